Context: an optimization exercise on an open-source flow, tuned for small area. The choices shown serve that exercise and are no tape-out recipe. RTL that was checked went through simulation tests only; none was proved equivalent to the original. The runs stand in the order in which they began. Some may have run side by side, so a run need not build on the results above it, and the first need not be the original design. Some runs may be left out. An edit can pass the tests and still lose a function that they never use. For run 15, only the layout was checked, not whether the RTL still works.

===== flow/config.mk =====
export PLATFORM = sky130hd
export DESIGN_NAME = CCI_stage_top
export DESIGN_NICKNAME = CCI_stage_top
export VERILOG_FILES = /design/flow/design.v
export SDC_FILE = /design/flow/constraint.sdc
export NUM_CORES = 4
export LEC_CHECK = 0
export CAP_MARGIN = 20
export CORE_MARGIN = 2
export CORE_UTILIZATION = 40
export SLEW_MARGIN = 20

===== flow/constraint.sdc =====
create_clock -name core_clock -period 5.0 [get_ports {clk}]
set_input_delay 1.0000 -clock core_clock [delete_from_list [all_inputs] [get_ports {clk}]]
set_output_delay 1.0000 -clock core_clock [all_outputs]
set_load 0.01 [all_outputs]

===== flow/design.v =====
`timescale 1ns / 1ps
module DataBuffer( 	
							input 			clk,					
							input 			reset,				
							input  [31:0]	dataIn,
							output [31:0]	DesDataOut0,	
							output [31:0]	DesDataOut1,				
							output [31:0]	DesDataOut2,				
							output [31:0]	DesDataOut3,				
							output [31:0]	DesDataOut4,				
							output [31:0]	DesDataOut5,				
							output [31:0]	DesDataOut6,				
							output [31:0]	DesDataOut7,				
							output [31:0]	DesDataOut8,				
							output [31:0]	DesDataOut9,				
							output [31:0]	DesDataOut10,				
							output [31:0]	DesDataOut11,				
							output [31:0]	DesDataOut12,				
							output [31:0]	DesDataOut13,				
							output [31:0]	DesDataOut14,				
							output [31:0]	DesDataOut15,				
							output 			d_valid
						);
   parameter 			length_Bitline=16,	length_d=32;    	 
	reg						 [length_d-1:0]	dataOut0;				 
   reg						 [length_d-1:0]	dataOut1;				 
	reg						 [length_d-1:0]	dataOut2;				 
	reg						 [length_d-1:0]	dataOut3;				 
	reg						 [length_d-1:0]	dataOut4;				 
	reg						 [length_d-1:0]	dataOut5;				 
	reg						 [length_d-1:0]	dataOut6;				 
	reg						 [length_d-1:0]	dataOut7;				 
	reg						 [length_d-1:0]	dataOut8;				 
	reg						 [length_d-1:0]	dataOut9;				 
	reg						 [length_d-1:0]	dataOut10;				 
	reg						 [length_d-1:0]	dataOut11;				 
	reg						 [length_d-1:0]	dataOut12;				 
	reg						 [length_d-1:0]	dataOut13;				 
	reg						 [length_d-1:0]	dataOut14;				 
	reg						 [length_d-1:0]	dataOut15;				 
	reg						 [3:0]				count10;
	reg												inputValid;
	reg						 [length_d-1:0]	buffer0[length_Bitline-1:0];
	reg						 [length_d-1:0]	buffer1[length_Bitline-1:0];
   reg    											dataValid;
	reg    					 						sel;
	reg    											ready;
   reg    					[4:0] 				i;
		always @ (posedge clk or posedge reset)
		begin
			if(reset)
			begin
				inputValid <= 1'b0;
				count10    <= 4'b0;
			end
			else 
			begin
				if(inputValid)
					count10 <= count10;
				else if (!inputValid)
				begin
					count10 <= count10 + 4'b1;
					if (count10 == 4'd10)
						inputValid <= 1'b1;			
				end
			end
		end
    always @(posedge clk)
    begin 
			if (reset)
        	begin
				dataOut0<=0;
            dataOut1<=0;
				dataOut2<=0;
				dataOut3<=0;
				dataOut4<=0;
				dataOut5<=0;
				dataOut6<=0;
				dataOut7<=0;
				dataOut8<=0;
				dataOut9<=0;
				dataOut10<=0;
				dataOut11<=0;
				dataOut12<=0;
				dataOut13<=0;
				dataOut14<=0;
				dataOut15<=0;
				ready<=0;
				sel<=0; 
				dataValid <= 0;
				i<=0;
			end
			else if(!reset)
			begin
				if(inputValid==1'b1)
					begin  
						if(sel==1'b0)
						begin	
							buffer0[i]<= dataIn;
							i<=i+ 5'b1;
							ready<=0;
						end						 
						else if (sel == 1'b1)  
						begin
							buffer1[i]<=dataIn;
							i<=i+5'b1;
							ready<=0;
						end						 
						if(i==length_Bitline-1)
						begin
							sel<= ~sel ;
							i<=0;
							ready<=1;    		 
						end					 	 
						else if (i == 5'd1)
						begin
							dataValid <= 1'b0;
						end 					 
				if(ready==1)
				begin
					if(sel==1)
						begin
							dataOut0<=buffer0[0];
							dataOut1<=buffer0[1];
							dataOut2<=buffer0[2];
							dataOut3<=buffer0[3];
							dataOut4<=buffer0[4];
							dataOut5<=buffer0[5];
							dataOut6<=buffer0[6];
							dataOut7<=buffer0[7];
							dataOut8<=buffer0[8];
							dataOut9<=buffer0[9];
							dataOut10<=buffer0[10];
							dataOut11<=buffer0[11];
							dataOut12<=buffer0[12];
							dataOut13<=buffer0[13];
							dataOut14<=buffer0[14];
							dataOut15<=buffer0[15];
							dataValid<=1;
						end			 
					else 
						 begin  
							dataOut0<=buffer1[0];
							dataOut1<=buffer1[1];
							dataOut2<=buffer1[2];  
							dataOut3<=buffer1[3];
							dataOut4<=buffer1[4];
							dataOut5<=buffer1[5];
							dataOut6<=buffer1[6];
							dataOut7<=buffer1[7];
							dataOut8<=buffer1[8];
							dataOut9<=buffer1[9];
							dataOut10<=buffer1[10];
							dataOut11<=buffer1[11];
							dataOut12<=buffer1[12];
							dataOut13<=buffer1[13];
							dataOut14<=buffer1[14];
							dataOut15<=buffer1[15];
							dataValid<=1;
						 end			 
					ready  <=0;
					end	 			 
			end						 
		end							 
	end		
		assign  	  d_valid     = dataValid;
		assign 	  DesDataOut0 = dataOut0;
		assign     DesDataOut1 = dataOut1;
		assign     DesDataOut2 = dataOut2;
		assign     DesDataOut3 = dataOut3;
		assign     DesDataOut4 = dataOut4;
		assign     DesDataOut5 = dataOut5;
		assign     DesDataOut6 = dataOut6;
		assign     DesDataOut7 = dataOut7;
		assign     DesDataOut8 = dataOut8;
		assign     DesDataOut9 = dataOut9;
		assign     DesDataOut10 = dataOut10;
		assign     DesDataOut11 = dataOut11;
		assign     DesDataOut12 = dataOut12;
		assign     DesDataOut13 = dataOut13;
		assign     DesDataOut14 = dataOut14;
		assign     DesDataOut15 = dataOut15;
endmodule 
`timescale 1ns / 1ps
module CCI_distortionUnit(
    input 				clk,
    input 				reset,
    input 				en,
    input 	[31:0]	affectedCellVoltage,
    input 	[15:0]	XY_CCI_left,
    input 	[15:0]	Y_CCI,
    input 	[15:0]	XY_CCI_right,
    output 	[31:0]	VlotageAferCCI,
	 output  			cciDone
    );
	 parameter sigmaY = 15'd131	;			 
	 parameter sigmaXY = 15'd10	;			 
	 reg									startCCI;
	 reg		signed		[15:0]	absDeltaValueXY1,absDeltaValueXY1_tmp;
	 reg		signed		[15:0]	absDeltaValueY,absDeltaValueY_tmp;
	 reg		signed		[15:0]	absDeltaValueXY2,absDeltaValueXY2_tmp;
	 reg						[31:0]	V_tmp1,V_tmp2,V_tmp3;
	 reg						[31:0]	CellVoltageD1,CellVoltageD2,CellVoltageD3;
	 reg						[15:0]   VlotageAferCCI_tmp,initVoltage_tmp;	
	 reg									cciDoneFlag;
	always @( posedge clk or posedge reset )
	begin
	if(reset)
	begin
		startCCI <= 1'b0;
		absDeltaValueXY1 <= 16'd0; absDeltaValueY <= 16'd0; absDeltaValueXY2 <= 16'd0;
		absDeltaValueXY1_tmp <= 16'd0; absDeltaValueY_tmp <= 16'd0; absDeltaValueXY2_tmp <= 16'd0;
		CellVoltageD1 <= 32'd0; CellVoltageD2 <= 32'd0;
		V_tmp1 <= 32'd0; V_tmp2 <= 32'd0; V_tmp3 <= 32'd0;
		VlotageAferCCI_tmp <= 16'd0; initVoltage_tmp <= 16'd0;
		cciDoneFlag <= 1'b0;
	end
	else
	begin
		if(en)
		begin
			startCCI 			<= 1'b1;
			absDeltaValueXY1 	<= XY_CCI_left;
			absDeltaValueY 	<= Y_CCI;
			absDeltaValueXY2	<=	XY_CCI_right;
		end
		if(startCCI==1'b1)
		begin
			if( absDeltaValueXY1 < 0	)                       	 
				absDeltaValueXY1_tmp <= ~(absDeltaValueXY1 - 16'd1);    
			else
				absDeltaValueXY1_tmp <= absDeltaValueXY1;
			if( absDeltaValueY <  0	)
				absDeltaValueY_tmp <= ~(absDeltaValueY - 16'd1);
			else
				absDeltaValueY_tmp <= absDeltaValueY;	
			if( absDeltaValueXY2 <  0	)
				absDeltaValueXY2_tmp <= ~(absDeltaValueXY2 - 16'd1)	;
			else
				absDeltaValueXY2_tmp <= absDeltaValueXY2;
			CellVoltageD1 <= affectedCellVoltage;
			V_tmp1 <= absDeltaValueXY1_tmp * sigmaXY;
			V_tmp2 <= absDeltaValueY_tmp   * sigmaY;
			V_tmp3 <= absDeltaValueXY2_tmp * sigmaXY;
			CellVoltageD2 <= CellVoltageD1;
			VlotageAferCCI_tmp <= CellVoltageD2[31:16] + V_tmp1[26:11] +V_tmp2[26:11] + V_tmp3[26:11];
			initVoltage_tmp <= CellVoltageD2[15:0];
			cciDoneFlag <= 1'b1;	 
		end			 
	end
	end			 
	assign VlotageAferCCI = { {VlotageAferCCI_tmp},initVoltage_tmp};
	assign cciDone  		 =	cciDoneFlag;
endmodule
`timescale 1ns / 1ps
 module CellToCell_Interference(
								input					clk,
								input    			reset,
								input					inputReady,
								input		[31:0]	CCIinputData0,
								input		[31:0]	CCIinputData1,
								input		[31:0]	CCIinputData2,
								input		[31:0]	CCIinputData3,
								input		[31:0]	CCIinputData4,
								input		[31:0]	CCIinputData5,
								input		[31:0]	CCIinputData6,
								input		[31:0]	CCIinputData7,
								input		[31:0]	CCIinputData8,
								input		[31:0]	CCIinputData9,
								input		[31:0]	CCIinputData10,
								input		[31:0]	CCIinputData11,
								input		[31:0]	CCIinputData12,
								input		[31:0]	CCIinputData13,
								input		[31:0]	CCIinputData14,
								input		[31:0]	CCIinputData15,
								output	[31:0]	VthAfterCCI0,
								output	[31:0]	VthAfterCCI1,
								output	[31:0]	VthAfterCCI2,								
								output	[31:0]	VthAfterCCI3,
								output	[31:0]	VthAfterCCI4,
								output	[31:0]	VthAfterCCI5,
								output	[31:0]	VthAfterCCI6,
								output	[31:0]	VthAfterCCI7,
								output	[31:0]	VthAfterCCI8,
								output	[31:0]	VthAfterCCI9,
								output	[31:0]	VthAfterCCI10,
								output	[31:0]	VthAfterCCI11,
								output	[31:0]	VthAfterCCI12,
								output	[31:0]	VthAfterCCI13,
								output	[31:0]	VthAfterCCI14,
								output	[31:0]	VthAfterCCI15,
								output				CCI_Done
								);
			reg	[15:0]	DeltaVoltage 		[15:0];
			reg	[12:0]	WordLine_Cnt				;
			reg	[31:0]	PresentVoltage		[15:0];
			reg	[31:0]	PreviousVoltage	[15:0];
			reg				en;
			wire				cciDoneFlag			[15:0];
			always @ (posedge clk or posedge reset)
			begin
				if(reset)
				begin
					PresentVoltage[0] <= 0;
					PresentVoltage[1] <= 0;
					PresentVoltage[2] <= 0;
					PresentVoltage[3] <= 0;
					PresentVoltage[4] <= 0;
					PresentVoltage[5] <= 0;
					PresentVoltage[6] <= 0;
					PresentVoltage[7] <= 0;
					PresentVoltage[8] <= 0;
					PresentVoltage[9] <= 0;
					PresentVoltage[10] <= 0;
					PresentVoltage[11] <= 0;
					PresentVoltage[12] <= 0;
					PresentVoltage[13] <= 0;
					PresentVoltage[14] <= 0;
					PresentVoltage[15] <= 0;
					PreviousVoltage[0]<=0;	
					PreviousVoltage[1]<=0;
					PreviousVoltage[2]<=0;
					PreviousVoltage[3]<=0;
					PreviousVoltage[4]<=0;
					PreviousVoltage[5]<=0;
					PreviousVoltage[6]<=0;
					PreviousVoltage[7]<=0;
					PreviousVoltage[8]<=0;
					PreviousVoltage[9]<=0;
					PreviousVoltage[10]<=0;
					PreviousVoltage[11]<=0;
					PreviousVoltage[12]<=0;
					PreviousVoltage[13]<=0;
					PreviousVoltage[14]<=0;
					PreviousVoltage[15]<=0;
					WordLine_Cnt       <=0;									
					en 					 <= 1'b0;
				end	
				else 
				begin
					if(inputReady)
					begin
						if (WordLine_Cnt==13'b0)
						begin
							PresentVoltage[0]  <= CCIinputData0[31:0];
							PresentVoltage[1]  <= CCIinputData1[31:0];
							PresentVoltage[2]  <= CCIinputData2[31:0];
							PresentVoltage[3]  <= CCIinputData3[31:0];
							PresentVoltage[4]  <= CCIinputData4[31:0];
							PresentVoltage[5]  <= CCIinputData5[31:0];
							PresentVoltage[6]  <= CCIinputData6[31:0];
							PresentVoltage[7]  <= CCIinputData7[31:0];
							PresentVoltage[8]  <= CCIinputData8[31:0];
							PresentVoltage[9]  <= CCIinputData9[31:0];
							PresentVoltage[10] <= CCIinputData10[31:0];
							PresentVoltage[11] <= CCIinputData11[31:0];
							PresentVoltage[12] <= CCIinputData12[31:0];
							PresentVoltage[13] <= CCIinputData13[31:0];
							PresentVoltage[14] <= CCIinputData14[31:0];
							PresentVoltage[15] <= CCIinputData15[31:0];
							PreviousVoltage[0]<=PresentVoltage[0];	
							PreviousVoltage[1]<=PresentVoltage[1];
							PreviousVoltage[2]<=PresentVoltage[2];
							PreviousVoltage[3]<=PresentVoltage[3];
							PreviousVoltage[4]<=PresentVoltage[4];
							PreviousVoltage[5]<=PresentVoltage[5];
							PreviousVoltage[6]<=PresentVoltage[6];
							PreviousVoltage[7]<=PresentVoltage[7];
							PreviousVoltage[8]<=PresentVoltage[8];
							PreviousVoltage[9]<=PresentVoltage[9];
							PreviousVoltage[10]<=PresentVoltage[10];
							PreviousVoltage[11]<=PresentVoltage[11];
							PreviousVoltage[12]<=PresentVoltage[12];
							PreviousVoltage[13]<=PresentVoltage[13];
							PreviousVoltage[14]<=PresentVoltage[14];
							PreviousVoltage[15]<=PresentVoltage[15];
							DeltaVoltage[0] <=  0;		
							DeltaVoltage[1]  <= 0;
							DeltaVoltage[2]  <= 0;
							DeltaVoltage[3]  <= 0;
							DeltaVoltage[4]  <= 0;
							DeltaVoltage[5]  <= 0;
							DeltaVoltage[6]  <= 0;
							DeltaVoltage[7]  <= 0;
							DeltaVoltage[8]  <= 0;
							DeltaVoltage[9]  <= 0;
							DeltaVoltage[10] <= 0;
							DeltaVoltage[11] <= 0;
							DeltaVoltage[12] <= 0;
							DeltaVoltage[13] <= 0;
							DeltaVoltage[14] <= 0;
							DeltaVoltage[15] <= 0;
							en <= 1'b1;
						end	 
						else	 
						begin 
							PreviousVoltage[0]<=PresentVoltage[0];	
							PreviousVoltage[1]<=PresentVoltage[1];
							PreviousVoltage[2]<=PresentVoltage[2];
							PreviousVoltage[3]<=PresentVoltage[3];
							PreviousVoltage[4]<=PresentVoltage[4];
							PreviousVoltage[5]<=PresentVoltage[5];
							PreviousVoltage[6]<=PresentVoltage[6];
							PreviousVoltage[7]<=PresentVoltage[7];
							PreviousVoltage[8]<=PresentVoltage[8];
							PreviousVoltage[9]<=PresentVoltage[9];
							PreviousVoltage[10]<=PresentVoltage[10];
							PreviousVoltage[11]<=PresentVoltage[11];
							PreviousVoltage[12]<=PresentVoltage[12];
							PreviousVoltage[13]<=PresentVoltage[13];
							PreviousVoltage[14]<=PresentVoltage[14];
							PreviousVoltage[15]<=PresentVoltage[15];
							PresentVoltage[0]  <= CCIinputData0[31:0];
							PresentVoltage[1]  <= CCIinputData1[31:0];
							PresentVoltage[2]  <= CCIinputData2[31:0];
							PresentVoltage[3]  <= CCIinputData3[31:0];
							PresentVoltage[4]  <= CCIinputData4[31:0];
							PresentVoltage[5]  <= CCIinputData5[31:0];
							PresentVoltage[6]  <= CCIinputData6[31:0];
							PresentVoltage[7]  <= CCIinputData7[31:0];
							PresentVoltage[8]  <= CCIinputData8[31:0];
							PresentVoltage[9]  <= CCIinputData9[31:0];
							PresentVoltage[10] <= CCIinputData10[31:0];
							PresentVoltage[11] <= CCIinputData11[31:0];
							PresentVoltage[12] <= CCIinputData12[31:0];
							PresentVoltage[13] <= CCIinputData13[31:0];
							PresentVoltage[14] <= CCIinputData14[31:0];
							PresentVoltage[15] <= CCIinputData15[31:0];
							DeltaVoltage[0] <= CCIinputData0[31:16]-CCIinputData0[15:0];		
							DeltaVoltage[1]  <= CCIinputData1[31:16]-CCIinputData1[15:0];
							DeltaVoltage[2]  <= CCIinputData2[31:16]-CCIinputData2[15:0];
							DeltaVoltage[3]  <= CCIinputData3[31:16]-CCIinputData3[15:0];
							DeltaVoltage[4]  <= CCIinputData4[31:16]-CCIinputData4[15:0];
							DeltaVoltage[5]  <= CCIinputData5[31:16]-CCIinputData5[15:0];
							DeltaVoltage[6]  <= CCIinputData6[31:16]-CCIinputData6[15:0];
							DeltaVoltage[7]  <= CCIinputData7[31:16]-CCIinputData7[15:0];
							DeltaVoltage[8]  <= CCIinputData8[31:16]-CCIinputData8[15:0];
							DeltaVoltage[9]  <= CCIinputData9[31:16]-CCIinputData9[15:0];
							DeltaVoltage[10] <= CCIinputData10[31:16]-CCIinputData10[15:0];
							DeltaVoltage[11] <= CCIinputData11[31:16]-CCIinputData11[15:0];
							DeltaVoltage[12] <= CCIinputData12[31:16]-CCIinputData12[15:0];
							DeltaVoltage[13] <= CCIinputData13[31:16]-CCIinputData13[15:0];
							DeltaVoltage[14] <= CCIinputData14[31:16]-CCIinputData14[15:0];
							DeltaVoltage[15] <= CCIinputData15[31:16]-CCIinputData15[15:0];
							en <= 1'b1;
						end	 
						WordLine_Cnt   <= WordLine_Cnt + 13'b1;
						if(WordLine_Cnt == 13'd8191)
							WordLine_Cnt   <=13'd0;
					end		 
					else
					begin
						en <= 1'b0;
					end
				end			 
			end				 
			CCI_distortionUnit 	 	cell_0(.clk(clk), .reset(reset), .en(en), .affectedCellVoltage(PreviousVoltage[0]),  .XY_CCI_left(16'd0),            .Y_CCI(DeltaVoltage[0]),  .XY_CCI_right(DeltaVoltage[1] ),  .VlotageAferCCI(VthAfterCCI0),  .cciDone(cciDoneFlag[0]));	
			CCI_distortionUnit 	 	cell_1(.clk(clk), .reset(reset), .en(en), .affectedCellVoltage(PreviousVoltage[1]),  .XY_CCI_left(DeltaVoltage[0]),  .Y_CCI(DeltaVoltage[1]),  .XY_CCI_right(DeltaVoltage[2] ),  .VlotageAferCCI(VthAfterCCI1),  .cciDone(cciDoneFlag[1]));	
			CCI_distortionUnit		cell_2(.clk(clk), .reset(reset), .en(en), .affectedCellVoltage(PreviousVoltage[2]),  .XY_CCI_left(DeltaVoltage[1]),  .Y_CCI(DeltaVoltage[2]),  .XY_CCI_right(DeltaVoltage[3] ),  .VlotageAferCCI(VthAfterCCI2),  .cciDone(cciDoneFlag[2]));
			CCI_distortionUnit		cell_3(.clk(clk), .reset(reset), .en(en), .affectedCellVoltage(PreviousVoltage[3]),  .XY_CCI_left(DeltaVoltage[2]),  .Y_CCI(DeltaVoltage[3]),  .XY_CCI_right(DeltaVoltage[4] ),  .VlotageAferCCI(VthAfterCCI3),  .cciDone(cciDoneFlag[3]));
			CCI_distortionUnit		cell_4(.clk(clk), .reset(reset), .en(en), .affectedCellVoltage(PreviousVoltage[4]),  .XY_CCI_left(DeltaVoltage[3]),  .Y_CCI(DeltaVoltage[4]),  .XY_CCI_right(DeltaVoltage[5] ),  .VlotageAferCCI(VthAfterCCI4),  .cciDone(cciDoneFlag[4]));
			CCI_distortionUnit		cell_5(.clk(clk), .reset(reset), .en(en), .affectedCellVoltage(PreviousVoltage[5]),  .XY_CCI_left(DeltaVoltage[4]),  .Y_CCI(DeltaVoltage[5]),  .XY_CCI_right(DeltaVoltage[6] ),  .VlotageAferCCI(VthAfterCCI5),  .cciDone(cciDoneFlag[5]));
			CCI_distortionUnit		cell_6(.clk(clk), .reset(reset), .en(en), .affectedCellVoltage(PreviousVoltage[6]),  .XY_CCI_left(DeltaVoltage[5]),  .Y_CCI(DeltaVoltage[6]),  .XY_CCI_right(DeltaVoltage[7] ),  .VlotageAferCCI(VthAfterCCI6),  .cciDone(cciDoneFlag[6]));
			CCI_distortionUnit		cell_7(.clk(clk), .reset(reset), .en(en), .affectedCellVoltage(PreviousVoltage[7]),  .XY_CCI_left(DeltaVoltage[6]),  .Y_CCI(DeltaVoltage[7]),  .XY_CCI_right(DeltaVoltage[8] ),  .VlotageAferCCI(VthAfterCCI7),  .cciDone(cciDoneFlag[7]));
			CCI_distortionUnit		cell_8(.clk(clk), .reset(reset), .en(en), .affectedCellVoltage(PreviousVoltage[8]),  .XY_CCI_left(DeltaVoltage[7]),  .Y_CCI(DeltaVoltage[8]),  .XY_CCI_right(DeltaVoltage[9] ),  .VlotageAferCCI(VthAfterCCI8),  .cciDone(cciDoneFlag[8]));
			CCI_distortionUnit		cell_9(.clk(clk), .reset(reset), .en(en), .affectedCellVoltage(PreviousVoltage[9]),  .XY_CCI_left(DeltaVoltage[8]),  .Y_CCI(DeltaVoltage[9]),  .XY_CCI_right(DeltaVoltage[10] ), .VlotageAferCCI(VthAfterCCI9),  .cciDone(cciDoneFlag[9]));
			CCI_distortionUnit		cell_10(.clk(clk), .reset(reset), .en(en), .affectedCellVoltage(PreviousVoltage[10]), .XY_CCI_left(DeltaVoltage[9]),  .Y_CCI(DeltaVoltage[10]), .XY_CCI_right(DeltaVoltage[11] ), .VlotageAferCCI(VthAfterCCI10), .cciDone(cciDoneFlag[10]));
			CCI_distortionUnit		cell_11(.clk(clk), .reset(reset), .en(en), .affectedCellVoltage(PreviousVoltage[11]), .XY_CCI_left(DeltaVoltage[10]), .Y_CCI(DeltaVoltage[11]), .XY_CCI_right(DeltaVoltage[12] ), .VlotageAferCCI(VthAfterCCI11), .cciDone(cciDoneFlag[11]));
			CCI_distortionUnit		cell_12(.clk(clk), .reset(reset), .en(en), .affectedCellVoltage(PreviousVoltage[12]), .XY_CCI_left(DeltaVoltage[11]), .Y_CCI(DeltaVoltage[12]), .XY_CCI_right(DeltaVoltage[13] ), .VlotageAferCCI(VthAfterCCI12), .cciDone(cciDoneFlag[12]));
			CCI_distortionUnit		cell_13(.clk(clk), .reset(reset), .en(en), .affectedCellVoltage(PreviousVoltage[13]), .XY_CCI_left(DeltaVoltage[12]), .Y_CCI(DeltaVoltage[13]), .XY_CCI_right(DeltaVoltage[14] ), .VlotageAferCCI(VthAfterCCI13), .cciDone(cciDoneFlag[13]));
			CCI_distortionUnit		cell_14(.clk(clk), .reset(reset), .en(en), .affectedCellVoltage(PreviousVoltage[14]), .XY_CCI_left(DeltaVoltage[13]), .Y_CCI(DeltaVoltage[14]), .XY_CCI_right(DeltaVoltage[15] ), .VlotageAferCCI(VthAfterCCI14), .cciDone(cciDoneFlag[14]));
			CCI_distortionUnit		cell_15(.clk(clk), .reset(reset), .en(en), .affectedCellVoltage(PreviousVoltage[15]), .XY_CCI_left(DeltaVoltage[14]), .Y_CCI(DeltaVoltage[15]), .XY_CCI_right(16'd0 ), 				 .VlotageAferCCI(VthAfterCCI15), .cciDone(cciDoneFlag[15]));
	assign  CCI_Done = cciDoneFlag[0] && cciDoneFlag[1] && cciDoneFlag[2] && cciDoneFlag[3] && cciDoneFlag[4] && cciDoneFlag[5] && cciDoneFlag[6] && cciDoneFlag[7] && cciDoneFlag[8] && cciDoneFlag[9] && cciDoneFlag[10] && cciDoneFlag[11] && cciDoneFlag[12] && cciDoneFlag[13] && cciDoneFlag[14] && cciDoneFlag[15] ;  
endmodule
`timescale 1ns / 1ps
module ParallelToSerialConversion(
											input					clk,
											input					reset,
											input					inputValid,
											input 	[31:0]	input_Vth0,
											input 	[31:0]	input_Vth1,
											input 	[31:0]	input_Vth2,
											input 	[31:0]	input_Vth3,
											input 	[31:0]	input_Vth4,
											input 	[31:0]	input_Vth5,
											input 	[31:0]	input_Vth6,
											input 	[31:0]	input_Vth7,
											input 	[31:0]	input_Vth8,
											input 	[31:0]	input_Vth9,
											input 	[31:0]	input_Vth10,
											input 	[31:0]	input_Vth11,
											input 	[31:0]	input_Vth12,
											input 	[31:0]	input_Vth13,
											input 	[31:0]	input_Vth14,
											input 	[31:0]	input_Vth15,
											output 	[31:0]	outputVoltage,
											output 				outputValid
								);
		reg		[31:0]	dataTmp0		[15:0];						
		reg		[31:0]	dataTmp1		[15:0];
		reg					sel;
		reg		[3:0]		i;
		reg					ready;
		reg		[31:0]	outputVoltagTmp;
		reg					dataValid;
		always @ (posedge clk or posedge reset)
		begin
			if(reset)
			begin
				outputVoltagTmp <= 31'd0;
				dataValid     <= 1'b0;
				i				  <= 4'b0 ;
				sel			  <= 1'b0;
				ready			  <= 1'b0;
			end
			else 
			begin
				if(inputValid)
				begin
					if(sel == 1'b0)
					begin
						dataTmp0[0]  <= 	input_Vth0;
						dataTmp0[1]  <= 	input_Vth1;
						dataTmp0[2]  <= 	input_Vth2;
						dataTmp0[3]  <= 	input_Vth3;
						dataTmp0[4]  <= 	input_Vth4;
						dataTmp0[5]  <= 	input_Vth5;
						dataTmp0[6]  <= 	input_Vth6;
						dataTmp0[7]  <= 	input_Vth7;
						dataTmp0[8]  <= 	input_Vth8;
						dataTmp0[9]  <= 	input_Vth9;
						dataTmp0[10] <= 	input_Vth10;
						dataTmp0[11] <= 	input_Vth11;
						dataTmp0[12] <= 	input_Vth12;
						dataTmp0[13] <= 	input_Vth13;
						dataTmp0[14] <= 	input_Vth14;
						dataTmp0[15] <= 	input_Vth15;
						ready        <=   1'b1;
						sel			 <=   1'b1;
						i				 <=   4'd0;
					end    
					else 
					begin
						dataTmp1[0]  <= 	input_Vth0;
						dataTmp1[1]  <= 	input_Vth1;
						dataTmp1[2]  <= 	input_Vth2;
						dataTmp1[3]  <= 	input_Vth3;
						dataTmp1[4]  <= 	input_Vth4;
						dataTmp1[5]  <= 	input_Vth5;
						dataTmp1[6]  <= 	input_Vth6;
						dataTmp1[7]  <= 	input_Vth7;
						dataTmp1[8]  <= 	input_Vth8;
						dataTmp1[9]  <= 	input_Vth9;
						dataTmp1[10] <= 	input_Vth10;
						dataTmp1[11] <= 	input_Vth11;
						dataTmp1[12] <= 	input_Vth12;
						dataTmp1[13] <= 	input_Vth13;
						dataTmp1[14] <= 	input_Vth14;
						dataTmp1[15] <= 	input_Vth15;
						ready        <=   1'b1;
						sel			 <=   1'b0;
						i            <=   4'd0;
					end	 
				end 		 
				if (ready == 1'b1)
				begin
				   if(sel == 1'b1)
					begin
						outputVoltagTmp 	<= 	dataTmp0[i];
						i 						<= 	i+1'b1;
						dataValid     		<= 	1'b1;
					end	 
					else
					begin
						outputVoltagTmp 	<= 	dataTmp1[i];
						i 						<= 	i+1'b1;
						dataValid     		<= 	1'b1;
					end	 
				end		 
			end			 
		end				 
assign  			outputVoltage 	= 	outputVoltagTmp;
assign			outputValid		= 	dataValid ; 
endmodule
`timescale 1ns / 1ps
module CCI_stage_top(
		input				clk,
		input				reset,
		input		[31:0]	dataIn,
		output	[31:0]	outputVoltage,
		output				outputValid
		);
	wire	[31:0]	CCIVthInput		[15:0];
	wire	[31:0]	VoltageAfterCCI	[15:0];
	wire			dataInputCCIValid;
	wire			cciDoneFlag;
	DataBuffer Buff_uut(
		.clk(clk), .reset(reset), .dataIn(dataIn),
		.DesDataOut0(CCIVthInput[0]),   .DesDataOut1(CCIVthInput[1]),
		.DesDataOut2(CCIVthInput[2]),   .DesDataOut3(CCIVthInput[3]),
		.DesDataOut4(CCIVthInput[4]),   .DesDataOut5(CCIVthInput[5]),
		.DesDataOut6(CCIVthInput[6]),   .DesDataOut7(CCIVthInput[7]),
		.DesDataOut8(CCIVthInput[8]),   .DesDataOut9(CCIVthInput[9]),
		.DesDataOut10(CCIVthInput[10]), .DesDataOut11(CCIVthInput[11]),
		.DesDataOut12(CCIVthInput[12]), .DesDataOut13(CCIVthInput[13]),
		.DesDataOut14(CCIVthInput[14]), .DesDataOut15(CCIVthInput[15]),
		.d_valid(dataInputCCIValid)
	);
	CellToCell_Interference cci_uut(
		.clk(clk), .reset(reset), .inputReady(dataInputCCIValid),
		.CCIinputData0(CCIVthInput[0]),   .CCIinputData1(CCIVthInput[1]),
		.CCIinputData2(CCIVthInput[2]),   .CCIinputData3(CCIVthInput[3]),
		.CCIinputData4(CCIVthInput[4]),   .CCIinputData5(CCIVthInput[5]),
		.CCIinputData6(CCIVthInput[6]),   .CCIinputData7(CCIVthInput[7]),
		.CCIinputData8(CCIVthInput[8]),   .CCIinputData9(CCIVthInput[9]),
		.CCIinputData10(CCIVthInput[10]), .CCIinputData11(CCIVthInput[11]),
		.CCIinputData12(CCIVthInput[12]), .CCIinputData13(CCIVthInput[13]),
		.CCIinputData14(CCIVthInput[14]), .CCIinputData15(CCIVthInput[15]),
		.VthAfterCCI0(VoltageAfterCCI[0]),   .VthAfterCCI1(VoltageAfterCCI[1]),
		.VthAfterCCI2(VoltageAfterCCI[2]),   .VthAfterCCI3(VoltageAfterCCI[3]),
		.VthAfterCCI4(VoltageAfterCCI[4]),   .VthAfterCCI5(VoltageAfterCCI[5]),
		.VthAfterCCI6(VoltageAfterCCI[6]),   .VthAfterCCI7(VoltageAfterCCI[7]),
		.VthAfterCCI8(VoltageAfterCCI[8]),   .VthAfterCCI9(VoltageAfterCCI[9]),
		.VthAfterCCI10(VoltageAfterCCI[10]), .VthAfterCCI11(VoltageAfterCCI[11]),
		.VthAfterCCI12(VoltageAfterCCI[12]), .VthAfterCCI13(VoltageAfterCCI[13]),
		.VthAfterCCI14(VoltageAfterCCI[14]), .VthAfterCCI15(VoltageAfterCCI[15]),
		.CCI_Done(cciDoneFlag)
	);
	ParallelToSerialConversion ParlToSeri_uut(
		.clk(clk), .reset(reset), .inputValid(cciDoneFlag),
		.input_Vth0(VoltageAfterCCI[0]),   .input_Vth1(VoltageAfterCCI[1]),
		.input_Vth2(VoltageAfterCCI[2]),   .input_Vth3(VoltageAfterCCI[3]),
		.input_Vth4(VoltageAfterCCI[4]),   .input_Vth5(VoltageAfterCCI[5]),
		.input_Vth6(VoltageAfterCCI[6]),   .input_Vth7(VoltageAfterCCI[7]),
		.input_Vth8(VoltageAfterCCI[8]),   .input_Vth9(VoltageAfterCCI[9]),
		.input_Vth10(VoltageAfterCCI[10]), .input_Vth11(VoltageAfterCCI[11]),
		.input_Vth12(VoltageAfterCCI[12]), .input_Vth13(VoltageAfterCCI[13]),
		.input_Vth14(VoltageAfterCCI[14]), .input_Vth15(VoltageAfterCCI[15]),
		.outputVoltage(outputVoltage),
		.outputValid(outputValid)
	);
endmodule

===== flow/run.sh =====
#!/bin/bash
# synth_recipe.tcl (not shown) runs the flow's synth.tcl, then flattens the netlist and writes it again
# the make line also repeats each setting of config.mk as NAME=value (left out here)
make -C /OpenROAD-flow-scripts/flow DESIGN_CONFIG=/design/flow/config.mk WORK_HOME=/design/flow/orfs CLKGATE_MAP_FILE= SYNTH_SCRIPT=/design/flow/synth_recipe.tcl finish

==> flow_summary.yaml, run 1 <==
synth:
  yosys.cell_types.count: 99
  postSynthAreaPerCell_um2: 13.06
  syn-num-nets: 24360
  netlist.area_leader.share: 0.3018
  synth-seq-cells: 6308
  yosysSeqAreaShare: 0.5773
  ys.warnings.count: 13
  postSynth.topFlopCell: "sky130_fd_sc_hd__dfrtp_1"
  synthesis.instances: 22120
  syn-cell-area_um2: 288900
  synth_async_reset_ratio: 0.5523
  post_synth_main_area_contributors: "sky130_fd_sc_hd__dfrtp_1 (30%), sky130_fd_sc_hd__edfxtp_1 (24%), sky130_fd_sc_hd__mux2_2 (11%), sky130_fd_sc_hd__ha_1 (7.7%), sky130_fd_sc_hd__dfxtp_1 (3.6%)"
  synth-edff-count: 2304
  post-synth-top-area-cell: "sky130_fd_sc_hd__dfrtp_1"
min_path:
  worst_hold_launch: "dataIn[29]"
  holdCritPathClass: "in -> reg"
worst_setup_path:
  end_kind: "register"
  worstReg2RegStart: "cci_uut.cell_6.V_tmp3[12]"
  worstPathCellList: "inv_1 > fa_1 > inv_1 > fa_1 > ha_1 > fa_1 > a21o_1 > a21oi_1 > o21bai_1 > a2111o_1 > a31o_2 > a21oi_1 > xnor2_1 > mux2_2"
  critPathMaxStageDelay_ns: 0.60
  critPathLaunchType: "register"
  path_type_of_the_worst_setup_path: "reg -> reg"
  cpMostUsedCell: "sky130_fd_sc_hd__fa_1"
  required_ns: 5.98
  critical_path.slowest_cell: "sky130_fd_sc_hd__dfrtp_1"
  worst_ep_arrival_time_ns: 5.40
  setup.worst_path.start: "cci_uut.cell_6.V_tmp3[12]"
  critical_path.max_fanout: 3
sta:
  slew_headroom: 0.2312
  worstMarginPinSlew_ns: 1.153
  setup_total_negative_slack_ns: 0
  finalWorstPathRequiredPeriod_ns: 4.418
  setup_violations: 0
  hold_viol_final: 0
  finalCritPeriodShare: 0.8836
  maxSlewViolCount: 0
  clock_skew_ns: 0.06167
  grt_setup_unrepaired: "false"
  fmax_ghz: 0.2263
finish:
  area_of_the_multi_input_gates_um2: 112800
  seqCellArea_um2: 166800
  layout-drive-gt1-share: 0.1920
  layout.filler_cells: 64560
  layout.cells.most_common_list: "sky130_fd_sc_hd__dfrtp_1 (3,478), sky130_fd_sc_hd__mux2_2 (2,694), sky130_fd_sc_hd__edfxtp_1 (2,304)"
  layout_commonest_cell: "sky130_fd_sc_hd__dfrtp_1"
  stdcell_count: 32720
  postLayoutCellArea_um2: 326400
  layout.nets: 24710
  area_growth_pct: 12.98
  finished_core_util: 0.4529
detailed_routing:
  drt-total-wl_mm: 890.8
  route.detailed.wl_per_inst_um: 27.23
  initial_drc_count: 18350
  vias_per_cell: 5.470
  drcViolationCount: 0
  route.vias.total: 179000
  drtAntennaViolNets: 0
  firstDrtPassIters: 8
clock_tree:
  cts.sink_count: 6308
  clkTransAtPathRegs_ns: 0.06
  cts_buffer_depth: 4
  postCtsSetupBuffers: 0
  cts_tree: "built"
  cts-buffers-inserted: 671
  ctsHtreeMaxLevel: 6
  cts_root_buffer: "sky130_fd_sc_hd__clkbuf_16"
  worstSkewPairLatency_ns: 1.14
  post_cts_resized: 0
  cts-hold-fix-buffers: 0
floorplanning:
  die_x_um: 853.9
  pin_count: 67
  starting_utilization_of_the_core_area: 0.4009
  dieHeight_um: 853.9
  floorplan.rows: 312
  floorplan.die_area_um2: 729100
  core_region_area_um2: 720600
place:
  dpl_cell_area_um2: 303400
  place.detailed.instances: 31370
  finalWeightedCongestion: 0.9457
  buffer_ports.inserted: 66
  post-dp-hpwl_mm: 657.5
global_route:
  initial_antenna_violation_count: 126
  grt_max_degree: 176
  global_route.overflow_total: 0
  grt_pass1_vias: 173800
  grt_first_pass_wirelength_mm: 1275
  globalRouteTotalUtil: 0.2402
outcome:
  status: "timing/DRC/antenna clean"
run:
  max_cap_violations: 0
-- area by class of cell --
cell class                      count  share of cell area
Sequential cell                  6308              0.5110
Multi-Input combinational cell  13300              0.3457
Clock buffer                      979             0.05885
Tap cell                         9577             0.03671
Inverter                         1660             0.01912
Timing Repair Buffer              530             0.01689
Clock inverter                    281             0.01100
Antenna cell                       86           0.0006593
-- layer usage --
| layer | global-route usage | share of wire | vias up |
|---|---|---|---|
| met5 | 0 | 0.00016 | - |
| met4 | 0.08098 | 0.039 | 22 |
| met3 | 0.04034 | 0.073 | 1260 |
| met2 | 0.3699 | 0.45 | 6112 |
| met1 | 0.3452 | 0.44 | 91300 |
| li1 | - | - | 80280 |
-- final timing paths --
path | to | slack, ns | cells past startpoint
min in group asynchronous | cci_uut.cell_3.VlotageAferCCI_tmp[9] | 1.31 | 5
worst min register to register | cci_uut.cell_7.absDeltaValueXY2[1] | 0.44 | 2
worst min-delay path | Buff_uut.buffer1[13][29] | 0.28 | 1
worst max register to register | cci_uut.cell_6.VlotageAferCCI_tmp[11] | 0.58 | 14
worst max-delay path | cci_uut.cell_6.VlotageAferCCI_tmp[11] | 0.58 | 14
max in group asynchronous | cci_uut.cell_3.absDeltaValueXY1_tmp[2] | 2.05 | 6
-- metrics by stage --
step / worst slack (ns) / hold WS [ns]
global route: 0.3859 / 0.2625
detailed placement: 0.6355 / 0.4491
global placement: 0.6360 / 0.4356
finish: 0.5819 / 0.2836
floorplan: -63.06 / 0.3310
CTS: 0.6216 / 0.2449
-- registers in the layout (all words and copies together) (netlist names), 256 cells and up --
| name | flops |
|---|---|
| cci_uut.PreviousVoltage | 512 |
| cci_uut.DeltaVoltage | 256 |
| Buff_uut.buffer0 | 512 |
| cci_uut.PresentVoltage | 512 |
| ParlToSeri_uut.dataTmp0 | 512 |
| ParlToSeri_uut.dataTmp1 | 512 |
| Buff_uut.buffer1 | 512 |
-- cell usage after synthesis, drive strengths merged, types with 78 or more instances --
| library cell | number |
|---|---|
| xor2 | 414 |
| or3 | 121 |
| dfxtp | 520 |
| dfrtp | 3484 |
| nand2 | 1331 |
| ha | 1774 |
| a22o | 79 |
| edfxtp | 2304 |
| inv | 1659 |
| o21ai | 1053 |
| nor2 | 892 |
| a221oi | 116 |
| buf | 109 |
| a22oi | 189 |
| o31ai | 170 |
| mux2 | 2694 |
| and3 | 105 |
| clkbuf | 746 |
| nor3 | 288 |
| nor2b | 115 |
| a21o | 158 |
| fa | 432 |
| and2 | 103 |
| xnor2 | 312 |
| a211oi | 78 |
| a31oi | 116 |
| mux2i | 649 |
| nand3 | 290 |
| a21oi | 794 |
-- cell families after synthesis --
| logic type | count (synthesis) | synth area share |
|---|---|---|
| flip-flops | 6308 | 0.5773 |
| AO/OA/AOI/OAI | 3395 | 0.07545 |
| XOR/XNOR | 726 | 0.02201 |
| buffers and inverters | 2515 | 0.03291 |
| AND/OR/NAND/NOR | 3624 | 0.05784 |
| adder cells (fa/ha/maj) | 2206 | 0.1068 |
| multiplexers | 3346 | 0.1277 |
-- worst max-delay path: cells and delay by family, from the launching register on --
family / cells / cell delay, ns
AOI/OAI and AO/OA: 6 / 1.40
xor gates and xnor gates: 1 / 0.08
adders and majority gates: 4 / 1.69
buffers and inverters: 2 / 0.26
DFF: 1 / 0.60
muxes: 1 / 0.27
Power of run 1 is not shown: the default activity estimate is doubtful for this run.
==> run 2, diff against run 1 <==
==> flow/design.v (replaced) <==
`timescale 1ns / 1ps
module CCI_stage_top(
		input				clk,
		input				reset,
		input		[31:0]	dataIn,
		output	reg	[31:0]	outputVoltage,
		output	reg			outputValid
		);
	localparam DEPTH = 37;			 
	reg		[16:0]	q;
	reg				live;			 
	reg		[32*DEPTH-1:0]	sr;		 
	reg		[31:0]	hold0;			 
	reg		[7:0]	y1;				 
	reg		[11:0]	z;				 
	reg		[11:0]	cr;				 
	reg		[11:0]	k1;				 
	wire	[31:0]	s0  = sr[0 +: 32];
	wire	[31:0]	s18 = sr[32*18 +: 32];
	wire	[31:0]	s36 = sr[32*36 +: 32];
	wire	[15:0]	d   = s0[31:16] - s0[15:0];
	wire	[15:0]	ad0 = d[15] ? (~d + 16'd1) : d;
	wire	[15:0]	ad  = (q[16:4] == 13'd0) ? 16'd0 : ad0;
	wire	[26:0]	p10  = ad * 5'd10;
	wire	[26:0]	p131 = ad * 8'd131;
	wire	[7:0]	f10  = p10[18:11];
	wire	[11:0]	f131 = p131[22:11];
	wire			edge0 = (q[3:0] == 4'd0);	 
	wire			cell1 = (q[3:0] == 4'd3);	 
	wire			cell0 = (q[3:0] == 4'd4);	 
	wire	[11:0]	term = cell1 ? k1 : cr;
	wire	[15:0]	upd  = s18[31:16] + {4'd0, term};
	always @(posedge clk) begin
		sr <= {sr[32*(DEPTH-1)-1 : 32*19], upd, s18[15:0], sr[32*18-1 : 0], dataIn};
		y1 <= f10;
		z  <= f131 + (edge0 ? 12'd0 : {4'd0, y1});
		cr <= (edge0 ? 12'd0 : {4'd0, f10}) + z;
		if (cell1) k1 <= cr;
		if (cell0) hold0 <= s36;
	end
	always @(posedge clk or posedge reset) begin
		if (reset) begin
			q             <= 17'h1FFF4;
			live          <= 1'b0;
			outputValid   <= 1'b0;
			outputVoltage <= 32'd0;
		end else begin
			q <= q + 17'd1;
			if (q[5] & ~q[4] & q[2]) live <= 1'b1;				 
			if (~q[5] & q[4] & q[2]) outputValid <= 1'b1;		 
			outputVoltage <= live ? (cell0 ? hold0 : s36) : 32'd0;
		end
	end
endmodule
==> run 2 against run 1 <==
  * The layout now fails its checks (setup timing)
  * Cell count shrank 89%
  * Area after synthesis shrank 89%
  * Core utilization grew 5.6 points
==> flow_summary.yaml, run 2 <==
synth:
  synth_common_cells: "sky130_fd_sc_hd__dfxtp_1 (1,216), sky130_fd_sc_hd__ha_1 (117), sky130_fd_sc_hd__inv_1 (93), sky130_fd_sc_hd__nand2_1 (88), sky130_fd_sc_hd__xnor2_1 (51)"
  postSynthAreaPerCell_um2: 15.63
  netlist.area_leader.share: 0.7486
  synth_async_reset_ratio: 0.03890
  synth-seq-cells: 1311
  post-synth-top-area-cell: "sky130_fd_sc_hd__dfxtp_1"
  leading_cell_type_by_number_of_instances_after_synthesis: "sky130_fd_sc_hd__dfxtp_1"
  ys.warnings.count: 1
  syn-num-nets: 2244
  yosys.cell_types.count: 71
  postSynth.topFlopCell: "sky130_fd_sc_hd__dfxtp_1"
  synthesis.instances: 2080
  yosysSeqAreaShare: 0.8290
  post_synth_main_area_contributors: "sky130_fd_sc_hd__dfxtp_1 (75%), sky130_fd_sc_hd__ha_1 (4.5%), sky130_fd_sc_hd__edfxtp_1 (4.1%), sky130_fd_sc_hd__dfrtp_1 (2.8%), sky130_fd_sc_hd__xnor2_1 (1.4%)"
  synth-edff-count: 44
  syn-cell-area_um2: 32520
detailed_routing:
  initial_drc_count: 419
  route.vias.total: 14620
  route.detailed.wl_per_inst_um: 10.75
  drcViolationCount: 0
  drt-total-wl_mm: 39.08
  firstDrtPassIters: 4
  drtAntennaViolNets: 0
  vias_per_cell: 4.022
worst_setup_path:
  regToRegSetupSlack_ns: -1.70
  worstReg2RegStart: "sr[1]"
  end_kind: "register"
  critPathMaxStageDelay_ns: 0.53
  worstRegToRegCells: 36
  cpMostUsedCell: "sky130_fd_sc_hd__a21oi_2"
  critPathLaunchType: "register"
  required_ns: 5.57
  critical_path.max_fanout: 3
  reg_to_reg_endpoint: "z[11]"
  worst_ep_arrival_time_ns: 7.26
  critPathCapture: "z[11]"
  path_type_of_the_worst_setup_path: "reg -> reg"
  critical_path.slowest_cell: "sky130_fd_sc_hd__or4b_1"
  setup.worst_path.start: "sr[1]"
finish:
  postLayoutCellArea_um2: 41000
  layout-drive-gt1-share: 0.2276
  max_flop_register: "sr"
  layout.nets: 2640
  largest_reg_flops: 1184
  layout_commonest_cell: "sky130_fd_sc_hd__dfxtp_1"
  layout.cells.most_common_list: "sky130_fd_sc_hd__dfxtp_1 (1,206), sky130_fd_sc_hd__buf_4 (207), sky130_fd_sc_hd__clkbuf_16 (124)"
  finished_core_util: 0.5091
  layout.filler_cells: 6635
  n_antenna_cell: 0
  area_growth_pct: 26.09
  layout_top_registers: "sr: 1184 flops, hold0: 32 flops, outputVoltage: 32 flops"
place:
  detailedPlace.worstSlack_ns: -1.846
  buffer_ports.inserted: 66
  post-dp-hpwl_mm: 25.15
  finalWeightedCongestion: 0.8240
  dpl_cell_area_um2: 36070
sta:
  grt_setup_unrepaired: "true"
  hold_viol_final: 0
  layout_setup_ws_ns: -1.695
  finalWorstPathRequiredPeriod_ns: 6.695
  slew_headroom: 0.3929
  maxSlewViolCount: 0
  setup_violations: 25
  fmax_ghz: 0.1494
  finalCritPeriodShare: 1.339
  worstMarginPinSlew_ns: 0.9106
  clock_skew_ns: 0.01825
clock_tree:
  cts_buffer_depth: 3
  clkTransAtPathRegs_ns: 0.06
  cts-hold-fix-buffers: 0
  cts_root_buffer: "sky130_fd_sc_hd__clkbuf_16"
  cts_tree: "built"
  cts-buffers-inserted: 116
  worstSkewPairLatency_ns: 0.66
  cts.sink_count: 1311
  ctsHtreeMaxLevel: 3
floorplanning:
  core_region_area_um2: 80550
  dieHeight_um: 289.1
  pin_count: 67
  floorplan.rows: 104
  floorplan.die_area_um2: 83600
  starting_utilization_of_the_core_area: 0.4037
  die_x_um: 289.1
run:
  max_cap_violations: 0
global_route:
  grt_first_pass_wirelength_mm: 66.78
  grt_max_degree: 65
  globalRouteTotalUtil: 0.09707
  global_route.overflow_total: 0
  grt_pass1_vias: 14940
  initial_antenna_violation_count: 0
min_path:
  holdCritPathClass: "reg -> reg"
outcome:
  status: "finished with violations"
  layout.failed_checks: "setup timing"
==> run 2: changes by cell type in the layout (fill, tap and decap cells not counted), sizes merged, moves of 751 or more <==
cell / previous run / this run
a21oi: 794 / 43
clkbuf: 979 / 171
dfrtp: 3484 / 37
edfxtp: 2304 / 44
ha: 1774 / 117
inv: 1679 / 96
mux2: 2694 / 13
nand2: 1331 / 89
nor2: 892 / 44
o21ai: 1053 / 23
==> run 2: critical path: cells and delay by family (launching register included) <==
family	cells	cell delay, ns
adders and majority gates	6	1.92
and+or+nand+nor	10	1.70
AOI/OAI and AO/OA	11	1.52
buffers and inverters	6	0.64
xor gates and xnor gates	3	0.45
DFF	1	0.36
==> run 2: per-stage QoR <==
stage                     instances  hold WS, ns  TNS, ns
after floorplan                2080       0.3096   -15.10
after global placement         3386       0.3096   -23.89
after detailed placement       3386       0.3121   -25.12
after CTS                      3621       0.3162   -20.04
after global routing           3635       0.3186   -29.78
final                          3635       0.3076   -20.80
==> run 2: kinds of logic (layout without fill, tap and decap cells) <==
kind of cell	Yosys count	after routing	share of synthesized area
buffers and inverters	107	602	0.01247
XOR/XNOR	82	82	0.02208
multiplexers	14	14	0.004925
adder cells (fa/ha/maj)	131	131	0.05333
AND/OR/NAND/NOR	259	259	0.04001
AO/OA/AOI/OAI	176	176	0.03821
flip-flops	1311	1311	0.8290
==> run 2: cell type report <==
type | instances | area [um^2] | share of cell area
well taps | 1060 | 1326 | 0.03235
flip-flops and latches | 1311 | 26970 | 0.6578
multi-input cells | 662 | 5889 | 0.1436
inverters | 93 | 354.1 | 0.008636
clock buffers | 171 | 3460 | 0.08437
clock inverters | 46 | 563.0 | 0.01373
repair buffers | 292 | 2437 | 0.05944
==> run 2: worst min-delay path by stage <==
stage,startpoint,to,slack [ns],depth (start not counted)
after floorplan,sr[968],sr[1000],0.31,0
after global placement,sr[482],sr[514],0.31,0
after detailed placement,sr[1010],sr[1042],0.31,0
after CTS,sr[575],sr[607],0.32,0
after global routing,sr[574],sr[606],0.32,0
final,sr[961],sr[993],0.31,0
==> run 2: metal layers <==
layer	global-route usage	up-vias	routed length, um
li1	-	7617	-
met1	0.1141	6715	17660
met2	0.1667	197	18690
met3	0.02709	91	1571
met4	0.04072	0	1152
met5	0	-	0
==> run 2: repair_timing <==
item	CTS	global route
buffers inserted	18	15
resized for setup	53	89
endpoints found under the setup margin	26	27
pin swaps	74	53
Power of run 2 is not shown: the default activity estimate is doubtful for this run.
==> run 3, diff against run 2 <==
==> flow/design.v (replaced) <==
`timescale 1ns / 1ps
module CCI_stage_top(
		input				clk,
		input				reset,
		input		[31:0]	dataIn,
		output	reg	[31:0]	outputVoltage,
		output	reg			outputValid
		);
	localparam DEPTH = 37;			 
	reg		[16:0]	u;
	reg				live;			 
	reg		[32*DEPTH-1:0]	sr;		 
	reg		[31:0]	hold0;			 
	reg				an;				 
	reg		[15:0]	ax;				 
	reg		[7:0]	y1;				 
	reg		[11:0]	z;				 
	reg		[11:0]	cr;				 
	reg		[11:0]	k1;				 
	wire	[31:0]	s0  = sr[0 +: 32];
	wire	[31:0]	s19 = sr[32*19 +: 32];
	wire	[31:0]	s36 = sr[32*36 +: 32];
	wire	[15:0]	d    = s0[31:16] - s0[15:0];
	wire			edge0 = (u[3:0] == 4'd15);	 
	wire			lineM = (u[16:4] == 13'd0);	 
	wire			cell0 = (u[3:0] == 4'd2);	 
	wire	[18:0]	p10 = {ax, 3'd0} + {2'd0, ax, 1'd0} + (an ? 19'd10 : 19'd0);
	wire	[7:0]	f10 = p10[18:11];
	wire	[7:0]	y1m = edge0 ? 8'd0 : y1;
	wire	[22:0]	pz  = {ax, 7'd0} + {6'd0, ax, 1'd0} + {7'd0, ax} + (an ? 23'd131 : 23'd0) + {y1m, 11'd0};
	wire	[11:0]	crn = (edge0 ? 12'd0 : {4'd0, f10}) + z;
	wire	[11:0]	term = cell0 ? k1 : cr;
	wire	[15:0]	upd  = s19[31:16] + {4'd0, term};
	always @(posedge clk) begin
		sr <= {sr[32*(DEPTH-1)-1 : 32*20], upd, s19[15:0], sr[32*19-1 : 0], dataIn};
		an <= d[15];
		ax <= d ^ {16{d[15]}};
		y1 <= f10;
		z  <= pz[22:11];
		cr <= lineM ? 12'd0 : crn;
		if (cell0) k1 <= cr;
		if (cell0) hold0 <= s36;
	end
	always @(posedge clk or posedge reset) begin
		if (reset) begin
			u             <= 17'h1FFF2;
			live          <= 1'b0;
			outputValid   <= 1'b0;
			outputVoltage <= 32'd0;
		end else begin
			u <= u + 17'd1;
			if (u[5] & ~u[4] & u[1]) live <= 1'b1;				 
			if (~u[5] & u[4] & u[1]) outputValid <= 1'b1;		 
			outputVoltage <= live ? (cell0 ? hold0 : s36) : 32'd0;
		end
	end
endmodule
==> run 3 against run 2 <==
  * The run now finishes clean
  * Routed wire length fell by 6.7%
  * Non-clock buffer count down 224
  * Via count fell by 11%
  * Global-route usage fell by 0.63 points
  * Critical path type unchanged
  * Largest cell class unchanged
==> flow_summary.yaml, run 3 <==
floorplanning:
  die_x_um: 287.0
  dieHeight_um: 287.0
  starting_utilization_of_the_core_area: 0.4048
  core_region_area_um2: 79130
  floorplan.rows: 103
  pin_count: 67
  floorplan.die_area_um2: 82360
finish:
  largest_reg_flops: 1184
  max_flop_register: "sr"
  n_antenna_cell: 0
  finished_core_util: 0.4785
  layout-drive-gt1-share: 0.09611
  area_growth_pct: 18.20
  layout_commonest_cell: "sky130_fd_sc_hd__dfxtp_1"
  layout.cells.most_common_list: "sky130_fd_sc_hd__dfxtp_1 (1,232), sky130_fd_sc_hd__nand2_1 (120), sky130_fd_sc_hd__clkbuf_16 (119)"
  layout_top_registers: "sr: 1184 flops, hold0: 32 flops, outputVoltage: 32 flops"
  layout.nets: 2297
min_path:
  holdCritPathClass: "reg -> reg"
synth:
  synth-seq-cells: 1327
  synth-edff-count: 44
  yosys.cell_types.count: 59
  synth_async_reset_ratio: 0.03843
  syn-cell-area_um2: 32030
  netlist.area_leader.share: 0.7700
  ys.warnings.count: 1
  syn-num-nets: 2128
  postSynth.topFlopCell: "sky130_fd_sc_hd__dfxtp_1"
  synth_common_cells: "sky130_fd_sc_hd__dfxtp_1 (1,232), sky130_fd_sc_hd__nand2_1 (120), sky130_fd_sc_hd__ha_1 (102), sky130_fd_sc_hd__xnor2_1 (53), sky130_fd_sc_hd__edfxtp_1 (44)"
  leading_cell_type_by_number_of_instances_after_synthesis: "sky130_fd_sc_hd__dfxtp_1"
  synthesis.instances: 1973
  post_synth_main_area_contributors: "sky130_fd_sc_hd__dfxtp_1 (77%), sky130_fd_sc_hd__edfxtp_1 (4.1%), sky130_fd_sc_hd__ha_1 (4.0%), sky130_fd_sc_hd__dfrtp_1 (2.9%), sky130_fd_sc_hd__xnor2_1 (1.4%)"
  post-synth-top-area-cell: "sky130_fd_sc_hd__dfxtp_1"
  yosysSeqAreaShare: 0.8516
  postSynthAreaPerCell_um2: 16.24
place:
  post-dp-hpwl_mm: 22.52
  finalWeightedCongestion: 0.8358
  buffer_ports.inserted: 66
clock_tree:
  cts-hold-fix-buffers: 0
  post_cts_resized: 0
  cts-buffers-inserted: 114
  cts_buffer_depth: 3
  postCtsSetupBuffers: 0
  ctsHtreeMaxLevel: 3
  clkTransAtPathRegs_ns: 0.06
  worstSkewPairLatency_ns: 0.65
  cts.sink_count: 1327
  cts_root_buffer: "sky130_fd_sc_hd__clkbuf_16"
  cts_tree: "built"
sta:
  setup_violations: 0
  finalWorstPathRequiredPeriod_ns: 4.289
  setup_total_negative_slack_ns: 0
  clock_skew_ns: 0.02603
  grt_setup_unrepaired: "false"
  hold_viol_final: 0
  worst_hold_margin_ns: 0.2987
  slew_headroom: 0.3047
  maxSlewViolCount: 0
  finalCritPeriodShare: 0.8577
  fmax_ghz: 0.2332
  worstMarginPinSlew_ns: 1.043
worst_setup_path:
  critical_path.max_fanout: 4
  path_type_of_the_worst_setup_path: "reg -> reg"
  worst_ep_arrival_time_ns: 4.80
  required_ns: 5.52
  end_kind: "register"
  regToRegSetupSlack_ns: 0.71
  critPathLaunchType: "register"
global_route:
  grt_first_pass_wirelength_mm: 61.09
  initial_antenna_violation_count: 0
  global_route.overflow_total: 0
  grt_pass1_vias: 13130
  grt_max_degree: 67
  globalRouteTotalUtil: 0.09079
detailed_routing:
  initial_drc_count: 450
  drtAntennaViolNets: 0
  firstDrtPassIters: 4
  met2_length_mm: 17.08
  top_layer_reached_by_signal_wires: "met4"
  drt-total-wl_mm: 36.46
  vias_per_cell: 3.976
  route.vias.total: 13070
  wl_met3_mm: 1.511
  route.detailed.wl_per_inst_um: 11.09
  drcViolationCount: 0
  m1WireLength_mm: 16.47
run:
  max_cap_violations: 0
outcome:
  status: "timing/DRC/antenna clean"
## run 3: cell types whose count changed in the layout (fill, tap and decap cells not counted), sizes merged, moves of 10 or more
cell / before / now
mux2: 13 / 1
and2: 3 / 16
nor2: 44 / 34
nand2: 89 / 120
xor2: 31 / 17
dfxtp: 1216 / 1232
buf: 226 / 2
nand3: 25 / 13
inv: 96 / 43
nor2b: 26 / 11
ha: 117 / 102
## run 3: routing by layer
metal / GRT usage / vias to the layer above
li1: - / 6755
met1: 0.1073 / 5983
met2: 0.1519 / 221
met3: 0.02349 / 111
met4: 0.04818 / 0
met5: 0 / -
## run 3: cells by family (layout without fill, tap and decap cells)
| logic type | after synthesis | in the layout | synth area share |
|---|---|---|---|
| muxes | 2 | 2 | 0.0006640 |
| DFF | 1327 | 1327 | 0.8516 |
| adders and majority gates | 121 | 121 | 0.05172 |
| and+or+nand+nor | 240 | 240 | 0.03394 |
| buffers and inverters | 53 | 317 | 0.006445 |
| xor gates and xnor gates | 73 | 73 | 0.02187 |
| AOI/OAI and AO/OA | 157 | 157 | 0.03375 |
## run 3: through the flow
stage | std cells | area [um^2] | setup WS (ns)
2_1_floorplan | 1973 | 32030 | 0.6561
3_3_place_gp | 3076 | 33960 | 0.7841
3_5_place_dp | 3076 | 33960 | 0.6529
4_1_cts | 3287 | 37850 | 0.6496
5_1_grt | 3287 | 37860 | 0.4173
6_report | 3287 | 37860 | 0.7115
## run 3: worst paths after layout
path / startpoint / endpoint / cells after the start
setup / recovery: an / cr[9] / 16
setup reg to reg: an / cr[9] / 16
min in group asynchronous: reset / outputVoltage[10] / 2
hold / removal: sr[537] / sr[569] / 0
max in group asynchronous: reset / u[2] / 2
hold reg to reg: sr[537] / sr[569] / 0
## run 3: cell type report
type	instances	area, um^2
clock buffers	172	3457
clock inverters	39	430.4
fillers	6752	41270
inverters	38	143.9
multi-input cells	593	4562
flip-flops and latches	1327	27280
well taps	1050	1314
repair buffers	68	675.6
## run 3: critical path: stages, from the launching register on
cell and delay, ns:
sky130_fd_sc_hd__dfxtp_1 0.38, sky130_fd_sc_hd__fa_1 0.45, sky130_fd_sc_hd__ha_1 0.29, sky130_fd_sc_hd__a41o_1 0.23
sky130_fd_sc_hd__a211oi_1 0.35, sky130_fd_sc_hd__or3_1 0.23, sky130_fd_sc_hd__nand2_1 0.09, sky130_fd_sc_hd__xor2_1 0.18
sky130_fd_sc_hd__and2_1 0.20, sky130_fd_sc_hd__ha_1 0.28, sky130_fd_sc_hd__a21o_1 0.16, sky130_fd_sc_hd__a21oi_1 0.22
sky130_fd_sc_hd__o21bai_1 0.14, sky130_fd_sc_hd__a2111o_1 0.49, sky130_fd_sc_hd__a32oi_1 0.23, sky130_fd_sc_hd__xor2_1 0.17
sky130_fd_sc_hd__nor2_1 0.05
Power of run 3 is not shown: the default activity estimate is doubtful for this run.
==> run 4, diff against run 3 <==
--- a/flow/config.mk
+++ b/flow/config.mk
@@ -9,3 +9,7 @@
 export CORE_MARGIN = 2
-export CORE_UTILIZATION = 40
+export CORE_UTILIZATION = 70
+export CTS_BUF_LIST = sky130_fd_sc_hd__clkbuf_4
+export CTS_CLUSTER_SIZE = 20
+export GPL_TIMING_DRIVEN = 0
+export PLACE_DENSITY = 0.8
 export SLEW_MARGIN = 20
==> run 4 against run 3 <==
  * Still clean
  * Worst setup slack got worse by 0.21 ns
  * Critical path depth fell by 2
  * Synthesized cell count unchanged
  * Final area down 1.9%
  * Routed wire length increased by 27%
  * Non-clock buffer count grew 14
  * First-iteration DRC count rose by 33%
  * Sequential share of layout area increased by 1.4 points
  * Critical endpoint is now sr[669]
  * Largest cell class unchanged
  * Highest routed layer unchanged
==> flow_summary.yaml, run 4 <==
outcome:
  status: "timing/DRC/antenna clean"
synth:
  leading_cell_type_by_number_of_instances_after_synthesis: "sky130_fd_sc_hd__dfxtp_1"
  syn-cell-area_um2: 32030
  yosys.cell_types.count: 59
  synthesis.instances: 1973
  yosysSeqAreaShare: 0.8516
  netlist.area_leader.share: 0.7700
  post-synth-top-area-cell: "sky130_fd_sc_hd__dfxtp_1"
  post_synth_main_area_contributors: "sky130_fd_sc_hd__dfxtp_1 (77%), sky130_fd_sc_hd__edfxtp_1 (4.1%), sky130_fd_sc_hd__ha_1 (4.0%), sky130_fd_sc_hd__dfrtp_1 (2.9%), sky130_fd_sc_hd__xnor2_1 (1.4%)"
  syn-num-nets: 2128
  synth_async_reset_ratio: 0.03843
  synth-edff-count: 44
  synth-seq-cells: 1327
  synth_common_cells: "sky130_fd_sc_hd__dfxtp_1 (1,232), sky130_fd_sc_hd__nand2_1 (120), sky130_fd_sc_hd__ha_1 (102), sky130_fd_sc_hd__xnor2_1 (53), sky130_fd_sc_hd__edfxtp_1 (44)"
  ys.warnings.count: 1
  postSynthAreaPerCell_um2: 16.24
  postSynth.topFlopCell: "sky130_fd_sc_hd__dfxtp_1"
place:
  post-dp-hpwl_mm: 25.12
  finalWeightedCongestion: 0.8343
  buffer_ports.inserted: 66
clock_tree:
  cts.sink_count: 1327
  post_cts_resized: 0
  cts-hold-fix-buffers: 0
  cts_buffer_depth: 4
  clkTransAtPathRegs_ns: 0.08
  cts_root_buffer: "sky130_fd_sc_hd__clkbuf_4"
  worstSkewPairLatency_ns: 1.06
  cts_tree: "built"
  ctsHtreeMaxLevel: 5
  postCtsSetupBuffers: 0
  cts-buffers-inserted: 305
detailed_routing:
  initial_drc_count: 598
  drtAntennaViolNets: 0
  drcViolationCount: 0
  drt-total-wl_mm: 46.31
  vias_per_cell: 4.715
  route.vias.total: 14850
  route.detailed.wl_per_inst_um: 14.70
  firstDrtPassIters: 5
worst_setup_path:
  required_ns: 5.92
  worst_ep_arrival_time_ns: 5.42
  end_kind: "register"
  critical_path.max_fanout: 53
  path_type_of_the_worst_setup_path: "reg -> reg"
  critPathLaunchType: "register"
global_route:
  grt_first_pass_wirelength_mm: 76.92
  grt_pass1_vias: 16800
  globalRouteTotalUtil: 0.2101
  global_route.overflow_total: 0
  initial_antenna_violation_count: 2
  grt_max_degree: 54
finish:
  layout_commonest_cell: "sky130_fd_sc_hd__dfxtp_1"
  layout.nets: 2502
  layout-drive-gt1-share: 0.1963
  layout.cells.most_common_list: "sky130_fd_sc_hd__dfxtp_1 (1,232), sky130_fd_sc_hd__clkbuf_4 (466), sky130_fd_sc_hd__nand2_1 (120)"
  max_flop_register: "sr"
  layout_top_registers: "sr: 1184 flops, hold0: 32 flops, outputVoltage: 32 flops"
  area_growth_pct: 15.98
  largest_reg_flops: 1184
sta:
  fmax_ghz: 0.2224
  hold_viol_final: 0
  finalWorstPathRequiredPeriod_ns: 4.497
  grt_setup_unrepaired: "false"
  slew_headroom: 0.4782
  worstMarginPinSlew_ns: 0.7755
  setup_violations: 0
  finalCritPeriodShare: 0.8993
  clock_skew_ns: 0.06278
  maxSlewViolCount: 0
  worst_hold_margin_ns: 0.2470
floorplanning:
  pin_count: 67
  die_x_um: 217.9
  starting_utilization_of_the_core_area: 0.7074
  dieHeight_um: 217.9
  core_region_area_um2: 45280
  floorplan.die_area_um2: 47490
  floorplan.rows: 78
min_path:
  holdCritPathClass: "in -> async"
run:
  max_cap_violations: 0
## run 4: cell counts after synthesis
No cell type changed its count.
## run 4: cell families after synthesis
kind of cell    after synthesis  synth area share
simple gates                240           0.03394
mux                           2         0.0006640
compound gates              157           0.03375
buf+inv                      53          0.006445
fa+ha+maj                   121           0.05172
xor+xnor                     73           0.02187
flops                      1327            0.8516
## run 4: through the flow
stage / TNS [ns] / instance area [um^2] / worst slack, ns / utilization / cells
floorplan: 0 / 32030 / 0.6561 / - / 1973
global placement: -2.415 / 33440 / -0.6368 / 0.7385 / 2639
detailed placement: 0 / 33470 / 0.6341 / 0.7391 / 2640
CTS: 0 / 37140 / 0.4877 / 0.8202 / 3147
global route: 0 / 37150 / 0.2304 / 0.8204 / 3150
finish: 0 / 37150 / 0.5033 / 0.8204 / 3150
## run 4: metal layers
metal,GRT usage,wire length (um)
met5,0,0
met4,0.1147,1244
met3,0.07448,2239
met2,0.3902,25770
met1,0.1997,17050
## run 4: area by class of cell
cell class | instances | area, um^2
inverters | 38 | 142.6
clock inverters | 42 | 185.2
fillers | 2198 | 8133
plain buffers | 15 | 67.56
repair buffers | 67 | 680.7
well taps | 600 | 750.7
clock buffers | 465 | 3491
diodes | 3 | 7.507
flip-flops and latches | 1327 | 27280
multi-input cells | 593 | 4547
## run 4: critical path: stages, from the launching register on
cell	delay [ns]
sky130_fd_sc_hd__dfstp_2	0.60
sky130_fd_sc_hd__ha_1	0.18
sky130_fd_sc_hd__nand2_1	0.31
sky130_fd_sc_hd__inv_2	0.30
sky130_fd_sc_hd__clkbuf_4	0.67
sky130_fd_sc_hd__nand2_1	0.11
sky130_fd_sc_hd__nand2_1	0.14
sky130_fd_sc_hd__ha_1	0.25
sky130_fd_sc_hd__a21o_1	0.16
sky130_fd_sc_hd__a21oi_1	0.37
sky130_fd_sc_hd__o21a_1	0.24
sky130_fd_sc_hd__o21ai_0	0.13
sky130_fd_sc_hd__a31oi_1	0.41
sky130_fd_sc_hd__mux2_2	0.40
sky130_fd_sc_hd__o2111ai_1	0.10
## run 4: final timing paths
kind,startpoint,to,slack (ns),cells past startpoint
setup / recovery,u[1],sr[669],0.50,14
hold / removal,reset,outputVoltage[5],0.25,2
setup reg to reg,u[1],sr[669],0.50,14
hold reg to reg,sr[61],sr[93],0.29,0
max in group asynchronous,reset,u[1],4.11,3
min in group core_clock,sr[61],sr[93],0.29,0
Power of run 4 is not shown: the default activity estimate is doubtful for this run.
==> run 5, diff against run 4 <==
--- a/flow/config.mk
+++ b/flow/config.mk
@@ -9,7 +9,7 @@
 export CORE_MARGIN = 2
-export CORE_UTILIZATION = 70
-export CTS_BUF_LIST = sky130_fd_sc_hd__clkbuf_4
-export CTS_CLUSTER_SIZE = 20
-export GPL_TIMING_DRIVEN = 0
-export PLACE_DENSITY = 0.8
+export CORE_UTILIZATION = 80
+export CTS_BUF_LIST = sky130_fd_sc_hd__clkbuf_16
+export CTS_CLUSTER_DIAMETER = 45
+export CTS_CLUSTER_SIZE = 30
+export PLACE_DENSITY = 0.88
 export SLEW_MARGIN = 20
==> run 5 against run 4 <==
  * Now fails the layout checks on setup timing
  * Via count grew 6.9%
  * First-iteration DRC count grew 130%
  * Global-route usage grew 16 points
  * Worst setup slack lost 0.51 ns
  * Cell count shrank 15%
==> flow_summary.yaml, run 5 <==
detailed_routing:
  drcViolationCount: 0
  vias_per_cell: 5.921
  drt-total-wl_mm: 78.06
  route.vias.total: 15870
  route.detailed.wl_per_inst_um: 29.11
  firstDrtPassIters: 6
  initial_drc_count: 1396
  drtAntennaViolNets: 0
finish:
  layout.nets: 2254
  layout.filler_cells: 1133
  layout_top_registers: "sr: 1184 flops, hold0: 32 flops, outputVoltage: 32 flops"
  postLayoutCellArea_um2: 35920
  n_antenna_cell: 0
  max_flop_register: "sr"
  layout-drive-gt1-share: 0.07328
  layout_commonest_cell: "sky130_fd_sc_hd__dfxtp_1"
  largest_reg_flops: 1184
  layout.cells.most_common_list: "sky130_fd_sc_hd__dfxtp_1 (1,230), sky130_fd_sc_hd__nand2_1 (120), sky130_fd_sc_hd__ha_1 (102)"
  area_growth_pct: 12.13
floorplanning:
  floorplan.rows: 73
  dieHeight_um: 204.1
  floorplan.die_area_um2: 41660
  pin_count: 67
  starting_utilization_of_the_core_area: 0.8081
  die_x_um: 204.1
  core_region_area_um2: 39640
place:
  post-dp-hpwl_mm: 34.66
  finalWeightedCongestion: 0.8045
  buffer_ports.inserted: 66
  dpl_cell_area_um2: 33310
sta:
  fmax_ghz: 0.1996
  finalCritPeriodShare: 1.002
  hold_viol_final: 0
  slew_headroom: 0.2151
  grt_setup_unrepaired: "true"
  layout_setup_ws_ns: -0.01081
  finalWorstPathRequiredPeriod_ns: 5.011
  maxSlewViolCount: 0
  worstMarginPinSlew_ns: 1.169
  clock_skew_ns: 0.03739
  setup_violations: 1
worst_setup_path:
  worst_ep_arrival_time_ns: 5.61
  worstReg2RegStart: "ax[5]"
  path_type_of_the_worst_setup_path: "reg -> reg"
  critical_path.max_fanout: 5
  critPathLaunchType: "register"
  end_kind: "register"
  required_ns: 5.59
  setup.worst_path.start: "ax[5]"
synth:
  yosysSeqAreaShare: 0.8516
  synth_simple_gate_area_share: 0.03394
  netlist.area_leader.share: 0.7700
  post-synth-top-area-cell: "sky130_fd_sc_hd__dfxtp_1"
  syn-num-nets: 2128
  synth-adder-area-share: 0.05172
  main_combinational_cell_family_by_area_after_synthesis: "adder cells"
  synthesis.instances: 1973
  postSynthAreaPerCell_um2: 16.24
  synth-compound-area-share: 0.03375
  leading_cell_type_by_number_of_instances_after_synthesis: "sky130_fd_sc_hd__dfxtp_1"
  ys.warnings.count: 1
  post_synth_main_area_contributors: "sky130_fd_sc_hd__dfxtp_1 (77%), sky130_fd_sc_hd__edfxtp_1 (4.1%), sky130_fd_sc_hd__ha_1 (4.0%), sky130_fd_sc_hd__dfrtp_1 (2.9%), sky130_fd_sc_hd__xnor2_1 (1.4%)"
  share_of_synthesized_area_spent_on_multiplexers: 0.0006640
  synthXorXnorAreaFrac: 0.02187
  syn-cell-area_um2: 32030
  synth-seq-cells: 1327
  synth-edff-count: 44
  postSynth.topFlopCell: "sky130_fd_sc_hd__dfxtp_1"
  yosys.cell_types.count: 59
  synth_common_cells: "sky130_fd_sc_hd__dfxtp_1 (1,232), sky130_fd_sc_hd__nand2_1 (120), sky130_fd_sc_hd__ha_1 (102), sky130_fd_sc_hd__xnor2_1 (53), sky130_fd_sc_hd__edfxtp_1 (44)"
  synth_async_reset_ratio: 0.03843
clock_tree:
  cts_tree: "built"
  clkTransAtPathRegs_ns: 0.11
  cts.sink_count: 1327
  cts_root_buffer: "sky130_fd_sc_hd__clkbuf_16"
  worstSkewPairLatency_ns: 0.65
  cts_buffer_depth: 3
  ctsHtreeMaxLevel: 3
  cts-buffers-inserted: 71
global_route:
  global_route.overflow_total: 0
  grt_max_degree: 65
  globalRouteTotalUtil: 0.3680
  grt_pass1_vias: 17250
  grt_first_pass_wirelength_mm: 110.1
  initial_antenna_violation_count: 1
run:
  max_cap_violations: 0
min_path:
  worst_hold_launch: "sr[321]"
  holdCritPathClass: "reg -> reg"
outcome:
  layout.failed_checks: "setup timing"
  status: "finished with violations"
## run 5: cell count changes in the layout (fill, tap and decap cells not counted), moves of 6 or more
cell and delta:
sky130_fd_sc_hd__clkbuf_1 -13, sky130_fd_sc_hd__clkbuf_16 +75, sky130_fd_sc_hd__clkbuf_4 -466, sky130_fd_sc_hd__clkinv_1 -33
sky130_fd_sc_hd__clkinv_4 +6, sky130_fd_sc_hd__inv_16 +9, sky130_fd_sc_hd__inv_6 +8, sky130_fd_sc_hd__inv_8 +7
## run 5: layout make-up
| class | count | area (um^2) | share of cell area |
|---|---|---|---|
| Clock buffer | 75 | 1877 | 0.05225 |
| Sequential cell | 1327 | 27280 | 0.7595 |
| Clock inverter | 55 | 694.4 | 0.01933 |
| Inverter | 38 | 143.9 | 0.004006 |
| Multi-Input combinational cell | 593 | 4589 | 0.1278 |
| Timing Repair Buffer | 68 | 675.6 | 0.01881 |
| Tap cell | 525 | 656.9 | 0.01829 |
## run 5: per-stage QoR
| stage | cells | hold slack (ns) | worst slack, ns | utilization | setup TNS (ns) |
|---|---|---|---|---|---|
| finish | 2681 | 0.3194 | -0.01081 | 0.9061 | -0.01081 |
| global route | 2681 | 0.3216 | -0.04081 | 0.9061 | -0.06298 |
| global placement | 2551 | 0.3095 | 0.8660 | 0.8402 | 0 |
| detailed placement | 2551 | 0.3121 | 0.5418 | 0.8402 | 0 |
| floorplan | 1973 | 0.3096 | 0.6561 | - | 0 |
| CTS | 2681 | 0.3180 | 0.03541 | 0.9053 | 0 |
## run 5: final timing paths
kind | depth (start not counted) | endpoint | slack, ns
max reg2reg | 14 | cr[11] | -0.01
min in group asynchronous | 2 | outputVoltage[4] | 0.85
max | 14 | cr[11] | -0.01
max in group asynchronous | 2 | u[3] | 3.52
min reg2reg | 0 | sr[353] | 0.32
min | 0 | sr[353] | 0.32
## run 5: timing repair
action | CTS | global route
endpoints found under the setup margin | 2 | 6
hold buffers | 0 | 0
pin swaps | 0 | 1
resized for setup | 2 | 6
buffers inserted | 0 | 0
## run 5: kinds of logic after synthesis
| logic type | after synthesis |
|---|---|
| flip-flops | 1327 |
| AO/OA/AOI/OAI | 157 |
| adder cells (fa/ha/maj) | 121 |
| buffers and inverters | 53 |
| XOR/XNOR | 73 |
| AND/OR/NAND/NOR | 240 |
| multiplexers | 2 |
## run 5: layer usage
metal | track usage | part of all wire
met5 | 0 | 0.00019
met4 | 0.2324 | 0.084
met3 | 0.08179 | 0.068
met2 | 0.6690 | 0.52
met1 | 0.3841 | 0.33
## run 5: critical path, cell delays in order (launching register included)
cell,delay [ns]
sky130_fd_sc_hd__dfxtp_1,0.56
sky130_fd_sc_hd__ha_1,0.33
sky130_fd_sc_hd__ha_1,0.34
sky130_fd_sc_hd__o2111ai_1,0.18
sky130_fd_sc_hd__or3_1,0.45
sky130_fd_sc_hd__a31oi_1,0.57
sky130_fd_sc_hd__xor2_1,0.23
sky130_fd_sc_hd__and2_1,0.24
sky130_fd_sc_hd__ha_1,0.32
sky130_fd_sc_hd__inv_1,0.10
sky130_fd_sc_hd__o21bai_1,0.41
sky130_fd_sc_hd__a2111o_1,0.43
sky130_fd_sc_hd__a31oi_2,0.19
sky130_fd_sc_hd__or3_1,0.45
sky130_fd_sc_hd__a21oi_1,0.17
Power of run 5 is not shown: the default activity estimate is doubtful for this run.
==> run 6, diff against run 5 <==
--- a/flow/config.mk
+++ b/flow/config.mk
@@ -9,7 +9,7 @@
 export CORE_MARGIN = 2
-export CORE_UTILIZATION = 80
+export CORE_UTILIZATION = 60
 export CTS_BUF_LIST = sky130_fd_sc_hd__clkbuf_16
-export CTS_CLUSTER_DIAMETER = 45
-export CTS_CLUSTER_SIZE = 30
-export PLACE_DENSITY = 0.88
+export CTS_CLUSTER_DIAMETER = 50
+export CTS_CLUSTER_SIZE = 25
+export PLACE_DENSITY = 0.75
 export SLEW_MARGIN = 20
==> run 6 against run 5 <==
  * The run now finishes clean
  * First-iteration DRC count shrank 63%
  * Cell count grew 5.3%
  * Fmax grew 19%
  * Core utilization shrank 23 points
  * Largest cell class unchanged
  * Register-to-register slack gained 0.80 ns
  * Worst hold slack gained 0.0011 ns
  * Clock-buffer cell count shrank 1
  * Worst setup slack gained 0.80 ns
==> flow_summary.yaml, run 6 <==
sta:
  hold_viol_final: 0
  finalWorstPathRequiredPeriod_ns: 4.210
  finalCritPeriodShare: 0.8419
  clock_skew_ns: 0.01837
  setup_total_negative_slack_ns: 0
  maxSlewViolCount: 0
  slew_headroom: 0.3472
  worst_hold_margin_ns: 0.3205
  setup_violations: 0
  fmax_ghz: 0.2375
  grt_setup_unrepaired: "false"
  worstMarginPinSlew_ns: 0.9792
finish:
  layout-drive-gt1-share: 0.06089
  layout_commonest_cell: "sky130_fd_sc_hd__dfxtp_1"
  area_growth_pct: 11.70
  max_flop_register: "sr"
  largest_reg_flops: 1184
  n_antenna_cell: 0
  layout.cells.most_common_list: "sky130_fd_sc_hd__dfxtp_1 (1,232), sky130_fd_sc_hd__nand2_1 (120), sky130_fd_sc_hd__ha_1 (102)"
  finished_core_util: 0.6795
  stdcell_count: 2823
  layout.nets: 2254
  layout_top_registers: "sr: 1184 flops, hold0: 32 flops, outputVoltage: 32 flops"
global_route:
  globalRouteTotalUtil: 0.1368
  initial_antenna_violation_count: 0
  global_route.overflow_total: 0
  grt_first_pass_wirelength_mm: 61.61
  grt_max_degree: 65
  grt_pass1_vias: 13220
clock_tree:
  postCtsSetupBuffers: 0
  cts-hold-fix-buffers: 0
  ctsHtreeMaxLevel: 3
  worstSkewPairLatency_ns: 0.61
  cts_tree: "built"
  post_cts_resized: 0
  cts-buffers-inserted: 71
  cts_buffer_depth: 3
  cts_root_buffer: "sky130_fd_sc_hd__clkbuf_16"
  clkTransAtPathRegs_ns: 0.09
  cts.sink_count: 1327
outcome:
  status: "timing/DRC/antenna clean"
synth:
  leading_cell_type_by_number_of_instances_after_synthesis: "sky130_fd_sc_hd__dfxtp_1"
  syn-num-nets: 2128
  ys.warnings.count: 1
  synth_common_cells: "sky130_fd_sc_hd__dfxtp_1 (1,232), sky130_fd_sc_hd__nand2_1 (120), sky130_fd_sc_hd__ha_1 (102), sky130_fd_sc_hd__xnor2_1 (53), sky130_fd_sc_hd__edfxtp_1 (44)"
  postSynth.topFlopCell: "sky130_fd_sc_hd__dfxtp_1"
  yosys.cell_types.count: 59
  postSynthAreaPerCell_um2: 16.24
  synth-edff-count: 44
  synth_async_reset_ratio: 0.03843
  post-synth-top-area-cell: "sky130_fd_sc_hd__dfxtp_1"
  synth-seq-cells: 1327
  post_synth_main_area_contributors: "sky130_fd_sc_hd__dfxtp_1 (77%), sky130_fd_sc_hd__edfxtp_1 (4.1%), sky130_fd_sc_hd__ha_1 (4.0%), sky130_fd_sc_hd__dfrtp_1 (2.9%), sky130_fd_sc_hd__xnor2_1 (1.4%)"
  syn-cell-area_um2: 32030
  synthesis.instances: 1973
  netlist.area_leader.share: 0.7700
  yosysSeqAreaShare: 0.8516
min_path:
  worst_hold_launch: "sr[211]"
  whs_path_depth: 0
  end_point_of_the_most_critical_hold_path: "sr[243]"
  holdCritPathClass: "reg -> reg"
worst_setup_path:
  worstRegToRegCells: 17
  critical_path.slowest_cell: "sky130_fd_sc_hd__fa_1"
  critPathMaxStageDelay_ns: 0.44
  critical_path.max_fanout: 4
  reg_to_reg_endpoint: "cr[10]"
  worst_ep_arrival_time_ns: 4.69
  critPathLaunchType: "register"
  worstPathCellList: "fa_1 > ha_1 > a41o_1 > a211oi_1 > o21bai_1 > a21oi_1 > xnor2_1 > and2_1 > ha_1 > fa_1 > a21o_1 > a21oi_1 > nor2b_1 > o21ai_0 > a211oi_1 > xnor2_1 > nor2_1"
  regToRegSetupSlack_ns: 0.79
  end_kind: "register"
  required_ns: 5.48
  path_type_of_the_worst_setup_path: "reg -> reg"
  worstReg2RegStart: "an"
place:
  place.detailed.instances: 2714
  finalWeightedCongestion: 0.8154
  post-dp-hpwl_mm: 22.81
  buffer_ports.inserted: 66
detailed_routing:
  initial_drc_count: 522
  drtAntennaViolNets: 0
  firstDrtPassIters: 4
  drcViolationCount: 0
  vias_per_cell: 4.591
  route.detailed.wl_per_inst_um: 12.96
  drt-total-wl_mm: 36.57
  route.vias.total: 12960
run:
  max_cap_violations: 0
floorplanning:
  starting_utilization_of_the_core_area: 0.6083
  pin_count: 67
  die_x_um: 235.1
  floorplan.rows: 84
  floorplan.die_area_um2: 55250
  dieHeight_um: 235.1
  core_region_area_um2: 52660
## run 6: worst max-delay path: cells and delay by family, from the launching register on
family	cells	cell delay [ns]
AO/OA/AOI/OAI	8	1.73
flip-flops	1	0.38
XOR/XNOR	2	0.31
adder cells (fa/ha/maj)	4	1.33
AND/OR/NAND/NOR	3	0.33
## run 6: kinds of logic after synthesis
kind of cell / after synthesis / share of synthesized area
flops: 1327 / 0.8516
simple gates: 240 / 0.03394
compound gates: 157 / 0.03375
fa+ha+maj: 121 / 0.05172
xor+xnor: 73 / 0.02187
buf+inv: 53 / 0.006445
mux: 2 / 0.0006640
## run 6: metrics by stage
step           setup WS [ns]  cell area, um^2
2_1_floorplan         0.6561            32030
3_3_place_gp          0.8009            33510
3_5_place_dp          0.7608            33510
4_1_cts               0.7630            35770
5_1_grt               0.3995            35780
6_report              0.7903            35780
## run 6: layout make-up
class / instances / area (um^2)
fillers: 3455 / 16880
multi-input cells: 593 / 4562
clock inverters: 35 / 406.6
well taps: 688 / 860.8
inverters: 38 / 143.9
clock buffers: 74 / 1852
repair buffers: 68 / 675.6
flip-flops and latches: 1327 / 27280
## run 6: per-layer routing
layer,GRT usage,vias to the layer above,part of all wire
li1,-,6630,-
met1,0.1604,6056,0.44
met2,0.2367,191,0.49
met3,0.02949,82,0.038
met4,0.07039,0,0.040
met5,0,-,0
## run 6: worst max path at each step
| stage | cells past startpoint | slack (ns) | from | endpoint |
|---|---|---|---|---|
| 2_1_floorplan | 14 | 0.66 | u[1] | sr[669] |
| 3_3_place_gp | 16 | 0.80 | an | cr[9] |
| 3_5_place_dp | 17 | 0.76 | an | cr[10] |
| 4_1_cts | 17 | 0.76 | an | cr[10] |
| 5_1_grt | 17 | 0.40 | an | cr[10] |
| 6_report | 17 | 0.79 | an | cr[10] |
Power of run 6 is not shown: the default activity estimate is doubtful for this run.
==> run 7, diff against run 6 <==
--- a/flow/config.mk
+++ b/flow/config.mk
@@ -10,5 +10,5 @@
 export CORE_UTILIZATION = 60
-export CTS_BUF_LIST = sky130_fd_sc_hd__clkbuf_16
+export CTS_BUF_LIST = sky130_fd_sc_hd__clkbuf_8
 export CTS_CLUSTER_DIAMETER = 50
-export CTS_CLUSTER_SIZE = 25
+export CTS_CLUSTER_SIZE = 18
 export PLACE_DENSITY = 0.75
==> run 7 against run 6 <==
  * Cell count up 0.43%
  * Critical path type unchanged
  * Sequential share of layout area is 1.8 points higher
  * Core utilization down 1.5 points
  * Still clean on timing, DRC and antenna
  * Area after synthesis is the same
  * First-iteration DRC count decreased by 4.0%
==> flow_summary.yaml, run 7 <==
worst_setup_path:
  timing.critical_path.buf_inv: 0
  worstReg2RegStart: "an"
  critPathMaxStageDelay_ns: 0.43
  path_type_of_the_worst_setup_path: "reg -> reg"
  setup.worst_path.start: "an"
  top_cell_family_by_delay_on_the_critical_path: "compound AO/OA/AOI/OAI gates"
  critPathLaunchType: "register"
  end_kind: "register"
  critical_path.slowest_cell: "sky130_fd_sc_hd__fa_1"
  critical_path.max_fanout: 4
  worstPathCellList: "fa_1 > ha_1 > a41o_1 > a211oi_1 > o21bai_1 > a21oi_1 > xnor2_1 > and2_1 > ha_1 > fa_1 > a21o_1 > a21oi_1 > nor2b_1 > o21ai_0 > a211oi_1 > xnor2_1 > nor2_1"
  worst_ep_arrival_time_ns: 4.77
  required_ns: 5.57
global_route:
  grt_pass1_vias: 13120
  globalRouteTotalUtil: 0.1321
  grt.met2_usage: 0.2242
  global_route.overflow_total: 0
  groute.layer.met1.usage: 0.1547
  grt_max_degree: 65
  initial_antenna_violation_count: 0
  grt_first_pass_wirelength_mm: 59.76
  met3_usage: 0.03019
  global_route.peak_usage_layer: "met2"
place:
  finalWeightedCongestion: 0.8154
  place.detailed.instances: 2714
  buffer_ports.inserted: 66
  post-dp-hpwl_mm: 22.81
  detailedPlace.worstSlack_ns: 0.7608
sta:
  setup_total_negative_slack_ns: 0
  layout_setup_ws_ns: 0.7990
  hold_viol_final: 0
  worstMarginPinSlew_ns: 0.9897
  slew_headroom: 0.3402
  setup_violations: 0
  grt_setup_unrepaired: "false"
  clock_skew_ns: 0.03939
  fmax_ghz: 0.2380
  maxSlewViolCount: 0
  finalCritPeriodShare: 0.8402
  finalWorstPathRequiredPeriod_ns: 4.201
synth:
  synth-edff-count: 44
  yosysSeqAreaShare: 0.8516
  post-synth-top-area-cell: "sky130_fd_sc_hd__dfxtp_1"
  synth_common_cells: "sky130_fd_sc_hd__dfxtp_1 (1,232), sky130_fd_sc_hd__nand2_1 (120), sky130_fd_sc_hd__ha_1 (102), sky130_fd_sc_hd__xnor2_1 (53), sky130_fd_sc_hd__edfxtp_1 (44)"
  post_synth_main_area_contributors: "sky130_fd_sc_hd__dfxtp_1 (77%), sky130_fd_sc_hd__edfxtp_1 (4.1%), sky130_fd_sc_hd__ha_1 (4.0%), sky130_fd_sc_hd__dfrtp_1 (2.9%), sky130_fd_sc_hd__xnor2_1 (1.4%)"
  synthesis.instances: 1973
  synth_async_reset_ratio: 0.03843
  postSynth.topFlopCell: "sky130_fd_sc_hd__dfxtp_1"
  synth-seq-cells: 1327
  leading_cell_type_by_number_of_instances_after_synthesis: "sky130_fd_sc_hd__dfxtp_1"
  syn-cell-area_um2: 32030
  netlist.area_leader.share: 0.7700
  syn-num-nets: 2128
  yosys.cell_types.count: 59
  postSynthAreaPerCell_um2: 16.24
  ys.warnings.count: 1
detailed_routing:
  vias_per_cell: 4.560
  drtAntennaViolNets: 0
  route.vias.total: 12930
  route.detailed.wl_per_inst_um: 12.56
  firstDrtPassIters: 4
  initial_drc_count: 501
  drcViolationCount: 0
  drt-total-wl_mm: 35.61
floorplanning:
  dieHeight_um: 235.1
  pin_count: 67
  floorplan.rows: 84
  floorplan.die_area_um2: 55250
  die_x_um: 235.1
  starting_utilization_of_the_core_area: 0.6083
  core_region_area_um2: 52660
clock_tree:
  cts_tree: "built"
  cts-hold-fix-buffers: 0
  cts_root_buffer: "sky130_fd_sc_hd__clkbuf_8"
  post_cts_resized: 0
  ctsHtreeMaxLevel: 3
  cts.sink_count: 1327
  cts_buffer_depth: 3
  postCtsSetupBuffers: 0
  worstSkewPairLatency_ns: 0.69
  clkTransAtPathRegs_ns: 0.11
  cts-buffers-inserted: 88
finish:
  largest_reg_flops: 1184
  layout-drive-gt1-share: 0.06148
  layout.cells.most_common_list: "sky130_fd_sc_hd__dfxtp_1 (1,232), sky130_fd_sc_hd__nand2_1 (120), sky130_fd_sc_hd__ha_1 (102)"
  layout.filler_cells: 3576
  finished_core_util: 0.6640
  stdcell_count: 2835
  seqCellArea_um2: 27280
  layout.nets: 2271
  layout_top_registers: "sr: 1184 flops, hold0: 32 flops, outputVoltage: 32 flops"
  area_growth_pct: 9.156
  layout_commonest_cell: "sky130_fd_sc_hd__dfxtp_1"
  area_of_the_multi_input_gates_um2: 4562
  n_antenna_cell: 0
  max_flop_register: "sr"
min_path:
  worst_hold_launch: "sr[1003]"
  holdCritPathClass: "reg -> reg"
outcome:
  status: "timing/DRC/antenna clean"
run:
  max_cap_violations: 0
run 7: cell counts after synthesis:
No cell type changed its count.
run 7: worst paths after layout:
check	end	depth (start not counted)	slack, ns
worst max-delay path	cr[10]	17	0.80
worst min register to register	sr[1035]	0	0.31
worst min-delay path	sr[1035]	0	0.31
worst max register to register	cr[10]	17	0.80
max in group asynchronous	outputVoltage[29]	2	3.62
min in group asynchronous	outputVoltage[4]	2	0.81
run 7: per-layer routing:
layer	wire [um]	part of all wire
met5	0	0
met4	1576	0.044
met3	1481	0.042
met2	16730	0.47
met1	15830	0.44
run 7: logic make-up after synthesis:
| logic type | after synthesis | share of synthesized area |
|---|---|---|
| DFF | 1327 | 0.8516 |
| and+or+nand+nor | 240 | 0.03394 |
| AOI/OAI and AO/OA | 157 | 0.03375 |
| adders and majority gates | 121 | 0.05172 |
| xor gates and xnor gates | 73 | 0.02187 |
| buffers and inverters | 53 | 0.006445 |
| muxes | 2 | 0.0006640 |
run 7: cell type report:
class | count | area share
inverters | 38 | 0.004115
clock inverters | 31 | 0.005869
repair buffers | 68 | 0.01932
flip-flops and latches | 1327 | 0.7802
well taps | 688 | 0.02462
clock buffers | 90 | 0.03543
multi-input cells | 593 | 0.1305
run 7: worst reg2reg max path: stages, from the launching register on:
cell and delay [ns]:
sky130_fd_sc_hd__dfxtp_1 0.39, sky130_fd_sc_hd__fa_1 0.44, sky130_fd_sc_hd__ha_1 0.28, sky130_fd_sc_hd__a41o_1 0.24, sky130_fd_sc_hd__a211oi_1 0.34, sky130_fd_sc_hd__o21bai_1 0.11, sky130_fd_sc_hd__a21oi_1 0.18, sky130_fd_sc_hd__xnor2_1 0.14
sky130_fd_sc_hd__and2_1 0.19, sky130_fd_sc_hd__ha_1 0.20, sky130_fd_sc_hd__fa_1 0.41, sky130_fd_sc_hd__a21o_1 0.17, sky130_fd_sc_hd__a21oi_1 0.18, sky130_fd_sc_hd__nor2b_1 0.09, sky130_fd_sc_hd__o21ai_0 0.33, sky130_fd_sc_hd__a211oi_1 0.17
sky130_fd_sc_hd__xnor2_1 0.17, sky130_fd_sc_hd__nor2_1 0.05
run 7: per-stage QoR:
stage	instance area (um^2)	hold slack (ns)
4_1_cts	34950	0.3133
5_1_grt	34960	0.3204
3_5_place_dp	33510	0.3121
6_report	34960	0.3141
2_1_floorplan	32030	0.3096
3_3_place_gp	33510	0.3095
Power of run 7 is not shown: the default activity estimate is doubtful for this run.
==> run 8, diff against run 7 <==
--- a/flow/config.mk
+++ b/flow/config.mk
@@ -11,4 +11,4 @@
 export CTS_BUF_LIST = sky130_fd_sc_hd__clkbuf_8
-export CTS_CLUSTER_DIAMETER = 50
-export CTS_CLUSTER_SIZE = 18
+export CTS_CLUSTER_DIAMETER = 45
+export CTS_CLUSTER_SIZE = 20
 export PLACE_DENSITY = 0.75
==> run 8 against run 7 <==
  * Area after synthesis unchanged
  * Sequential cell count unchanged
  * First-iteration DRC count decreased by 6.4%
  * Largest cell class unchanged
  * Critical path depth unchanged
  * Fmax decreased by 0.37%
  * Critical path type unchanged
  * Final area increased by 1.6%
  * Global-route usage increased by 0.16 points
  * Critical endpoint unchanged
==> flow_summary.yaml, run 8 <==
worst_setup_path:
  critical_path.slowest_cell: "sky130_fd_sc_hd__fa_1"
  critPathLaunchType: "register"
  timing.critical_path.buf_inv: 0
  top_cell_family_by_delay_on_the_critical_path: "compound AO/OA/AOI/OAI gates"
  required_ns: 5.57
  end_kind: "register"
  critical_path.max_fanout: 4
  critPathMaxStageDelay_ns: 0.44
  path_type_of_the_worst_setup_path: "reg -> reg"
  regToRegSetupSlack_ns: 0.78
  worstPathCellList: "fa_1 > ha_1 > a41o_1 > a211oi_1 > o21bai_1 > a21oi_1 > xnor2_1 > and2_1 > ha_1 > fa_1 > a21o_1 > a21oi_1 > nor2b_1 > o21ai_0 > a211oi_1 > xnor2_1 > nor2_1"
  worst_ep_arrival_time_ns: 4.79
sta:
  clock_skew_ns: 0.03732
  hold_viol_final: 0
  setup_total_negative_slack_ns: 0
  finalWorstPathRequiredPeriod_ns: 4.217
  grt_setup_unrepaired: "false"
  fmax_ghz: 0.2372
  setup_violations: 0
  worstMarginPinSlew_ns: 0.9962
  layout_setup_ws_ns: 0.7833
  finalCritPeriodShare: 0.8433
  slew_headroom: 0.3359
  maxSlewViolCount: 0
clock_tree:
  postCtsSetupBuffers: 0
  cts-buffers-inserted: 92
  cts_tree: "built"
  cts-hold-fix-buffers: 0
  post_cts_resized: 0
  cts.sink_count: 1327
  clkTransAtPathRegs_ns: 0.11
  cts_buffer_depth: 3
  worstSkewPairLatency_ns: 0.70
  cts_root_buffer: "sky130_fd_sc_hd__clkbuf_8"
  ctsHtreeMaxLevel: 3
detailed_routing:
  drt-total-wl_mm: 35.90
  firstDrtPassIters: 4
  drcViolationCount: 0
  route.vias.total: 12960
  route.detailed.wl_per_inst_um: 12.50
  vias_per_cell: 4.514
  initial_drc_count: 469
  drtAntennaViolNets: 0
finish:
  layout.nets: 2275
  largest_reg_flops: 1184
  n_antenna_cell: 0
  layout.cells.most_common_list: "sky130_fd_sc_hd__dfxtp_1 (1,232), sky130_fd_sc_hd__nand2_1 (120), sky130_fd_sc_hd__ha_1 (102)"
  max_flop_register: "sr"
  layout_commonest_cell: "sky130_fd_sc_hd__dfxtp_1"
  layout-drive-gt1-share: 0.08059
  area_growth_pct: 10.89
  layout_top_registers: "sr: 1184 flops, hold0: 32 flops, outputVoltage: 32 flops"
place:
  post-dp-hpwl_mm: 22.81
  finalWeightedCongestion: 0.8154
  detailedPlace.worstSlack_ns: 0.7608
  buffer_ports.inserted: 66
synth:
  synth-seq-cells: 1327
  syn-num-nets: 2128
  synth_async_reset_ratio: 0.03843
  post-synth-top-area-cell: "sky130_fd_sc_hd__dfxtp_1"
  synthesis.instances: 1973
  postSynthAreaPerCell_um2: 16.24
  leading_cell_type_by_number_of_instances_after_synthesis: "sky130_fd_sc_hd__dfxtp_1"
  yosys.cell_types.count: 59
  postSynth.topFlopCell: "sky130_fd_sc_hd__dfxtp_1"
  syn-cell-area_um2: 32030
  ys.warnings.count: 1
  post_synth_main_area_contributors: "sky130_fd_sc_hd__dfxtp_1 (77%), sky130_fd_sc_hd__edfxtp_1 (4.1%), sky130_fd_sc_hd__ha_1 (4.0%), sky130_fd_sc_hd__dfrtp_1 (2.9%), sky130_fd_sc_hd__xnor2_1 (1.4%)"
  yosysSeqAreaShare: 0.8516
  netlist.area_leader.share: 0.7700
  synth_common_cells: "sky130_fd_sc_hd__dfxtp_1 (1,232), sky130_fd_sc_hd__nand2_1 (120), sky130_fd_sc_hd__ha_1 (102), sky130_fd_sc_hd__xnor2_1 (53), sky130_fd_sc_hd__edfxtp_1 (44)"
  synth-edff-count: 44
floorplanning:
  starting_utilization_of_the_core_area: 0.6083
  pin_count: 67
  dieHeight_um: 235.1
  floorplan.die_area_um2: 55250
  floorplan.rows: 84
  die_x_um: 235.1
  core_region_area_um2: 52660
global_route:
  grt_pass1_vias: 13160
  globalRouteTotalUtil: 0.1338
  global_route.overflow_total: 0
  grt_first_pass_wirelength_mm: 60.55
  grt_max_degree: 65
  initial_antenna_violation_count: 0
outcome:
  status: "timing/DRC/antenna clean"
min_path:
  holdCritPathClass: "reg -> reg"
run:
  max_cap_violations: 0
run 8: cell counts after synthesis:
Identical to the previous run, type by type.
run 8: through the flow:
step                        util  instance area [um^2]  instances  hold WS (ns)
after floorplan                -                 32030       1973        0.3096
after global placement    0.6364                 33510       2714        0.3095
after detailed placement  0.6364                 33510       2714        0.3121
after CTS                 0.6744                 35510       2872        0.3013
after global routing      0.6746                 35520       2872        0.3091
final                     0.6746                 35520       2872        0.3092
run 8: area by class of cell:
type	instances	area, um^2
clock inverter	57	609.3
clock buffer	101	1390
multi-input combinational	593	4562
fill	3504	17140
tap	688	860.8
inverter	38	143.9
sequential	1327	27280
timing repair buffer	68	675.6
run 8: path summary, 6_finish.rpt:
kind	start	endpoint	cells after the start
hold reg to reg	sr[670]	sr[702]	0
hold / removal	sr[670]	sr[702]	0
setup reg to reg	an	cr[10]	17
setup / recovery	an	cr[10]	17
max in group asynchronous	reset	u[2]	2
min in group asynchronous	reset	outputVoltage[4]	2
run 8: cells by family after synthesis:
logic type | after synthesis | share of synthesized area
buf+inv | 53 | 0.006445
xor+xnor | 73 | 0.02187
flops | 1327 | 0.8516
mux | 2 | 0.0006640
simple gates | 240 | 0.03394
compound gates | 157 | 0.03375
fa+ha+maj | 121 | 0.05172
run 8: metal layers:
metal / GRT usage / up-vias / share of wire
met3: 0.03066 / 90 / 0.040
met4: 0.07979 / 0 / 0.045
met2: 0.2242 / 214 / 0.47
met5: 0 / - / 0
met1: 0.1577 / 5970 / 0.45
li1: - / 6690 / -
Power of run 8 is not shown: the default activity estimate is doubtful for this run.
==> run 9, diff against run 8 <==
==> flow/flow/run.sh (new file) <==
#!/bin/bash
# The standard layout (standard.sh), with two changes made through ORFS's own
# variables: the port buffers use the smallest buffer cell, and CTS balances
# the tree without dummy loads. Each tool's output goes to orfs/logs; make's
# own output goes to flow_make.log here.
set -euo pipefail
export BUFFER_PORTS_ARGS="-buffer_cell sky130_fd_sc_hd__buf_1"
export CTS_ARGS="-sink_clustering_enable -repair_clock_nets -dont_use_dummy_load -sink_clustering_size 18 -sink_clustering_max_diameter 50 -buf_list sky130_fd_sc_hd__clkbuf_8"
bash standard.sh > flow_make.log 2>&1
==> flow/standard.sh (new file) <==
#!/bin/bash
# synth_recipe.tcl (not shown) runs the flow's synth.tcl, then flattens the netlist and writes it again
# the make line also repeats each setting of config.mk as NAME=value (left out here)
make -C /OpenROAD-flow-scripts/flow DESIGN_CONFIG=/design/flow/config.mk WORK_HOME=/design/flow/orfs CLKGATE_MAP_FILE= SYNTH_SCRIPT=/design/flow/synth_recipe.tcl "${@:-finish}"
--- a/flow/config.mk
+++ b/flow/config.mk
@@ -11,4 +11,4 @@
 export CTS_BUF_LIST = sky130_fd_sc_hd__clkbuf_8
-export CTS_CLUSTER_DIAMETER = 45
-export CTS_CLUSTER_SIZE = 20
+export CTS_CLUSTER_DIAMETER = 50
+export CTS_CLUSTER_SIZE = 18
 export PLACE_DENSITY = 0.75
removed: flow/run.sh
==> run 9 against run 8 <==
  * Still clean on timing, DRC and antenna
  * First-iteration DRC count down 5.5%
  * Area after synthesis unchanged
  * Die area unchanged
==> flow_summary.yaml, run 9 <==
worst_setup_path:
  critical_path.slowest_cell: "sky130_fd_sc_hd__a2111o_1"
  end_kind: "register"
  critical_path.max_fanout: 4
  required_ns: 5.50
  worstPathCellList: "fa_1 > ha_1 > a41o_1 > a211oi_1 > or3_1 > nand2_1 > xor2_1 > and2_1 > ha_1 > a21o_1 > a21oi_1 > o21bai_1 > a2111o_1 > a32oi_1 > xor2_1 > nor2_1"
  timing.critical_path.buf_inv: 0
  path_type_of_the_worst_setup_path: "reg -> reg"
  top_cell_family_by_delay_on_the_critical_path: "compound AO/OA/AOI/OAI gates"
  worst_ep_arrival_time_ns: 4.73
  critPathMaxStageDelay_ns: 0.48
  critPathLaunchType: "register"
sta:
  clock_skew_ns: 0.08635
  finalCritPeriodShare: 0.8457
  setup_total_negative_slack_ns: 0
  setup_violations: 0
  fmax_ghz: 0.2365
  maxSlewViolCount: 0
  worstMarginPinSlew_ns: 0.9705
  grt_setup_unrepaired: "false"
  slew_headroom: 0.3530
  finalWorstPathRequiredPeriod_ns: 4.228
  hold_viol_final: 0
detailed_routing:
  initial_drc_count: 443
  drcViolationCount: 0
  firstDrtPassIters: 4
  route.detailed.wl_per_inst_um: 12.48
  drt-total-wl_mm: 34.97
  drtAntennaViolNets: 0
  vias_per_cell: 4.571
  route.vias.total: 12810
clock_tree:
  ctsHtreeMaxLevel: 3
  cts.sink_count: 1327
  clkTransAtPathRegs_ns: 0.09
  postCtsSetupBuffers: 0
  cts_root_buffer: "sky130_fd_sc_hd__clkbuf_8"
  cts-buffers-inserted: 89
  cts_buffer_depth: 3
  cts_tree: "built"
  post_cts_resized: 0
  cts-hold-fix-buffers: 0
  worstSkewPairLatency_ns: 0.68
finish:
  layout_commonest_cell: "sky130_fd_sc_hd__dfxtp_1"
  area_growth_pct: 7.183
  largest_reg_flops: 1184
  layout.cells.most_common_list: "sky130_fd_sc_hd__dfxtp_1 (1,232), sky130_fd_sc_hd__nand2_1 (120), sky130_fd_sc_hd__ha_1 (102)"
  n_antenna_cell: 0
  layout_top_registers: "sr: 1184 flops, hold0: 32 flops, outputVoltage: 32 flops"
  layout-drive-gt1-share: 0.05579
  layout.nets: 2272
  stdcell_count: 2803
  max_flop_register: "sr"
synth:
  yosysSeqAreaShare: 0.8516
  synthesis.instances: 1973
  post_synth_main_area_contributors: "sky130_fd_sc_hd__dfxtp_1 (77%), sky130_fd_sc_hd__edfxtp_1 (4.1%), sky130_fd_sc_hd__ha_1 (4.0%), sky130_fd_sc_hd__dfrtp_1 (2.9%), sky130_fd_sc_hd__xnor2_1 (1.4%)"
  postSynthAreaPerCell_um2: 16.24
  ys.warnings.count: 1
  synth-seq-cells: 1327
  synth-edff-count: 44
  yosys.cell_types.count: 59
  synth_common_cells: "sky130_fd_sc_hd__dfxtp_1 (1,232), sky130_fd_sc_hd__nand2_1 (120), sky130_fd_sc_hd__ha_1 (102), sky130_fd_sc_hd__xnor2_1 (53), sky130_fd_sc_hd__edfxtp_1 (44)"
  leading_cell_type_by_number_of_instances_after_synthesis: "sky130_fd_sc_hd__dfxtp_1"
  syn-cell-area_um2: 32030
  synth_async_reset_ratio: 0.03843
  netlist.area_leader.share: 0.7700
  syn-num-nets: 2128
  postSynth.topFlopCell: "sky130_fd_sc_hd__dfxtp_1"
  post-synth-top-area-cell: "sky130_fd_sc_hd__dfxtp_1"
min_path:
  holdCritPathClass: "reg -> reg"
global_route:
  grt_pass1_vias: 12870
  grt_first_pass_wirelength_mm: 58.35
  globalRouteTotalUtil: 0.1292
  grt_max_degree: 65
  initial_antenna_violation_count: 0
  global_route.overflow_total: 0
place:
  buffer_ports.inserted: 66
  post-dp-hpwl_mm: 22.56
  finalWeightedCongestion: 0.7669
  place.detailed.instances: 2714
floorplanning:
  pin_count: 67
  starting_utilization_of_the_core_area: 0.6083
  dieHeight_um: 235.1
  core_region_area_um2: 52660
  floorplan.rows: 84
  floorplan.die_area_um2: 55250
  die_x_um: 235.1
outcome:
  status: "timing/DRC/antenna clean"
run:
  max_cap_violations: 0
==> run 9: cell counts after synthesis <==
No cell type changed its count.
==> run 9: path summary, 6_finish.rpt <==
path / from / cells after the start / endpoint / slack [ns]
setup / recovery: an / 16 / cr[9] / 0.77
min in group asynchronous: reset / 2 / outputVoltage[5] / 0.45
max in group asynchronous: reset / 2 / u[0] / 3.93
hold / removal: sr[440] / 0 / sr[472] / 0.29
setup reg to reg: an / 16 / cr[9] / 0.77
hold reg to reg: sr[440] / 0 / sr[472] / 0.29
==> run 9: cell families (layout without fill, tap and decap cells) <==
kind of cell / Yosys count / in the layout / share of synthesized area
xor+xnor: 73 / 73 / 0.02187
buf+inv: 53 / 195 / 0.006445
simple gates: 240 / 240 / 0.03394
mux: 2 / 2 / 0.0006640
fa+ha+maj: 121 / 121 / 0.05172
flops: 1327 / 1327 / 0.8516
compound gates: 157 / 157 / 0.03375
==> run 9: final cells by class <==
type	count	area, um^2
clock buffers	89	1225
fillers	3684	18320
inverters	38	143.9
multi-input cells	593	4562
flip-flops and latches	1327	27280
well taps	688	860.8
repair buffers	68	262.8
==> run 9: layer usage <==
metal  up-vias  part of all wire  routed length [um]  global-route usage
li1       6584                 -                   -                   -
met1      5954              0.44               15500              0.1514
met2       194              0.48               16650              0.2205
met3        80             0.043                1494             0.03102
met4         0             0.038                1325             0.06866
met5         -                 0                   0                   0
==> run 9: through the flow <==
stage                     hold slack, ns  worst slack, ns  utilization  area, um^2
after floorplan                   0.3096           0.6561            -       32030
after global placement            0.3095           0.8010       0.6286       33100
after detailed placement          0.3121           0.7969       0.6286       33100
after CTS                         0.2806           0.7256       0.6518       34320
after global routing              0.2884           0.4953       0.6520       34330
final                             0.2912           0.7715       0.6520       34330
Power of run 9 is not shown: the default activity estimate is doubtful for this run.
==> run 10, diff against run 9 <==
--- a/flow/flow/run.sh
+++ b/flow/flow/run.sh
@@ -7,3 +7,3 @@
 export BUFFER_PORTS_ARGS="-buffer_cell sky130_fd_sc_hd__buf_1"
-export CTS_ARGS="-sink_clustering_enable -repair_clock_nets -dont_use_dummy_load -sink_clustering_size 18 -sink_clustering_max_diameter 50 -buf_list sky130_fd_sc_hd__clkbuf_8"
+export CTS_ARGS="-sink_clustering_enable -repair_clock_nets -dont_use_dummy_load -sink_clustering_size 22 -sink_clustering_max_diameter 40 -buf_list sky130_fd_sc_hd__clkbuf_8"
 bash standard.sh > flow_make.log 2>&1
--- a/flow/config.mk
+++ b/flow/config.mk
@@ -9,7 +9,4 @@
 export CORE_MARGIN = 2
-export CORE_UTILIZATION = 60
-export CTS_BUF_LIST = sky130_fd_sc_hd__clkbuf_8
-export CTS_CLUSTER_DIAMETER = 50
-export CTS_CLUSTER_SIZE = 18
-export PLACE_DENSITY = 0.75
+export CORE_UTILIZATION = 70
+export PLACE_DENSITY = 0.8
 export SLEW_MARGIN = 20
==> run 10 against run 9 <==
  * Sequential share of layout area decreased by 0.15 points
  * Fmax is 1.7% higher
  * First-iteration DRC count is 20% higher
  * Clock skew down 0.012 ns
  * Core utilization is 11 points higher
  * Die area shrank 14%
  * Synthesized cell count is the same
  * Clock-buffer cell count up 11
  * Critical endpoint unchanged
  * Highest routed layer unchanged
==> flow_summary.yaml, run 10 <==
outcome:
  status: "timing/DRC/antenna clean"
floorplanning:
  dieHeight_um: 217.9
  floorplan.rows: 78
  pin_count: 67
  core_region_area_um2: 45280
  starting_utilization_of_the_core_area: 0.7074
  die_x_um: 217.9
  floorplan.die_area_um2: 47490
worst_setup_path:
  required_ns: 5.52
  critPathLaunchType: "register"
  critical_path.max_fanout: 4
  end_kind: "register"
  worstReg2RegStart: "an"
  worstRegToRegCells: 16
  reg_to_reg_endpoint: "cr[9]"
  worst_ep_arrival_time_ns: 4.68
  regToRegSetupSlack_ns: 0.84
  path_type_of_the_worst_setup_path: "reg -> reg"
detailed_routing:
  drcViolationCount: 0
  firstDrtPassIters: 7
  initial_drc_count: 532
  vias_per_cell: 4.803
  route.detailed.wl_per_inst_um: 15.29
  drt-total-wl_mm: 41.74
  drtAntennaViolNets: 0
  route.vias.total: 13110
global_route:
  globalRouteTotalUtil: 0.1839
  grt_pass1_vias: 14170
  global_route.overflow_total: 0
  initial_antenna_violation_count: 1
  grt_max_degree: 65
  grt_first_pass_wirelength_mm: 67.53
clock_tree:
  post_cts_resized: 0
  cts_tree: "built"
  cts_root_buffer: "sky130_fd_sc_hd__clkbuf_8"
  cts_buffer_depth: 3
  cts.sink_count: 1327
  cts-buffers-inserted: 100
  ctsHtreeMaxLevel: 3
  clkTransAtPathRegs_ns: 0.11
  worstSkewPairLatency_ns: 0.69
  cts-hold-fix-buffers: 0
  postCtsSetupBuffers: 0
finish:
  max_flop_register: "sr"
  layout-drive-gt1-share: 0.06200
  largest_reg_flops: 1184
  layout_commonest_cell: "sky130_fd_sc_hd__dfxtp_1"
  layout_top_registers: "sr: 1184 flops, hold0: 32 flops, outputVoltage: 32 flops"
  area_growth_pct: 7.386
  layout.nets: 2286
  layout.cells.most_common_list: "sky130_fd_sc_hd__dfxtp_1 (1,232), sky130_fd_sc_hd__nand2_1 (120), sky130_fd_sc_hd__ha_1 (102)"
place:
  buffer_ports.inserted: 66
  finalWeightedCongestion: 0.8142
  post-dp-hpwl_mm: 27.02
run:
  max_cap_violations: 0
synth:
  yosysSeqAreaShare: 0.8516
  synth-seq-cells: 1327
  synth-edff-count: 44
  ys.warnings.count: 1
  syn-cell-area_um2: 32030
  post_synth_main_area_contributors: "sky130_fd_sc_hd__dfxtp_1 (77%), sky130_fd_sc_hd__edfxtp_1 (4.1%), sky130_fd_sc_hd__ha_1 (4.0%), sky130_fd_sc_hd__dfrtp_1 (2.9%), sky130_fd_sc_hd__xnor2_1 (1.4%)"
  syn-num-nets: 2128
  postSynthAreaPerCell_um2: 16.24
  yosys.cell_types.count: 59
  synthesis.instances: 1973
  synth_async_reset_ratio: 0.03843
  leading_cell_type_by_number_of_instances_after_synthesis: "sky130_fd_sc_hd__dfxtp_1"
  synth_common_cells: "sky130_fd_sc_hd__dfxtp_1 (1,232), sky130_fd_sc_hd__nand2_1 (120), sky130_fd_sc_hd__ha_1 (102), sky130_fd_sc_hd__xnor2_1 (53), sky130_fd_sc_hd__edfxtp_1 (44)"
  netlist.area_leader.share: 0.7700
  post-synth-top-area-cell: "sky130_fd_sc_hd__dfxtp_1"
  postSynth.topFlopCell: "sky130_fd_sc_hd__dfxtp_1"
sta:
  finalWorstPathRequiredPeriod_ns: 4.158
  slew_headroom: 0.3220
  finalCritPeriodShare: 0.8315
  worstMarginPinSlew_ns: 1.017
  maxSlewViolCount: 0
  grt_setup_unrepaired: "false"
  clock_skew_ns: 0.07399
  setup_violations: 0
  hold_viol_final: 0
  fmax_ghz: 0.2405
  setup_total_negative_slack_ns: 0
min_path:
  whs_path_depth: 0
  worst_hold_launch: "sr[679]"
  holdCritPathClass: "reg -> reg"
  end_point_of_the_most_critical_hold_path: "sr[711]"
[run 10: cell counts after synthesis]
No cell type changed its count.
[run 10: metal layers]
metal	GRT usage	vias to the layer above	share of wire
li1	-	6618	-
met4	0.08367	0	0.041
met5	0	-	0
met2	0.3428	234	0.52
met1	0.1984	6142	0.41
met3	0.04003	118	0.034
[run 10: cells by family after synthesis]
family	after synthesis	synth area share
multiplexers	2	0.0006640
adder cells (fa/ha/maj)	121	0.05172
buffers and inverters	53	0.006445
XOR/XNOR	73	0.02187
AND/OR/NAND/NOR	240	0.03394
AO/OA/AOI/OAI	157	0.03375
flip-flops	1327	0.8516
[run 10: per-stage QoR]
stage | hold WS, ns | setup WS (ns) | std cells | utilization | instance area [um^2]
floorplan | 0.3096 | 0.6561 | 1973 | - | 32030
global placement | 0.3095 | 0.7993 | 2629 | 0.7290 | 33010
detailed placement | 0.3121 | 0.7630 | 2629 | 0.7290 | 33010
CTS | 0.2744 | 0.7565 | 2729 | 0.7594 | 34390
global route | 0.2690 | 0.4380 | 2730 | 0.7596 | 34400
finish | 0.2712 | 0.8425 | 2730 | 0.7596 | 34400
[run 10: worst max-delay path, stage by stage (launching register included)]
cell and delay [ns]:
sky130_fd_sc_hd__dfxtp_1 0.37, sky130_fd_sc_hd__fa_1 0.44, sky130_fd_sc_hd__ha_1 0.28, sky130_fd_sc_hd__a41o_1 0.25, sky130_fd_sc_hd__a211oi_1 0.37, sky130_fd_sc_hd__or3_1 0.19, sky130_fd_sc_hd__nand2_1 0.09, sky130_fd_sc_hd__xor2_1 0.16
sky130_fd_sc_hd__and2_1 0.19, sky130_fd_sc_hd__ha_1 0.27, sky130_fd_sc_hd__a21o_1 0.15, sky130_fd_sc_hd__a21oi_1 0.20, sky130_fd_sc_hd__o21bai_1 0.12, sky130_fd_sc_hd__a2111o_1 0.48, sky130_fd_sc_hd__a32oi_1 0.25, sky130_fd_sc_hd__xor2_1 0.17
sky130_fd_sc_hd__nor2_1 0.05
[run 10: worst max-delay path by stage]
stage | startpoint | endpoint | slack [ns] | depth (start not counted)
after floorplan | u[1] | sr[669] | 0.66 | 14
after global placement | an | cr[9] | 0.80 | 16
after detailed placement | an | cr[9] | 0.76 | 16
after CTS | an | cr[9] | 0.76 | 16
after global routing | an | cr[9] | 0.44 | 16
final | an | cr[9] | 0.84 | 16
[run 10: final cells by class]
class,instances,area [um^2]
tap,600,750.7
timing repair buffer,71,285.3
sequential,1327,27280
inverter,38,142.6
fill,2528,10890
antenna,1,2.502
multi-input combinational,593,4562
clock buffer,100,1376
Power of run 10 is not shown: the default activity estimate is doubtful for this run.
==> run 11, diff against run 10 <==
--- a/flow/flow/run.sh
+++ b/flow/flow/run.sh
@@ -7,3 +7,3 @@
 export BUFFER_PORTS_ARGS="-buffer_cell sky130_fd_sc_hd__buf_1"
-export CTS_ARGS="-sink_clustering_enable -repair_clock_nets -dont_use_dummy_load -sink_clustering_size 22 -sink_clustering_max_diameter 40 -buf_list sky130_fd_sc_hd__clkbuf_8"
+export CTS_ARGS="-sink_clustering_enable -repair_clock_nets -dont_use_dummy_load -sink_clustering_size 20 -sink_clustering_max_diameter 50 -buf_list sky130_fd_sc_hd__clkbuf_8"
 bash standard.sh > flow_make.log 2>&1
--- a/flow/config.mk
+++ b/flow/config.mk
@@ -7,6 +7,7 @@
 export LEC_CHECK = 0
+export ABC_AREA = 1
 export CAP_MARGIN = 20
 export CORE_MARGIN = 2
-export CORE_UTILIZATION = 70
-export PLACE_DENSITY = 0.8
+export CORE_UTILIZATION = 60
+export PLACE_DENSITY = 0.75
 export SLEW_MARGIN = 20
==> run 11 against run 10 <==
  * Via count rose by 14%
  * Final area rose by 3.4%
  * Cell count rose by 21%
  * Worst hold slack barely moved
  * Area after synthesis rose by 3.8%
  * Global-route usage fell by 2.9 points
  * Synthesized cell count rose by 22%
  * Sequential share of layout area fell by 2.6 points
  * Fmax rose by 17%
  * Die area rose by 21%
  * Non-clock buffer count fell by 3
  * Highest routed layer unchanged
==> flow_summary.yaml, run 11 <==
finish:
  area_growth_pct: 6.918
  layout.filler_cells: 3948
  postLayoutCellArea_um2: 35560
  largest_reg_flops: 1184
  layout_top_registers: "sr: 1184 flops, hold0: 32 flops, outputVoltage: 32 flops"
  layout.nets: 2711
  n_antenna_cell: 0
  layout-drive-gt1-share: 0.04894
  layout.cells.most_common_list: "sky130_fd_sc_hd__dfxtp_1 (1,232), sky130_fd_sc_hd__nand2_1 (357), sky130_fd_sc_hd__inv_1 (157)"
  layout_commonest_cell: "sky130_fd_sc_hd__dfxtp_1"
  max_flop_register: "sr"
worst_setup_path:
  worstReg2RegStart: "an"
  cpMostUsedCell: "sky130_fd_sc_hd__nand2_1"
  critical_path.max_fanout: 4
  path_type_of_the_worst_setup_path: "reg -> reg"
  critical_path.slowest_cell: "sky130_fd_sc_hd__fa_1"
  required_ns: 5.58
  worst_ep_arrival_time_ns: 4.12
  worstPathCellList: "fa_1 > ha_1 > nand2_1 > o21bai_1 > nand2_1 > nand2_1 > nand3_1 > nand2_1 > nand2_1 > a21oi_1 > ha_1 > fa_1 > nand2_1 > o21ai_0 > a21oi_1 > or2_2 > a21oi_1"
  regToRegSetupSlack_ns: 1.46
  end_kind: "register"
  critPathLaunchType: "register"
  setup.worst_path.start: "an"
  critPathMaxStageDelay_ns: 0.44
place:
  post-dp-hpwl_mm: 30.15
  dpl_cell_area_um2: 34390
  buffer_ports.inserted: 66
  finalWeightedCongestion: 0.8315
  detailedPlace.worstSlack_ns: 1.498
floorplanning:
  dieHeight_um: 239.5
  die_x_um: 239.5
  starting_utilization_of_the_core_area: 0.6049
  floorplan.die_area_um2: 57340
  floorplan.rows: 86
  core_region_area_um2: 54990
  pin_count: 67
detailed_routing:
  firstDrtPassIters: 4
  drt-total-wl_mm: 42.87
  drcViolationCount: 0
  route.detailed.wl_per_inst_um: 12.98
  drtAntennaViolNets: 0
  route.vias.total: 14900
  initial_drc_count: 555
  vias_per_cell: 4.512
global_route:
  grt_max_degree: 65
  globalRouteTotalUtil: 0.1550
  initial_antenna_violation_count: 0
  grt_first_pass_wirelength_mm: 70.22
  grt_pass1_vias: 14970
  global_route.overflow_total: 0
clock_tree:
  cts-buffers-inserted: 85
  postCtsSetupBuffers: 0
  worstSkewPairLatency_ns: 0.65
  cts-hold-fix-buffers: 0
  cts_tree: "built"
  post_cts_resized: 0
  ctsHtreeMaxLevel: 3
  cts_buffer_depth: 3
  cts.sink_count: 1327
  clkTransAtPathRegs_ns: 0.10
  cts_root_buffer: "sky130_fd_sc_hd__clkbuf_8"
synth:
  synth_common_cells: "sky130_fd_sc_hd__dfxtp_1 (1,232), sky130_fd_sc_hd__nand2_1 (357), sky130_fd_sc_hd__inv_1 (158), sky130_fd_sc_hd__nor2_1 (138), sky130_fd_sc_hd__ha_1 (102)"
  synthesis.instances: 2414
  yosys.cell_types.count: 41
  leading_cell_type_by_number_of_instances_after_synthesis: "sky130_fd_sc_hd__dfxtp_1"
  post-synth-top-area-cell: "sky130_fd_sc_hd__dfxtp_1"
  ys.warnings.count: 1
  yosysSeqAreaShare: 0.8201
  postSynthAreaPerCell_um2: 13.78
  postSynth.topFlopCell: "sky130_fd_sc_hd__dfxtp_1"
  netlist.area_leader.share: 0.7415
  synth-edff-count: 44
  syn-num-nets: 2569
  post_synth_main_area_contributors: "sky130_fd_sc_hd__dfxtp_1 (74%), sky130_fd_sc_hd__nand2_1 (4.0%), sky130_fd_sc_hd__edfxtp_1 (4.0%), sky130_fd_sc_hd__ha_1 (3.8%), sky130_fd_sc_hd__dfrtp_1 (2.8%)"
  synth_async_reset_ratio: 0.03843
  synth-seq-cells: 1327
  syn-cell-area_um2: 33260
sta:
  setup_total_negative_slack_ns: 0
  finalWorstPathRequiredPeriod_ns: 3.545
  hold_viol_final: 0
  finalCritPeriodShare: 0.7090
  worstMarginPinSlew_ns: 0.9399
  clock_skew_ns: 0.06225
  slew_headroom: 0.3734
  fmax_ghz: 0.2821
  worst_hold_margin_ns: 0.2707
  grt_setup_unrepaired: "false"
  setup_violations: 0
  layout_setup_ws_ns: 1.455
  maxSlewViolCount: 0
min_path:
  worst_hold_launch: "sr[446]"
  holdCritPathClass: "reg -> reg"
run:
  max_cap_violations: 0
outcome:
  status: "timing/DRC/antenna clean"
run 11: worst max-delay path: cells and delay by family (launching register included):
family | cells | cell delay (ns)
adders and majority gates | 4 | 1.20
DFF | 1 | 0.38
AOI/OAI and AO/OA | 5 | 1.07
and+or+nand+nor | 8 | 0.83
run 11: layer usage:
layer	share of wire	GRT usage	vias up	routed length, um
met5	0	0	-	0
met4	0.034	0.07481	0	1470
met3	0.034	0.03008	86	1461
met2	0.50	0.2806	199	21290
met1	0.44	0.1753	6796	18650
li1	-	-	7816	-
run 11: through the flow:
stage,utilization,instances
after floorplan,-,2414
after global placement,0.6255,3217
after detailed placement,0.6255,3217
after CTS,0.6467,3302
after global routing,0.6468,3302
final,0.6468,3302
run 11: final timing paths:
check,end,cells after the start
min reg2reg,sr[478],0
max,cr[6],17
max reg2reg,cr[6],17
min,sr[478],0
min in group asynchronous,outputVoltage[4],2
max in group asynchronous,u[0],2
run 11: cells by family (layout without fill, tap and decap cells):
kind of cell             Yosys count  count (layout)  synth area share
flip-flops                      1327            1327            0.8201
AND/OR/NAND/NOR                  618             618           0.07775
buffers and inverters            174             314           0.02028
AO/OA/AOI/OAI                    137             137           0.02231
adder cells (fa/ha/maj)          121             121           0.04980
XOR/XNOR                          37              37          0.009743
run 11: area by class of cell:
class,instances,area [um^2],area share
well taps,748,935.9,0.02632
repair buffers,68,262.8,0.007388
clock buffers,85,1170,0.03290
inverters,161,606.8,0.01706
flip-flops and latches,1327,27280,0.7671
multi-input cells,913,5309,0.1493
Power of run 11 is not shown: the default activity estimate is doubtful for this run.
==> run 12, diff against run 11 <==
--- a/flow/config.mk
+++ b/flow/config.mk
@@ -7,3 +7,2 @@
 export LEC_CHECK = 0
-export ABC_AREA = 1
 export CAP_MARGIN = 20
==> run 12 against run 11 <==
  * Die area down 3.6%
  * Area after synthesis down 3.7%
  * Clock-buffer cell count down 2
  * Clock skew up 0.020 ns
  * Register-to-register slack worse by 0.63 ns
  * Global-route usage down 2.7 points
  * Largest cell class unchanged
==> flow_summary.yaml, run 12 <==
min_path:
  holdCritPathClass: "reg -> reg"
sta:
  fmax_ghz: 0.2393
  clock_skew_ns: 0.08203
  maxSlewViolCount: 0
  slew_headroom: 0.3469
  finalWorstPathRequiredPeriod_ns: 4.179
  setup_total_negative_slack_ns: 0
  worstMarginPinSlew_ns: 0.9797
  finalCritPeriodShare: 0.8358
  hold_viol_final: 0
  setup_violations: 0
  grt_setup_unrepaired: "false"
detailed_routing:
  drcViolationCount: 0
  drt-total-wl_mm: 34.88
  drtAntennaViolNets: 0
  firstDrtPassIters: 6
  vias_per_cell: 4.576
  initial_drc_count: 462
  route.vias.total: 12800
  route.detailed.wl_per_inst_um: 12.47
clock_tree:
  post_cts_resized: 0
  ctsHtreeMaxLevel: 3
  cts-buffers-inserted: 83
  cts.sink_count: 1327
  worstSkewPairLatency_ns: 0.66
  cts_tree: "built"
  postCtsSetupBuffers: 0
  clkTransAtPathRegs_ns: 0.10
  cts_root_buffer: "sky130_fd_sc_hd__clkbuf_8"
  cts_buffer_depth: 3
  cts-hold-fix-buffers: 0
global_route:
  global_route.overflow_total: 0
  grt_max_degree: 65
  initial_antenna_violation_count: 0
  globalRouteTotalUtil: 0.1282
  grt_pass1_vias: 12710
  grt_first_pass_wirelength_mm: 57.98
floorplanning:
  starting_utilization_of_the_core_area: 0.6083
  die_x_um: 235.1
  pin_count: 67
  floorplan.die_area_um2: 55250
  dieHeight_um: 235.1
  floorplan.rows: 84
  core_region_area_um2: 52660
finish:
  finished_core_util: 0.6505
  layout-drive-gt1-share: 0.05311
  area_growth_pct: 6.925
  max_flop_register: "sr"
  layout.nets: 2266
  n_antenna_cell: 0
  layout.cells.most_common_list: "sky130_fd_sc_hd__dfxtp_1 (1,232), sky130_fd_sc_hd__nand2_1 (120), sky130_fd_sc_hd__ha_1 (102)"
  stdcell_count: 2797
  largest_reg_flops: 1184
  layout_commonest_cell: "sky130_fd_sc_hd__dfxtp_1"
  layout_top_registers: "sr: 1184 flops, hold0: 32 flops, outputVoltage: 32 flops"
synth:
  synthesis.instances: 1973
  postSynth.topFlopCell: "sky130_fd_sc_hd__dfxtp_1"
  postSynthAreaPerCell_um2: 16.24
  syn-num-nets: 2128
  yosysSeqAreaShare: 0.8516
  synth-edff-count: 44
  ys.warnings.count: 1
  synth_common_cells: "sky130_fd_sc_hd__dfxtp_1 (1,232), sky130_fd_sc_hd__nand2_1 (120), sky130_fd_sc_hd__ha_1 (102), sky130_fd_sc_hd__xnor2_1 (53), sky130_fd_sc_hd__edfxtp_1 (44)"
  netlist.area_leader.share: 0.7700
  post-synth-top-area-cell: "sky130_fd_sc_hd__dfxtp_1"
  leading_cell_type_by_number_of_instances_after_synthesis: "sky130_fd_sc_hd__dfxtp_1"
  synth_async_reset_ratio: 0.03843
  yosys.cell_types.count: 59
  syn-cell-area_um2: 32030
  post_synth_main_area_contributors: "sky130_fd_sc_hd__dfxtp_1 (77%), sky130_fd_sc_hd__edfxtp_1 (4.1%), sky130_fd_sc_hd__ha_1 (4.0%), sky130_fd_sc_hd__dfrtp_1 (2.9%), sky130_fd_sc_hd__xnor2_1 (1.4%)"
  synth-seq-cells: 1327
worst_setup_path:
  critPathLaunchType: "register"
  required_ns: 5.53
  worstPathCellList: "fa_1 > ha_1 > a41o_1 > a211oi_1 > or3_1 > nand2_1 > xor2_1 > and2_1 > ha_1 > a21o_1 > a21oi_1 > o21bai_1 > a2111o_1 > a32oi_1 > xor2_1 > nor2_1"
  path_type_of_the_worst_setup_path: "reg -> reg"
  critical_path.slowest_cell: "sky130_fd_sc_hd__a2111o_1"
  critPathMaxStageDelay_ns: 0.48
  end_kind: "register"
  worst_ep_arrival_time_ns: 4.70
  critical_path.max_fanout: 4
run:
  max_cap_violations: 0
place:
  finalWeightedCongestion: 0.7669
  post-dp-hpwl_mm: 22.56
  place.detailed.instances: 2714
  buffer_ports.inserted: 66
outcome:
  status: "timing/DRC/antenna clean"
run 12: area by class of cell:
cell class,count,area (um^2)
Fill cell,3702,18410
Clock buffer,83,1142
Tap cell,688,860.8
Timing Repair Buffer,68,262.8
Sequential cell,1327,27280
Multi-Input combinational cell,593,4562
Inverter,38,143.9
run 12: critical path, delay by kind of cell, from the launching register on:
family / cells / cell delay (ns)
DFF: 1 / 0.39
adders and majority gates: 3 / 0.99
and+or+nand+nor: 4 / 0.56
xor gates and xnor gates: 2 / 0.35
AOI/OAI and AO/OA: 7 / 1.78
run 12: worst paths after layout:
| kind | from | endpoint | slack [ns] | depth (start not counted) |
|---|---|---|---|---|
| min reg2reg | sr[311] | sr[343] | 0.27 | 0 |
| max | an | cr[9] | 0.82 | 16 |
| max in group asynchronous | reset | u[0] | 3.95 | 2 |
| min in group asynchronous | reset | outputVoltage[4] | 0.46 | 2 |
| max reg2reg | an | cr[9] | 0.82 | 16 |
| min | sr[311] | sr[343] | 0.27 | 0 |
run 12: logic make-up after synthesis:
logic type	share of synthesized area
adder cells (fa/ha/maj)	0.05172
AND/OR/NAND/NOR	0.03394
flip-flops	0.8516
multiplexers	0.0006640
XOR/XNOR	0.02187
buffers and inverters	0.006445
AO/OA/AOI/OAI	0.03375
run 12: through the flow:
stage	hold slack (ns)	cell area (um^2)	worst slack (ns)
3_5_place_dp	0.3121	33100	0.7969
2_1_floorplan	0.3096	32030	0.6561
3_3_place_gp	0.3095	33100	0.8010
6_report	0.2662	34250	0.8210
5_1_grt	0.2569	34250	0.5649
4_1_cts	0.2671	34240	0.7955
run 12: per-layer routing:
layer	share of wire	global-route usage
met5	0	0
met4	0.039	0.06809
met3	0.042	0.02937
met2	0.47	0.2168
met1	0.45	0.1529
Power of run 12 is not shown: the default activity estimate is doubtful for this run.
==> run 13, diff against run 12 <==
--- a/flow/config.mk
+++ b/flow/config.mk
@@ -9,4 +9,4 @@
 export CORE_MARGIN = 2
-export CORE_UTILIZATION = 60
-export PLACE_DENSITY = 0.75
+export CORE_UTILIZATION = 50
+export PLACE_DENSITY = 0.65
 export SLEW_MARGIN = 20
==> run 13 against run 12 <==
  * Sequential share of layout area down 0.73 points
  * Routed wire length down 0.65%
  * First-iteration DRC count up 11%
  * Area after synthesis unchanged
  * Worst hold slack better by 0.0076 ns
  * Synthesized cell count unchanged
  * Cell count up 6.0%
  * Die area up 20%
  * Sequential cell count unchanged
  * Fmax down 2.6%
  * Clock skew up 0.0021 ns
  * Register-to-register slack worse by 0.11 ns
==> flow_summary.yaml, run 13 <==
clock_tree:
  clkTransAtPathRegs_ns: 0.10
  post_cts_resized: 0
  worstSkewPairLatency_ns: 0.67
  cts_buffer_depth: 3
  cts-hold-fix-buffers: 0
  cts.sink_count: 1327
  postCtsSetupBuffers: 0
  cts_tree: "built"
  cts-buffers-inserted: 91
  ctsHtreeMaxLevel: 3
  cts_root_buffer: "sky130_fd_sc_hd__clkbuf_8"
worst_setup_path:
  critical_path.max_fanout: 4
  regToRegSetupSlack_ns: 0.71
  path_type_of_the_worst_setup_path: "reg -> reg"
  required_ns: 5.48
  worst_ep_arrival_time_ns: 4.77
  critPathMaxStageDelay_ns: 0.48
  critical_path.slowest_cell: "sky130_fd_sc_hd__a2111o_1"
  worstPathCellList: "fa_1 > ha_1 > a41o_1 > a211oi_1 > or3_1 > nand2_1 > xor2_1 > and2_1 > ha_1 > a21o_1 > a21oi_1 > o21bai_1 > a2111o_1 > a31oi_1 > or3_1 > a21oi_1"
  worstRegToRegCells: 16
  worstReg2RegStart: "an"
  critPathLaunchType: "register"
  end_kind: "register"
  reg_to_reg_endpoint: "cr[11]"
synth:
  synth-seq-cells: 1327
  post_synth_main_area_contributors: "sky130_fd_sc_hd__dfxtp_1 (77%), sky130_fd_sc_hd__edfxtp_1 (4.1%), sky130_fd_sc_hd__ha_1 (4.0%), sky130_fd_sc_hd__dfrtp_1 (2.9%), sky130_fd_sc_hd__xnor2_1 (1.4%)"
  synth_common_cells: "sky130_fd_sc_hd__dfxtp_1 (1,232), sky130_fd_sc_hd__nand2_1 (120), sky130_fd_sc_hd__ha_1 (102), sky130_fd_sc_hd__xnor2_1 (53), sky130_fd_sc_hd__edfxtp_1 (44)"
  ys.warnings.count: 1
  yosys.cell_types.count: 59
  netlist.area_leader.share: 0.7700
  post-synth-top-area-cell: "sky130_fd_sc_hd__dfxtp_1"
  synth-edff-count: 44
  synth_async_reset_ratio: 0.03843
  syn-num-nets: 2128
  yosysSeqAreaShare: 0.8516
  syn-cell-area_um2: 32030
  postSynth.topFlopCell: "sky130_fd_sc_hd__dfxtp_1"
  synthesis.instances: 1973
  leading_cell_type_by_number_of_instances_after_synthesis: "sky130_fd_sc_hd__dfxtp_1"
  postSynthAreaPerCell_um2: 16.24
sta:
  worst_hold_margin_ns: 0.2738
  finalWorstPathRequiredPeriod_ns: 4.290
  slew_headroom: 0.3996
  worstMarginPinSlew_ns: 0.9007
  finalCritPeriodShare: 0.8579
  setup_total_negative_slack_ns: 0
  maxSlewViolCount: 0
  grt_setup_unrepaired: "false"
  setup_violations: 0
  clock_skew_ns: 0.08411
  fmax_ghz: 0.2331
  hold_viol_final: 0
outcome:
  status: "timing/DRC/antenna clean"
place:
  finalWeightedCongestion: 0.7720
  place.detailed.instances: 2873
  post-dp-hpwl_mm: 22.14
  buffer_ports.inserted: 66
detailed_routing:
  drtAntennaViolNets: 0
  route.detailed.wl_per_inst_um: 11.69
  route.vias.total: 12790
  initial_drc_count: 512
  firstDrtPassIters: 5
  drt-total-wl_mm: 34.65
  vias_per_cell: 4.315
  drcViolationCount: 0
min_path:
  worst_hold_launch: "sr[148]"
  holdCritPathClass: "reg -> reg"
  end_point_of_the_most_critical_hold_path: "sr[180]"
  whs_path_depth: 0
finish:
  largest_reg_flops: 1184
  max_flop_register: "sr"
  layout_commonest_cell: "sky130_fd_sc_hd__dfxtp_1"
  layout.cells.most_common_list: "sky130_fd_sc_hd__dfxtp_1 (1,232), sky130_fd_sc_hd__nand2_1 (120), sky130_fd_sc_hd__ha_1 (102)"
  stdcell_count: 2964
  layout.nets: 2275
  n_antenna_cell: 0
  layout_top_registers: "sr: 1184 flops, hold0: 32 flops, outputVoltage: 32 flops"
  area_growth_pct: 7.910
  layout-drive-gt1-share: 0.05713
  layout.filler_cells: 5041
floorplanning:
  core_region_area_um2: 63200
  floorplan.rows: 92
  floorplan.die_area_um2: 66110
  starting_utilization_of_the_core_area: 0.5069
  pin_count: 67
  dieHeight_um: 257.1
  die_x_um: 257.1
run:
  max_cap_violations: 0
global_route:
  initial_antenna_violation_count: 0
  grt_first_pass_wirelength_mm: 57.95
  grt_max_degree: 65
  globalRouteTotalUtil: 0.1078
  grt_pass1_vias: 12750
  global_route.overflow_total: 0
==> run 13: logic make-up (layout without fill, tap and decap cells) <==
family,count (synthesis),in the layout,synth area share
XOR/XNOR,73,73,0.02187
buffers and inverters,53,198,0.006445
adder cells (fa/ha/maj),121,121,0.05172
multiplexers,2,2,0.0006640
flip-flops,1327,1327,0.8516
AO/OA/AOI/OAI,157,157,0.03375
AND/OR/NAND/NOR,240,240,0.03394
==> run 13: worst max-delay path, delay by kind of cell (launching register included) <==
family                   cells  cell delay, ns
adder cells (fa/ha/maj)      3            1.01
XOR/XNOR                     1            0.17
AND/OR/NAND/NOR              4            0.61
flip-flops                   1            0.39
AO/OA/AOI/OAI                8            1.92
==> run 13: through the flow <==
stage / setup slack (ns) / utilization / area, um^2
floorplan: 0.6561 / - / 32030
global placement: 0.7817 / 0.5270 / 33300
detailed placement: 0.7333 / 0.5271 / 33310
CTS: 0.6794 / 0.5469 / 34560
global route: 0.3899 / 0.5470 / 34570
finish: 0.7105 / 0.5470 / 34570
==> run 13: routing by layer <==
metal  vias to the layer above  GRT usage  part of all wire
li1                       6605          -                 -
met1                      5882     0.1220              0.44
met2                       209     0.1895              0.48
met3                        95    0.02876             0.044
met4                         0    0.04974             0.037
met5                         -          0                 0
==> run 13: layout make-up <==
cell class                      instances  area [um^2]  area share
Inverter                               38        143.9    0.004163
Timing Repair Buffer                   69        270.3    0.007819
Clock buffer                           91         1252     0.03623
Multi-Input combinational cell        593         4562      0.1320
Sequential cell                      1327        27280      0.7892
Tap cell                              846         1059     0.03062
==> run 13: how the worst max path moves through the flow <==
stage	start	endpoint	slack, ns	depth (start not counted)
2_1_floorplan	u[1]	sr[669]	0.66	14
3_3_place_gp	an	cr[9]	0.78	16
3_5_place_dp	an	cr[9]	0.73	16
4_1_cts	an	cr[11]	0.68	16
5_1_grt	an	cr[11]	0.39	16
6_report	an	cr[11]	0.71	16
Power of run 13 is not shown: the default activity estimate is doubtful for this run.
==> run 14, diff against run 13 <==
--- a/flow/flow/run.sh
+++ b/flow/flow/run.sh
@@ -7,3 +7,3 @@
 export BUFFER_PORTS_ARGS="-buffer_cell sky130_fd_sc_hd__buf_1"
-export CTS_ARGS="-sink_clustering_enable -repair_clock_nets -dont_use_dummy_load -sink_clustering_size 20 -sink_clustering_max_diameter 50 -buf_list sky130_fd_sc_hd__clkbuf_8"
+export CTS_ARGS="-sink_clustering_enable -repair_clock_nets -dont_use_dummy_load -sink_clustering_size 11 -sink_clustering_max_diameter 40 -buf_list sky130_fd_sc_hd__clkbuf_4"
 bash standard.sh > flow_make.log 2>&1
--- a/flow/config.mk
+++ b/flow/config.mk
@@ -9,4 +9,4 @@
 export CORE_MARGIN = 2
-export CORE_UTILIZATION = 50
-export PLACE_DENSITY = 0.65
+export CORE_UTILIZATION = 60
+export PLACE_DENSITY = 0.75
 export SLEW_MARGIN = 20
==> run 14 against run 13 <==
  * Die area fell by 16%
  * Routed wire length rose by 3.2%
  * Via count rose by 4.3%
  * Clock-buffer cell count rose by 54
  * Cell count fell by 2.5%
  * Critical endpoint is now cr[9]
==> flow_summary.yaml, run 14 <==
synth:
  yosys.cell_types.count: 59
  synth-edff-count: 44
  synth-seq-cells: 1327
  synth_common_cells: "sky130_fd_sc_hd__dfxtp_1 (1,232), sky130_fd_sc_hd__nand2_1 (120), sky130_fd_sc_hd__ha_1 (102), sky130_fd_sc_hd__xnor2_1 (53), sky130_fd_sc_hd__edfxtp_1 (44)"
  syn-cell-area_um2: 32030
  postSynth.topFlopCell: "sky130_fd_sc_hd__dfxtp_1"
  leading_cell_type_by_number_of_instances_after_synthesis: "sky130_fd_sc_hd__dfxtp_1"
  netlist.area_leader.share: 0.7700
  post-synth-top-area-cell: "sky130_fd_sc_hd__dfxtp_1"
  ys.warnings.count: 1
  yosysSeqAreaShare: 0.8516
  syn-num-nets: 2128
  postSynthAreaPerCell_um2: 16.24
  post_synth_main_area_contributors: "sky130_fd_sc_hd__dfxtp_1 (77%), sky130_fd_sc_hd__edfxtp_1 (4.1%), sky130_fd_sc_hd__ha_1 (4.0%), sky130_fd_sc_hd__dfrtp_1 (2.9%), sky130_fd_sc_hd__xnor2_1 (1.4%)"
  synth_async_reset_ratio: 0.03843
  synthesis.instances: 1973
floorplanning:
  floorplan.die_area_um2: 55250
  floorplan.rows: 84
  pin_count: 67
  starting_utilization_of_the_core_area: 0.6083
  die_x_um: 235.1
  core_region_area_um2: 52660
  dieHeight_um: 235.1
worst_setup_path:
  worstRegToRegCells: 16
  critPathLaunchType: "register"
  path_type_of_the_worst_setup_path: "reg -> reg"
  worstReg2RegStart: "an"
  reg_to_reg_endpoint: "cr[9]"
  critical_path.max_fanout: 4
  required_ns: 5.79
  regToRegSetupSlack_ns: 0.78
  worst_ep_arrival_time_ns: 5.01
  end_kind: "register"
min_path:
  holdCritPathClass: "in -> async"
global_route:
  groute.layer.met1.usage: 0.1505
  grt_pass1_vias: 13450
  globalRouteTotalUtil: 0.1359
  grt_first_pass_wirelength_mm: 60.20
  initial_antenna_violation_count: 1
  global_route.peak_usage_layer: "met2"
  global_route.overflow_total: 0
  met3_usage: 0.04723
  grt_max_degree: 65
  grt.met2_usage: 0.2267
finish:
  layout_top_registers: "sr: 1184 flops, hold0: 32 flops, outputVoltage: 32 flops"
  layout-drive-gt1-share: 0.07905
  layout.cells.most_common_list: "sky130_fd_sc_hd__dfxtp_1 (1,232), sky130_fd_sc_hd__clkbuf_4 (145), sky130_fd_sc_hd__nand2_1 (120)"
  max_flop_register: "sr"
  layout.nets: 2358
  largest_reg_flops: 1184
  layout_commonest_cell: "sky130_fd_sc_hd__dfxtp_1"
  area_growth_pct: 7.703
sta:
  worstMarginPinSlew_ns: 0.9712
  finalWorstPathRequiredPeriod_ns: 4.222
  finalCritPeriodShare: 0.8444
  clock_skew_ns: 0.1071
  setup_violations: 0
  fmax_ghz: 0.2369
  setup_total_negative_slack_ns: 0
  slew_headroom: 0.3525
  hold_viol_final: 0
  grt_setup_unrepaired: "false"
  maxSlewViolCount: 0
clock_tree:
  worstSkewPairLatency_ns: 0.95
  ctsHtreeMaxLevel: 4
  clkTransAtPathRegs_ns: 0.11
  cts_buffer_depth: 3
  cts_tree: "built"
  cts-hold-fix-buffers: 30
  cts.sink_count: 1327
  cts_root_buffer: "sky130_fd_sc_hd__clkbuf_4"
  cts-buffers-inserted: 145
  postCtsSetupBuffers: 0
  post_cts_resized: 0
place:
  buffer_ports.inserted: 66
  finalWeightedCongestion: 0.7669
  post-dp-hpwl_mm: 22.56
detailed_routing:
  drt-total-wl_mm: 35.77
  firstDrtPassIters: 6
  route.detailed.wl_per_inst_um: 12.38
  initial_drc_count: 400
  drcViolationCount: 0
  vias_per_cell: 4.617
  route.vias.total: 13340
  drtAntennaViolNets: 0
run:
  max_cap_violations: 0
outcome:
  status: "timing/DRC/antenna clean"
-- run 14: through the flow --
stage	std cells	utilization	cell area (um^2)	hold WS (ns)	setup WS [ns]
4_1_cts	2889	0.6550	34490	0.006245	0.7377
3_5_place_dp	2714	0.6286	33100	0.3121	0.7969
6_report	2890	0.6552	34500	0.1788	0.7782
2_1_floorplan	1973	-	32030	0.3096	0.6561
3_3_place_gp	2714	0.6286	33100	0.3095	0.8010
5_1_grt	2890	0.6552	34500	0.05315	0.5221
-- run 14: worst max path at each step --
stage	start	to	slack (ns)	cells after the start
floorplan	u[1]	sr[669]	0.66	14
global placement	an	cr[9]	0.80	16
CTS	an	cr[9]	0.74	16
finish	an	cr[9]	0.78	16
detailed placement	an	cr[9]	0.80	16
global route	an	cr[8]	0.52	17
-- run 14: cell families after synthesis --
kind of cell | count (synthesis) | synth area share
xor+xnor | 73 | 0.02187
fa+ha+maj | 121 | 0.05172
compound gates | 157 | 0.03375
mux | 2 | 0.0006640
buf+inv | 53 | 0.006445
flops | 1327 | 0.8516
simple gates | 240 | 0.03394
-- run 14: area by class of cell --
cell class                 instances  area, um^2
antenna                            1       2.502
timing repair buffer              98       563.0
sequential                      1327       27280
tap                              688       860.8
clock buffer                     145        1089
fill                            3679       18160
multi-input combinational        593        4562
inverter                          38       143.9
-- run 14: layer usage --
layer  share of wire  vias to the layer above
met4           0.040                        0
met5               0                        -
met2            0.48                      240
li1                -                     6835
met3           0.049                      107
met1            0.43                     6162
-- run 14: worst max-delay path, cell delays in order (launching register included) --
cell	delay [ns]
sky130_fd_sc_hd__dfxtp_1	0.39
sky130_fd_sc_hd__fa_1	0.43
sky130_fd_sc_hd__ha_1	0.28
sky130_fd_sc_hd__a41o_1	0.24
sky130_fd_sc_hd__a211oi_1	0.35
sky130_fd_sc_hd__or3_1	0.21
sky130_fd_sc_hd__nand2_1	0.11
sky130_fd_sc_hd__xor2_1	0.18
sky130_fd_sc_hd__and2_1	0.20
sky130_fd_sc_hd__ha_1	0.28
sky130_fd_sc_hd__a21o_1	0.16
sky130_fd_sc_hd__a21oi_1	0.21
sky130_fd_sc_hd__o21bai_1	0.12
sky130_fd_sc_hd__a2111o_1	0.47
sky130_fd_sc_hd__a32oi_1	0.22
sky130_fd_sc_hd__xor2_1	0.17
sky130_fd_sc_hd__nor2_1	0.05
Power of run 14 is not shown: the default activity estimate is doubtful for this run.
==> run 15, diff against run 14 <==
--- a/flow/design.v
+++ b/flow/design.v
@@ -22,3 +22,4 @@
 	wire	[31:0]	s36 = sr[32*36 +: 32];
-	wire	[15:0]	d    = s0[31:16] - s0[15:0];
+	wire	[15:0]	d;
+	cci_add #(16) add_d (.a(s0[31:16]), .b(~s0[15:0]), .ci(1'b1), .s(d));
 	wire			edge0 = (u[3:0] == 4'd15);	 
@@ -26,9 +27,31 @@
 	wire			cell0 = (u[3:0] == 4'd2);	 
-	wire	[18:0]	p10 = {ax, 3'd0} + {2'd0, ax, 1'd0} + (an ? 19'd10 : 19'd0);
+	wire	[18:0]	r1  = {ax, 3'd0};
+	wire	[18:0]	r2  = {2'd0, ax, 1'd0};
+	wire	[18:0]	r3  = {15'd0, an, 1'b0, an, 1'b0};
+	wire	[18:0]	p10s = r1 ^ r2 ^ r3;
+	wire	[18:0]	p10c = ((r1 & r2) | (r1 & r3) | (r2 & r3)) << 1;
+	wire	[18:0]	p10;
+	cci_add #(19) add_p10 (.a(p10s), .b(p10c), .ci(1'b0), .s(p10));
 	wire	[7:0]	f10 = p10[18:11];
 	wire	[7:0]	y1m = edge0 ? 8'd0 : y1;
-	wire	[22:0]	pz  = {ax, 7'd0} + {6'd0, ax, 1'd0} + {7'd0, ax} + (an ? 23'd131 : 23'd0) + {y1m, 11'd0};
-	wire	[11:0]	crn = (edge0 ? 12'd0 : {4'd0, f10}) + z;
+	wire	[22:0]	q1  = {ax, 7'd0};
+	wire	[22:0]	q2  = {6'd0, ax, 1'd0};
+	wire	[22:0]	q3  = {7'd0, ax};
+	wire	[22:0]	q4  = {15'd0, an, 5'd0, an, an};
+	wire	[22:0]	q5  = {4'd0, y1m, 11'd0};
+	wire	[22:0]	t1s = q1 ^ q2 ^ q3;
+	wire	[22:0]	t1c = ((q1 & q2) | (q1 & q3) | (q2 & q3)) << 1;
+	wire	[22:0]	t2s = t1s ^ t1c ^ q4;
+	wire	[22:0]	t2c = ((t1s & t1c) | (t1s & q4) | (t1c & q4)) << 1;
+	wire	[22:0]	t3s = t2s ^ t2c ^ q5;
+	wire	[22:0]	t3c = ((t2s & t2c) | (t2s & q5) | (t2c & q5)) << 1;
+	wire	[22:0]	pz;
+	cci_add #(23) add_pz (.a(t3s), .b(t3c), .ci(1'b0), .s(pz));
+	wire	[11:0]	crn;
+	cci_add #(12) add_cr (.a(edge0 ? 12'd0 : {4'd0, f10}), .b(z), .ci(1'b0), .s(crn));
 	wire	[11:0]	term = cell0 ? k1 : cr;
-	wire	[15:0]	upd  = s19[31:16] + {4'd0, term};
+	wire	[15:0]	upd;
+	cci_add #(16) add_upd (.a(s19[31:16]), .b({4'd0, term}), .ci(1'b0), .s(upd));
+	wire	[16:0]	un;
+	cci_add #(17) add_u (.a(u), .b(17'd0), .ci(1'b1), .s(un));
 	always @(posedge clk) begin
@@ -50,3 +73,3 @@
 		end else begin
-			u <= u + 17'd1;
+			u <= un;
 			if (u[5] & ~u[4] & u[1]) live <= 1'b1;				 
@@ -57 +80,25 @@
 endmodule
+module cci_add #(parameter W = 16) (
+		input		[W-1:0]	a,
+		input		[W-1:0]	b,
+		input				ci,
+		output		[W-1:0]	s
+		);
+	wire	[W-1:0]	p = a ^ b;
+	wire	[W-1:0]	g = a & b;
+	wire	[W:0]	c;
+	assign c[0] = ci;
+	genvar i;
+	generate for (i = 0; i < W; i = i + 1) begin : g_c
+		if (i % 4 == 0)
+			assign c[i+1] = g[i] | (p[i] & c[i]);
+		else if (i % 4 == 1)
+			assign c[i+1] = g[i] | (p[i] & g[i-1]) | (p[i] & p[i-1] & c[i-1]);
+		else if (i % 4 == 2)
+			assign c[i+1] = g[i] | (p[i] & g[i-1]) | (p[i] & p[i-1] & g[i-2]) | (p[i] & p[i-1] & p[i-2] & c[i-2]);
+		else
+			assign c[i+1] = g[i] | (p[i] & g[i-1]) | (p[i] & p[i-1] & g[i-2]) | (p[i] & p[i-1] & p[i-2] & g[i-3])
+			              | (p[i] & p[i-1] & p[i-2] & p[i-3] & c[i-3]);
+	end endgenerate
+	assign s = p ^ c[W-1:0];
+endmodule
--- a/flow/flow/run.sh
+++ b/flow/flow/run.sh
@@ -7,3 +7,3 @@
 export BUFFER_PORTS_ARGS="-buffer_cell sky130_fd_sc_hd__buf_1"
-export CTS_ARGS="-sink_clustering_enable -repair_clock_nets -dont_use_dummy_load -sink_clustering_size 11 -sink_clustering_max_diameter 40 -buf_list sky130_fd_sc_hd__clkbuf_4"
+export CTS_ARGS="-sink_clustering_enable -repair_clock_nets -dont_use_dummy_load -sink_clustering_size 20 -sink_clustering_max_diameter 50 -buf_list sky130_fd_sc_hd__clkbuf_8"
 bash standard.sh > flow_make.log 2>&1
==> run 15 against run 14 <==
  * Synthesized cell count down 0.30%
  * Register-to-register slack lost 0.41 ns
  * Non-clock buffer count shrank 27
  * Sequential share of layout area up 0.39 points
==> flow_summary.yaml, run 15 <==
sta:
  maxSlewViolCount: 0
  fmax_ghz: 0.2161
  clock_skew_ns: 0.07456
  setup_violations: 0
  hold_viol_final: 0
  grt_setup_unrepaired: "false"
  finalCritPeriodShare: 0.9254
  slew_headroom: 0.3955
  worstMarginPinSlew_ns: 0.9068
  finalWorstPathRequiredPeriod_ns: 4.627
  setup_total_negative_slack_ns: 0
finish:
  layout.nets: 2289
  layout_top_registers: "sr: 1184 flops, hold0: 32 flops, outputVoltage: 32 flops"
  n_antenna_cell: 0
  area_growth_pct: 6.953
  max_flop_register: "sr"
  largest_reg_flops: 1184
  stdcell_count: 2794
  layout.cells.most_common_list: "sky130_fd_sc_hd__dfxtp_1 (1,229), sky130_fd_sc_hd__nand2_1 (125), sky130_fd_sc_hd__ha_1 (118)"
  layout.filler_cells: 3653
  layout-drive-gt1-share: 0.05461
  layout_commonest_cell: "sky130_fd_sc_hd__dfxtp_1"
synth:
  synth-edff-count: 44
  synthXorXnorAreaFrac: 0.01746
  synth_common_cells: "sky130_fd_sc_hd__dfxtp_1 (1,232), sky130_fd_sc_hd__nand2_1 (125), sky130_fd_sc_hd__ha_1 (118), sky130_fd_sc_hd__inv_1 (70), sky130_fd_sc_hd__edfxtp_1 (44)"
  synth-seq-cells: 1327
  post-synth-top-area-cell: "sky130_fd_sc_hd__dfxtp_1"
  yosys.cell_types.count: 52
  synthesis.instances: 1967
  netlist.area_leader.share: 0.7683
  yosysSeqAreaShare: 0.8497
  share_of_synthesized_area_spent_on_multiplexers: 0.0003118
  post_synth_main_area_contributors: "sky130_fd_sc_hd__dfxtp_1 (77%), sky130_fd_sc_hd__ha_1 (4.6%), sky130_fd_sc_hd__edfxtp_1 (4.1%), sky130_fd_sc_hd__dfrtp_1 (2.9%), sky130_fd_sc_hd__fa_1 (1.8%)"
  ys.warnings.count: 1
  synth_simple_gate_area_share: 0.03169
  synth_async_reset_ratio: 0.03843
  syn-cell-area_um2: 32100
  syn-num-nets: 2148
  synth-compound-area-share: 0.02627
  postSynthAreaPerCell_um2: 16.32
  leading_cell_type_by_number_of_instances_after_synthesis: "sky130_fd_sc_hd__dfxtp_1"
  synth-adder-area-share: 0.06408
  postSynth.topFlopCell: "sky130_fd_sc_hd__dfxtp_1"
  main_combinational_cell_family_by_area_after_synthesis: "adder cells"
clock_tree:
  cts.sink_count: 1327
  cts_tree: "built"
  worstSkewPairLatency_ns: 0.66
  cts-buffers-inserted: 82
  cts_root_buffer: "sky130_fd_sc_hd__clkbuf_8"
  clkTransAtPathRegs_ns: 0.11
  cts_buffer_depth: 3
  ctsHtreeMaxLevel: 3
  cts-hold-fix-buffers: 0
min_path:
  end_point_of_the_most_critical_hold_path: "sr[495]"
  whs_path_depth: 0
  worst_hold_launch: "sr[463]"
  holdCritPathClass: "reg -> reg"
global_route:
  grt_pass1_vias: 12700
  globalRouteTotalUtil: 0.1266
  global_route.overflow_total: 0
  grt_first_pass_wirelength_mm: 57.16
  initial_antenna_violation_count: 0
  grt_max_degree: 65
detailed_routing:
  drt-total-wl_mm: 34.16
  vias_per_cell: 4.543
  drtAntennaViolNets: 0
  firstDrtPassIters: 4
  route.vias.total: 12690
  drcViolationCount: 0
  route.detailed.wl_per_inst_um: 12.22
  initial_drc_count: 441
worst_setup_path:
  critPathLaunchType: "register"
  worstReg2RegStart: "an"
  path_type_of_the_worst_setup_path: "reg -> reg"
  critical_path.max_fanout: 5
  worst_ep_arrival_time_ns: 5.17
  reg_to_reg_endpoint: "cr[8]"
  worstRegToRegCells: 19
  end_kind: "register"
  regToRegSetupSlack_ns: 0.37
  required_ns: 5.54
floorplanning:
  starting_utilization_of_the_core_area: 0.6084
  floorplan.die_area_um2: 55370
  pin_count: 67
  core_region_area_um2: 52760
  dieHeight_um: 235.3
  floorplan.rows: 84
  die_x_um: 235.3
place:
  post-dp-hpwl_mm: 22.22
  place.detailed.instances: 2711
  buffer_ports.inserted: 66
  finalWeightedCongestion: 0.8140
run:
  max_cap_violations: 0
outcome:
  status: "timing/DRC/antenna clean"
==> run 15: cell count changes in the layout (fill, tap and decap cells not counted), sizes merged, moves of 15 or more <==
cell         change
nor2            -16
inv             +33
clkbuf          -63
ha              +16
dlygate4sd3     -30
xnor2           -15
==> run 15: worst max path at each step <==
stage / endpoint / start / cells after the start
final: cr[8] / an / 19
after global placement: cr[8] / an / 19
after floorplan: sr[669] / u[1] / 15
after global routing: cr[8] / an / 19
after CTS: cr[8] / an / 19
after detailed placement: cr[8] / an / 19
==> run 15: logic make-up after synthesis <==
kind of cell	count (synthesis)
adders and majority gates	147
DFF	1327
muxes	1
buffers and inverters	85
xor gates and xnor gates	64
and+or+nand+nor	220
AOI/OAI and AO/OA	123
==> run 15: critical path, stage by stage, from the launching register on <==
cell and delay, ns:
sky130_fd_sc_hd__dfxtp_1 0.39, sky130_fd_sc_hd__fa_1 0.44, sky130_fd_sc_hd__ha_1 0.28, sky130_fd_sc_hd__nand4_1 0.10, sky130_fd_sc_hd__o221ai_1 0.14, sky130_fd_sc_hd__nand3_1 0.13
sky130_fd_sc_hd__a31oi_2 0.14, sky130_fd_sc_hd__o41a_1 0.50, sky130_fd_sc_hd__a21oi_1 0.25, sky130_fd_sc_hd__o21bai_1 0.11, sky130_fd_sc_hd__fa_1 0.46, sky130_fd_sc_hd__and2_1 0.15
sky130_fd_sc_hd__ha_1 0.34, sky130_fd_sc_hd__o21a_1 0.12, sky130_fd_sc_hd__o21ai_0 0.15, sky130_fd_sc_hd__a21oi_1 0.12, sky130_fd_sc_hd__o21ai_1 0.20, sky130_fd_sc_hd__nand2b_1 0.08
sky130_fd_sc_hd__ha_1 0.30, sky130_fd_sc_hd__nor2b_1 0.13
==> run 15: per-layer routing <==
metal	share of wire	wire [um]	vias up	GRT usage
li1	-	-	6517	-
met1	0.44	15060	5873	0.1459
met2	0.48	16450	211	0.2226
met3	0.040	1355	91	0.03283
met4	0.038	1289	0	0.05675
met5	0	0	-	0
==> run 15: final cells by class <==
type / count / area [um^2] / area share
clock buffer: 82 / 1129 / 0.03287
tap: 688 / 860.8 / 0.02507
timing repair buffer: 71 / 285.3 / 0.008309
sequential: 1327 / 27280 / 0.7946
inverter: 71 / 267.8 / 0.007799
multi-input combinational: 555 / 4509 / 0.1313
==> run 15: repair_timing <==
action                     in CTS  in global routing
setup buffers                   0                  1
setup endpoints to repair       0                  3
resized for setup               0                  5
==> run 15: metrics by stage <==
step                      setup slack (ns)  instance area [um^2]  hold slack [ns]    util
final                               0.3730                 34330           0.2459  0.6508
after global routing               0.01236                 34330           0.2489  0.6508
after CTS                           0.1280                 34310           0.2434  0.6502
after detailed placement            0.1334                 33180           0.3121  0.6288
after global placement              0.2844                 33180           0.3096  0.6288
after floorplan                     0.2279                 32100           0.3096       -
Power of run 15 is not shown: the default activity estimate is doubtful for this run.
==> run 16, diff against run 15 <==
==> flow/design.v (replaced) <==
`timescale 1ns / 1ps
module CCI_stage_top(
		input				clk,
		input				reset,
		input		[31:0]	dataIn,
		output	reg	[31:0]	outputVoltage,
		output	reg			outputValid
		);
	localparam DEPTH = 37;			 
	reg		[16:0]	u;
	reg				live;			 
	reg		[32*DEPTH-1:0]	sr;		 
	reg		[31:0]	hold0;			 
	reg				an;				 
	reg		[15:0]	ax;				 
	reg		[7:0]	y1;				 
	reg		[11:0]	z;				 
	reg		[11:0]	cr;				 
	reg		[11:0]	k1;				 
	wire	[31:0]	s0  = sr[0 +: 32];
	wire	[31:0]	s19 = sr[32*19 +: 32];
	wire	[31:0]	s36 = sr[32*36 +: 32];
	wire	[15:0]	d    = s0[31:16] - s0[15:0];
	wire			edge0 = (u[3:0] == 4'd15);	 
	wire			lineM = (u[16:4] == 13'd0);	 
	wire			cell0 = (u[3:0] == 4'd2);	 
	wire	[18:0]	p10 = {ax, 3'd0} + {2'd0, ax, 1'd0} + (an ? 19'd10 : 19'd0);
	wire	[7:0]	f10 = p10[18:11];
	wire	[7:0]	y1m = edge0 ? 8'd0 : y1;
	wire	[22:0]	pz  = {ax, 7'd0} + {6'd0, ax, 1'd0} + {7'd0, ax} + (an ? 23'd131 : 23'd0) + {y1m, 11'd0};
	wire	[11:0]	crn = (edge0 ? 12'd0 : {4'd0, f10}) + z;
	wire	[11:0]	term = cell0 ? k1 : cr;
	wire	[15:0]	upd  = s19[31:16] + {4'd0, term};
	always @(posedge clk) begin
		sr <= {sr[32*(DEPTH-1)-1 : 32*20], upd, s19[15:0], sr[32*19-1 : 0], dataIn};
		an <= d[15];
		ax <= d ^ {16{d[15]}};
		y1 <= f10;
		z  <= pz[22:11];
		cr <= lineM ? 12'd0 : crn;
		if (cell0) k1 <= cr;
		if (cell0) hold0 <= s36;
	end
	always @(posedge clk or posedge reset) begin
		if (reset) begin
			u             <= 17'h1FFF2;
			live          <= 1'b0;
			outputValid   <= 1'b0;
			outputVoltage <= 32'd0;
		end else begin
			u <= u + 17'd1;
			if (u[5] & ~u[4] & u[1]) live <= 1'b1;				 
			if (~u[5] & u[4] & u[1]) outputValid <= 1'b1;		 
			outputVoltage <= live ? (cell0 ? hold0 : s36) : 32'd0;
		end
	end
endmodule
--- a/flow/flow/run.sh
+++ b/flow/flow/run.sh
@@ -7,3 +7,3 @@
 export BUFFER_PORTS_ARGS="-buffer_cell sky130_fd_sc_hd__buf_1"
-export CTS_ARGS="-sink_clustering_enable -repair_clock_nets -dont_use_dummy_load -sink_clustering_size 20 -sink_clustering_max_diameter 50 -buf_list sky130_fd_sc_hd__clkbuf_8"
+export CTS_ARGS="-sink_clustering_enable -repair_clock_nets -dont_use_dummy_load -sink_clustering_size 20 -sink_clustering_max_diameter 40 -buf_list sky130_fd_sc_hd__clkbuf_8"
 bash standard.sh > flow_make.log 2>&1
--- a/flow/config.mk
+++ b/flow/config.mk
@@ -10,3 +10,3 @@
 export CORE_UTILIZATION = 60
-export PLACE_DENSITY = 0.75
+export PLACE_DENSITY = 0.9
 export SLEW_MARGIN = 20
==> run 16 against run 15 <==
  * Highest routed layer unchanged
  * Final area is 0.65% higher
  * Critical path depth is 3 lower
  * Non-clock buffer count decreased by 3
  * Largest cell class unchanged
  * Routed wire length is 16% higher
  * Worst setup slack better by 0.37 ns
==> flow_summary.yaml, run 16 <==
outcome:
  status: "timing/DRC/antenna clean"
synth:
  leading_cell_type_by_number_of_instances_after_synthesis: "sky130_fd_sc_hd__dfxtp_1"
  syn-num-nets: 2128
  post_synth_main_area_contributors: "sky130_fd_sc_hd__dfxtp_1 (77%), sky130_fd_sc_hd__edfxtp_1 (4.1%), sky130_fd_sc_hd__ha_1 (4.0%), sky130_fd_sc_hd__dfrtp_1 (2.9%), sky130_fd_sc_hd__xnor2_1 (1.4%)"
  syn-cell-area_um2: 32030
  yosys.cell_types.count: 59
  postSynthAreaPerCell_um2: 16.24
  postSynth.topFlopCell: "sky130_fd_sc_hd__dfxtp_1"
  synthesis.instances: 1973
  yosysSeqAreaShare: 0.8516
  synth_common_cells: "sky130_fd_sc_hd__dfxtp_1 (1,232), sky130_fd_sc_hd__nand2_1 (120), sky130_fd_sc_hd__ha_1 (102), sky130_fd_sc_hd__xnor2_1 (53), sky130_fd_sc_hd__edfxtp_1 (44)"
  synth-seq-cells: 1327
  synth_async_reset_ratio: 0.03843
  post-synth-top-area-cell: "sky130_fd_sc_hd__dfxtp_1"
  synth-edff-count: 44
  ys.warnings.count: 1
  netlist.area_leader.share: 0.7700
sta:
  fmax_ghz: 0.2349
  hold_viol_final: 0
  setup_total_negative_slack_ns: 0
  finalCritPeriodShare: 0.8513
  slew_headroom: 0.2797
  clock_skew_ns: 0.05960
  grt_setup_unrepaired: "false"
  maxSlewViolCount: 0
  setup_violations: 0
  worstMarginPinSlew_ns: 1.072
  finalWorstPathRequiredPeriod_ns: 4.257
finish:
  n_antenna_cell: 0
  largest_reg_flops: 1184
  layout-drive-gt1-share: 0.06332
  layout_commonest_cell: "sky130_fd_sc_hd__dfxtp_1"
  layout.nets: 2289
  max_flop_register: "sr"
  area_growth_pct: 7.886
  layout.filler_cells: 3378
  layout.cells.most_common_list: "sky130_fd_sc_hd__dfxtp_1 (1,232), sky130_fd_sc_hd__nand2_1 (120), sky130_fd_sc_hd__clkbuf_8 (106)"
  layout_top_registers: "sr: 1184 flops, hold0: 32 flops, outputVoltage: 32 flops"
clock_tree:
  cts-hold-fix-buffers: 0
  cts_tree: "built"
  postCtsSetupBuffers: 0
  cts.sink_count: 1327
  clkTransAtPathRegs_ns: 0.12
  post_cts_resized: 0
  ctsHtreeMaxLevel: 3
  worstSkewPairLatency_ns: 0.69
  cts-buffers-inserted: 106
  cts_buffer_depth: 3
  cts_root_buffer: "sky130_fd_sc_hd__clkbuf_8"
global_route:
  initial_antenna_violation_count: 0
  grt_first_pass_wirelength_mm: 64.48
  grt_pass1_vias: 13840
  globalRouteTotalUtil: 0.1451
  grt_max_degree: 65
  global_route.overflow_total: 0
worst_setup_path:
  critPathMaxStageDelay_ns: 0.48
  worstPathCellList: "fa_1 > ha_1 > a41o_1 > a211oi_1 > or3_1 > nand2_1 > xor2_1 > and2_1 > ha_1 > a21o_1 > a21oi_1 > o21bai_1 > a2111o_1 > a32oi_1 > xor2_1 > nor2_1"
  path_type_of_the_worst_setup_path: "reg -> reg"
  critPathLaunchType: "register"
  critical_path.max_fanout: 4
  top_cell_family_by_delay_on_the_critical_path: "compound AO/OA/AOI/OAI gates"
  critical_path.slowest_cell: "sky130_fd_sc_hd__a2111o_1"
  required_ns: 5.50
  end_kind: "register"
  timing.critical_path.buf_inv: 0
  worst_ep_arrival_time_ns: 4.76
floorplanning:
  core_region_area_um2: 52660
  die_x_um: 235.1
  dieHeight_um: 235.1
  floorplan.die_area_um2: 55250
  pin_count: 67
  starting_utilization_of_the_core_area: 0.6083
  floorplan.rows: 84
detailed_routing:
  drt-total-wl_mm: 39.52
  firstDrtPassIters: 5
  drcViolationCount: 0
  route.vias.total: 13180
  route.detailed.wl_per_inst_um: 14.01
  initial_drc_count: 519
  drtAntennaViolNets: 0
  vias_per_cell: 4.673
place:
  post-dp-hpwl_mm: 25.61
  buffer_ports.inserted: 66
  finalWeightedCongestion: 0.8002
run:
  max_cap_violations: 0
min_path:
  holdCritPathClass: "reg -> reg"
## run 16: path summary, 6_finish.rpt
path,startpoint,end,slack (ns),depth (start not counted)
max in group asynchronous,reset,outputVoltage[10],3.97,2
max,an,cr[9],0.74,16
min,sr[691],sr[723],0.28,0
max reg2reg,an,cr[9],0.74,16
min reg2reg,sr[691],sr[723],0.28,0
min in group asynchronous,reset,outputVoltage[1],0.46,2
## run 16: cells by family after synthesis
logic type               after synthesis  share of synthesized area
AO/OA/AOI/OAI                        157                    0.03375
adder cells (fa/ha/maj)              121                    0.05172
XOR/XNOR                              73                    0.02187
buffers and inverters                 53                   0.006445
AND/OR/NAND/NOR                      240                    0.03394
multiplexers                           2                  0.0006640
flip-flops                          1327                     0.8516
## run 16: layer usage
metal | vias to the layer above | part of all wire | track usage
li1 | 6639 | - | -
met1 | 6176 | 0.41 | 0.1562
met2 | 251 | 0.51 | 0.2683
met3 | 112 | 0.040 | 0.03583
met4 | 0 | 0.035 | 0.06387
met5 | - | 0 | 0
## run 16: layout make-up
cell class              count  area [um^2]  share of cell area
flip-flops and latches   1327        27280              0.7894
inverters                  38        143.9            0.004164
multi-input cells         593         4553              0.1318
well taps                 688        860.8             0.02491
repair buffers             68        262.8            0.007603
clock buffers             106         1459             0.04222
## run 16: through the flow
step                std cells  area, um^2    util  setup slack, ns  hold WS (ns)
floorplan                1973       32030       -           0.6561        0.3096
global placement         2714       33100  0.6286           0.8213        0.3095
detailed placement       2714       33100  0.6286           0.7455        0.3121
CTS                      2820       34560  0.6563           0.7114        0.2734
global route             2820       34560  0.6563           0.4540        0.2736
finish                   2820       34560  0.6563           0.7434        0.2764
Power of run 16 is not shown: the default activity estimate is doubtful for this run.

-- port drivers added, routing unchanged --
In the flow no input, the clock included, has a driving cell. The finished layouts below were timed again as built, in two steps. Step 1 assumes that a clkbuf_16 drives the clock port and a buf_2 every other input. Step 2 moves the port delays by t, midway between the first and last clock arrival at a register: inputs arrive t later, outputs are due t later. That takes back most of the time a late clock gives input paths. Slacks: ideal ports / drivers / drivers and shift; pairs: ideal ports / drivers.
run | t, ns | setup WS [ns] | worst setup path at the end | worst slew at a driven data input, ns
run 1 | 1.255 | 0.582 / 0.582 / 0.543 | input to register | 0.19
run 2 | 0.710 | -1.695 / -1.695 / -1.695 | register to register | 0.05
run 3 | 0.700 | 0.711 / 0.711 / 0.711 | register to register | 0.03
run 4 | 1.074 | 0.503 / 0.503 / 0.503 | register to register | 0.04
run 5 | 0.695 | -0.011 / -0.011 / -0.011 | register to register | 0.05
run 6 | 0.657 | 0.790 / 0.790 / 0.790 | register to register | 0.03
run 7 | 0.724 | 0.799 / 0.799 / 0.799 | register to register | 0.03
run 8 | 0.733 | 0.783 / 0.783 / 0.783 | register to register | 0.03
run 9 | 0.688 | 0.772 / 0.772 / 0.772 | register to register | 0.03
run 10 | 0.713 | 0.842 / 0.842 / 0.842 | register to register | 0.05
run 11 | 0.696 | 1.455 / 1.455 / 1.455 | register to register | 0.04
run 12 | 0.681 | 0.821 / 0.821 / 0.821 | register to register | 0.03
run 13 | 0.694 | 0.710 / 0.710 / 0.710 | register to register | 0.04
run 14 | 0.946 | 0.778 / 0.778 / 0.778 | register to register | 0.05
run 15 | 0.679 | 0.373 / 0.373 / 0.373 | register to register | 0.03
run 16 | 0.715 | 0.743 / 0.743 / 0.743 | register to register | 0.03
The setup slack of run 1, which loses most, moves by 0.000 ns with the drivers and by -0.039 ns with both steps.
